From an optimization exercise on the open Yosys and OpenROAD flow, aimed at small area; shortcuts taken in it are not production practice. Where RTL was checked, it was by simulation tests only, not by an equivalence proof against the original. Runs are listed by start time; runs that overlapped did not see each other's results, and the first one shown may already differ from the original design. The series may have gaps, and a smaller design here may also do less where the tests do not look. Function not checked in run 2: the RTL went through the layout flow alone. No driver is modelled on the clock port, so clocking that relies on it looks cheaper here than on a real chip.

[flow/config.mk]
export PLATFORM = sky130hd
export DESIGN_NAME = dual_axis_servo_uart_v5
export DESIGN_NICKNAME = dual_axis_servo_uart_v5
export VERILOG_FILES = /design/flow/design.v
export SDC_FILE = /design/flow/constraint.sdc
export NUM_CORES = 4
export LEC_CHECK = 0
export CAP_MARGIN = 20
export CORE_MARGIN = 2
export CORE_UTILIZATION = 40
export SLEW_MARGIN = 20
[flow/constraint.sdc]
create_clock -name core_clock -period 20.0 [get_ports {clk50mhz}]
set_input_delay 4.0000 -clock core_clock [delete_from_list [all_inputs] [get_ports {clk50mhz}]]
set_output_delay 4.0000 -clock core_clock [all_outputs]
set_load 0.01 [all_outputs]
[flow/design.v]
`timescale 1ns / 1ps
module dual_axis_servo_uart_v5(
    input clk50mhz,
    input rst,               
    input uart_rx,
    output reg servo_x,      
    output reg servo_y1,     
    output reg servo_y2      
);
    parameter CLK_FREQ   = 50000000;
    parameter BAUD_RATE  = 9600;
    parameter BAUD_TICK  = CLK_FREQ / BAUD_RATE;
    reg [12:0] baud_cnt;
    reg [3:0] bit_cnt;
    reg [9:0] rx_shift;
    reg receiving;
    reg [7:0] rx_data;
    reg data_ready;
    reg [7:0] x_target;
    reg [7:0] y_target;
    reg [7:0] x_position;
    reg [7:0] y_position;
    reg [7:0] x_prev;
    reg [7:0] y_prev;
    reg [15:0] smooth_cnt;
    reg [19:0] pwm_cnt;
    reg state_waiting;   
    always @(posedge clk50mhz) begin
        if (rst) begin
            baud_cnt <= 0;
            bit_cnt <= 0;
            rx_shift <= 10'b1111111111;
            receiving <= 0;
            rx_data <= 0;
            data_ready <= 0;
        end else begin
        data_ready <= 0;
        if (!receiving) begin
            if (uart_rx == 0) begin
                receiving <= 1;
                baud_cnt <= BAUD_TICK / 2;
                bit_cnt <= 0;
            end
        end else begin
            if (baud_cnt == 0) begin
                baud_cnt <= BAUD_TICK - 1;
                rx_shift <= {uart_rx, rx_shift[9:1]};
                bit_cnt <= bit_cnt + 1;
                if (bit_cnt == 9) begin
                    receiving <= 0;
                    rx_data <= rx_shift[9:2];
                    data_ready <= 1;
                end
            end else begin
                baud_cnt <= baud_cnt - 1;
            end
        end
        end
    end
    always @(posedge clk50mhz) begin
        if (rst) begin
            x_target <= 8'd192;
            y_target <= 8'd192;
            x_prev <= 8'd192;
            y_prev <= 8'd192;
            state_waiting <= 0;
        end else
        if (data_ready) begin
            if (state_waiting == 0) begin
                if (rx_data != x_prev) begin
                    x_target <= rx_data;
                    x_prev <= rx_data;
                end
            end else begin
                if (rx_data != y_prev) begin
                    y_target <= rx_data;
                    y_prev <= rx_data;
                end
            end
            state_waiting <= ~state_waiting;
        end
    end
    always @(posedge clk50mhz) begin
        if (rst) begin
            smooth_cnt <= 0;
            x_position <= 8'd192;
            y_position <= 8'd192;
        end else
        if (smooth_cnt >= 16'd25000) begin
            smooth_cnt <= 0;
            if (x_position < x_target) x_position <= x_position + 1;
            else if (x_position > x_target) x_position <= x_position - 1;
            if (y_position < y_target) y_position <= y_position + 1;
            else if (y_position > y_target) y_position <= y_position - 1;
        end else begin
            smooth_cnt <= smooth_cnt + 1;
        end
    end
    always @(posedge clk50mhz) begin
        if (rst)
            pwm_cnt <= 0;
        else
        if (pwm_cnt >= 20'd999_999)
            pwm_cnt <= 0;
        else
            pwm_cnt <= pwm_cnt + 1;
    end
    wire [19:0] pulse_width_x = 20'd50000 + x_position * 20'd196;
    wire [19:0] pulse_width_y = 20'd50000 + y_position * 20'd196;
    always @(posedge clk50mhz) begin
        if (rst) begin
            servo_x  <= 0;
            servo_y1 <= 0;
            servo_y2 <= 0;
        end else begin
        servo_x  <= (pwm_cnt < pulse_width_x);  
        servo_y1 <= (pwm_cnt < pulse_width_y);  
        servo_y2 <= (pwm_cnt < pulse_width_y);  
        end
    end
endmodule
[flow/run.sh]
#!/bin/bash
# synth_recipe.tcl (not shown) runs the flow's synth.tcl, then flattens the netlist and writes it again
# the make line also repeats each setting of config.mk as NAME=value (left out here)
make -C /OpenROAD-flow-scripts/flow DESIGN_CONFIG=/design/flow/config.mk WORK_HOME=/design/flow/orfs CLKGATE_MAP_FILE= SYNTH_SCRIPT=/design/flow/synth_recipe.tcl finish
==> metrics.md, run 1 <==
| Metric | Value |
|---|---|
| Max Cap Viol | 0 |
| Start-to-end type of the worst setup path | reg2out |
| Number of flip-flops in the largest register | 20 |
| Total Routing Usage GR | 15.0% |
| CP required | between 15 and 20 ns |
| Setup fix buffers added after clock tree synthesis | 0 |
| Share of final-layout standard cells stronger than drive strength 1 | 3.72% |
| Post-detailed-route count of antenna-violating nets | 0 |
| Number of antenna violations at the first check in global routing | 0 |
| Final setup slack of the worst path | 14.80 ns |
| Largest Register | pwm_cnt |
| Master of the slowest instance on the critical path | sky130_fd_sc_hd__clkdlybuf4s50_1 |
| Number of remaining DRC errors | 0 |
| Type of origin of the critical path | register |
| Routed wire length per instance | 12.6 um |
| Final Cycle Share | 26.0% |
| Layout Area Growth over Synthesis | 7.34% |
| Max Clock Skew | 0.00918 ns |
| Number of buffers inserted for hold repair after clock tree synthesis | 0 |
| Area occupied by multi-input gates | approximately 5300 um^2 |
| RSZ-0062 raised after global routing | no |
| Count of synthesis-stage warnings from yosys | 1 |
| Critical path capture point type | output pin |
| Unique cell type count in the Yosys netlist | 60 |
| Num CTS Buffers | 9 |
| Syn avg cell area | 8.67 um^2 |
| Antenna Cells | 0 |
| Number of enable-type register cells in the synthesized netlist | 0 |
| Number of H-tree levels | 3 |
| First drt pass iteration count | 4 |
| Avg Vias per Cell | approximately 5.2 |
| Worst max-slew margin expressed relative to the limit | 39.5% |
| Area of the mapped netlist | about 7700 um^2 |
| Number of top-level pins | 6 |
| Worst hold-check path type | reg2reg |
| Post-Place Worst Slack | 14.40 ns |
| Number of gates resized after CTS | 0 |
| Combined buffer and inverter count along the critical path | 1 |
| Max Clk Rate | slightly below 0.2 GHz |
| Vias after detailed routing | 5793 |
| Final setup violation count | 0 |
| Post-route setup TNS | 0 ns |
| Yosys reg bits | 106 |
| Area used by sequential logic in the layout | approximately 2100 um^2 |
| Longest individual stage delay on the worst path | about 0.53 ns |
| Register area share after synthesis | 27.7% |
| Wire length of the first global-routing pass | 25.3 mm |
| Registers with the most flip-flops | pwm_cnt: 20 flops, smooth_cnt: 16 flops, baud_cnt: 13 flops |
| Vertical die dimension | 142 um |
| Predominant post-synthesis flop cell | sky130_fd_sc_hd__dfxtp_1 |
| Fraction of registers with async set/reset | 0% |
| Sequence of cells on the critical path | clkdlybuf4s50_1 |
| Total wire length after detailed routing | 14.1 mm |
| Iteration-0 DRC count of the detailed router | 183 |
| Floorplan die area | 20300 um^2 |
| Hold violation count in the final report | 0 |
| Maximum clock path buffer count | 2 |
| Clock insertion delay at the later pin of the skew report | between 0.3 and 0.4 ns |
| Post-Synthesis Net Count | 1012 |
| Fill cell total of the finished layout | 1878 |
| Clock tree from TritonCTS | done |
| Via count of the first global-routing pass | 5541 |
| Global route total overflow | 0 |
| Pin count of the biggest net entering global routing | 80 |
| HPWL after detailed placement | about 10 mm |
| Synth Instances | 883 |
| NumNets Final | 1010 |
| Number of buffers inserted by port buffering | 5 |
| Worst Path Arrival | 1.20 ns |
| Number of max-slew violations in the final report | 0 |
| Fin crit period | 5.20 ns |
| Transition at the pin with the smallest max-transition slack | 0.907 ns |
| Clock-pin slew reported for the worst setup and hold paths after clock tree synthesis | about 0.070 ns |
| Core Area | 18800 um^2 |
| Row count | 50 |
| Initial standard-cell utilization of the core | roughly two fifths |
| Critical path fanouts, max | 2 |
| Result of the run | finished clean |
| TritonCTS sink count | 106 |
| Final weighted congestion of routability-driven global placement | roughly 0.79 |
| Root cell of the clock tree | sky130_fd_sc_hd__clkbuf_16 |
| Die extent in x | 142 um |
| Gate family responsible for the most delay along the worst path | buffers and inverters |
## per-layer routing
layer | GRT usage [%] | up-vias | wire (um)
met4 | 3.44 | 0 | 117
li1 | - | 3114 | -
met1 | 19.4 | 2646 | 7210
met2 | 25.6 | 25 | 6470
met5 | 0 | - | 0
met3 | 3.13 | 8 | 281
## layout by cell type, fill, tap and decap left out, types with 19 or more instances in the layout
cell type,netlist,final
sky130_fd_sc_hd__a21o_1,21,21
sky130_fd_sc_hd__ha_1,118,118
sky130_fd_sc_hd__nand3_1,30,30
sky130_fd_sc_hd__nand2_1,67,67
sky130_fd_sc_hd__inv_1,46,46
sky130_fd_sc_hd__xnor2_1,48,48
sky130_fd_sc_hd__mux2i_1,27,27
sky130_fd_sc_hd__dfxtp_1,106,106
sky130_fd_sc_hd__a21oi_1,61,61
sky130_fd_sc_hd__xor2_1,38,38
sky130_fd_sc_hd__nor2_1,106,106
sky130_fd_sc_hd__nor2b_1,19,19
## cell usage after synthesis (all sizes together) (3+ instances only)
cell	count	area, um^2
a21o	21	158
o21a	7	52.6
nand2	67	251
o21ai	20	104
mux2i	27	270
a311oi	4	35.0
inv	46	173
fa	8	160
clkbuf	10	37.5
and2	3	18.8
a211o	4	35.0
nor3	9	45.0
o31ai	4	30.0
or2	5	31.3
nand2b	14	87.6
nor3b	5	42.5
xnor2	48	420
nor2b	19	119
o211ai	4	30.0
nand3b	11	82.6
a31oi	6	37.5
xor2	38	333
or3	3	18.8
nand4	14	87.6
a21oi	61	305
ha	118	1480
nor2	106	398
o21bai	4	30.0
a21boi	4	30.0
nor4	8	50.1
nand3	30	150
buf	10	67.6
and3	12	75.1
dfxtp	106	2120
## cell type report
type	count	area share [%]
sequential	106	25.8
multi-input combinational	711	63.9
inverter	46	2.10
tap	234	3.56
timing repair buffer	7	0.731
clock inverter	4	0.701
clock buffer	12	3.12
## cell families after synthesis
family,after synthesis,synth area share [%]
and+or+nand+nor,314,20.0
AOI/OAI and AO/OA,155,13.5
adders and majority gates,126,21.4
DFF,106,27.7
xor gates and xnor gates,86,9.84
buffers and inverters,66,3.63
muxes,29,3.83
other,1,0.0490
## path summary, 6_finish.rpt
| path | startpoint | to | slack (ns) | cells past startpoint |
|---|---|---|---|---|
| max reg2reg | y_position[1]$_SDFFE_PP0P_ | servo_y2$_SDFF_PP0_ | 15.59 | 16 |
| max | servo_y2$_SDFF_PP0_ | servo_y2 | 14.80 | 1 |
| min reg2reg | pwm_cnt[0]$_SDFF_PP0_ | pwm_cnt[0]$_SDFF_PP0_ | 0.44 | 1 |
| min | pwm_cnt[0]$_SDFF_PP0_ | pwm_cnt[0]$_SDFF_PP0_ | 0.44 | 1 |
## through the flow
stage                     hold WS (ns)  utilization, %  instances  instance area, um^2
after floorplan                  0.417               -        883                 7650
after global placement           0.428            42.1       1104                 7900
after detailed placement         0.440            42.1       1104                 7900
after CTS                        0.450            43.8       1120                 8210
after global routing             0.484            43.8       1120                 8210
final                            0.444            43.8       1120                 8210
Power of run 1 is not shown: the default activity estimate is doubtful for this run.
==> run 2: changes to the inputs <==
==> flow/design.v (replaced) <==
`timescale 1ns / 1ps
module dual_axis_servo_uart_v5(
    input clk50mhz,
    input rst,
    input uart_rx,
    output reg servo_x,
    output reg servo_y1,
    output servo_y2
);
    reg [12:0] baud;
    reg [8:0]  sr;           
    reg        receiving;
    reg        data_ready;
    reg        axis_y;
    reg [7:0]  x_target, y_target, x_pos, y_pos;
    reg [14:0] sm;           
    reg [7:0]  r;            
    reg [12:0] q;
    wire tick_b = baud[0] & ~baud[1] & baud[3] & ~baud[4] & ~baud[6] & ~baud[7] & baud[8] & ~baud[9] & ~baud[10] & baud[11] & ~baud[12];
    always @(posedge clk50mhz) begin
        if (rst) begin
            receiving <= 0;
            data_ready <= 0;
        end else begin
            data_ready <= receiving & tick_b & sr[0];
            if (!receiving) receiving <= ~uart_rx;
            else if (tick_b & sr[0]) receiving <= 0;
        end
    end
    always @(posedge clk50mhz) begin
        if (!receiving) begin
            baud <= 13'd3045;
            sr <= 9'h100;
        end else if (tick_b) begin
            baud <= 13'd871;
            if (!sr[0]) sr <= {uart_rx, sr[8:1]};
        end else
            baud <= {baud[11:0], ~(baud[12] ^ baud[0])};
    end
    always @(posedge clk50mhz) begin
        if (rst) begin
            x_target <= 8'd192;
            y_target <= 8'd192;
            axis_y <= 0;
        end else if (data_ready) begin
            if (!axis_y) x_target <= sr[8:1];
            else y_target <= sr[8:1];
            axis_y <= ~axis_y;
        end
    end
    wire tick_s = sm[0] & sm[1] & sm[2] & sm[3] & sm[4] & sm[5] & sm[6] & sm[8] & sm[10] & sm[12] & sm[14];
    always @(posedge clk50mhz) begin
        if (rst | tick_s) sm <= 15'd15592;
        else sm <= {sm[13:0], ~(sm[14] ^ sm[13])};
    end
    always @(posedge clk50mhz) begin
        if (rst) begin
            x_pos <= 8'd192;
            y_pos <= 8'd192;
        end else if (tick_s) begin
            if (x_pos < x_target) x_pos <= x_pos + 1'b1;
            else if (x_pos > x_target) x_pos <= x_pos - 1'b1;
            if (y_pos < y_target) y_pos <= y_pos + 1'b1;
            else if (y_pos > y_target) y_pos <= y_pos - 1'b1;
        end
    end
    wire r_wrap = r[0] & r[1] & r[2] & r[3] & r[5] & r[6];
    wire r_end = r[0] & r[1] & ~r[2] & r[4] & ~r[5] & r[6];
    wire end_frame = q[12] & q[9] & q[8] & q[7] & q[6] & q[5] & q[3] & q[2] & q[1] & r_end;
    always @(posedge clk50mhz) begin
        if (rst | end_frame) begin
            r <= 8'd204;
            q <= 0;
        end else if (r_wrap) begin
            r <= 8'd77;
            q <= q + 1'b1;
        end else
            r <= {r[6:0], ~(r[7] ^ r[2])};
    end
    wire lo = (q[12:9] == 0);
    always @(posedge clk50mhz) begin
        if (rst) begin
            servo_x <= 0;
            servo_y1 <= 0;
        end else begin
            servo_x  <= lo & (~q[8] | (q[7:0] < x_pos));
            servo_y1 <= lo & (~q[8] | (q[7:0] < y_pos));
        end
    end
    assign servo_y2 = servo_y1;
endmodule
--- a/flow/config.mk
+++ b/flow/config.mk
@@ -9,3 +9,4 @@
 export CORE_MARGIN = 2
-export CORE_UTILIZATION = 40
+export CORE_UTILIZATION = 70
+export PLACE_DENSITY = 0.8
 export SLEW_MARGIN = 20
==> metrics.md, run 2 <==
| Metric | Value |
|---|---|
| Avg Vias per Cell | 5.60 (+8.3%) |
| Number of enable-type register cells in the synthesized netlist | 0 (unchanged) |
| Total wire length after detailed routing | 8.24 mm (-41%) |
| Vias after detailed routing | 3265 (-44%) |
| Unique cell type count in the Yosys netlist | 50 (-17%) |
| Post-detailed-route count of antenna-violating nets | 0 (unchanged) |
| Number of buffers inserted by port buffering | 5 (unchanged) |
| Number of H-tree levels | 3 (unchanged) |
| Top-count cell post-synth | sky130_fd_sc_hd__dfxtp_1 |
| Total Routing Usage GR | 24.6% (+9.6 points) |
| Fill cell total of the finished layout | 447 (-76%) |
| Row count | 29 (-42%) |
| Core Area | 6350 um^2 (-66%) |
| Result of the run | finished clean |
| TritonCTS sink count | 95 (-10%) |
| Synth Instances | 497 (-44%) |
| Hold violation count in the final report | 0 (unchanged) |
| Cell type contributing the most total cell area after synthesis | sky130_fd_sc_hd__dfxtp_1 |
| Antenna Cells | 0 (unchanged) |
| Most common cell after layout, fill and taps aside | sky130_fd_sc_hd__dfxtp_1 |
| Critical path capture point type | register |
| Start-to-end type of the worst setup path | in2reg |
| Transition at the pin with the smallest max-transition slack | 0.772 ns (-0.135 ns) |
| Setup fix buffers added after clock tree synthesis | 0 (unchanged) |
| Root cell of the clock tree | sky130_fd_sc_hd__clkbuf_8 |
| Yosys reg bits | 95 (-10%) |
| Post-synth top area share | 41.2% (+13 points) |
| Layout Area Growth over Synthesis | 7.20% |
| CP required | 20.30 ns (+4.30 ns) |
| Max Clk Rate | 0.178 GHz (-7.3%) |
| Global route total overflow | 0 (unchanged) |
| Final setup violation count | 0 (unchanged) |
| Share of final-layout standard cells stronger than drive strength 1 | 10.5% (+6.7 points) |
| Number of top-level pins | 6 (unchanged) |
| RSZ-0062 raised after global routing | no |
| Critical path fanouts, max | 39 (+37) |
| Initial standard-cell utilization of the core | 72.8% (+32 points) |
| Largest Register | sm |
| Number of max-slew violations in the final report | 0 (unchanged) |
| Count of synthesis-stage warnings from yosys | 1 (unchanged) |
| Ranking of synthesized cells by instance count | 95 x sky130_fd_sc_hd__dfxtp_1, 50 x sky130_fd_sc_hd__nand2_1, 43 x sky130_fd_sc_hd__ha_1 |
| Worst max-slew margin expressed relative to the limit | 48.3% (+8.8 points) |
| Post-route setup TNS | 0 ns (unchanged) |
| Area of the mapped netlist | 4620 um^2 (-40%) |
| Max Cap Viol | 0 (unchanged) |
| Synth area leaders | sky130_fd_sc_hd__dfxtp_1 41%, sky130_fd_sc_hd__ha_1 12%, sky130_fd_sc_hd__a21oi_1 4.3% |
| Die extent in x | 85.2 um (-40%) |
| Vertical die dimension | 85.2 um (-40%) |
| Type of origin of the critical path | input port |
| NumNets Final | 549 (-46%) |
| Final Cycle Share | 28.1% (+2.1 points) |
| Fin crit period | 5.62 ns (+0.413 ns) |
| Fraction of registers with async set/reset | 0% (unchanged) |
| Number of remaining DRC errors | 0 (unchanged) |
| Predominant post-synthesis flop cell | sky130_fd_sc_hd__dfxtp_1 |
| Number of buffers inserted for hold repair after clock tree synthesis | 0 (unchanged) |
| Pin count of the biggest net entering global routing | 40 (-50%) |
| Via count of the first global-routing pass | 3148 (-43%) |
| Commonest non-fill, non-tap cells in the layout | 95 x sky130_fd_sc_hd__dfxtp_1, 50 x sky130_fd_sc_hd__nand2_1, 43 x sky130_fd_sc_hd__ha_1 |
| Maximum clock path buffer count | 2 (unchanged) |
| Final weighted congestion of routability-driven global placement | 0.782 (-0.75%) |
| Max Clock Skew | 0.0143 ns (+0.00511 ns) |
| Worst hold-check path type | reg2reg |
| Registers with the most flip-flops | sm: 15 flops, baud: 13 flops, q: 13 flops |
| Number of flip-flops in the largest register | 15 (-25%) |
| Register area share after synthesis | 41.2% (+13 points) |
| First drt pass iteration count | 4 (unchanged) |
| Clock tree from TritonCTS | done |
| Iteration-0 DRC count of the detailed router | 102 (-44%) |
| Routed wire length per instance | 14.1 um (+12%) |
| Wire length of the first global-routing pass | 14.2 mm (-44%) |
| Syn avg cell area | 9.30 um^2 (+7.3%) |
| Clock insertion delay at the later pin of the skew report | 0.37 ns (+0.02 ns) |
| Number of antenna violations at the first check in global routing | 0 (unchanged) |
| Floorplan die area | 7270 um^2 (-64%) |
| Worst Path Arrival | 5.92 ns (+4.72 ns) |
| Post-Synthesis Net Count | 545 (-46%) |
| HPWL after detailed placement | 5.98 mm (-43%) |
| Number of gates resized after CTS | 0 (unchanged) |
| Num CTS Buffers | 9 (unchanged) |
| Clock-pin slew reported for the worst setup and hold paths after clock tree synthesis | 0.09 ns (+0.02 ns) |
==> run 2: through the flow <==
stage,util [%],area [um^2],cells,hold slack (ns),setup WS [ns]
CTS,77.9,4950,582,0.422,14.40
finish,78.0,4950,583,0.419,14.38
global route,78.0,4950,583,0.439,14.26
global placement,74.1,4700,566,0.394,14.07
floorplan,-,4620,497,0.386,15.28
detailed placement,74.3,4720,566,0.396,14.01
==> run 2: logic make-up after synthesis <==
family | after synthesis | share of synthesized area, %
DFF | 95 | 41.2
xor gates and xnor gates | 28 | 5.31
adders and majority gates | 45 | 12.5
buffers and inverters | 51 | 4.52
muxes | 17 | 3.68
AOI/OAI and AO/OA | 79 | 11.1
and+or+nand+nor | 182 | 21.7
==> run 2: per-layer routing <==
| metal | vias to the layer above | track usage [%] | wire [um] | share of wire (%) |
|---|---|---|---|---|
| met5 | - | 0 | 0 | 0 |
| met4 | 0 | 8.08 | 162 | 2.0 |
| met3 | 12 | 5.84 | 231 | 2.8 |
| met2 | 34 | 42.0 | 3970 | 48 |
| met1 | 1546 | 30.6 | 3870 | 47 |
| li1 | 1673 | - | - | - |
==> run 2: critical path, cell delays in order <==
cell	delay (ns)
sky130_fd_sc_hd__clkdlybuf4s50_1	0.45
sky130_fd_sc_hd__buf_4	0.35
sky130_fd_sc_hd__clkinv_1	0.41
sky130_fd_sc_hd__o41ai_4	0.25
sky130_fd_sc_hd__buf_4	0.32
sky130_fd_sc_hd__nand2b_1	0.12
==> run 2: layout make-up <==
class                           instances  area [um^2]  share of cell area (%)
Timing Repair Buffer                    7         65.1                    1.31
Sequential cell                        95         1900                    38.4
Multi-Input combinational cell        351         2520                    50.9
Clock buffer                           11          141                    2.85
Clock inverter                          5         88.8                    1.79
Tap cell                               77         96.3                    1.94
Inverter                               37          139                    2.80
==> run 2: path summary, 6_finish.rpt <==
path	from	endpoint	slack (ns)	cells after the start
min reg2reg	baud[5]$_SDFF_PP1_	baud[6]$_SDFF_PP1_	0.42	1
max	rst	r[7]$_SDFF_PP1_	14.38	6
min	baud[5]$_SDFF_PP1_	baud[6]$_SDFF_PP1_	0.42	1
max reg2reg	x_pos[0]$_SDFFE_PP0P_	x_pos[7]$_SDFFE_PP1P_	16.95	14
Power of run 2 is not shown: the default activity estimate is doubtful for this run.
==> run 3: changes to the inputs <==
--- a/flow/design.v
+++ b/flow/design.v
@@ -55,2 +55,19 @@
     end
+    wire [8:0] xlt, xgt, ylt, ygt;      
+    wire [8:0] xc, yc;
+    assign xlt[0] = 1'b0; assign xgt[0] = 1'b0;
+    assign ylt[0] = 1'b0; assign ygt[0] = 1'b0;
+    genvar i;
+    generate for (i = 0; i < 8; i = i + 1) begin : g_cmp
+        assign xlt[i+1] = (~x_pos[i] & x_target[i]) | (~(x_pos[i] ^ x_target[i]) & xlt[i]);
+        assign xgt[i+1] = (x_pos[i] & ~x_target[i]) | (~(x_pos[i] ^ x_target[i]) & xgt[i]);
+        assign ylt[i+1] = (~y_pos[i] & y_target[i]) | (~(y_pos[i] ^ y_target[i]) & ylt[i]);
+        assign ygt[i+1] = (y_pos[i] & ~y_target[i]) | (~(y_pos[i] ^ y_target[i]) & ygt[i]);
+    end endgenerate
+    assign xc[0] = tick_s & (xlt[8] | xgt[8]);
+    assign yc[0] = tick_s & (ylt[8] | ygt[8]);
+    generate for (i = 0; i < 8; i = i + 1) begin : g_ud
+        assign xc[i+1] = xc[i] & (x_pos[i] ^ xgt[8]);
+        assign yc[i+1] = yc[i] & (y_pos[i] ^ ygt[8]);
+    end endgenerate
     always @(posedge clk50mhz) begin
@@ -59,7 +76,5 @@
             y_pos <= 8'd192;
-        end else if (tick_s) begin
-            if (x_pos < x_target) x_pos <= x_pos + 1'b1;
-            else if (x_pos > x_target) x_pos <= x_pos - 1'b1;
-            if (y_pos < y_target) y_pos <= y_pos + 1'b1;
-            else if (y_pos > y_target) y_pos <= y_pos - 1'b1;
+        end else begin
+            x_pos <= x_pos ^ xc[7:0];
+            y_pos <= y_pos ^ yc[7:0];
         end
@@ -69,2 +84,7 @@
     wire end_frame = q[12] & q[9] & q[8] & q[7] & q[6] & q[5] & q[3] & q[2] & q[1] & r_end;
+    wire [13:0] qc;
+    assign qc[0] = r_wrap;
+    generate for (i = 0; i < 13; i = i + 1) begin : g_q
+        assign qc[i+1] = qc[i] & q[i];
+    end endgenerate
     always @(posedge clk50mhz) begin
@@ -73,8 +93,13 @@
             q <= 0;
-        end else if (r_wrap) begin
-            r <= 8'd77;
-            q <= q + 1'b1;
-        end else
-            r <= {r[6:0], ~(r[7] ^ r[2])};
+        end else begin
+            r <= r_wrap ? 8'd77 : {r[6:0], ~(r[7] ^ r[2])};
+            q <= q ^ qc[12:0];
+        end
     end
+    wire [8:0] xo, yo;
+    assign xo[0] = 1'b0; assign yo[0] = 1'b0;
+    generate for (i = 0; i < 8; i = i + 1) begin : g_pwm
+        assign xo[i+1] = (~q[i] & x_pos[i]) | (~(q[i] ^ x_pos[i]) & xo[i]);
+        assign yo[i+1] = (~q[i] & y_pos[i]) | (~(q[i] ^ y_pos[i]) & yo[i]);
+    end endgenerate
     wire lo = (q[12:9] == 0);
@@ -85,4 +110,4 @@
         end else begin
-            servo_x  <= lo & (~q[8] | (q[7:0] < x_pos));
-            servo_y1 <= lo & (~q[8] | (q[7:0] < y_pos));
+            servo_x  <= lo & (~q[8] | xo[8]);
+            servo_y1 <= lo & (~q[8] | yo[8]);
         end
==> flow/flow/run.sh (new file) <==
#!/bin/bash
# Own layout flow: the standard synthesis, then the combinational logic
# between the standard synthesis's registers is re-mapped by ABC with an
# area-oriented script (registers, their names and cell types are kept),
# then the standard layout steps from the re-mapped netlist.
set -euo pipefail
R=orfs/results/${FLOW_PLATFORM}/dual_axis_servo_uart_v5/base
LIB=${FLOW_HOME}/platforms/${FLOW_PLATFORM}/lib/sky130_fd_sc_hd__tt_025C_1v80.lib
bash standard.sh synth > std_synth.log 2>&1
cp ${R}/1_2_yosys.v std_1_2_yosys.v
sed -e "s#@LIB@#${LIB}#g" -e "s#@IN@#std_1_2_yosys.v#" -e "s#@OUT@#${R}/1_2_yosys.v#" \
    -e "s#@ABC@#$(pwd)/flow/area.abc#" flow/resynth.ys > resynth_run.ys
yosys -s resynth_run.ys > resynth.log 2>&1
rm -f ${R}/1_synth.odb ${R}/1_synth.sdc
bash standard.sh synth > odb.log 2>&1
bash standard.sh > layout.log 2>&1
==> flow/flow/area.abc (new file) <==
strash; dc2; dch -f; map -a; strash; dc2; dch -f; &get -n; &nf -R 1000; &put
==> flow/flow/resynth.ys (new file) <==
read_liberty -ignore_miss_func @LIB@
blackbox sky130_fd_sc_hd__dfxtp_1
read_verilog @IN@
hierarchy -top dual_axis_servo_uart_v5
flatten
opt -purge
abc -liberty @LIB@ -dont_use *probe* -dont_use *lpflow* -script @ABC@
opt_clean -purge
hilomap -singleton -hicell sky130_fd_sc_hd__conb_1 HI -locell sky130_fd_sc_hd__conb_1 LO
insbuf -buf sky130_fd_sc_hd__buf_4 A X
read_liberty -lib @LIB@
tee -o resynth_stat.txt stat -liberty @LIB@
check -assert -mapped
write_verilog -noattr -nohex -nodec @OUT@
==> flow/standard.sh (new file) <==
#!/bin/bash
# synth_recipe.tcl (not shown) runs the flow's synth.tcl, then flattens the netlist and writes it again
# the make line also repeats each setting of config.mk as NAME=value (left out here)
make -C /OpenROAD-flow-scripts/flow DESIGN_CONFIG=/design/flow/config.mk WORK_HOME=/design/flow/orfs CLKGATE_MAP_FILE= SYNTH_SCRIPT=/design/flow/synth_recipe.tcl "${@:-finish}"
removed: flow/run.sh
==> metrics.md, run 3 <==
| Metric | Value |
|---|---|
| Avg Vias per Cell | 6.04 (+7.8%) |
| Floorplan die area | 5980 um^2 (-18%) |
| Synth Instances | 435 (-12%) |
| Number of max-slew violations in the final report | 0 (unchanged) |
| Hold violation count in the final report | 0 (unchanged) |
| Total wire length after detailed routing | 8.03 mm (-2.5%) |
| RSZ-0062 raised after global routing | no |
| Core Area | 5140 um^2 (-19%) |
| Fin crit period | 5.44 ns (-0.173 ns) |
| Final setup violation count | 0 (unchanged) |
| Largest Register | sm |
| Post-route setup TNS | 0 ns (unchanged) |
| Number of remaining DRC errors | 0 (unchanged) |
| Row count | 26 (-10%) |
| Worst max-slew margin expressed relative to the limit | 50.6% (+2.3 points) |
| Count of synthesis-stage warnings from yosys | 1 (unchanged) |
| Number of gates resized after CTS | 0 (unchanged) |
| Area of the mapped netlist | 3760 um^2 (-19%) |
| Maximum clock path buffer count | 2 (unchanged) |
| Wire length of the first global-routing pass | 13.7 mm (-3.5%) |
| Setup fix buffers added after clock tree synthesis | 0 (unchanged) |
| Clock-pin slew reported for the worst setup and hold paths after clock tree synthesis | 0.09 ns (about the same) |
| Antenna Cells | 0 (unchanged) |
| Number of buffers inserted for hold repair after clock tree synthesis | 0 (unchanged) |
| Initial standard-cell utilization of the core | 73.2% (+0.48 points) |
| Endpoint of the most critical register-to-register path | y_pos[7]$_SDFF_PP1_ |
| Registers with the most flip-flops | sm: 15 flops, baud: 13 flops, q: 13 flops |
| Hold_sp | baud[5]$_SDFF_PP1_ |
| Most common cell after layout, fill and taps aside | sky130_fd_sc_hd__dfxtp_1 |
| Pin count of the biggest net entering global routing | 38 (-5.0%) |
| Number of H-tree levels | 3 (unchanged) |
| Routed wire length per instance | 15.2 um (+7.9%) |
| Max Cap Viol | 0 (unchanged) |
| Final Cycle Share | 27.2% (-0.86 points) |
| Total Routing Usage GR | 28.7% (+4.1 points) |
| Global route total overflow | 0 (unchanged) |
| Vertical die dimension | 77.3 um (-9.3%) |
| Post-Synthesis Net Count | 438 (-20%) |
| CP required | 20.26 ns (-0.04 ns) |
| Via count of the first global-routing pass | 2950 (-6.3%) |
| Final weighted congestion of routability-driven global placement | 0.846 (+8.2%) |
| Result of the run | finished clean |
| Commonest non-fill, non-tap cells in the layout | 95 x sky130_fd_sc_hd__dfxtp_1, 45 x sky130_fd_sc_hd__nand2_1, 41 x sky130_fd_sc_hd__a21oi_1 |
| Iteration-0 DRC count of the detailed router | 251 (+150%) |
| Layout Area Growth over Synthesis | 9.37% |
| Combined buffer and inverter count along the critical path | 3 (-1) |
| First drt pass iteration count | 5 (+1) |
| Root cell of the clock tree | sky130_fd_sc_hd__clkbuf_8 |
| Critical path capture point type | register |
| Start-to-end type of the worst setup path | in2reg |
| Gate family responsible for the most delay along the worst path | buffers and inverters |
| Type of origin of the critical path | input port |
| Number of antenna violations at the first check in global routing | 0 (unchanged) |
| Master of the slowest instance on the critical path | sky130_fd_sc_hd__clkdlybuf4s50_1 |
| NumNets Final | 455 (-17%) |
| Transition at the pin with the smallest max-transition slack | 0.741 ns (-0.0314 ns) |
| Critical path fanouts, max | 37 (-5.1%) |
| Share of final-layout standard cells stronger than drive strength 1 | 3.94% (-6.5 points) |
| Destination of the worst hold path | baud[6]$_SDFF_PP1_ |
| Worst hold-check path type | reg2reg |
| Max Clk Rate | 0.184 GHz (+3.2%) |
| TritonCTS sink count | 95 (unchanged) |
| Worst Path Arrival | 5.70 ns (-0.22 ns) |
| Number of top-level pins | 6 (unchanged) |
| Number of flip-flops in the largest register | 15 (unchanged) |
| Clock tree from TritonCTS | done |
| Cells after DPL | 511 (-9.7%) |
| Number of buffers inserted by port buffering | 5 (unchanged) |
| Final standard cell count with taps included and fillers excluded | 527 (-9.6%) |
| Post-detailed-route count of antenna-violating nets | 0 (unchanged) |
| Crit Reg-Reg Startpoint | y_pos[3]$_SDFF_PP0_ |
| Num CTS Buffers | 9 (unchanged) |
| Sequence of cells on the critical path | clkdlybuf4s50_1, buf_4, clkinv_1, and3_1, a22o_1 |
| FF-to-FF path depth | 16 (+2) |
| HPWL after detailed placement | 5.42 mm (-9.4%) |
| Die extent in x | 77.3 um (-9.3%) |
| Max Clock Skew | 0.00698 ns (-0.00730 ns) |
| Clock insertion delay at the later pin of the skew report | 0.36 ns (about the same) |
| Syn avg cell area | 8.65 um^2 (-6.9%) |
| Count of cells along the worst hold path | 1 (unchanged) |
| Minimum setup slack among reg-to-reg paths | 17.09 ns (+0.14 ns) |
| Vias after detailed routing | 3183 (-2.5%) |
| Longest individual stage delay on the worst path | 0.45 ns (about the same) |
-- run 3: worst register-to-register path: cells and delay by family (launching register included) --
family,cells,cell delay [ns]
AO/OA/AOI/OAI,8,1.26
AND/OR/NAND/NOR,4,0.77
flip-flops,1,0.39
buffers and inverters,4,0.39
-- run 3: metrics by stage --
stage	cell area, um^2	hold WS (ns)	worst slack (ns)	util (%)
floorplan	3760	0.386	15.28	-
global placement	3910	0.396	14.26	76.1
detailed placement	3910	0.400	14.22	76.1
CTS	4120	0.427	14.59	80.1
global route	4120	0.447	14.44	80.1
finish	4120	0.424	14.56	80.1
-- run 3: worst max-delay path by stage --
| stage | startpoint | to | cells past startpoint |
|---|---|---|---|
| 6_report | rst | x_target[2]$_SDFFE_PP0P_ | 5 |
| 2_1_floorplan | rst | q[6]$_SDFF_PP0_ | 3 |
| 5_1_grt | rst | x_target[2]$_SDFFE_PP0P_ | 5 |
| 4_1_cts | rst | x_target[2]$_SDFFE_PP0P_ | 5 |
| 3_5_place_dp | rst | x_target[2]$_SDFFE_PP0P_ | 5 |
| 3_3_place_gp | rst | q[10]$_SDFF_PP0_ | 5 |
-- run 3: cell type report --
class	instances	area [um^2]
fill	369	1020
timing repair buffer	7	65.1
inverter	33	124
clock buffer	11	151
tap	70	87.6
multi-input combinational	306	1730
sequential	95	1900
clock inverter	5	56.3
-- run 3: routing by layer --
metal  wire length, um  vias to the layer above  GRT usage (%)
met3               376                       14           4.88
met1              3770                     1487           38.3
met4               139                        0           13.0
li1                  -                     1579              -
met2              3750                      103           45.9
met5                 0                        -              0
Power of run 3 is not shown: the default activity estimate is doubtful for this run.
==> run 4: changes to the inputs <==
--- a/flow/flow/run.sh
+++ b/flow/flow/run.sh
@@ -15,2 +15,2 @@
 bash standard.sh synth > odb.log 2>&1
-bash standard.sh > layout.log 2>&1
+bash standard.sh "CTS_ARGS=-sink_clustering_enable -repair_clock_nets -dont_use_dummy_load -sink_clustering_size 50 -sink_clustering_max_diameter 300" "BUFFER_PORTS_ARGS=-buffer_cell sky130_fd_sc_hd__buf_1" finish > layout.log 2>&1
==> metrics.md, run 4 <==
| Metric | Value |
|---|---|
| Critical path capture point type | register |
| Row count | 26 (unchanged) |
| Hold violation count in the final report | 0 (unchanged) |
| Worst hold-check path type | reg2reg |
| Transition at the pin with the smallest max-transition slack | 0.723 ns (-0.0176 ns) |
| Iteration-0 DRC count of the detailed router | 250 (-0.40%) |
| Routed wire length per instance | 14.6 um (-3.9%) |
| HPWL after detailed placement | 5.45 mm (+0.47%) |
| Number of top-level pins | 6 (unchanged) |
| Combined buffer and inverter count along the critical path | 3 (unchanged) |
| Number of remaining DRC errors | 0 (unchanged) |
| Pin count of the biggest net entering global routing | 38 (unchanged) |
| Registers with the most flip-flops | sm: 15 flops, baud: 13 flops, q: 13 flops |
| Share of final-layout standard cells stronger than drive strength 1 | 2.44% (-1.5 points) |
| Number of H-tree levels | 3 (unchanged) |
| Most common cell after layout, fill and taps aside | sky130_fd_sc_hd__dfxtp_1 |
| Syn avg cell area | 8.65 um^2 (unchanged) |
| Type of origin of the critical path | input port |
| Antenna Cells | 0 (unchanged) |
| Largest Register | sm |
| Longest individual stage delay on the worst path | 0.34 ns (-0.11 ns) |
| Hold_sp | sm[9]$_SDFF_PP0_ |
| Die extent in x | 77.3 um (unchanged) |
| Minimum setup slack among reg-to-reg paths | 17.07 ns (-0.02 ns) |
| Total wire length after detailed routing | 7.62 mm (-5.2%) |
| Post-Synthesis Net Count | 438 (unchanged) |
| Global route total overflow | 0 (unchanged) |
| Root cell of the clock tree | sky130_fd_sc_hd__clkbuf_8 |
| Post-route setup TNS | 0 ns (unchanged) |
| Number of buffers inserted for hold repair after clock tree synthesis | 0 (unchanged) |
| Max Cap Viol | 0 (unchanged) |
| Master of the slowest instance on the critical path | sky130_fd_sc_hd__buf_4 |
| Via count of the first global-routing pass | 2899 (-1.7%) |
| Critical path fanouts, max | 37 (unchanged) |
| Final setup violation count | 0 (unchanged) |
| Result of the run | finished clean |
| First drt pass iteration count | 5 (unchanged) |
| Clock tree from TritonCTS | done |
| Avg Vias per Cell | 6.02 (-0.41%) |
| Count of synthesis-stage warnings from yosys | 1 (unchanged) |
| Clock insertion delay at the later pin of the skew report | 0.35 ns (about the same) |
| Commonest non-fill, non-tap cells in the layout | 95 x sky130_fd_sc_hd__dfxtp_1, 45 x sky130_fd_sc_hd__nand2_1, 41 x sky130_fd_sc_hd__a21oi_1 |
| Sequence of cells on the critical path | buf_1, buf_4, clkinv_1, and3_1, a22o_1 |
| Core Area | 5140 um^2 (unchanged) |
| Setup fix buffers added after clock tree synthesis | 0 (unchanged) |
| Max Clock Skew | 0.0164 ns (+0.00939 ns) |
| Worst Path Arrival | 5.28 ns (-0.42 ns) |
| TritonCTS sink count | 95 (unchanged) |
| Crit. Startpoint | rst |
| Area of the mapped netlist | 3760 um^2 (unchanged) |
| Vertical die dimension | 77.3 um (unchanged) |
| Wire length of the first global-routing pass | 13.3 mm (-2.9%) |
| Number of gates resized after CTS | 0 (unchanged) |
| Fin crit period | 5.05 ns (-0.399 ns) |
| Post-detailed-route count of antenna-violating nets | 0 (unchanged) |
| Number of antenna violations at the first check in global routing | 0 (unchanged) |
| Final weighted congestion of routability-driven global placement | 0.816 (-3.5%) |
| Final Cycle Share | 25.2% (-2.0 points) |
| Number of buffers inserted by port buffering | 5 (unchanged) |
| Worst max-slew margin expressed relative to the limit | 51.8% (+1.2 points) |
| Synth Instances | 435 (unchanged) |
| Max Clk Rate | 0.198 GHz (+7.9%) |
| Start-to-end type of the worst setup path | in2reg |
| Crit Reg-Reg Startpoint | y_pos[1]$_SDFF_PP0_ |
| Vias after detailed routing | 3128 (-1.7%) |
| RSZ-0062 raised after global routing | no |
| Num CTS Buffers | 9 (unchanged) |
| CP required | 20.24 ns (-0.02 ns) |
| Floorplan die area | 5980 um^2 (unchanged) |
| Maximum clock path buffer count | 2 (unchanged) |
| NumNets Final | 455 (unchanged) |
| Initial standard-cell utilization of the core | 73.2% (unchanged) |
| Total Routing Usage GR | 27.6% (-1.1 points) |
| Number of flip-flops in the largest register | 15 (unchanged) |
| Clock-pin slew reported for the worst setup and hold paths after clock tree synthesis | 0.07 ns (-0.02 ns) |
| Gate family responsible for the most delay along the worst path | buffers and inverters |
| Layout Area Growth over Synthesis | 6.31% |
| Number of max-slew violations in the final report | 0 (unchanged) |
-- run 4: worst register-to-register path: stages, from the launching register on --
cell	delay, ns
sky130_fd_sc_hd__dfxtp_1	0.51
sky130_fd_sc_hd__clkinv_1	0.22
sky130_fd_sc_hd__nand2_1	0.12
sky130_fd_sc_hd__nand2_1	0.06
sky130_fd_sc_hd__o311a_1	0.29
sky130_fd_sc_hd__o21ai_0	0.21
sky130_fd_sc_hd__a21oi_1	0.10
sky130_fd_sc_hd__o21ai_0	0.49
sky130_fd_sc_hd__nand3_1	0.22
sky130_fd_sc_hd__nor2_1	0.22
sky130_fd_sc_hd__o21ai_0	0.14
sky130_fd_sc_hd__a21oi_1	0.13
sky130_fd_sc_hd__o21ai_0	0.10
-- run 4: worst paths after layout --
path | endpoint | cells past startpoint
worst max-delay path | x_target[1]$_SDFFE_PP0P_ | 5
worst min-delay path | sm[10]$_SDFF_PP1_ | 1
worst max register to register | y_pos[7]$_SDFF_PP1_ | 12
worst min register to register | sm[10]$_SDFF_PP1_ | 1
-- run 4: cell type report --
| type | instances | area [um^2] |
|---|---|---|
| sequential | 95 | 1900 |
| multi-input combinational | 306 | 1730 |
| fill | 396 | 1140 |
| clock buffer | 9 | 124 |
| inverter | 33 | 124 |
| tap | 70 | 87.6 |
| timing repair buffer | 7 | 33.8 |
-- run 4: layer usage --
layer  global-route usage (%)  up-vias  routed length (um)
met3                     5.35       16                 453
met1                     39.5     1429                3600
met5                        0        -                   0
met4                     9.11        0                 117
met2                     42.3      111                3440
li1                         -     1572                   -
-- run 4: through the flow --
step / hold slack [ns] / worst slack, ns / util [%] / instance area, um^2 / cells
finish: 0.411 / 14.95 / 77.9 / 4000 / 520
global route: 0.433 / 14.86 / 77.9 / 4000 / 520
CTS: 0.414 / 14.96 / 77.9 / 4000 / 520
detailed placement: 0.398 / 14.61 / 75.5 / 3880 / 511
global placement: 0.393 / 14.67 / 75.5 / 3880 / 511
floorplan: 0.386 / 15.28 / - / 3760 / 435
Power of run 4 is not shown: the default activity estimate is doubtful for this run.
==> run 5: changes to the inputs <==
--- a/flow/flow/run.sh
+++ b/flow/flow/run.sh
@@ -15,2 +15,2 @@
 bash standard.sh synth > odb.log 2>&1
-bash standard.sh "CTS_ARGS=-sink_clustering_enable -repair_clock_nets -dont_use_dummy_load -sink_clustering_size 50 -sink_clustering_max_diameter 300" "BUFFER_PORTS_ARGS=-buffer_cell sky130_fd_sc_hd__buf_1" finish > layout.log 2>&1
+bash standard.sh "CTS_ARGS=-sink_clustering_enable -repair_clock_nets -dont_use_dummy_load" "BUFFER_PORTS_ARGS=-buffer_cell sky130_fd_sc_hd__buf_1" finish > layout.log 2>&1
==> metrics.md, run 5 <==
| Metric | Value |
|---|---|
| Antenna Cells | 0 (unchanged) |
| Type of origin of the critical path | input port |
| Clock tree from TritonCTS | done |
| Critical path capture point type | register |
| Number of top-level pins | 6 (unchanged) |
| Clock-pin slew reported for the worst setup and hold paths after clock tree synthesis | 0.07 ns (about the same) |
| Syn avg cell area | 8.65 um^2 (unchanged) |
| Master of the slowest instance on the critical path | sky130_fd_sc_hd__buf_4 |
| Final weighted congestion of routability-driven global placement | 0.816 (unchanged) |
| Vias after detailed routing | 3128 (unchanged) |
| Largest Register | sm |
| Area of the mapped netlist | 3760 um^2 (unchanged) |
| Synth Instances | 435 (unchanged) |
| Total wire length after detailed routing | 7.62 mm (unchanged) |
| TritonCTS sink count | 95 (unchanged) |
| Num CTS Buffers | 9 (unchanged) |
| Via count of the first global-routing pass | 2899 (unchanged) |
| Max Cap Viol | 0 (unchanged) |
| Number of remaining DRC errors | 0 (unchanged) |
| Max Clock Skew | 0.0164 ns (unchanged) |
| Commonest non-fill, non-tap cells in the layout | 95 x sky130_fd_sc_hd__dfxtp_1, 45 x sky130_fd_sc_hd__nand2_1, 41 x sky130_fd_sc_hd__a21oi_1 |
| Wire length of the first global-routing pass | 13.3 mm (unchanged) |
| Share of final-layout standard cells stronger than drive strength 1 | 2.44% (unchanged) |
| Sequence of cells on the critical path | buf_1, buf_4, clkinv_1, and3_1, a22o_1 |
| Routed wire length per instance | 14.6 um (unchanged) |
| Number of flip-flops in the largest register | 15 (unchanged) |
| RSZ-0062 raised after global routing | no |
| Post-Synthesis Net Count | 438 (unchanged) |
| Avg Vias per Cell | 6.02 (unchanged) |
| Initial standard-cell utilization of the core | 73.2% (unchanged) |
| Layout Area Growth over Synthesis | 6.31% (unchanged) |
| Pin count of the biggest net entering global routing | 38 (unchanged) |
| Most common cell after layout, fill and taps aside | sky130_fd_sc_hd__dfxtp_1 |
| First drt pass iteration count | 5 (unchanged) |
| Worst max-slew margin expressed relative to the limit | 51.8% (unchanged) |
| Longest individual stage delay on the worst path | 0.34 ns (about the same) |
| Vertical die dimension | 77.3 um (unchanged) |
| Worst Path Arrival | 5.28 ns (about the same) |
| Post-route setup TNS | 0 ns (unchanged) |
| Die extent in x | 77.3 um (unchanged) |
| Number of buffers inserted for hold repair after clock tree synthesis | 0 (unchanged) |
| Final core utilization | 77.9% (unchanged) |
| Setup fix buffers added after clock tree synthesis | 0 (unchanged) |
| Iteration-0 DRC count of the detailed router | 250 (unchanged) |
| Floorplan die area | 5980 um^2 (unchanged) |
| Worst hold-check path type | reg2reg |
| NumNets Final | 455 (unchanged) |
| Max Clk Rate | 0.198 GHz (unchanged) |
| Final Cycle Share | 25.2% (unchanged) |
| Number of gates resized after CTS | 0 (unchanged) |
| Start-to-end type of the worst setup path | in2reg |
| Global route total overflow | 0 (unchanged) |
| Area used by sequential logic in the layout | 1900 um^2 (unchanged) |
| Combined buffer and inverter count along the critical path | 3 (unchanged) |
| Number of buffers inserted by port buffering | 5 (unchanged) |
| CP required | 20.24 ns (about the same) |
| Core Area | 5140 um^2 (unchanged) |
| Result of the run | finished clean |
| Hold violation count in the final report | 0 (unchanged) |
| Registers with the most flip-flops | sm: 15 flops, baud: 13 flops, q: 13 flops |
| Critical path fanouts, max | 37 (unchanged) |
| Total Routing Usage GR | 27.6% (unchanged) |
| Gate family responsible for the most delay along the worst path | buffers and inverters |
| Number of max-slew violations in the final report | 0 (unchanged) |
| Clock insertion delay at the later pin of the skew report | 0.35 ns (about the same) |
| Post-detailed-route count of antenna-violating nets | 0 (unchanged) |
| Transition at the pin with the smallest max-transition slack | 0.723 ns (unchanged) |
| Area occupied by multi-input gates | 1730 um^2 (unchanged) |
| Fill cell total of the finished layout | 396 (unchanged) |
| HPWL after detailed placement | 5.45 mm (unchanged) |
| Maximum clock path buffer count | 2 (unchanged) |
| Fin crit period | 5.05 ns (unchanged) |
| Number of H-tree levels | 3 (unchanged) |
| Row count | 26 (unchanged) |
| Hold_ws | 0.411 ns (unchanged) |
| Final setup violation count | 0 (unchanged) |
| Count of synthesis-stage warnings from yosys | 1 (unchanged) |
| Number of antenna violations at the first check in global routing | 0 (unchanged) |
| Root cell of the clock tree | sky130_fd_sc_hd__clkbuf_8 |
[run 5: through the flow]
stage	instances	setup slack (ns)	cell area (um^2)
after global placement	511	14.67	3880
after floorplan	435	15.28	3760
after detailed placement	511	14.61	3880
after global routing	520	14.86	4000
after CTS	520	14.96	4000
final	520	14.95	4000
[run 5: final timing paths]
| path | startpoint | endpoint | slack (ns) | cells after the start |
|---|---|---|---|---|
| max | rst | x_target[1]$_SDFFE_PP0P_ | 14.95 | 5 |
| min | sm[9]$_SDFF_PP0_ | sm[10]$_SDFF_PP1_ | 0.41 | 1 |
| max reg2reg | y_pos[1]$_SDFF_PP0_ | y_pos[7]$_SDFF_PP1_ | 17.07 | 12 |
| min reg2reg | sm[9]$_SDFF_PP0_ | sm[10]$_SDFF_PP1_ | 0.41 | 1 |
[run 5: layout make-up]
cell class	count	area share [%]
Timing Repair Buffer	7	0.844
Multi-Input combinational cell	306	43.3
Clock buffer	9	3.09
Tap cell	70	2.19
Inverter	33	3.09
Sequential cell	95	47.5
[run 5: worst register-to-register path, stage by stage, from the launching register on]
cell and delay (ns):
sky130_fd_sc_hd__dfxtp_1 0.51, sky130_fd_sc_hd__clkinv_1 0.22, sky130_fd_sc_hd__nand2_1 0.12, sky130_fd_sc_hd__nand2_1 0.06, sky130_fd_sc_hd__o311a_1 0.29, sky130_fd_sc_hd__o21ai_0 0.21
sky130_fd_sc_hd__a21oi_1 0.10, sky130_fd_sc_hd__o21ai_0 0.49, sky130_fd_sc_hd__nand3_1 0.22, sky130_fd_sc_hd__nor2_1 0.22, sky130_fd_sc_hd__o21ai_0 0.14, sky130_fd_sc_hd__a21oi_1 0.13
sky130_fd_sc_hd__o21ai_0 0.10
[run 5: layer usage]
layer | global-route usage (%) | vias to the layer above | share of wire, %
li1 | - | 1572 | -
met1 | 39.5 | 1429 | 47
met2 | 42.3 | 111 | 45
met3 | 5.35 | 16 | 5.9
met4 | 9.11 | 0 | 1.5
met5 | 0 | - | 0
Power of run 5 is not shown: the default activity estimate is doubtful for this run.
==> run 6: changes to the inputs <==
--- a/flow/flow/run.sh
+++ b/flow/flow/run.sh
@@ -15,2 +15,2 @@
 bash standard.sh synth > odb.log 2>&1
-bash standard.sh "CTS_ARGS=-sink_clustering_enable -repair_clock_nets -dont_use_dummy_load" "BUFFER_PORTS_ARGS=-buffer_cell sky130_fd_sc_hd__buf_1" finish > layout.log 2>&1
+bash standard.sh "CTS_ARGS=-sink_clustering_enable -repair_clock_nets -dont_use_dummy_load -buf_list {sky130_fd_sc_hd__clkbuf_4 sky130_fd_sc_hd__clkbuf_8}" "BUFFER_PORTS_ARGS=-buffer_cell sky130_fd_sc_hd__buf_1" finish > layout.log 2>&1
==> flow/flow/area.abc (replaced) <==
strash; &get -n; &deepsyn -T 60; &put; dch -f; map -a; strash; dc2; dch -f; &get -n; &nf -R 1000; &put
--- a/flow/config.mk
+++ b/flow/config.mk
@@ -9,4 +9,4 @@
 export CORE_MARGIN = 2
-export CORE_UTILIZATION = 70
-export PLACE_DENSITY = 0.8
+export CORE_UTILIZATION = 80
+export PLACE_DENSITY = 0.85
 export SLEW_MARGIN = 20
==> metrics.md, run 6 <==
| Metric | Value |
|---|---|
| Result of the run | finished clean |
| Clock-pin slew reported for the worst setup and hold paths after clock tree synthesis | 0.07 ns (about the same) |
| Final setup violation count | 0 (unchanged) |
| Worst hold-check path type | reg2reg |
| Num CTS Buffers | 9 (unchanged) |
| First drt pass iteration count | 5 (unchanged) |
| Number of top-level pins | 6 (unchanged) |
| Floorplan die area | 5090 um^2 (-15%) |
| Antenna Cells | 0 (unchanged) |
| Final weighted congestion of routability-driven global placement | 0.848 (+3.8%) |
| Final core utilization | 88.3% (+10 points) |
| Clock tree from TritonCTS | done |
| Post-route setup TNS | 0 ns (unchanged) |
| Fin crit period | 5.22 ns (+0.175 ns) |
| Avg Vias per Cell | 6.51 (+8.3%) |
| Longest individual stage delay on the worst path | 0.50 ns (+0.16 ns) |
| Number of buffers inserted by port buffering | 5 (unchanged) |
| Vertical die dimension | 71.3 um (-7.7%) |
| Number of antenna violations at the first check in global routing | 0 (unchanged) |
| HPWL after detailed placement | 5.21 mm (-4.4%) |
| Vias after detailed routing | 2963 (-5.3%) |
| Critical path capture point type | register |
| Routed wire length per instance | 16.8 um (+15%) |
| Worst max-slew margin expressed relative to the limit | 58.9% (+7.2 points) |
| Die extent in x | 71.3 um (-7.7%) |
| Registers with the most flip-flops | sm: 15 flops, baud: 13 flops, q: 13 flops |
| Row count | 24 (-7.7%) |
| Max Cap Viol | 0 (unchanged) |
| Start-to-end type of the worst setup path | in2reg |
| Worst Path Arrival | 5.46 ns (+0.18 ns) |
| Root cell of the clock tree | sky130_fd_sc_hd__clkbuf_8 |
| Post-detailed-route count of antenna-violating nets | 0 (unchanged) |
| Most common cell after layout, fill and taps aside | sky130_fd_sc_hd__dfxtp_1 |
| Commonest non-fill, non-tap cells in the layout | 95 x sky130_fd_sc_hd__dfxtp_1, 28 x sky130_fd_sc_hd__nand2_1, 25 x sky130_fd_sc_hd__a21oi_1 |
| Maximum clock path buffer count | 2 (unchanged) |
| TritonCTS sink count | 95 (unchanged) |
| Layout Area Growth over Synthesis | 5.93% |
| Iteration-0 DRC count of the detailed router | 343 (+37%) |
| Number of buffers inserted for hold repair after clock tree synthesis | 0 (unchanged) |
| Max Clock Skew | 0.0187 ns (+0.00228 ns) |
| Sequence of cells on the critical path | buf_1, buf_4, clkinv_1, nand2_1, a21oi_1, o21a_1 |
| Wire length of the first global-routing pass | 12.7 mm (-5.0%) |
| Number of gates resized after CTS | 0 (unchanged) |
| Number of max-slew violations in the final report | 0 (unchanged) |
| Count of synthesis-stage warnings from yosys | 1 (unchanged) |
| Via count of the first global-routing pass | 2709 (-6.6%) |
| CP required | 20.24 ns (about the same) |
| Pin count of the biggest net entering global routing | 28 (-26%) |
| Number of flip-flops in the largest register | 15 (unchanged) |
| Type of origin of the critical path | input port |
| Final Cycle Share | 26.1% (+0.88 points) |
| Clock insertion delay at the later pin of the skew report | 0.36 ns (about the same) |
| Setup fix buffers added after clock tree synthesis | 0 (unchanged) |
| Initial standard-cell utilization of the core | 83.3% (+10 points) |
| Area of the mapped netlist | 3630 um^2 (-3.6%) |
| NumNets Final | 408 (-10%) |
| Largest Register | sm |
| Finished Cell Area | 3840 um^2 (-4.0%) |
| Master of the slowest instance on the critical path | sky130_fd_sc_hd__nand2_1 |
| Max Clk Rate | 0.192 GHz (-3.4%) |
| RSZ-0062 raised after global routing | no |
| Hold violation count in the final report | 0 (unchanged) |
| Global route total overflow | 0 (unchanged) |
| Share of final-layout standard cells stronger than drive strength 1 | 2.73% (+0.29 points) |
| Core Area | 4350 um^2 (-15%) |
| Transition at the pin with the smallest max-transition slack | 0.613 ns (-0.110 ns) |
| Total Routing Usage GR | 31.5% (+3.9 points) |
| Number of H-tree levels | 3 (unchanged) |
| Number of remaining DRC errors | 0 (unchanged) |
| Total wire length after detailed routing | 7.66 mm (+0.51%) |
| Syn avg cell area | 9.35 um^2 (+8.1%) |
| Critical path fanouts, max | 27 (-27%) |
| Synth Instances | 388 (-11%) |
| Post-Synthesis Net Count | 391 (-11%) |
| Instance area after placement | 3720 um^2 (-4.1%) |
## run 6: cell count changes in the layout (fill, tap and decap cells not counted), moves of 9 or more
cell                       before  now
sky130_fd_sc_hd__clkinv_1      33   24
sky130_fd_sc_hd__a21oi_1       41   25
sky130_fd_sc_hd__o21ai_0       28   17
sky130_fd_sc_hd__nand2_1       45   28
sky130_fd_sc_hd__nor2b_1       11    2
sky130_fd_sc_hd__a22o_1         6   18
## run 6: critical path, delay by kind of cell
kind	cells	cell delay, ns
compound gates	2	0.20
buf+inv	3	0.77
simple gates	1	0.50
## run 6: per-layer routing
metal	routed length, um	vias up	global-route usage (%)
li1	-	1444	-
met1	3390	1383	42.1
met2	3640	114	50.6
met3	485	22	5.63
met4	138	0	13.6
met5	0	-	0
## run 6: worst paths after layout
check | startpoint | end | slack (ns) | cells past startpoint
setup / recovery | rst | q[2]$_SDFF_PP0_ | 14.78 | 6
hold / removal | sm[11]$_SDFF_PP1_ | sm[12]$_SDFF_PP1_ | 0.42 | 1
setup reg to reg | x_pos[6]$_SDFF_PP1_ | x_pos[7]$_SDFF_PP1_ | 17.09 | 11
hold reg to reg | sm[11]$_SDFF_PP1_ | sm[12]$_SDFF_PP1_ | 0.42 | 1
## run 6: final cells by class
| class | count | area (um^2) |
|---|---|---|
| clock buffer | 9 | 124 |
| fill | 220 | 510 |
| inverter | 24 | 90.1 |
| multi-input combinational | 268 | 1630 |
| sequential | 95 | 1900 |
| tap | 52 | 65.1 |
| timing repair buffer | 7 | 33.8 |
## run 6: through the flow
stage | instances | setup slack, ns | hold slack [ns]
5_1_grt | 455 | 14.60 | 0.456
4_1_cts | 455 | 14.76 | 0.418
3_5_place_dp | 446 | 14.43 | 0.402
2_1_floorplan | 388 | 15.23 | 0.390
3_3_place_gp | 446 | 14.46 | 0.392
6_report | 455 | 14.78 | 0.417
Power of run 6 is not shown: the default activity estimate is doubtful for this run.
==> run 7: changes to the inputs <==
--- a/flow/flow/run.sh
+++ b/flow/flow/run.sh
@@ -15,2 +15,2 @@
 bash standard.sh synth > odb.log 2>&1
-bash standard.sh "CTS_ARGS=-sink_clustering_enable -repair_clock_nets -dont_use_dummy_load -buf_list {sky130_fd_sc_hd__clkbuf_4 sky130_fd_sc_hd__clkbuf_8}" "BUFFER_PORTS_ARGS=-buffer_cell sky130_fd_sc_hd__buf_1" finish > layout.log 2>&1
+bash standard.sh "CTS_ARGS=-sink_clustering_enable -repair_clock_nets -dont_use_dummy_load -buf_list sky130_fd_sc_hd__clkbuf_4" "POST_CTS_TCL=$(pwd)/flow/post_cts.tcl" "BUFFER_PORTS_ARGS=-buffer_cell sky130_fd_sc_hd__buf_1" finish > layout.log 2>&1
==> flow/flow/post_cts.tcl (new file) <==
# Upsize the clock buffers that drive many sinks, so that every flip-flop
# clock pin keeps a fast slew; the others stay small.
set resized 0
foreach inst [get_cells *] {
  if { [get_property $inst ref_name] == "sky130_fd_sc_hd__clkbuf_4" } {
    set out [get_pins -of_objects $inst -filter "direction == output"]
    set net [get_nets -of_objects $out]
    set n [llength [get_pins -of_objects $net -filter "direction == input"]]
    if { $n >= 12 } {
      replace_cell $inst sky130_fd_sc_hd__clkbuf_8
      incr resized
    }
  }
}
puts "post_cts: resized $resized clock buffers"
if { $resized > 0 } {
  detailed_placement
  check_placement -verbose
}
==> metrics.md, run 7 <==
| Metric | Value |
|---|---|
| Max Cap Viol | 0 (unchanged) |
| Timing endpoint of the critical path | q[2]$_SDFF_PP0_ |
| Vias after detailed routing | 3047 (+2.8%) |
| Die extent in x | 71.3 um (unchanged) |
| CP required | 20.35 ns (+0.11 ns) |
| Global route total overflow | 0 (unchanged) |
| Largest Register | sm |
| Max Clk Rate | 0.195 GHz (+1.9%) |
| Area used by sequential logic in the layout | 1900 um^2 (unchanged) |
| Final Cycle Share | 25.6% (-0.50 points) |
| Total wire length after detailed routing | 7.84 mm (+2.3%) |
| Longest individual stage delay on the worst path | 0.49 ns (about the same) |
| Final weighted congestion of routability-driven global placement | 0.848 (unchanged) |
| Synth Instances | 388 (unchanged) |
| Count of synthesis-stage warnings from yosys | 1 (unchanged) |
| Final setup slack of the worst path | 14.88 ns (+0.0996 ns) |
| Commonest non-fill, non-tap cells in the layout | 95 x sky130_fd_sc_hd__dfxtp_1, 28 x sky130_fd_sc_hd__nand2_1, 25 x sky130_fd_sc_hd__a21oi_1 |
| Hold violation count in the final report | 0 (unchanged) |
| Layout Area Growth over Synthesis | 4.90% |
| Master of the slowest instance on the critical path | sky130_fd_sc_hd__nand2_1 |
| Avg Vias per Cell | 6.70 (+2.8%) |
| Endpoint of the most critical register-to-register path | x_pos[7]$_SDFF_PP1_ |
| Antenna Cells | 0 (unchanged) |
| HPWL after detailed placement | 5.21 mm (unchanged) |
| Pin count of the biggest net entering global routing | 28 (unchanged) |
| Total Routing Usage GR | 32.7% (+1.2 points) |
| Post-route setup TNS | 0 ns (unchanged) |
| Type of origin of the critical path | input port |
| Clock tree from TritonCTS | done |
| FF-to-FF path depth | 11 (unchanged) |
| RSZ-0062 raised after global routing | no |
| Minimum setup slack among reg-to-reg paths | 17.04 ns (-0.05 ns) |
| Post-detailed-route count of antenna-violating nets | 0 (unchanged) |
| Row count | 24 (unchanged) |
| Syn avg cell area | 9.35 um^2 (unchanged) |
| Routed wire length per instance | 17.2 um (+2.3%) |
| Number of antenna violations at the first check in global routing | 0 (unchanged) |
| NumNets Final | 408 (unchanged) |
| Clock insertion delay at the later pin of the skew report | 0.44 ns (+0.08 ns) |
| Number of top-level pins | 6 (unchanged) |
| Result of the run | finished clean |
| Crit. Startpoint | rst |
| Crit Reg-Reg Startpoint | x_pos[6]$_SDFF_PP1_ |
| Sequence of cells on the critical path | buf_1, buf_4, clkinv_1, nand2_1, a21oi_1, o21a_1 |
| Worst hold-check path type | reg2reg |
| Post-Synthesis Net Count | 391 (unchanged) |
| Number of max-slew violations in the final report | 0 (unchanged) |
| Vertical die dimension | 71.3 um (unchanged) |
| Post-Place Worst Slack | 14.43 ns (unchanged) |
| Area occupied by multi-input gates | 1630 um^2 (unchanged) |
| Critical path capture point type | register |
| Number of remaining DRC errors | 0 (unchanged) |
| Start-to-end type of the worst setup path | in2reg |
| Critical path fanouts, max | 27 (unchanged) |
| Share of final-layout standard cells stronger than drive strength 1 | 2.73% (unchanged) |
| Worst max-slew margin expressed relative to the limit | 59.8% (+0.88 points) |
| Max Clock Skew | 0.0411 ns (+0.0224 ns) |
| Worst Path Arrival | 5.47 ns (about the same) |
| Fin crit period | 5.12 ns (-0.0996 ns) |
| Final setup violation count | 0 (unchanged) |
| Number of buffers inserted by port buffering | 5 (unchanged) |
| Fill cell total of the finished layout | 230 (+4.5%) |
| Initial standard-cell utilization of the core | 83.3% (unchanged) |
| Iteration-0 DRC count of the detailed router | 360 (+5.0%) |
| Core Area | 4350 um^2 (unchanged) |
| Clock-pin slew reported for the worst setup and hold paths after clock tree synthesis | 0.11 ns (+0.04 ns) |
| Registers with the most flip-flops | sm: 15 flops, baud: 13 flops, q: 13 flops |
| Transition at the pin with the smallest max-transition slack | 0.600 ns (-0.0131 ns) |
| Area of the mapped netlist | 3630 um^2 (unchanged) |
| Most common cell after layout, fill and taps aside | sky130_fd_sc_hd__dfxtp_1 |
| Number of flip-flops in the largest register | 15 (unchanged) |
| Via count of the first global-routing pass | 2751 (+1.6%) |
| TritonCTS sink count | 95 (unchanged) |
| Wire length of the first global-routing pass | 13.0 mm (+2.6%) |
| Floorplan die area | 5090 um^2 (unchanged) |
| First drt pass iteration count | 6 (+1) |
[run 7: how the worst min path moves through the flow]
stage | from | to | slack [ns] | cells past startpoint
after global placement | sm[9]$_SDFF_PP0_ | sm[10]$_SDFF_PP1_ | 0.39 | 1
after detailed placement | sm[11]$_SDFF_PP1_ | sm[12]$_SDFF_PP1_ | 0.40 | 1
final | sm[11]$_SDFF_PP1_ | sm[12]$_SDFF_PP1_ | 0.43 | 1
after global routing | sm[10]$_SDFF_PP1_ | sm[11]$_SDFF_PP1_ | 0.46 | 1
after floorplan | sm[9]$_SDFF_PP0_ | sm[10]$_SDFF_PP1_ | 0.39 | 1
[run 7: critical path, delay by kind of cell]
| family | cells | cell delay [ns] |
|---|---|---|
| AND/OR/NAND/NOR | 1 | 0.49 |
| buffers and inverters | 3 | 0.77 |
| AO/OA/AOI/OAI | 2 | 0.20 |
[run 7: cell type report]
type / count / area share (%)
Inverter: 24 / 2.37
Multi-Input combinational cell: 268 / 42.8
Timing Repair Buffer: 7 / 0.888
Tap cell: 52 / 1.71
Clock buffer: 9 / 2.27
Sequential cell: 95 / 50.0
[run 7: metal layers]
metal	share of wire, %	vias to the layer above	global-route usage, %
met4	2.1	0	15.1
met3	6.9	23	5.49
met1	44	1440	43.8
li1	-	1448	-
met5	0	-	0
met2	47	136	52.3
[run 7: metrics by stage]
stage	instance area (um^2)	utilization [%]	std cells	hold slack [ns]
6_report	3810	87.4	455	0.425
5_1_grt	3810	87.4	455	0.458
3_5_place_dp	3720	85.4	446	0.402
3_3_place_gp	3720	85.4	446	0.392
2_1_floorplan	3630	-	388	0.390
Power of run 7 is not shown: the default activity estimate is doubtful for this run.
==> run 8: changes to the inputs <==
--- a/flow/design.v
+++ b/flow/design.v
@@ -12,5 +12,6 @@
     reg        receiving;
-    reg        data_ready;
     reg        axis_y;
-    reg [7:0]  x_target, y_target, x_pos, y_pos;
+    reg [7:0]  x_target, y_target;
+    reg [7:0]  x_np, y_np;      
+    wire [7:0] x_pos = ~x_np, y_pos = ~y_np;
     reg [14:0] sm;           
@@ -19,14 +20,13 @@
     wire tick_b = baud[0] & ~baud[1] & baud[3] & ~baud[4] & ~baud[6] & ~baud[7] & baud[8] & ~baud[9] & ~baud[10] & baud[11] & ~baud[12];
+    wire data_ready = ~receiving & baud[1];
     always @(posedge clk50mhz) begin
-        if (rst) begin
+        if (rst)
             receiving <= 0;
-            data_ready <= 0;
-        end else begin
-            data_ready <= receiving & tick_b & sr[0];
-            if (!receiving) receiving <= ~uart_rx;
-            else if (tick_b & sr[0]) receiving <= 0;
-        end
+        else if (!receiving)
+            receiving <= ~uart_rx;
+        else if (tick_b & sr[0])
+            receiving <= 0;
     end
     always @(posedge clk50mhz) begin
-        if (!receiving) begin
+        if (rst | ~receiving) begin
             baud <= 13'd3045;
@@ -35,3 +35,3 @@
             baud <= 13'd871;
-            if (!sr[0]) sr <= {uart_rx, sr[8:1]};
+            sr <= {uart_rx, sr[8:1]};
         end else
@@ -45,4 +45,4 @@
         end else if (data_ready) begin
-            if (!axis_y) x_target <= sr[8:1];
-            else y_target <= sr[8:1];
+            if (!axis_y) x_target <= sr[7:0];
+            else y_target <= sr[7:0];
             axis_y <= ~axis_y;
@@ -74,7 +74,7 @@
         if (rst) begin
-            x_pos <= 8'd192;
-            y_pos <= 8'd192;
+            x_np <= ~8'd192;
+            y_np <= ~8'd192;
         end else begin
-            x_pos <= x_pos ^ xc[7:0];
-            y_pos <= y_pos ^ yc[7:0];
+            x_np <= x_np ^ xc[7:0];
+            y_np <= y_np ^ yc[7:0];
         end
==> flow/flow/run.sh (replaced) <==
#!/bin/bash
# Own layout flow:
#  1. the standard synthesis (standard.sh synth), unchanged;
#  2. the combinational logic between its registers is re-mapped by ABC with
#     a few area-oriented scripts, run side by side; the smallest netlist that
#     passes yosys's mapped-design check is kept (the registers, their names
#     and their cell types are left as the standard synthesis made them);
#  3. the standard layout steps from that netlist, with CTS told not to
#     add dummy loads and to use clkbuf_4, after which the clock buffers that
#     drive many sinks are upsized (flow/post_cts.tcl); port buffers are buf_1.
# Each tool writes its full output to a log file of its own in this folder.
set -euo pipefail
R=orfs/results/${FLOW_PLATFORM}/dual_axis_servo_uart_v5/base
LIB=${FLOW_HOME}/platforms/${FLOW_PLATFORM}/lib/sky130_fd_sc_hd__tt_025C_1v80.lib
HERE=$(pwd)

bash standard.sh synth > std_synth.log 2>&1
cp ${R}/1_2_yosys.v std_1_2_yosys.v

i=0
while IFS= read -r S; do
  [ -z "$S" ] && continue
  i=$((i+1))
  mkdir -p resyn${i}
  echo "$S" > resyn${i}/script.abc
  sed -e "s#@LIB@#${LIB}#g" -e "s#@IN@#${HERE}/std_1_2_yosys.v#" \
      -e "s#@OUT@#${HERE}/resyn${i}/out.v#" -e "s#@ABC@#${HERE}/resyn${i}/script.abc#" \
      -e "s#@STAT@#${HERE}/resyn${i}/stat.txt#" flow/resynth.ys > resyn${i}/resynth.ys
  (yosys -s resyn${i}/resynth.ys > resyn${i}.log 2>&1 || true) &
done < flow/abc_scripts.txt
wait

best=""; best_area=""
for d in resyn*/; do
  d=${d%/}
  [ -f ${d}/out.v ] && [ -f ${d}/stat.txt ] || continue
  a=$(grep 'Chip area' ${d}/stat.txt | awk '{print $NF}' || true)
  [ -n "$a" ] || continue
  if [ -z "$best" ] || awk -v a="$a" -v b="$best_area" 'BEGIN{exit !(a < b)}'; then
    best=$d; best_area=$a
  fi
done
echo "standard synthesis: $(grep 'Chip area' orfs/reports/${FLOW_PLATFORM}/dual_axis_servo_uart_v5/base/synth_stat.txt | awk '{print $NF}' || true)" > resyn_choice.log
for d in resyn*/; do echo "${d%/}: $(grep 'Chip area' ${d}stat.txt 2>/dev/null | awk '{print $NF}' || true)" >> resyn_choice.log; done
if [ -n "$best" ]; then
  echo "kept: $best ($best_area)" >> resyn_choice.log
  cp ${best}/out.v ${R}/1_2_yosys.v
  rm -f ${R}/1_synth.odb ${R}/1_synth.sdc
  bash standard.sh synth > odb.log 2>&1
else
  echo "kept: standard synthesis" >> resyn_choice.log
fi

bash standard.sh \
  "CTS_ARGS=-sink_clustering_enable -repair_clock_nets -dont_use_dummy_load -buf_list sky130_fd_sc_hd__clkbuf_4" \
  "POST_CTS_TCL=${HERE}/flow/post_cts.tcl" \
  "BUFFER_PORTS_ARGS=-buffer_cell sky130_fd_sc_hd__buf_1" \
  finish > layout.log 2>&1
==> flow/flow/abc_scripts.txt (new file) <==
strash; &get -n; &deepsyn -T 60; &nf -R 1000; &put
strash; &get -n; &deepsyn -T 60; &put; dch -f; map -a; strash; dc2; dch -f; &get -n; &nf -R 1000; &put
strash; &get -n; &deepsyn -T 60 -S 7; &put; dch -f; amap
strash; dc2; dch -f; map -a; strash; dc2; dch -f; &get -n; &nf -R 1000; &put
--- a/flow/flow/resynth.ys
+++ b/flow/flow/resynth.ys
@@ -1,3 +1,6 @@
+# Re-map the combinational logic of the standard synthesis's netlist.
+# Liberty cells are read with their functions; the flip-flop cells are kept as
+# black boxes, so the registers keep their instances, names and cell types.
 read_liberty -ignore_miss_func @LIB@
-blackbox sky130_fd_sc_hd__dfxtp_1
+blackbox sky130_fd_sc_hd__df* sky130_fd_sc_hd__edf* sky130_fd_sc_hd__sdf* sky130_fd_sc_hd__sedf* sky130_fd_sc_hd__dl*
 read_verilog @IN@
@@ -11,3 +14,3 @@
 read_liberty -lib @LIB@
-tee -o resynth_stat.txt stat -liberty @LIB@
+tee -o @STAT@ stat -liberty @LIB@
 check -assert -mapped
removed: flow/flow/area.abc
==> metrics.md, run 8 <==
| Metric | Value |
|---|---|
| Post-route setup TNS | 0 ns (unchanged) |
| First drt pass iteration count | 5 (-1) |
| Clock-pin slew reported for the worst setup and hold paths after clock tree synthesis | 0.09 ns (-0.02 ns) |
| Synth Instances | 364 (-6.2%) |
| Hold violation count in the final report | 0 (unchanged) |
| Fin crit period | 5.44 ns (+0.320 ns) |
| Endpoint of the most critical register-to-register path | q[12]$_SDFF_PP0_ |
| Critical path fanouts, max | 35 (+30%) |
| Wire length of the first global-routing pass | 12.8 mm (-1.7%) |
| CP required | 20.36 ns (about the same) |
| Syn avg cell area | 9.58 um^2 (+2.4%) |
| Sequence of cells on the critical path | buf_1, buf_4, clkinv_1, o21ai_0, nor2_1, nor2_1, a22o_1 |
| HPWL after detailed placement | 4.98 mm (-4.3%) |
| Crit Reg-Reg Startpoint | r[1]$_SDFF_PP0_ |
| Area of the mapped netlist | 3490 um^2 (-3.9%) |
| Worst hold-check path type | reg2reg |
| Largest Register | sm |
| Layout Area Growth over Synthesis | 6.10% |
| Row count | 24 (unchanged) |
| Max Clock Skew | 0.0367 ns (-0.00441 ns) |
| Global route total overflow | 0 (unchanged) |
| Antenna Cells | 0 (unchanged) |
| Number of remaining DRC errors | 0 (unchanged) |
| TritonCTS sink count | 94 (-1.1%) |
| Commonest non-fill, non-tap cells in the layout | 94 x sky130_fd_sc_hd__dfxtp_1, 38 x sky130_fd_sc_hd__a21oi_1, 25 x sky130_fd_sc_hd__nor2_1 |
| Final standard cell count with taps included and fillers excluded | 433 (-4.8%) |
| Vertical die dimension | 70.0 um (-1.9%) |
| Number of flip-flops in the largest register | 15 (unchanged) |
| Die extent in x | 70.0 um (-1.9%) |
| Registers with the most flip-flops | sm: 15 flops, baud: 13 flops, q: 13 flops |
| RSZ-0062 raised after global routing | no |
| Transition at the pin with the smallest max-transition slack | 0.911 ns (+0.311 ns) |
| Count of cells along the worst hold path | 1 (unchanged) |
| Gate family responsible for the most delay along the worst path | buffers and inverters |
| Fill cell total of the finished layout | 238 (+3.5%) |
| Total Routing Usage GR | 32.9% (+0.20 points) |
| Type of origin of the critical path | input port |
| Combined buffer and inverter count along the critical path | 3 (unchanged) |
| Number of buffers inserted by port buffering | 5 (unchanged) |
| Vias after detailed routing | 2841 (-6.8%) |
| Longest individual stage delay on the worst path | 0.39 ns (-0.10 ns) |
| Destination of the worst hold path | baud[9]$_SDFF_PP1_ |
| Critical path capture point type | register |
| Start-to-end type of the worst setup path | in2reg |
| Clock tree from TritonCTS | done |
| Final weighted congestion of routability-driven global placement | 0.868 (+2.4%) |
| Worst Path Arrival | 5.80 ns (+0.33 ns) |
| Core Area | 4260 um^2 (-2.1%) |
| Final core utilization | 86.8% (-0.65 points) |
| Via count of the first global-routing pass | 2745 (-0.22%) |
| Routed wire length per instance | 16.8 um (-2.4%) |
| Master of the slowest instance on the critical path | sky130_fd_sc_hd__nor2_1 |
| Minimum setup slack among reg-to-reg paths | 16.91 ns (-0.13 ns) |
| Most frequent CP cell | sky130_fd_sc_hd__nor2_1 |
| Max Cap Viol | 0 (unchanged) |
| Post-detailed-route count of antenna-violating nets | 0 (unchanged) |
| Max Clk Rate | 0.184 GHz (-5.9%) |
| Post-Synthesis Net Count | 367 (-6.1%) |
| NumNets Final | 386 (-5.4%) |
| Cells after DPL | 424 (-4.9%) |
| Pin count of the biggest net entering global routing | 36 (+29%) |
| Iteration-0 DRC count of the detailed router | 333 (-7.5%) |
| Final setup violation count | 0 (unchanged) |
| Most common cell after layout, fill and taps aside | sky130_fd_sc_hd__dfxtp_1 |
| Number of top-level pins | 6 (unchanged) |
| Final Cycle Share | 27.2% (+1.6 points) |
| Count of synthesis-stage warnings from yosys | 1 (unchanged) |
| Avg Vias per Cell | 6.56 (-2.0%) |
| Worst max-slew margin expressed relative to the limit | 38.8% (-21 points) |
| Floorplan die area | 4900 um^2 (-3.7%) |
| Number of max-slew violations in the final report | 0 (unchanged) |
| FF-to-FF path depth | 11 (unchanged) |
| Result of the run | finished clean |
| Initial standard-cell utilization of the core | 81.8% (-1.6 points) |
| Number of antenna violations at the first check in global routing | 0 (unchanged) |
| Share of final-layout standard cells stronger than drive strength 1 | 3.67% (+0.95 points) |
| Clock insertion delay at the later pin of the skew report | 0.44 ns (about the same) |
| Total wire length after detailed routing | 7.28 mm (-7.1%) |
| Hold_sp | baud[8]$_SDFF_PP1_ |
-- run 8: final cells by class --
type	count	area (um^2)	share of cell area, %
clock buffer	9	98.8	2.67
timing repair buffer	9	48.8	1.32
multi-input combinational	259	1570	42.4
sequential	94	1880	50.9
inverter	10	37.5	1.01
tap	52	65.1	1.76
-- run 8: worst max-delay path by stage --
stage          startpoint                        to  slack, ns  cells after the start
6_report              rst  y_target[3]$_SDFFE_PP0P_      14.56                      7
3_3_place_gp          rst  y_target[1]$_SDFFE_PP0P_      14.32                      7
2_1_floorplan         rst        sr[8]$_SDFFE_PP1P_      14.58                      5
3_5_place_dp          rst  y_target[0]$_SDFFE_PP0P_      14.21                      7
5_1_grt               rst  y_target[3]$_SDFFE_PP0P_      14.44                      7
-- run 8: metal layers --
layer | vias to the layer above | GRT usage [%] | part of all wire, %
li1 | 1397 | - | -
met3 | 17 | 6.20 | 4.9
met4 | 0 | 14.1 | 1.8
met2 | 102 | 54.2 | 48
met5 | - | 0 | 0
met1 | 1325 | 42.7 | 45
-- run 8: worst register-to-register path, delay by kind of cell (launching register included) --
family | cells | cell delay, ns
and+or+nand+nor | 9 | 2.47
DFF | 1 | 0.35
AOI/OAI and AO/OA | 2 | 0.19
-- run 8: per-stage QoR --
step	setup slack, ns	instance area (um^2)	hold WS [ns]
6_report	14.56	3700	0.415
5_1_grt	14.44	3700	0.432
3_5_place_dp	14.21	3600	0.397
3_3_place_gp	14.32	3600	0.398
2_1_floorplan	14.58	3490	0.390
Power of run 8 is not shown: the default activity estimate is doubtful for this run.
==> run 9: changes to the inputs <==
--- a/flow/config.mk
+++ b/flow/config.mk
@@ -7,6 +7,7 @@
 export LEC_CHECK = 0
-export CAP_MARGIN = 20
+export CAP_MARGIN = 0
 export CORE_MARGIN = 2
 export CORE_UTILIZATION = 80
+export GPL_TIMING_DRIVEN = 0
 export PLACE_DENSITY = 0.85
-export SLEW_MARGIN = 20
+export SLEW_MARGIN = 0
==> metrics.md, run 9 <==
| Metric | Value |
|---|---|
| Sequence of cells on the critical path | clkbuf_2, clkinv_1, nand2_1, nor4_2, nor2b_1, a21oi_1 |
| Max Clk Rate | 0.169 GHz (-8.3%) |
| Gate family responsible for the most delay along the worst path | simple AND/OR/NAND/NOR gates |
| Clock insertion delay at the later pin of the skew report | 0.44 ns (about the same) |
| Number of remaining DRC errors | 0 (unchanged) |
| Longest individual stage delay on the worst path | 0.84 ns (+0.45 ns) |
| Share of final-layout standard cells stronger than drive strength 1 | 3.69% (+0.019 points) |
| Final Cycle Share | 29.7% (+2.5 points) |
| Floorplan die area | 4900 um^2 (unchanged) |
| Worst max-slew margin expressed relative to the limit | 19.8% (-19 points) |
| Largest Register | sm |
| Row count | 24 (unchanged) |
| CP required | 20.27 ns (-0.09 ns) |
| TritonCTS sink count | 94 (unchanged) |
| Antenna Cells | 0 (unchanged) |
| Number of antenna violations at the first check in global routing | 0 (unchanged) |
| Final weighted congestion of routability-driven global placement | 0.902 (+4.0%) |
| NumNets Final | 384 (-0.52%) |
| Global route total overflow | 0 (unchanged) |
| Post-Synthesis Net Count | 367 (unchanged) |
| Start-to-end type of the worst setup path | in2reg |
| HPWL after detailed placement | 5.01 mm (+0.49%) |
| Hold violation count in the final report | 0 (unchanged) |
| Vertical die dimension | 70.0 um (unchanged) |
| Master of the slowest instance on the critical path | sky130_fd_sc_hd__nor4_2 |
| Critical path fanouts, max | 35 (unchanged) |
| Number of max-slew violations in the final report | 0 (unchanged) |
| Die extent in x | 70.0 um (unchanged) |
| Registers with the most flip-flops | sm: 15 flops, baud: 13 flops, q: 13 flops |
| Transition at the pin with the smallest max-transition slack | 1.19 ns (+0.282 ns) |
| Total wire length after detailed routing | 7.55 mm (+3.8%) |
| Initial standard-cell utilization of the core | 81.8% (unchanged) |
| First drt pass iteration count | 4 (-1) |
| Fin crit period | 5.93 ns (+0.493 ns) |
| Worst hold-check path type | reg2reg |
| Clock-pin slew reported for the worst setup and hold paths after clock tree synthesis | 0.09 ns (about the same) |
| Number of top-level pins | 6 (unchanged) |
| Most common cell after layout, fill and taps aside | sky130_fd_sc_hd__dfxtp_1 |
| Critical path capture point type | register |
| Max Cap Viol | 0 (unchanged) |
| Synth Instances | 364 (unchanged) |
| Type of origin of the critical path | input port |
| Syn avg cell area | 9.58 um^2 (unchanged) |
| Pin count of the biggest net entering global routing | 36 (unchanged) |
| Commonest non-fill, non-tap cells in the layout | 94 x sky130_fd_sc_hd__dfxtp_1, 38 x sky130_fd_sc_hd__a21oi_1, 25 x sky130_fd_sc_hd__nor2_1 |
| Worst Path Arrival | 6.21 ns (+0.41 ns) |
| Post-detailed-route count of antenna-violating nets | 0 (unchanged) |
| Core Area | 4260 um^2 (unchanged) |
| Max Clock Skew | 0.0439 ns (+0.00720 ns) |
| Combined buffer and inverter count along the critical path | 2 (-1) |
| Final setup violation count | 0 (unchanged) |
| Clock tree from TritonCTS | done |
| Post-route setup TNS | 0 ns (unchanged) |
| RSZ-0062 raised after global routing | no |
| Result of the run | finished clean |
| Total Routing Usage GR | 32.2% (-0.77 points) |
| Wire length of the first global-routing pass | 12.5 mm (-2.1%) |
| Number of flip-flops in the largest register | 15 (unchanged) |
| Count of synthesis-stage warnings from yosys | 1 (unchanged) |
| Layout Area Growth over Synthesis | 5.71% |
| Number of buffers inserted by port buffering | 5 (unchanged) |
| Area of the mapped netlist | 3490 um^2 (unchanged) |
| Via count of the first global-routing pass | 2754 (+0.33%) |
| Avg Vias per Cell | 6.69 (+2.0%) |
| Vias after detailed routing | 2884 (+1.5%) |
| Routed wire length per instance | 17.5 um (+4.2%) |
| Iteration-0 DRC count of the detailed router | 218 (-35%) |
-- run 9: changes by cell type in the layout (fill, tap and decap cells not counted) --
cell / previous run / this run
sky130_fd_sc_hd__clkbuf_8: 5 / 4
sky130_fd_sc_hd__clkbuf_2: 0 / 1
sky130_fd_sc_hd__nor4_1: 4 / 3
sky130_fd_sc_hd__buf_4: 4 / 2
sky130_fd_sc_hd__clkbuf_4: 4 / 5
sky130_fd_sc_hd__buf_1: 5 / 4
sky130_fd_sc_hd__nor4_2: 0 / 1
-- run 9: through the flow --
step           instance area, um^2  util, %  hold WS (ns)  cells  setup slack, ns
3_5_place_dp                  3590     84.1         0.414    422            13.03
3_3_place_gp                  3570     83.7         0.400    421            13.00
2_1_floorplan                 3490        -         0.390    364            14.58
5_1_grt                       3690     86.4         0.460    431            13.95
6_report                      3690     86.4         0.443    431            14.07
-- run 9: final cells by class --
type | instances | area [um^2]
plain buffers | 1 | 7.51
clock buffers | 9 | 92.6
fillers | 238 | 578
inverters | 10 | 37.5
multi-input cells | 259 | 1570
flip-flops and latches | 94 | 1880
well taps | 52 | 65.1
repair buffers | 6 | 27.5
-- run 9: per-layer routing --
metal  routed length (um)  global-route usage [%]
met1                 3140                    39.1
met2                 3840                    56.2
met3                  348                    8.66
met4                  222                    8.97
met5                    0                       0
-- run 9: worst paths after layout --
| check | cells past startpoint | end | slack, ns | startpoint |
|---|---|---|---|---|
| worst min register to register | 1 | sm[12]$_SDFF_PP1_ | 0.44 | sm[11]$_SDFF_PP1_ |
| worst max-delay path | 6 | sr[8]$_SDFFE_PP1P_ | 14.07 | rst |
| worst max register to register | 10 | y_np[7]$_SDFF_PP0_ | 16.75 | sm[2]$_SDFF_PP0_ |
| worst min-delay path | 1 | sm[12]$_SDFF_PP1_ | 0.44 | sm[11]$_SDFF_PP1_ |
Power of run 9 is not shown: the default activity estimate is doubtful for this run.
==> run 10: changes to the inputs <==
--- a/flow/design.v
+++ b/flow/design.v
@@ -18,3 +18,3 @@
     reg [7:0]  r;            
-    reg [12:0] q;
+    reg [11:0] q;            
     wire tick_b = baud[0] & ~baud[1] & baud[3] & ~baud[4] & ~baud[6] & ~baud[7] & baud[8] & ~baud[9] & ~baud[10] & baud[11] & ~baud[12];
@@ -81,8 +81,9 @@
     end
-    wire r_wrap = r[0] & r[1] & r[2] & r[3] & r[5] & r[6];
-    wire r_end = r[0] & r[1] & ~r[2] & r[4] & ~r[5] & r[6];
-    wire end_frame = q[12] & q[9] & q[8] & q[7] & q[6] & q[5] & q[3] & q[2] & q[1] & r_end;
-    wire [13:0] qc;
+    wire r_wrap = r[1] & r[2] & r[3] & r[4] & r[5] & r[6] & r[7];
+    wire r_end = r[0] & r[1] & r[2] & ~r[3] & ~r[5] & ~r[6] & r[7];
+    wire end_frame = q[11] & q[10] & q[9] & q[8] & q[7] & q[6] & q[3] & r_end;    
+    wire lo = ~q[11] & ~q[10] & ~q[9];                                             
+    wire [12:0] qc;
     assign qc[0] = r_wrap;
-    generate for (i = 0; i < 13; i = i + 1) begin : g_q
+    generate for (i = 0; i < 12; i = i + 1) begin : g_q
         assign qc[i+1] = qc[i] & q[i];
@@ -91,7 +92,7 @@
         if (rst | end_frame) begin
-            r <= 8'd204;
+            r <= 8'd61;
             q <= 0;
         end else begin
-            r <= r_wrap ? 8'd77 : {r[6:0], ~(r[7] ^ r[2])};
-            q <= q ^ qc[12:0];
+            r <= (r_wrap & lo) ? 8'd74 : {r[6:0], ~(r[7] ^ r[5] ^ r[4] ^ r[3])};
+            q <= q ^ qc[11:0];
         end
@@ -104,3 +105,2 @@
     end endgenerate
-    wire lo = (q[12:9] == 0);
     always @(posedge clk50mhz) begin
--- a/flow/flow/post_cts.tcl
+++ b/flow/flow/post_cts.tcl
@@ -8,3 +8,3 @@
     set n [llength [get_pins -of_objects $net -filter "direction == input"]]
-    if { $n >= 12 } {
+    if { $n >= 10 } {
       replace_cell $inst sky130_fd_sc_hd__clkbuf_8
==> metrics.md, run 10 <==
| Metric | Value |
|---|---|
| Result of the run | finished clean |
| Post-Place Worst Slack | 13.32 ns (+0.288 ns) |
| Transition at the pin with the smallest max-transition slack | 1.33 ns (+0.133 ns) |
| Max Clk Rate | 0.158 GHz (-6.2%) |
| Start-to-end type of the worst setup path | in2reg |
| Worst max-slew margin expressed relative to the limit | 11.6% (-8.2 points) |
| Met2 Track Usage GR | 59.5% (+3.3 points) |
| Number of buffers inserted by port buffering | 5 (unchanged) |
| Area of the mapped netlist | 3480 um^2 (-0.29%) |
| Die extent in x | 69.9 um (-0.14%) |
| Total wire length after detailed routing | 8.06 mm (+6.7%) |
| Minimum setup slack among reg-to-reg paths | 17.34 ns (+0.59 ns) |
| Post-Synthesis Net Count | 368 (+0.27%) |
| Hold_ws | 0.424 ns (-0.0187 ns) |
| Count of synthesis-stage warnings from yosys | 1 (unchanged) |
| Type of origin of the critical path | input port |
| TritonCTS sink count | 93 (-1.1%) |
| Fin crit period | 6.32 ns (+0.390 ns) |
| Commonest non-fill, non-tap cells in the layout | 93 x sky130_fd_sc_hd__dfxtp_1, 31 x sky130_fd_sc_hd__a21oi_1, 28 x sky130_fd_sc_hd__nor2_1 |
| Global route total overflow | 0 (unchanged) |
| Max Cap Viol | 0 (unchanged) |
| Largest Register | sm |
| HPWL after detailed placement | 5.13 mm (+2.5%) |
| Met1 demand-to-capacity share in global routing | 43.0% (+3.9 points) |
| Iteration-0 DRC count of the detailed router | 360 (+65%) |
| Core Area | 4090 um^2 (-4.2%) |
| Fill cell total of the finished layout | 184 (-23%) |
| Number of flip-flops in the largest register | 15 (unchanged) |
| Critical path fanouts, max | 30 (-14%) |
| Worst Path Arrival | 6.64 ns (+0.43 ns) |
| Longest individual stage delay on the worst path | 0.94 ns (+0.10 ns) |
| Pin count of the biggest net entering global routing | 31 (-14%) |
| Floorplan die area | 4890 um^2 (-0.27%) |
| Number of top-level pins | 6 (unchanged) |
| Row count | 23 (-4.2%) |
| Combined buffer and inverter count along the critical path | 2 (unchanged) |
| Antenna Cells | 0 (unchanged) |
| Initial standard-cell utilization of the core | 85.1% (+3.3 points) |
| Synth Instances | 365 (+0.27%) |
| Syn avg cell area | 9.53 um^2 (-0.56%) |
| Clock insertion delay at the later pin of the skew report | 0.44 ns (about the same) |
| Routed wire length per instance | 18.7 um (+7.0%) |
| Master of the slowest instance on the critical path | sky130_fd_sc_hd__buf_1 |
| Clock tree from TritonCTS | done |
| NumNets Final | 385 (+0.26%) |
| Registers with the most flip-flops | sm: 15 flops, baud: 13 flops, q: 12 flops |
| Cells after DPL | 421 (-0.24%) |
| Max Clock Skew | 0.0183 ns (-0.0255 ns) |
| Sequence of cells on the critical path | buf_1, clkinv_1, nand2_1, nor2_1, a22o_1 |
| CP required | 20.32 ns (+0.05 ns) |
| Vias after detailed routing | 3020 (+4.7%) |
| Via count of the first global-routing pass | 2829 (+2.7%) |
| Critical path capture point type | register |
| Final weighted congestion of routability-driven global placement | 0.804 (-11%) |
| Area occupied by multi-input gates | 1560 um^2 (-0.72%) |
| Worst hold-check path type | reg2reg |
| Post-route setup TNS | 0 ns (unchanged) |
| First drt pass iteration count | 6 (+2) |
| Hold violation count in the final report | 0 (unchanged) |
| Routing usage on met3 | 6.49% (-2.2 points) |
| Most common cell after layout, fill and taps aside | sky130_fd_sc_hd__dfxtp_1 |
| Wire length of the first global-routing pass | 13.3 mm (+6.4%) |
| Final Cycle Share | 31.6% (+1.9 points) |
| Share of final-layout standard cells stronger than drive strength 1 | 3.16% (-0.54 points) |
| Layout Area Growth over Synthesis | 6.26% |
| Final standard cell count with taps included and fillers excluded | 430 (-0.23%) |
| Gate family responsible for the most delay along the worst path | buffers and inverters |
| Area used by sequential logic in the layout | 1860 um^2 (-1.1%) |
| Post-detailed-route count of antenna-violating nets | 0 (unchanged) |
| Number of antenna violations at the first check in global routing | 0 (unchanged) |
| Avg Vias per Cell | 7.02 (+5.0%) |
| GR peak layer | met2 |
| Final setup violation count | 0 (unchanged) |
| Number of max-slew violations in the final report | 0 (unchanged) |
| RSZ-0062 raised after global routing | no |
| Vertical die dimension | 69.9 um (-0.14%) |
| Number of remaining DRC errors | 0 (unchanged) |
| Final setup slack of the worst path | 13.68 ns (-0.390 ns) |
| Total Routing Usage GR | 34.7% (+2.6 points) |
| Clock-pin slew reported for the worst setup and hold paths after clock tree synthesis | 0.08 ns (about the same) |
-- run 10: final cells by class --
class / count / share of cell area [%]
flip-flops and latches: 93 / 50.4
multi-input cells: 257 / 42.3
clock buffers: 9 / 3.18
well taps: 50 / 1.69
inverters: 14 / 1.42
repair buffers: 6 / 0.813
plain buffers: 1 / 0.203
-- run 10: worst paths after layout --
path,from,to,cells after the start
max,rst,sr[7]$_SDFFE_PP0P_,5
min,baud[5]$_SDFF_PP1_,baud[6]$_SDFF_PP1_,1
min reg2reg,baud[5]$_SDFF_PP1_,baud[6]$_SDFF_PP1_,1
max reg2reg,sm[6]$_SDFF_PP1_,x_np[6]$_SDFF_PP0_,11
-- run 10: routing by layer --
layer	vias to the layer above	share of wire [%]
met5	-	0
met4	0	3.0
met3	39	7.2
met2	149	49
met1	1425	41
li1	1407	-
-- run 10: metrics by stage --
stage	util, %	cell area [um^2]
floorplan	-	3480
global placement	87.1	3560
global route	90.4	3690
finish	90.4	3690
detailed placement	87.5	3580
Power of run 10 is not shown: the default activity estimate is doubtful for this run.
==> run 11: changes to the inputs <==
--- a/flow/config.mk
+++ b/flow/config.mk
@@ -9,5 +9,5 @@
 export CORE_MARGIN = 2
-export CORE_UTILIZATION = 80
+export CORE_UTILIZATION = 90
 export GPL_TIMING_DRIVEN = 0
-export PLACE_DENSITY = 0.85
+export PLACE_DENSITY = 0.95
 export SLEW_MARGIN = 0
==> metrics.md, run 11 <==
| Metric | Value |
|---|---|
| Last stage reached | global placement without I/O (3_1_place_gp_skip_io) |
| Error that halted the flow | [ERROR GPL-0301] Utilization 107.778 % exceeds 100%. |
| Post-Synthesis Net Count | 368 (unchanged) |
| Vertical die dimension | 66.2 um (-5.4%) |
| Synth Instances | 365 (unchanged) |
| Initial standard-cell utilization of the core | 94.3% (+9.2 points) |
| Syn avg cell area | 9.53 um^2 (unchanged) |
| Row count | 22 (-4.3%) |
| Result of the run | did not finish |
| Area of the mapped netlist | 3480 um^2 (unchanged) |
| Die extent in x | 66.2 um (-5.4%) |
| Count of synthesis-stage warnings from yosys | 1 (unchanged) |
==> run 12: changes to the inputs <==
--- a/flow/config.mk
+++ b/flow/config.mk
@@ -8,4 +8,6 @@
 export CAP_MARGIN = 0
+export CELL_PAD_IN_SITES_DETAIL_PLACEMENT = 0
+export CELL_PAD_IN_SITES_GLOBAL_PLACEMENT = 0
 export CORE_MARGIN = 2
-export CORE_UTILIZATION = 90
+export CORE_UTILIZATION = 88
 export GPL_TIMING_DRIVEN = 0
==> metrics.md, run 12 <==
| Metric | Value |
|---|---|
| Row count | 22 (unchanged) |
| Result of the run | did not finish |
| Initial standard-cell utilization of the core | 92.9% (-1.4 points) |
| Post-Synthesis Net Count | 368 (unchanged) |
| Die extent in x | 66.9 um (+1.1%) |
| Syn avg cell area | 9.53 um^2 (unchanged) |
| Last stage reached | global placement without I/O (3_1_place_gp_skip_io) |
| Error that halted the flow | [ERROR GPL-0301] Utilization 106.167 % exceeds 100%. |
| Area of the mapped netlist | 3480 um^2 (unchanged) |
| Vertical die dimension | 66.9 um (+1.1%) |
| Count of synthesis-stage warnings from yosys | 1 (unchanged) |
| Synth Instances | 365 (unchanged) |
==> run 13: changes to the inputs <==
==> flow/flow/abc_scripts.txt (replaced) <==
strash; &get -n; &deepsyn -T 60; &nf -R 1000; &put
strash; &get -n; &deepsyn -T 60 -S 3; &nf -R 1000; &put
strash; &get -n; &deepsyn -T 60; &put; dch -f; map -a; strash; dc2; dch -f; &get -n; &nf -R 1000; &put
strash; &get -n; &deepsyn -T 60 -S 7; &put; dch -f; amap
--- a/flow/flow/post_cts.tcl
+++ b/flow/flow/post_cts.tcl
@@ -8,3 +8,3 @@
     set n [llength [get_pins -of_objects $net -filter "direction == input"]]
-    if { $n >= 10 } {
+    if { $n >= 11 } {
       replace_cell $inst sky130_fd_sc_hd__clkbuf_8
--- a/flow/flow/resynth.ys
+++ b/flow/flow/resynth.ys
@@ -12,3 +12,3 @@
 hilomap -singleton -hicell sky130_fd_sc_hd__conb_1 HI -locell sky130_fd_sc_hd__conb_1 LO
-insbuf -buf sky130_fd_sc_hd__buf_4 A X
+insbuf -buf sky130_fd_sc_hd__buf_1 A X
 read_liberty -lib @LIB@
--- a/flow/config.mk
+++ b/flow/config.mk
@@ -8,8 +8,6 @@
 export CAP_MARGIN = 0
-export CELL_PAD_IN_SITES_DETAIL_PLACEMENT = 0
-export CELL_PAD_IN_SITES_GLOBAL_PLACEMENT = 0
 export CORE_MARGIN = 2
-export CORE_UTILIZATION = 88
+export CORE_UTILIZATION = 80
 export GPL_TIMING_DRIVEN = 0
-export PLACE_DENSITY = 0.95
+export PLACE_DENSITY = 0.85
 export SLEW_MARGIN = 0
==> metrics.md, run 13 <==
| Metric | Value |
|---|---|
| Result of the run | finished clean |
| Instance area after placement | around 3600 um^2 |
| Wire length of the first global-routing pass | roughly 14 mm |
| Hold violation count in the final report | 0 |
| Area of the mapped netlist | 3470 um^2 (-0.11%) |
| Vias after detailed routing | 2989 |
| Worst Path Arrival | 6.79 ns |
| Finished Cell Area | 3680 um^2 |
| Clock-pin slew reported for the worst setup and hold paths after clock tree synthesis | 0.07 ns |
| HPWL after detailed placement | 5.02 mm |
| Layout Area Growth over Synthesis | 5.98% |
| Number of remaining DRC errors | 0 |
| Antenna Cells | 0 |
| Final setup slack of the worst path | 13.51 ns |
| Count of synthesis-stage warnings from yosys | 1 (unchanged) |
| TritonCTS sink count | 93 |
| Worst max-slew margin expressed relative to the limit | 10.8% |
| Iteration-0 DRC count of the detailed router | 390 |
| Initial standard-cell utilization of the core | 85.0% (-7.9 points) |
| Total wire length after detailed routing | 8.07 mm |
| Number of top-level pins | 6 |
| Routed wire length per instance | 18.8 um |
| Master of the slowest instance on the critical path | sky130_fd_sc_hd__buf_1 |
| Core Area | 4090 um^2 |
| Worst hold-check path type | reg2reg |
| Final weighted congestion of routability-driven global placement | between 0.7 and 0.8 |
| Share of final-layout standard cells stronger than drive strength 1 | a little under 3% |
| Fin crit period | 6.49 ns |
| CP required | roughly 20 ns |
| Critical path fanouts, max | 30 |
| Sequence of cells on the critical path | buf_1, clkinv_1, nand2_1, nor2_1, a22o_1 |
| Largest Register | sm |
| Clock insertion delay at the later pin of the skew report | 0.46 ns |
| Total Routing Usage GR | 35.7% |
| Final core utilization | 90.1% |
| Crit Reg-Reg Startpoint | sm[10]$_SDFF_PP1_ |
| Synth Instances | 365 (unchanged) |
| Start-to-end type of the worst setup path | in2reg |
| Number of antenna violations at the first check in global routing | 0 |
| Type of origin of the critical path | input port |
| Post-Place Worst Slack | 13.22 ns |
| Die extent in x | 69.9 um (+4.5%) |
| Most common cell after layout, fill and taps aside | sky130_fd_sc_hd__dfxtp_1 |
| Registers with the most flip-flops | sm: 15 flops, baud: 13 flops, q: 12 flops |
| Number of buffers inserted by port buffering | 5 |
| FF-to-FF path depth | 11 |
| Syn avg cell area | 9.52 um^2 (-0.11%) |
| Number of max-slew violations in the final report | 0 |
| RSZ-0062 raised after global routing | no |
| Critical path capture point type | register |
| Max Clock Skew | a little over 0.04 ns |
| Clock tree from TritonCTS | done |
| Transition at the pin with the smallest max-transition slack | 1.34 ns |
| Longest individual stage delay on the worst path | 0.96 ns |
| Max Clk Rate | ~0.15 GHz |
| First drt pass iteration count | 5 |
| Final setup violation count | 0 |
| Endpoint of the most critical register-to-register path | x_np[6]$_SDFF_PP0_ |
| Row count | 23 (+4.5%) |
| Post-route setup TNS | 0 ns |
| Crit. Startpoint | rst |
| Minimum setup slack among reg-to-reg paths | 17.39 ns |
| Max Cap Viol | 0 |
| Avg Vias per Cell | 6.95 |
| Timing endpoint of the critical path | sr[6]$_SDFFE_PP0P_ |
| Commonest non-fill, non-tap cells in the layout | 93 x sky130_fd_sc_hd__dfxtp_1, 31 x sky130_fd_sc_hd__a21oi_1, 28 x sky130_fd_sc_hd__nor2_1 |
| Final Cycle Share | 32.4% |
| Global route total overflow | 0 |
| Post-Synthesis Net Count | 368 (unchanged) |
| Pin count of the biggest net entering global routing | 31 |
| Post-detailed-route count of antenna-violating nets | 0 |
| Vertical die dimension | 69.9 um (+4.5%) |
| NumNets Final | 385 |
| Via count of the first global-routing pass | around 2800 |
| Floorplan die area | a little under 5000 um^2 |
| Number of flip-flops in the largest register | 15 |
run 13: layer usage:
| layer | GRT usage (%) | wire, um | vias to the layer above |
|---|---|---|---|
| met1 | 46.4 | 3300 | 1394 |
| met4 | 18.2 | 335 | 0 |
| met5 | 0 | 0 | - |
| li1 | - | - | 1398 |
| met2 | 57.1 | 3830 | 164 |
| met3 | 6.93 | 604 | 33 |
run 13: stage by stage:
| stage | hold slack (ns) | instances |
|---|---|---|
| 3_5_place_dp | 0.414 | 421 |
| 2_1_floorplan | 0.390 | 365 |
| 6_report | 0.430 | 430 |
| 5_1_grt | 0.447 | 430 |
| 3_3_place_gp | 0.400 | 420 |
run 13: area by class of cell:
cell class                      count  area [um^2]
Multi-Input combinational cell    257         1560
Timing Repair Buffer                6         26.3
Inverter                           14         52.6
Tap cell                           50         62.6
Clock buffer                        9          111
Buffer                              1         3.75
Fill cell                         198          405
Sequential cell                    93         1860
run 13: worst min-delay path by stage:
stage	startpoint	to	cells after the start
2_1_floorplan	sm[9]$_SDFF_PP0_	sm[10]$_SDFF_PP1_	1
3_3_place_gp	sm[11]$_SDFF_PP1_	sm[12]$_SDFF_PP1_	1
3_5_place_dp	sm[11]$_SDFF_PP1_	sm[12]$_SDFF_PP1_	1
5_1_grt	sm[11]$_SDFF_PP1_	sm[12]$_SDFF_PP1_	1
6_report	sm[11]$_SDFF_PP1_	sm[12]$_SDFF_PP1_	1
run 13: worst max-delay path: cells and delay by family:
kind	cells	cell delay, ns
compound gates	1	0.31
buf+inv	2	1.84
simple gates	2	0.63
Power of run 13 is not shown: the default activity estimate is doubtful for this run.
==> run 14: changes to the inputs <==
--- a/flow/flow/run.sh
+++ b/flow/flow/run.sh
@@ -54,3 +54,3 @@
 bash standard.sh \
-  "CTS_ARGS=-sink_clustering_enable -repair_clock_nets -dont_use_dummy_load -buf_list sky130_fd_sc_hd__clkbuf_4" \
+  "CTS_ARGS=-sink_clustering_enable -repair_clock_nets -dont_use_dummy_load -buf_list sky130_fd_sc_hd__clkbuf_8" \
   "POST_CTS_TCL=${HERE}/flow/post_cts.tcl" \
==> metrics.md, run 14 <==
| Metric | Value |
|---|---|
| Total wire length after detailed routing | 7.67 mm (-4.9%) |
| Max Cap Viol | 0 (unchanged) |
| Synth Instances | 355 (-2.7%) |
| Commonest non-fill, non-tap cells in the layout | 93 x sky130_fd_sc_hd__dfxtp_1, 31 x sky130_fd_sc_hd__a21oi_1, 24 x sky130_fd_sc_hd__nor2_1 |
| Number of antenna violations at the first check in global routing | 0 (unchanged) |
| Largest Register | sm |
| Clock tree from TritonCTS | done |
| Worst Path Arrival | 5.99 ns (-0.80 ns) |
| Final Cycle Share | 28.8% (-3.7 points) |
| Area occupied by multi-input gates | 1550 um^2 (-0.56%) |
| CP required | 20.23 ns (-0.08 ns) |
| Most common cell after layout, fill and taps aside | sky130_fd_sc_hd__dfxtp_1 |
| Share of final-layout standard cells stronger than drive strength 1 | 3.24% (+0.35 points) |
| Worst hold-check path type | reg2reg |
| Worst max-slew margin expressed relative to the limit | 40.3% (+29 points) |
| Post-route setup TNS | 0 ns (unchanged) |
| Number of remaining DRC errors | 0 (unchanged) |
| Area of the mapped netlist | 3460 um^2 (-0.47%) |
| Number of max-slew violations in the final report | 0 (unchanged) |
| NumNets Final | 375 (-2.6%) |
| Post-detailed-route count of antenna-violating nets | 0 (unchanged) |
| Routed wire length per instance | 18.3 um (-2.7%) |
| Max Clk Rate | 0.174 GHz (+13%) |
| Critical path fanouts, max | 35 (+17%) |
| Core Area | 4090 um^2 (unchanged) |
| Antenna Cells | 0 (unchanged) |
| Sequence of cells on the critical path | clkbuf_2, clkinv_1, nand2_1, nor2_1, and2_0 |
| Number of flip-flops in the largest register | 15 (unchanged) |
| Registers with the most flip-flops | sm: 15 flops, baud: 13 flops, q: 12 flops |
| Longest individual stage delay on the worst path | 0.55 ns (-0.41 ns) |
| Layout Area Growth over Synthesis | 6.51% |
| Max Clock Skew | 0.0140 ns (-0.0273 ns) |
| Instance area after placement | 3560 um^2 (-0.35%) |
| Start-to-end type of the worst setup path | in2reg |
| Area used by sequential logic in the layout | 1860 um^2 (unchanged) |
| RSZ-0062 raised after global routing | no |
| Clock insertion delay at the later pin of the skew report | 0.35 ns (-0.11 ns) |
| Vertical die dimension | 69.7 um (-0.22%) |
| Avg Vias per Cell | 6.80 (-2.1%) |
| Row count | 23 (unchanged) |
| Clock-pin slew reported for the worst setup and hold paths after clock tree synthesis | 0.08 ns (about the same) |
| Final weighted congestion of routability-driven global placement | 0.836 (+6.1%) |
| Die extent in x | 69.7 um (-0.22%) |
| Total Routing Usage GR | 33.5% (-2.2 points) |
| Global route total overflow | 0 (unchanged) |
| Via count of the first global-routing pass | 2646 (-6.6%) |
| Vias after detailed routing | 2858 (-4.4%) |
| Transition at the pin with the smallest max-transition slack | 0.884 ns (-0.454 ns) |
| Pin count of the biggest net entering global routing | 36 (+16%) |
| Combined buffer and inverter count along the critical path | 2 (unchanged) |
| Initial standard-cell utilization of the core | 84.6% (-0.40 points) |
| Gate family responsible for the most delay along the worst path | buffers and inverters |
| Critical path capture point type | register |
| First drt pass iteration count | 6 (+1) |
| Result of the run | finished clean |
| Number of buffers inserted by port buffering | 5 (unchanged) |
| TritonCTS sink count | 93 (unchanged) |
| Count of synthesis-stage warnings from yosys | 1 (unchanged) |
| Iteration-0 DRC count of the detailed router | 378 (-3.1%) |
| Type of origin of the critical path | input port |
| Post-Synthesis Net Count | 358 (-2.7%) |
| Finished Cell Area | 3680 um^2 (about the same) |
| Syn avg cell area | 9.74 um^2 (+2.3%) |
| HPWL after detailed placement | 5.22 mm (+4.1%) |
| Master of the slowest instance on the critical path | sky130_fd_sc_hd__clkbuf_2 |
| Final setup violation count | 0 (unchanged) |
| Hold violation count in the final report | 0 (unchanged) |
| Wire length of the first global-routing pass | 12.8 mm (-6.7%) |
| Fin crit period | 5.75 ns (-0.733 ns) |
| Number of top-level pins | 6 (unchanged) |
| Fill cell total of the finished layout | 189 (-4.5%) |
| Floorplan die area | 4860 um^2 (-0.44%) |
## run 14: changes by cell type in the layout (fill, tap and decap cells not counted), sizes merged, moves of 2 or more
cell / before / now
o21ai: 22 / 18
or2: 8 / 11
nor2: 28 / 24
a221o: 1 / 3
a22oi: 4 / 6
o21a: 0 / 5
nand2b: 7 / 1
and3: 13 / 16
a211o: 1 / 3
and2: 10 / 6
o21bai: 4 / 2
clkinv: 14 / 12
## run 14: path summary, 6_finish.rpt
kind,start,slack (ns),depth (start not counted),endpoint
worst max-delay path,rst,14.25,5,baud[3]$_SDFF_PP0_
worst min-delay path,sm[11]$_SDFF_PP1_,0.40,1,sm[12]$_SDFF_PP1_
worst max register to register,x_np[4]$_SDFF_PP1_,17.40,11,x_np[6]$_SDFF_PP0_
worst min register to register,sm[11]$_SDFF_PP1_,0.40,1,sm[12]$_SDFF_PP1_
## run 14: final cells by class
type / instances / share of cell area, %
plain buffers: 1 / 0.102
well taps: 50 / 1.70
multi-input cells: 249 / 42.2
inverters: 12 / 1.22
clock buffers: 9 / 3.36
flip-flops and latches: 93 / 50.6
repair buffers: 6 / 0.849
## run 14: per-stage QoR
| step | setup slack (ns) | utilization [%] | hold slack [ns] | cells |
|---|---|---|---|---|
| after detailed placement | 13.16 | 87.0 | 0.397 | 411 |
| final | 14.25 | 90.1 | 0.402 | 420 |
| after floorplan | 14.93 | - | 0.390 | 355 |
| after global routing | 14.10 | 90.1 | 0.443 | 420 |
| after global placement | 13.06 | 86.6 | 0.396 | 410 |
## run 14: layer usage
layer,part of all wire [%],up-vias,global-route usage (%)
li1,-,1384,-
met1,43,1349,44.1
met2,50,101,54.3
met3,5.1,24,6.54
met4,2.5,0,14.5
met5,0,-,0
## run 14: worst register-to-register path: stages (launching register included)
cell                       delay (ns)
sky130_fd_sc_hd__dfxtp_1         0.41
sky130_fd_sc_hd__a222oi_1        0.36
sky130_fd_sc_hd__nand3_1         0.16
sky130_fd_sc_hd__o221ai_1        0.28
sky130_fd_sc_hd__a211o_1         0.19
sky130_fd_sc_hd__nand3b_1        0.13
sky130_fd_sc_hd__nor3_1          0.26
sky130_fd_sc_hd__nor3b_1         0.30
sky130_fd_sc_hd__nand2b_1        0.12
sky130_fd_sc_hd__nand2_1         0.09
sky130_fd_sc_hd__a21oi_1         0.07
sky130_fd_sc_hd__o21a_1          0.14
Power of run 14 is not shown: the default activity estimate is doubtful for this run.
==> run 15: changes to the inputs <==
--- a/flow/flow/run.sh
+++ b/flow/flow/run.sh
@@ -54,3 +54,3 @@
 bash standard.sh \
-  "CTS_ARGS=-sink_clustering_enable -repair_clock_nets -dont_use_dummy_load -buf_list sky130_fd_sc_hd__clkbuf_8" \
+  "CTS_ARGS=-sink_clustering_enable -repair_clock_nets -dont_use_dummy_load -buf_list sky130_fd_sc_hd__clkbuf_16" \
   "POST_CTS_TCL=${HERE}/flow/post_cts.tcl" \
==> metrics.md, run 15 <==
| Metric | Value |
|---|---|
| Result of the run | finished clean |
| Share of final-layout standard cells stronger than drive strength 1 | 3.24% (unchanged) |
| Final setup violation count | 0 (unchanged) |
| TritonCTS sink count | 93 (unchanged) |
| Iteration-0 DRC count of the detailed router | 461 (+22%) |
| Area of the mapped netlist | 3460 um^2 (unchanged) |
| Die extent in x | 69.7 um (unchanged) |
| Clock insertion delay at the later pin of the skew report | 0.34 ns (about the same) |
| Number of buffers inserted by port buffering | 5 (unchanged) |
| CP required | 20.23 ns (about the same) |
| Crit Reg-Reg Startpoint | x_np[4]$_SDFF_PP1_ |
| Routed wire length per instance | 22.1 um (+21%) |
| Master of the slowest instance on the critical path | sky130_fd_sc_hd__nor2_1 |
| Gate family responsible for the most delay along the worst path | simple AND/OR/NAND/NOR gates |
| Critical path fanouts, max | 35 (unchanged) |
| Max Cap Viol | 0 (unchanged) |
| Wire length of the first global-routing pass | 15.4 mm (+21%) |
| Clock-pin slew reported for the worst setup and hold paths after clock tree synthesis | 0.06 ns (-0.02 ns) |
| Initial standard-cell utilization of the core | 84.6% (unchanged) |
| Clock tree from TritonCTS | done |
| Minimum setup slack among reg-to-reg paths | 17.27 ns (-0.13 ns) |
| Number of antenna violations at the first check in global routing | 0 (unchanged) |
| HPWL after detailed placement | 5.22 mm (unchanged) |
| Total Routing Usage GR | 40.8% (+7.3 points) |
| NumNets Final | 375 (unchanged) |
| Sequence of cells on the critical path | clkbuf_2, nor2_1, nand2_1, nor2_1, nor2_1, a22o_1 |
| Post-Synthesis Net Count | 358 (unchanged) |
| Start-to-end type of the worst setup path | in2reg |
| Syn avg cell area | 9.74 um^2 (unchanged) |
| Hold violation count in the final report | 0 (unchanged) |
| RSZ-0062 raised after global routing | no |
| Via count of the first global-routing pass | 3032 (+15%) |
| Global route total overflow | 0 (unchanged) |
| Avg Vias per Cell | 7.44 (+9.3%) |
| Layout Area Growth over Synthesis | 9.45% |
| Combined buffer and inverter count along the critical path | 1 (-1) |
| Endpoint of the most critical register-to-register path | x_np[5]$_SDFF_PP1_ |
| Transition at the pin with the smallest max-transition slack | 0.848 ns (-0.0351 ns) |
| Vertical die dimension | 69.7 um (unchanged) |
| Number of top-level pins | 6 (unchanged) |
| First drt pass iteration count | 6 (unchanged) |
| FF-to-FF path depth | 10 (-1) |
| Instance area after placement | 3560 um^2 (unchanged) |
| Final standard cell count with taps included and fillers excluded | 420 (unchanged) |
| Synth Instances | 355 (unchanged) |
| Worst Path Arrival | 6.03 ns (+0.04 ns) |
| Longest individual stage delay on the worst path | 0.65 ns (+0.10 ns) |
| Type of origin of the critical path | input port |
| Number of max-slew violations in the final report | 0 (unchanged) |
| Finished Cell Area | 3780 um^2 (+2.8%) |
| Registers with the most flip-flops | sm: 15 flops, baud: 13 flops, q: 12 flops |
| Vias after detailed routing | 3123 (+9.3%) |
| Number of cells on the critical path | 6 (+1) |
| Row count | 23 (unchanged) |
| Critical path capture point type | register |
| Number of remaining DRC errors | 0 (unchanged) |
| Most frequent CP cell | sky130_fd_sc_hd__nor2_1 |
| Largest Register | sm |
| Final Cycle Share | 29.0% (+0.25 points) |
| Most common cell after layout, fill and taps aside | sky130_fd_sc_hd__dfxtp_1 |
| Number of flip-flops in the largest register | 15 (unchanged) |
| Cells after DPL | 411 (unchanged) |
| Commonest non-fill, non-tap cells in the layout | 93 x sky130_fd_sc_hd__dfxtp_1, 31 x sky130_fd_sc_hd__a21oi_1, 24 x sky130_fd_sc_hd__nor2_1 |
| Fin crit period | 5.80 ns (+0.0495 ns) |
| Total wire length after detailed routing | 9.30 mm (+21%) |
| Crit. Startpoint | rst |
| Worst hold-check path type | reg2reg |
| Worst max-slew margin expressed relative to the limit | 42.6% (+2.4 points) |
| Floorplan die area | 4860 um^2 (unchanged) |
| Count of synthesis-stage warnings from yosys | 1 (unchanged) |
| Max Clock Skew | 0.0108 ns (-0.00319 ns) |
| Timing endpoint of the critical path | x_target[1]$_SDFFE_PP0P_ |
| Antenna Cells | 0 (unchanged) |
| Post-route setup TNS | 0 ns (unchanged) |
| Final weighted congestion of routability-driven global placement | 0.836 (unchanged) |
| Post-detailed-route count of antenna-violating nets | 0 (unchanged) |
| Max Clk Rate | 0.172 GHz (-0.85%) |
| Core Area | 4090 um^2 (unchanged) |
| Pin count of the biggest net entering global routing | 36 (unchanged) |
run 15: how the worst min path moves through the flow:
| stage | startpoint | endpoint | depth (start not counted) |
|---|---|---|---|
| 2_1_floorplan | sm[9]$_SDFF_PP0_ | sm[10]$_SDFF_PP1_ | 1 |
| 3_3_place_gp | sm[9]$_SDFF_PP0_ | sm[10]$_SDFF_PP1_ | 1 |
| 5_1_grt | sm[11]$_SDFF_PP1_ | sm[12]$_SDFF_PP1_ | 1 |
| 6_report | sm[11]$_SDFF_PP1_ | sm[12]$_SDFF_PP1_ | 1 |
| 3_5_place_dp | sm[11]$_SDFF_PP1_ | sm[12]$_SDFF_PP1_ | 1 |
run 15: area by class of cell:
cell class                 instances  area [um^2]
sequential                        93         1860
multi-input combinational        249         1550
fill                             152          303
clock buffer                       9          225
tap                               50         62.6
inverter                          12         45.0
timing repair buffer               6         31.3
buffer                             1         3.75
run 15: metal layers:
metal	wire, um	up-vias	track usage [%]
met1	3500	1438	50.9
met4	534	0	22.0
met5	0	-	0
met2	4370	244	65.3
met3	886	63	10.2
li1	-	1378	-
run 15: worst register-to-register path: cells and delay by family, from the launching register on:
| kind | cells | cell delay, ns |
|---|---|---|
| compound gates | 6 | 1.31 |
| simple gates | 4 | 0.89 |
| flops | 1 | 0.41 |
run 15: through the flow:
step | util (%) | hold slack (ns) | worst slack, ns
floorplan | - | 0.390 | 14.93
global placement | 86.6 | 0.396 | 13.06
detailed placement | 87.0 | 0.397 | 13.16
global route | 92.6 | 0.423 | 14.07
finish | 92.6 | 0.406 | 14.20
Power of run 15 is not shown: the default activity estimate is doubtful for this run.
==> run 16: changes to the inputs <==
--- a/flow/flow/run.sh
+++ b/flow/flow/run.sh
@@ -54,3 +54,3 @@
 bash standard.sh \
-  "CTS_ARGS=-sink_clustering_enable -repair_clock_nets -dont_use_dummy_load -buf_list sky130_fd_sc_hd__clkbuf_16" \
+  "CTS_ARGS=-sink_clustering_enable -repair_clock_nets -dont_use_dummy_load -buf_list sky130_fd_sc_hd__clkbuf_4" \
   "POST_CTS_TCL=${HERE}/flow/post_cts.tcl" \
--- a/flow/flow/post_cts.tcl
+++ b/flow/flow/post_cts.tcl
@@ -9,3 +9,3 @@
     if { $n >= 11 } {
-      replace_cell $inst sky130_fd_sc_hd__clkbuf_8
+      replace_cell $inst sky130_fd_sc_hd__buf_6
       incr resized
--- a/flow/config.mk
+++ b/flow/config.mk
@@ -8,2 +8,3 @@
 export CAP_MARGIN = 0
+export CORE_ASPECT_RATIO = 0.4
 export CORE_MARGIN = 2
==> metrics.md, run 16 <==
| Metric | Value |
|---|---|
| Result of the run | finished clean |
| Count of synthesis-stage warnings from yosys | 1 (unchanged) |
| Number of remaining DRC errors | 0 (unchanged) |
| Number of antenna violations at the first check in global routing | 0 (unchanged) |
| Final setup violation count | 0 (unchanged) |
| Avg Vias per Cell | 6.59 (-11%) |
| Transition at the pin with the smallest max-transition slack | 1.33 ns (+0.479 ns) |
| Worst Path Arrival | 6.71 ns (+0.68 ns) |
| Core Area | 4220 um^2 (+3.3%) |
| Layout Area Growth over Synthesis | 5.58% |
| Largest Register | sm |
| RSZ-0062 raised after global routing | no |
| Worst max-slew margin expressed relative to the limit | 11.5% (-31 points) |
| Fill cell total of the finished layout | 231 (+52%) |
| Vertical die dimension | 45.7 um (-35%) |
| Synth Instances | 365 (+2.8%) |
| Routed wire length per instance | 17.2 um (-22%) |
| Master of the slowest instance on the critical path | sky130_fd_sc_hd__buf_1 |
| Post-detailed-route count of antenna-violating nets | 0 (unchanged) |
| Clock insertion delay at the later pin of the skew report | 0.45 ns (+0.11 ns) |
| Fin crit period | 6.43 ns (+0.630 ns) |
| Max Cap Viol | 0 (unchanged) |
| Number of max-slew violations in the final report | 0 (unchanged) |
| Number of top-level pins | 6 (unchanged) |
| Total wire length after detailed routing | 7.57 mm (-19%) |
| Pin count of the biggest net entering global routing | 31 (-14%) |
| Clock tree from TritonCTS | done |
| Commonest non-fill, non-tap cells in the layout | 93 x sky130_fd_sc_hd__dfxtp_1, 31 x sky130_fd_sc_hd__a21oi_1, 28 x sky130_fd_sc_hd__nor2_1 |
| Die extent in x | 108 um (+55%) |
| HPWL after detailed placement | 5.38 mm (+3.0%) |
| Syn avg cell area | 9.52 um^2 (-2.3%) |
| NumNets Final | 385 (+2.7%) |
| Vias after detailed routing | 2892 (-7.4%) |
| Area of the mapped netlist | 3470 um^2 (+0.47%) |
| CP required | 20.28 ns (+0.05 ns) |
| Hold_sp | baud[2]$_SDFF_PP1_ |
| Registers with the most flip-flops | sm: 15 flops, baud: 13 flops, q: 12 flops |
| Via count of the first global-routing pass | 2613 (-14%) |
| Row count | 15 (-35%) |
| Hold violation count in the final report | 0 (unchanged) |
| Post-Synthesis Net Count | 368 (+2.8%) |
| TritonCTS sink count | 93 (unchanged) |
| Worst hold-check path type | reg2reg |
| Critical path fanouts, max | 30 (-14%) |
| Start-to-end type of the worst setup path | in2reg |
| Longest individual stage delay on the worst path | 0.95 ns (+0.30 ns) |
| Max Clk Rate | 0.155 GHz (-9.8%) |
| Clock-pin slew reported for the worst setup and hold paths after clock tree synthesis | 0.08 ns (+0.02 ns) |
| Initial standard-cell utilization of the core | 82.3% (-2.3 points) |
| Wire length of the first global-routing pass | 12.2 mm (-21%) |
| Antenna Cells | 0 (unchanged) |
| Critical path capture point type | register |
| Global route total overflow | 0 (unchanged) |
| Number of buffers inserted by port buffering | 5 (unchanged) |
| Final weighted congestion of routability-driven global placement | 0.886 (+6.0%) |
| Final Cycle Share | 32.2% (+3.2 points) |
| First drt pass iteration count | 4 (-2) |
| Iteration-0 DRC count of the detailed router | 196 (-57%) |
| Floorplan die area | 4940 um^2 (+1.6%) |
| Share of final-layout standard cells stronger than drive strength 1 | 2.89% (-0.35 points) |
| Crit. Startpoint | rst |
| Sequence of cells on the critical path | buf_1, clkinv_1, nand2_1, nor2_1, and2_0 |
| Max Clock Skew | 0.0599 ns (+0.0491 ns) |
| Type of origin of the critical path | input port |
| Post-route setup TNS | 0 ns (unchanged) |
| Number of flip-flops in the largest register | 15 (unchanged) |
| Most common cell after layout, fill and taps aside | sky130_fd_sc_hd__dfxtp_1 |
| Crit Reg-Reg Startpoint | r[3]$_SDFF_PP1_ |
| Total Routing Usage GR | 33.5% (-7.3 points) |
## run 16: final timing paths
| kind | endpoint | cells after the start | slack [ns] |
|---|---|---|---|
| setup / recovery | baud[4]$_SDFF_PP0_ | 5 | 13.57 |
| hold / removal | baud[3]$_SDFF_PP0_ | 1 | 0.43 |
| setup reg to reg | q[10]$_SDFF_PP0_ | 10 | 17.41 |
| hold reg to reg | baud[3]$_SDFF_PP0_ | 1 | 0.43 |
## run 16: metrics by stage
step	hold WS [ns]	instance area (um^2)	worst slack [ns]	util (%)	instances
2_1_floorplan	0.390	3470	14.93	-	365
3_3_place_gp	0.401	3570	13.11	84.4	429
3_5_place_dp	0.399	3580	13.20	84.8	430
5_1_grt	0.438	3670	13.33	86.8	439
6_report	0.434	3670	13.57	86.8	439
## run 16: worst max-delay path: cells and delay by family
kind	cells	cell delay [ns]
simple gates	3	0.90
buf+inv	2	1.80
## run 16: metal layers
| metal | up-vias | share of wire (%) | wire length (um) | global-route usage (%) |
|---|---|---|---|---|
| met4 | 0 | 1.3 | 97 | 13.3 |
| met3 | 15 | 7.3 | 551 | 10.1 |
| met1 | 1374 | 46 | 3480 | 42.2 |
| met2 | 100 | 45 | 3440 | 56.0 |
| li1 | 1403 | - | - | - |
| met5 | - | 0 | 0 | 0 |
## run 16: final cells by class
| class | instances | area (um^2) | area share, % |
|---|---|---|---|
| Tap cell | 59 | 73.8 | 2.01 |
| Clock buffer | 9 | 86.3 | 2.35 |
| Multi-Input combinational cell | 257 | 1560 | 42.6 |
| Timing Repair Buffer | 6 | 26.3 | 0.716 |
| Sequential cell | 93 | 1860 | 50.8 |
| Inverter | 14 | 52.6 | 1.43 |
| Buffer | 1 | 3.75 | 0.102 |
Power of run 16 is not shown: the default activity estimate is doubtful for this run.
==> run 17: changes to the inputs <==
--- a/flow/config.mk
+++ b/flow/config.mk
@@ -8,3 +8,3 @@
 export CAP_MARGIN = 0
-export CORE_ASPECT_RATIO = 0.4
+export CORE_ASPECT_RATIO = 0.7
 export CORE_MARGIN = 2
==> metrics.md, run 17 <==
| Metric | Value |
|---|---|
| Clock insertion delay at the later pin of the skew report | 0.45 ns (about the same) |
| Pin count of the biggest net entering global routing | 31 (unchanged) |
| TritonCTS sink count | 93 (unchanged) |
| Total Routing Usage GR | 32.8% (-0.64 points) |
| Wire length of the first global-routing pass | 11.9 mm (-1.8%) |
| Commonest non-fill, non-tap cells in the layout | 93 x sky130_fd_sc_hd__dfxtp_1, 31 x sky130_fd_sc_hd__a21oi_1, 28 x sky130_fd_sc_hd__nor2_1 |
| Post-Synthesis Net Count | 368 (unchanged) |
| Count of synthesis-stage warnings from yosys | 1 (unchanged) |
| Number of antenna violations at the first check in global routing | 0 (unchanged) |
| Met2 Track Usage GR | 52.8% (-3.2 points) |
| Max Clock Skew | 0.0616 ns (+0.00166 ns) |
| Post-detailed-route count of antenna-violating nets | 0 (unchanged) |
| CP required | 20.28 ns (about the same) |
| Hold_ws | 0.414 ns (-0.0207 ns) |
| First drt pass iteration count | 5 (+1) |
| Crit. Startpoint | rst |
| Largest Register | sm |
| Type of origin of the critical path | input port |
| Hold_sp | sm[9]$_SDFF_PP0_ |
| Synth Instances | 365 (unchanged) |
| Worst Path Arrival | 6.83 ns (+0.12 ns) |
| Transition at the pin with the smallest max-transition slack | 1.43 ns (+0.107 ns) |
| Die extent in x | 82.8 um (-24%) |
| Hold violation count in the final report | 0 (unchanged) |
| Post-route setup TNS | 0 ns (unchanged) |
| Layout Area Growth over Synthesis | 5.55% (about the same) |
| Max Clk Rate | 0.153 GHz (-1.9%) |
| Number of max-slew violations in the final report | 0 (unchanged) |
| Fin crit period | 6.56 ns (+0.124 ns) |
| Final Cycle Share | 32.8% (+0.62 points) |
| Avg Vias per Cell | 6.69 (+1.5%) |
| Worst hold-check path type | reg2reg |
| Share of final-layout standard cells stronger than drive strength 1 | 2.89% (unchanged) |
| Via count of the first global-routing pass | 2607 (-0.23%) |
| Total wire length after detailed routing | 7.53 mm (-0.53%) |
| Iteration-0 DRC count of the detailed router | 251 (+28%) |
| Initial standard-cell utilization of the core | 81.6% (-0.60 points) |
| Clock tree from TritonCTS | done |
| Number of flip-flops in the largest register | 15 (unchanged) |
| Most common cell after layout, fill and taps aside | sky130_fd_sc_hd__dfxtp_1 |
| Routed wire length per instance | 17.3 um (+0.39%) |
| Core Area | 4250 um^2 (+0.74%) |
| Worst max-slew margin expressed relative to the limit | 4.38% (-7.1 points) |
| Row count | 20 (+5) |
| Final weighted congestion of routability-driven global placement | 0.817 (-7.7%) |
| Final setup violation count | 0 (unchanged) |
| Number of buffers inserted by port buffering | 5 (unchanged) |
| Critical path fanouts, max | 30 (unchanged) |
| NumNets Final | 385 (unchanged) |
| Met1 demand-to-capacity share in global routing | 43.4% (+1.2 points) |
| Clock-pin slew reported for the worst setup and hold paths after clock tree synthesis | 0.08 ns (about the same) |
| Crit Reg-Reg Startpoint | sm[14]$_SDFF_PP0_ |
| Registers with the most flip-flops | sm: 15 flops, baud: 13 flops, q: 12 flops |
| Global route total overflow | 0 (unchanged) |
| Area of the mapped netlist | 3470 um^2 (unchanged) |
| RSZ-0062 raised after global routing | no |
| Number of top-level pins | 6 (unchanged) |
| Antenna Cells | 0 (unchanged) |
| HPWL after detailed placement | 5.05 mm (-6.3%) |
| Start-to-end type of the worst setup path | in2reg |
| Result of the run | finished clean |
| Max Cap Viol | 0 (unchanged) |
| Floorplan die area | 4890 um^2 (-0.97%) |
| GR peak layer | met2 |
| Number of remaining DRC errors | 0 (unchanged) |
| Critical path capture point type | register |
| Routing usage on met3 | 8.69% (-1.5 points) |
| Minimum setup slack among reg-to-reg paths | 17.48 ns (+0.07 ns) |
| Syn avg cell area | 9.52 um^2 (unchanged) |
| Vias after detailed routing | 2908 (+0.55%) |
| Vertical die dimension | 59.1 um (+29%) |
## run 17: cell count changes in the layout (fill, tap and decap cells not counted), sizes merged
cell	before	now
clkbuf	4	3
buf	12	13
## run 17: metal layers
metal | part of all wire (%) | routed length [um]
met1 | 45 | 3350
met2 | 46 | 3470
met3 | 7.5 | 564
met4 | 1.8 | 138
met5 | 0 | 0
## run 17: final cells by class
type | count | area (um^2)
clock buffer | 9 | 90.1
multi-input combinational | 257 | 1560
sequential | 93 | 1860
buffer | 1 | 3.75
inverter | 14 | 52.6
timing repair buffer | 6 | 26.3
tap | 55 | 68.8
fill | 234 | 588
## run 17: metrics by stage
step,instance area (um^2),setup slack [ns],cells,utilization (%)
final,3670,13.44,435,86.2
after global placement,3560,12.97,425,83.7
after global routing,3670,13.39,435,86.2
after detailed placement,3580,13.20,426,84.1
after floorplan,3470,14.93,365,-
## run 17: path summary, 6_finish.rpt
kind / to / cells after the start
setup / recovery: q[3]$_SDFF_PP0_ / 6
hold / removal: sm[10]$_SDFF_PP1_ / 1
setup reg to reg: x_np[5]$_SDFF_PP1_ / 10
hold reg to reg: sm[10]$_SDFF_PP1_ / 1
## run 17: critical path, stage by stage
cell,delay [ns]
sky130_fd_sc_hd__buf_1,1.02
sky130_fd_sc_hd__clkinv_1,0.91
sky130_fd_sc_hd__o41ai_2,0.40
sky130_fd_sc_hd__buf_4,0.30
sky130_fd_sc_hd__o21bai_1,0.13
sky130_fd_sc_hd__a21oi_1,0.05
Power of run 17 is not shown: the default activity estimate is doubtful for this run.
==> run 18: changes to the inputs <==
--- a/flow/design.v
+++ b/flow/design.v
@@ -15,3 +15,3 @@
     reg [7:0]  x_np, y_np;      
-    wire [7:0] x_pos = ~x_np, y_pos = ~y_np;
+    wire [7:0] x_pos = x_np ^ 8'd245, y_pos = y_np ^ 8'd114;
     reg [14:0] sm;           
@@ -74,4 +74,4 @@
         if (rst) begin
-            x_np <= ~8'd192;
-            y_np <= ~8'd192;
+            x_np <= 8'd192 ^ 8'd245;
+            y_np <= 8'd192 ^ 8'd114;
         end else begin
--- a/flow/config.mk
+++ b/flow/config.mk
@@ -8,3 +8,3 @@
 export CAP_MARGIN = 0
-export CORE_ASPECT_RATIO = 0.7
+export CORE_ASPECT_RATIO = 2.0
 export CORE_MARGIN = 2
==> metrics.md, run 18 <==
| Metric | Value |
|---|---|
| Result of the run | finished clean |
| Post-Place Worst Slack | 13.11 ns (-0.0906 ns) |
| Met3 WL | 338 um (-40%) |
| Worst Path Arrival | 6.86 ns (+0.03 ns) |
| Transition at the pin with the smallest max-transition slack | 1.34 ns (-0.0910 ns) |
| Most common cell after layout, fill and taps aside | sky130_fd_sc_hd__dfxtp_1 |
| Share of final-layout standard cells stronger than drive strength 1 | 2.88% (-0.015 points) |
| Max Clock Skew | 0.0581 ns (-0.00347 ns) |
| Layout Area Growth over Synthesis | 5.36% |
| Die extent in x | 50.5 um (-39%) |
| Number of antenna violations at the first check in global routing | 0 (unchanged) |
| Destination of the worst hold path | sm[12]$_SDFF_PP1_ |
| Synth Instances | 367 (+0.55%) |
| Clock tree from TritonCTS | done |
| Worst max-slew margin expressed relative to the limit | 10.4% (+6.1 points) |
| Post-detailed-route count of antenna-violating nets | 0 (unchanged) |
| Type of origin of the critical path | input port |
| Hold violation count in the final report | 0 (unchanged) |
| Post-route setup TNS | 0 ns (unchanged) |
| Start-to-end type of the worst setup path | in2reg |
| TritonCTS sink count | 93 (unchanged) |
| Number of max-slew violations in the final report | 0 (unchanged) |
| Clock-pin slew reported for the worst setup and hold paths after clock tree synthesis | 0.09 ns (about the same) |
| Largest Register | sm |
| Instance area after placement | 3550 um^2 (-0.59%) |
| FF-to-FF path depth | 12 (+2) |
| Count of synthesis-stage warnings from yosys | 1 (unchanged) |
| Area of the mapped netlist | 3460 um^2 (-0.50%) |
| Wl on met1 | 2.93 mm (-13%) |
| Hold_sp | sm[11]$_SDFF_PP1_ |
| Number of top-level pins | 6 (unchanged) |
| Worst hold-check path type | reg2reg |
| Core Area | 4130 um^2 (-2.9%) |
| Count of cells along the worst hold path | 1 (unchanged) |
| Number of buffers inserted by port buffering | 5 (unchanged) |
| Vias after detailed routing | 2948 (+1.4%) |
| Critical path fanouts, max | 30 (unchanged) |
| Final setup violation count | 0 (unchanged) |
| Wire length of the first global-routing pass | 13.4 mm (+12%) |
| Finished Cell Area | 3640 um^2 (-0.68%) |
| Final setup slack of the worst path | 13.40 ns (-0.0451 ns) |
| Syn avg cell area | 9.42 um^2 (-1.0%) |
| Total Routing Usage GR | 36.0% (+3.2 points) |
| CP required | 20.26 ns (-0.02 ns) |
| Endpoint of the most critical register-to-register path | x_np[6]$_SDFF_PP0_ |
| Fill cell total of the finished layout | 218 (-6.8%) |
| Antenna Cells | 0 (unchanged) |
| Final Cycle Share | 33.0% (+0.23 points) |
| Initial standard-cell utilization of the core | 83.7% (+2.0 points) |
| Registers with the most flip-flops | sm: 15 flops, baud: 13 flops, q: 12 flops |
| Iteration-0 DRC count of the detailed router | 141 (-44%) |
| Number of remaining DRC errors | 0 (unchanged) |
| NumNets Final | 387 (+0.52%) |
| Global route total overflow | 0 (unchanged) |
| Avg Vias per Cell | 6.79 (+1.6%) |
| Minimum setup slack among reg-to-reg paths | 17.31 ns (-0.17 ns) |
| Fin crit period | 6.60 ns (+0.0451 ns) |
| Crit Reg-Reg Startpoint | sm[4]$_SDFF_PP0_ |
| Max Cap Viol | 0 (unchanged) |
| Commonest non-fill, non-tap cells in the layout | 93 x sky130_fd_sc_hd__dfxtp_1, 38 x sky130_fd_sc_hd__a21oi_1, 31 x sky130_fd_sc_hd__nor2_1 |
| Total wire length after detailed routing | 8.06 mm (+7.1%) |
| Clock insertion delay at the later pin of the skew report | 0.44 ns (about the same) |
| Final weighted congestion of routability-driven global placement | 0.900 (+10%) |
| RSZ-0062 raised after global routing | no |
| Row count | 33 (+65%) |
| Pin count of the biggest net entering global routing | 31 (unchanged) |
| Via count of the first global-routing pass | 2909 (+12%) |
| Vertical die dimension | 97.0 um (+64%) |
| Number of flip-flops in the largest register | 15 (unchanged) |
| Floorplan die area | 4890 um^2 (about the same) |
| DR top layer | met4 |
| Met2 Wirelength | 4.38 mm (+26%) |
| Routed wire length per instance | 18.6 um (+7.3%) |
| Post-Synthesis Net Count | 370 (+0.54%) |
| First drt pass iteration count | 8 (+3) |
| HPWL after detailed placement | 5.63 mm (+11%) |
| Critical path capture point type | register |
| Max Clk Rate | 0.151 GHz (-0.68%) |
## run 18: layout make-up
cell class / count / area, um^2 / area share [%]
clock buffers: 9 / 86.3 / 2.37
repair buffers: 6 / 26.3 / 0.722
multi-input cells: 259 / 1550 / 42.4
inverters: 14 / 52.6 / 1.44
plain buffers: 1 / 3.75 / 0.103
well taps: 52 / 65.1 / 1.79
flip-flops and latches: 93 / 1860 / 51.1
## run 18: worst max path at each step
| stage | from | to | slack (ns) | cells after the start |
|---|---|---|---|---|
| after floorplan | rst | x_target[0]$_SDFFE_PP0P_ | 14.93 | 5 |
| after detailed placement | rst | q[1]$_SDFF_PP0_ | 13.11 | 6 |
| after global routing | rst | q[1]$_SDFF_PP0_ | 13.26 | 6 |
| final | rst | q[1]$_SDFF_PP0_ | 13.40 | 6 |
| after global placement | rst | q[1]$_SDFF_PP0_ | 12.93 | 5 |
## run 18: worst max-delay path: stages
cell and delay (ns):
sky130_fd_sc_hd__buf_1 0.96, sky130_fd_sc_hd__clkinv_1 1.00, sky130_fd_sc_hd__o41ai_2 0.41, sky130_fd_sc_hd__buf_4 0.29
sky130_fd_sc_hd__o21bai_1 0.12, sky130_fd_sc_hd__a21oi_1 0.06
## run 18: routing by layer
layer / GRT usage, % / up-vias
met5: 0 / -
met4: 21.0 / 0
met3: 6.33 / 38
met2: 64.1 / 110
met1: 37.8 / 1396
li1: - / 1404
## run 18: metrics by stage
stage,hold slack (ns),utilization [%],cells
2_1_floorplan,0.386,-,367
3_3_place_gp,0.399,85.7,424
3_5_place_dp,0.396,86.1,425
5_1_grt,0.376,88.2,434
6_report,0.366,88.2,434
Power of run 18 is not shown: the default activity estimate is doubtful for this run.
==> run 19: changes to the inputs <==
--- a/flow/design.v
+++ b/flow/design.v
@@ -15,3 +15,3 @@
     reg [7:0]  x_np, y_np;      
-    wire [7:0] x_pos = x_np ^ 8'd245, y_pos = y_np ^ 8'd114;
+    wire [7:0] x_pos = ~x_np, y_pos = ~y_np;
     reg [14:0] sm;           
@@ -74,4 +74,4 @@
         if (rst) begin
-            x_np <= 8'd192 ^ 8'd245;
-            y_np <= 8'd192 ^ 8'd114;
+            x_np <= ~8'd192;
+            y_np <= ~8'd192;
         end else begin
--- a/flow/config.mk
+++ b/flow/config.mk
@@ -8,3 +8,2 @@
 export CAP_MARGIN = 0
-export CORE_ASPECT_RATIO = 2.0
 export CORE_MARGIN = 2
==> metrics.md, run 19 <==
| Metric | Value |
|---|---|
| Iteration-0 DRC count of the detailed router | 293 (+110%) |
| Worst Path Arrival | 6.83 ns (-0.03 ns) |
| Count of cells along the worst hold path | 1 (unchanged) |
| Start-to-end type of the worst setup path | in2reg |
| Endpoint of the most critical register-to-register path | x_np[6]$_SDFF_PP0_ |
| Met3 WL | 421 um (+25%) |
| Minimum setup slack among reg-to-reg paths | 17.41 ns (+0.10 ns) |
| Post-Synthesis Net Count | 368 (-0.54%) |
| Number of buffers inserted by port buffering | 5 (unchanged) |
| Die extent in x | 69.9 um (+38%) |
| Clock-pin slew reported for the worst setup and hold paths after clock tree synthesis | 0.10 ns (about the same) |
| Fill cell total of the finished layout | 200 (-8.3%) |
| Area occupied by multi-input gates | 1560 um^2 (+1.1%) |
| Largest Register | sm |
| Transition at the pin with the smallest max-transition slack | 1.36 ns (+0.0210 ns) |
| Max Clock Skew | 0.0707 ns (+0.0126 ns) |
| Wire length of the first global-routing pass | 13.3 mm (-1.1%) |
| Clock tree from TritonCTS | done |
| Global route total overflow | 0 (unchanged) |
| Fin crit period | 6.53 ns (-0.0672 ns) |
| Number of max-slew violations in the final report | 0 (unchanged) |
| Number of top-level pins | 6 (unchanged) |
| DR top layer | met4 |
| Number of flip-flops in the largest register | 15 (unchanged) |
| Destination of the worst hold path | sm[8]$_SDFF_PP0_ |
| TritonCTS sink count | 93 (unchanged) |
| Registers with the most flip-flops | sm: 15 flops, baud: 13 flops, q: 12 flops |
| Critical path capture point type | register |
| FF-to-FF path depth | 11 (-1) |
| Hold violation count in the final report | 0 (unchanged) |
| Critical path fanouts, max | 30 (unchanged) |
| Most common cell after layout, fill and taps aside | sky130_fd_sc_hd__dfxtp_1 |
| Commonest non-fill, non-tap cells in the layout | 93 x sky130_fd_sc_hd__dfxtp_1, 31 x sky130_fd_sc_hd__a21oi_1, 28 x sky130_fd_sc_hd__nor2_1 |
| RSZ-0062 raised after global routing | no |
| Vertical die dimension | 69.9 um (-28%) |
| Worst hold-check path type | reg2reg |
| Final Cycle Share | 32.7% (-0.34 points) |
| Type of origin of the critical path | input port |
| Max Cap Viol | 0 (unchanged) |
| Total wire length after detailed routing | 7.70 mm (-4.5%) |
| Final setup violation count | 0 (unchanged) |
| Count of synthesis-stage warnings from yosys | 1 (unchanged) |
| Number of antenna violations at the first check in global routing | 0 (unchanged) |
| Post-route setup TNS | 0 ns (unchanged) |
| Initial standard-cell utilization of the core | 85.0% (+1.3 points) |
| Synth Instances | 365 (-0.54%) |
| Max Clk Rate | 0.153 GHz (+1.0%) |
| Share of final-layout standard cells stronger than drive strength 1 | 2.89% (+0.015 points) |
| Total Routing Usage GR | 34.3% (-1.7 points) |
| Syn avg cell area | 9.52 um^2 (+1.1%) |
| Avg Vias per Cell | 6.84 (+0.76%) |
| Hold_sp | sm[7]$_SDFF_PP1_ |
| Area of the mapped netlist | 3470 um^2 (+0.51%) |
| Post-detailed-route count of antenna-violating nets | 0 (unchanged) |
| Met2 Wirelength | 3.72 mm (-15%) |
| Core Area | 4090 um^2 (-1.0%) |
| Row count | 23 (-30%) |
| Result of the run | finished clean |
| Crit Reg-Reg Startpoint | sm[10]$_SDFF_PP1_ |
| Routed wire length per instance | 17.9 um (-3.7%) |
| Vias after detailed routing | 2943 (-0.17%) |
| Wl on met1 | 3.25 mm (+11%) |
| Clock insertion delay at the later pin of the skew report | 0.47 ns (+0.03 ns) |
| Worst max-slew margin expressed relative to the limit | 9.04% (-1.4 points) |
| Layout Area Growth over Synthesis | 5.48% |
| Pin count of the biggest net entering global routing | 31 (unchanged) |
| Number of remaining DRC errors | 0 (unchanged) |
| Via count of the first global-routing pass | 2838 (-2.4%) |
| Antenna Cells | 0 (unchanged) |
| First drt pass iteration count | 5 (-3) |
| Area used by sequential logic in the layout | 1860 um^2 (unchanged) |
| HPWL after detailed placement | 5.02 mm (-11%) |
| CP required | 20.30 ns (+0.04 ns) |
| NumNets Final | 385 (-0.52%) |
| Final weighted congestion of routability-driven global placement | 0.788 (-12%) |
| Floorplan die area | 4880 um^2 (-0.18%) |
run 19: how the worst max path moves through the flow:
stage | from | to | slack (ns)
after floorplan | rst | x_target[0]$_SDFFE_PP0P_ | 14.93
after global placement | rst | q[1]$_SDFF_PP0_ | 13.06
after detailed placement | rst | baud[12]$_SDFF_PP0_ | 13.22
after global routing | rst | sr[2]$_SDFFE_PP0P_ | 13.29
final | rst | sr[6]$_SDFFE_PP0P_ | 13.47
run 19: area by class of cell:
class	instances	area share [%]
repair buffers	6	0.717
flip-flops and latches	93	50.8
multi-input cells	257	42.7
well taps	50	1.71
inverters	14	1.43
clock buffers	9	2.56
plain buffers	1	0.102
run 19: metrics by stage:
step	hold WS (ns)	util [%]	cell area [um^2]	cells	setup slack, ns
final	0.423	89.7	3660	430	13.47
after global routing	0.439	89.7	3660	430	13.29
after detailed placement	0.414	87.4	3570	421	13.22
after global placement	0.400	87.0	3550	420	13.06
after floorplan	0.390	-	3470	365	14.93
run 19: worst max-delay path: stages:
cell and delay, ns:
sky130_fd_sc_hd__buf_1 0.97, sky130_fd_sc_hd__clkinv_1 0.92, sky130_fd_sc_hd__nand2_1 0.41, sky130_fd_sc_hd__nor2_1 0.25, sky130_fd_sc_hd__a22o_1 0.28
run 19: metal layers:
layer  vias to the layer above  GRT usage, %
met5                         -             0
met4                         0          18.2
met3                        39          6.20
met2                       109          55.8
met1                      1397          43.7
li1                       1398             -
Power of run 19 is not shown: the default activity estimate is doubtful for this run.
==> run 20: changes to the inputs <==
--- a/flow/design.v
+++ b/flow/design.v
@@ -15,3 +15,3 @@
     reg [7:0]  x_np, y_np;      
-    wire [7:0] x_pos = ~x_np, y_pos = ~y_np;
+    wire [7:0] x_pos = x_np ^ 8'd245, y_pos = y_np ^ 8'd114;
     reg [14:0] sm;           
@@ -74,4 +74,4 @@
         if (rst) begin
-            x_np <= ~8'd192;
-            y_np <= ~8'd192;
+            x_np <= 8'd192 ^ 8'd245;
+            y_np <= 8'd192 ^ 8'd114;
         end else begin
==> metrics.md, run 20 <==
| Metric | Value |
|---|---|
| Crit Reg-Reg Startpoint | sm[10]$_SDFF_PP1_ |
| Vertical die dimension | 69.7 um (-0.24%) |
| Transition at the pin with the smallest max-transition slack | 1.36 ns (-0.00134 ns) |
| Antenna Cells | 0 (unchanged) |
| Instance area after placement | 3550 um^2 (-0.49%) |
| FF-to-FF path depth | 11 (unchanged) |
| Avg Vias per Cell | 6.76 (-1.3%) |
| Total Routing Usage GR | 32.6% (-1.7 points) |
| Layout Area Growth over Synthesis | 5.29% |
| Critical path fanouts, max | 30 (unchanged) |
| Hold_sp | sm[11]$_SDFF_PP1_ |
| Clock-pin slew reported for the worst setup and hold paths after clock tree synthesis | 0.10 ns (about the same) |
| Core Area | 4090 um^2 (unchanged) |
| Iteration-0 DRC count of the detailed router | 269 (-8.2%) |
| Gate family responsible for the most delay along the worst path | buffers and inverters |
| TritonCTS sink count | 93 (unchanged) |
| Finished Cell Area | 3640 um^2 (-0.68%) |
| Die extent in x | 69.7 um (-0.24%) |
| Commonest non-fill, non-tap cells in the layout | 93 x sky130_fd_sc_hd__dfxtp_1, 38 x sky130_fd_sc_hd__a21oi_1, 31 x sky130_fd_sc_hd__nor2_1 |
| Number of cells on the critical path | 6 (+1) |
| Critical path capture point type | register |
| Crit. Startpoint | rst |
| Most common cell after layout, fill and taps aside | sky130_fd_sc_hd__dfxtp_1 |
| Combined buffer and inverter count along the critical path | 3 (+1) |
| Count of cells along the worst hold path | 1 (unchanged) |
| Start-to-end type of the worst setup path | in2reg |
| Area of the mapped netlist | 3460 um^2 (-0.50%) |
| Initial standard-cell utilization of the core | 84.6% (-0.43 points) |
| Number of top-level pins | 6 (unchanged) |
| NumNets Final | 387 (+0.52%) |
| Met3 WL | 438 um (+4.0%) |
| Wire length of the first global-routing pass | 12.8 mm (-3.7%) |
| Sequence of cells on the critical path | buf_1, clkinv_1, o41ai_2, buf_4, o21bai_1, a21oi_1 |
| Master of the slowest instance on the critical path | sky130_fd_sc_hd__buf_1 |
| DR top layer | met4 |
| Number of antenna violations at the first check in global routing | 0 (unchanged) |
| Result of the run | finished clean |
| Post-Place Worst Slack | 13.14 ns (-0.0783 ns) |
| Wl on met1 | 3.14 mm (-3.4%) |
| Number of buffers inserted by port buffering | 5 (unchanged) |
| Count of synthesis-stage warnings from yosys | 1 (unchanged) |
| Worst hold-check path type | reg2reg |
| Fin crit period | 6.42 ns (-0.119 ns) |
| Registers with the most flip-flops | sm: 15 flops, baud: 13 flops, q: 12 flops |
| Row count | 23 (unchanged) |
| Via count of the first global-routing pass | 2807 (-1.1%) |
| Final weighted congestion of routability-driven global placement | 0.800 (+1.6%) |
| Worst Path Arrival | 6.76 ns (-0.07 ns) |
| CP required | 20.35 ns (+0.05 ns) |
| Worst max-slew margin expressed relative to the limit | 9.13% (+0.089 points) |
| Global route total overflow | 0 (unchanged) |
| Area occupied by multi-input gates | 1550 um^2 (-1.1%) |
| Fill cell total of the finished layout | 208 (+4.0%) |
| RSZ-0062 raised after global routing | no |
| Clock tree from TritonCTS | done |
| Final setup slack of the worst path | 13.58 ns (+0.119 ns) |
| Met2 Wirelength | 3.67 mm (-1.3%) |
| Syn avg cell area | 9.42 um^2 (-1.0%) |
| Number of flip-flops in the largest register | 15 (unchanged) |
| Hold violation count in the final report | 0 (unchanged) |
| Final Cycle Share | 32.1% (-0.60 points) |
| Vias after detailed routing | 2919 (-0.82%) |
| Share of final-layout standard cells stronger than drive strength 1 | 2.88% (-0.015 points) |
| Number of remaining DRC errors | 0 (unchanged) |
| Pin count of the biggest net entering global routing | 31 (unchanged) |
| Max Clk Rate | 0.156 GHz (+1.9%) |
| Max Cap Viol | 0 (unchanged) |
| Final setup violation count | 0 (unchanged) |
| Max Clock Skew | 0.0690 ns (-0.00168 ns) |
| Type of origin of the critical path | input port |
| Clock insertion delay at the later pin of the skew report | 0.46 ns (about the same) |
| HPWL after detailed placement | 4.93 mm (-1.8%) |
| Area used by sequential logic in the layout | 1860 um^2 (unchanged) |
| First drt pass iteration count | 6 (+1) |
| Largest Register | sm |
| Floorplan die area | 4860 um^2 (-0.47%) |
| Total wire length after detailed routing | 7.43 mm (-3.5%) |
| Post-route setup TNS | 0 ns (unchanged) |
| Synth Instances | 367 (+0.55%) |
| Post-detailed-route count of antenna-violating nets | 0 (unchanged) |
| Post-Synthesis Net Count | 370 (+0.54%) |
| Number of max-slew violations in the final report | 0 (unchanged) |
| Routed wire length per instance | 17.2 um (-3.9%) |
| Longest individual stage delay on the worst path | 0.97 ns (about the same) |
==> run 20: layer usage <==
| metal | up-vias | GRT usage, % |
|---|---|---|
| li1 | 1399 | - |
| met1 | 1383 | 39.7 |
| met2 | 117 | 56.0 |
| met3 | 20 | 5.23 |
| met4 | 0 | 16.7 |
| met5 | - | 0 |
==> run 20: final cells by class <==
type	instances	share of cell area [%]
multi-input combinational	259	42.5
inverter	14	1.44
sequential	93	51.2
tap	50	1.72
timing repair buffer	6	0.722
buffer	1	0.103
clock buffer	9	2.37
==> run 20: stage by stage <==
stage	hold WS (ns)	std cells	util, %
floorplan	0.386	367	-
global placement	0.391	422	86.6
detailed placement	0.406	423	86.9
global route	0.371	432	89.0
finish	0.359	432	89.0
==> run 20: final timing paths <==
check | to | slack (ns)
worst max-delay path | q[3]$_SDFF_PP0_ | 13.58
worst min-delay path | sm[12]$_SDFF_PP1_ | 0.36
worst max register to register | y_np[6]$_SDFF_PP0_ | 17.30
worst min register to register | sm[12]$_SDFF_PP1_ | 0.36
Power of run 20 is not shown: the default activity estimate is doubtful for this run.

[separate check: timing with driven ports]
In the flow no input, the clock included, has a driving cell. The finished layouts below were timed again as built, in two steps. Step 1: set_driving_cell puts a clkbuf_16 on clk50mhz and a buf_2 on each other input, an assumption about the parent block. Step 2 also shifts input and output timing later by t, the mid clock arrival at the registers, as if the neighbouring blocks saw the same clock. a / b / c = no drivers / after step 1 / after step 2; a / b = the first two.
run	shift t [ns]	setup slack, ns	worst hold slack (ns)	worst setup path at the end	worst register clock-pin slew, ns
run 1	0.390	14.795 / 14.754 / 14.433	0.444 / 0.444 / 0.444	input to register	0.08 / 0.08
run 2	0.393	14.382 / 14.389 / 13.996	0.419 / 0.419 / 0.419	input to register	0.10 / 0.10
run 3	0.389	14.555 / 14.563 / 14.175	0.424 / 0.424 / 0.424	input to register	0.09 / 0.09
run 4	0.366	14.954 / 14.958 / 14.592	0.411 / 0.411 / 0.411	input to register	0.08 / 0.08
run 5	0.366	14.954 / 14.958 / 14.592	0.411 / 0.411 / 0.411	input to register	0.08 / 0.08
run 6	0.377	14.779 / 14.784 / 14.408	0.417 / 0.417 / 0.417	input to register	0.09 / 0.09
run 7	0.448	14.879 / 14.886 / 14.438	0.425 / 0.425 / 0.425	input to register	0.11 / 0.11
run 8	0.444	14.559 / 14.563 / 14.119	0.415 / 0.415 / 0.415	input to register	0.11 / 0.11
run 9	0.441	14.065 / 14.072 / 13.632	0.443 / 0.443 / 0.443	input to register	0.12 / 0.12
run 10	0.457	13.676 / 13.667 / 13.210	0.424 / 0.424 / 0.424	input to register	0.09 / 0.09
run 13	0.465	13.514 / 13.483 / 13.018	0.430 / 0.430 / 0.430	input to register	0.11 / 0.11
run 14	0.376	14.247 / 14.255 / 13.879	0.402 / 0.402 / 0.402	input to register	0.08 / 0.08
run 15	0.369	14.197 / 14.211 / 13.841	0.406 / 0.406 / 0.406	input to register	0.06 / 0.06
run 16	0.441	13.567 / 13.561 / 13.121	0.434 / 0.434 / 0.434	input to register	0.11 / 0.11
run 17	0.447	13.444 / 13.436 / 12.989	0.414 / 0.414 / 0.414	input to register	0.10 / 0.10
run 18	0.435	13.398 / 13.393 / 12.958	0.366 / 0.366 / 0.366	input to register	0.10 / 0.10
run 19	0.459	13.466 / 13.437 / 12.978	0.423 / 0.423 / 0.423	input to register	0.10 / 0.10
run 20	0.458	13.585 / 13.573 / 13.115	0.359 / 0.359 / 0.359	input to register	0.11 / 0.11
After both steps setup and hold are still met in every run listed. For run 13, which loses most, drivers alone change the setup slack by -0.031 ns; drivers and shift together by -0.496 ns.
